What follows belongs to an exercise in optimizing a design on an open flow for small area; a production flow would make more cautious choices. Where RTL was checked, it was by simulation tests only, not by an equivalence proof against the original. The runs stand in the order in which they began. Some may have run side by side, so a run need not build on the results above it, and the first need not be the original design. The series may have gaps, and a smaller design here may also do less where the tests do not look. The RTL of runs 2 and 3 was laid out without a check of its function. The clock cells of runs 16 to 18 come from the design's own scripts or RTL, not from TritonCTS. The clock port is modelled as an ideal driver, which makes a skipped or thinned clock tree look cheaper than it is; a real chip needs a root buffer or a tree. Power is estimated from default activity; no workload was simulated.

===== flow/config.mk =====
export PLATFORM = sky130hd
export DESIGN_NAME = level
export DESIGN_NICKNAME = level
export VERILOG_FILES = /design/flow/design.v
export SDC_FILE = /design/flow/constraint.sdc
export NUM_CORES = 4
export LEC_CHECK = 0
export CAP_MARGIN = 20
export CORE_MARGIN = 2
export CORE_UTILIZATION = 40
export SLEW_MARGIN = 20

===== flow/constraint.sdc =====
create_clock -name core_clock -period 20.0 [get_ports {clk}]
set_input_delay 4.0000 -clock core_clock [delete_from_list [all_inputs] [get_ports {clk}]]
set_output_delay 4.0000 -clock core_clock [all_outputs]
set_load 0.01 [all_outputs]

===== flow/run.sh =====
#!/bin/bash
# synth_recipe.tcl (not shown) runs the flow's synth.tcl, then flattens the netlist and writes it again
# the make line also repeats each setting of config.mk as NAME=value (left out here)
make -C /OpenROAD-flow-scripts/flow DESIGN_CONFIG=/design/flow/config.mk WORK_HOME=/design/flow/orfs CLKGATE_MAP_FILE= SYNTH_SCRIPT=/design/flow/synth_recipe.tcl finish

===== flow/design.v =====
module level_fsm (
  input wire          clk_i,
  input wire          reset_i,
  input wire          i2c_busy_i,
  input wire          i2c_rxak_i,
  input wire          i2c_arb_lost_i,
  input wire          i2c_write_done_i,
  input wire          i2c_data_out_valid_i,
  input wire  [7:0]   i2c_data_out_i,
  output wire         i2c_write_o,
  output wire         i2c_read_o,
  output logic [7:0]  i2c_slave_addr_o,
  output logic [7:0]  i2c_din_o,
  output logic [7:0]  i2c_command_byte_o,
  output logic [7:0]  i2c_num_bytes_o,
  output wire         error_led_o,
  output logic [8:0]  led_o
);
logic signed [7:0] raw_buffer;
localparam slave_address = {7'h68, 1'b0};
localparam accel_register = 8'h3D;
localparam wake_register = 8'h6b;
typedef enum logic [6:0] { 
  ENSURE_BUSY_1 =      7'b0000_000,  
  ASSIGN_WRITE_2 =     7'b0001_000,  
  ASSERT_WRITE_3 =     7'b0010_001,  
  WAIT_FOR_BUSY_4 =    7'b0011_000,  
  WAIT_FOR_DONE_5 =    7'b0100_000,  
  VERIFY_6 =           7'b0101_000,  
  ENSURE_BUSY_7 =      7'b0110_000,  
  ASSIGN_WRITE_8 =     7'b0111_000,  
  ASSERT_READ_9 =      7'b1000_010,  
  WAIT_FOR_BUSY_10 =   7'b1001_000,  
  WAIT_FOR_VALID_11 =  7'b1010_000,  
  VERIFY_12 =          7'b1011_000,  
  LED_OPERATION_13 =   7'b1100_000,  
  ERROR =              7'b1101_100
} state_e;
state_e state;
assign i2c_write_o = state[0];
assign i2c_read_o = state[1];
assign error_led_o = state[2];
always @(posedge clk_i) begin
  if (reset_i) begin 
    state <= ENSURE_BUSY_1;
    led_o <= 9'b0;
    raw_buffer <= 8'b0;
    i2c_din_o <= 8'b0;
    i2c_command_byte_o <= 8'h0;
    i2c_slave_addr_o <= 8'b0;
    i2c_num_bytes_o <= 8'd0;
  end
  else begin
    case(state)
      ENSURE_BUSY_1: begin
        if (i2c_busy_i === 1) state <= ENSURE_BUSY_1;
        else begin 
          state <= ASSIGN_WRITE_2;
          i2c_din_o <= 8'b0;
          i2c_command_byte_o <= wake_register;
          i2c_slave_addr_o <= slave_address;
          i2c_num_bytes_o <= 8'd2;
        end
      end
      ASSIGN_WRITE_2: state <= ASSERT_WRITE_3;  
      ASSERT_WRITE_3: state <= WAIT_FOR_BUSY_4;  
      WAIT_FOR_BUSY_4: begin
        if (i2c_busy_i === 1) state <= WAIT_FOR_DONE_5;  
        else state <= WAIT_FOR_BUSY_4;
      end
      WAIT_FOR_DONE_5: begin  
        if (i2c_write_done_i === 1) state <= VERIFY_6;
        else state <= WAIT_FOR_DONE_5;
      end
      VERIFY_6: begin
        if (i2c_arb_lost_i === 0 && i2c_rxak_i === 0) state <= ENSURE_BUSY_7; 
        else state <= ERROR;
      end
      ENSURE_BUSY_7: begin  
        if (i2c_busy_i === 1) state <= ENSURE_BUSY_7;
        else begin 
          state <= ASSIGN_WRITE_8;
          i2c_command_byte_o <= accel_register;
          i2c_slave_addr_o <= slave_address;
          i2c_num_bytes_o <= 8'd2;
        end
      end
      ASSIGN_WRITE_8: state <= ASSERT_READ_9;  
      ASSERT_READ_9: state <= WAIT_FOR_BUSY_10;  
      WAIT_FOR_BUSY_10: begin
        if (i2c_busy_i === 1) state <= WAIT_FOR_VALID_11;  
        else state <= WAIT_FOR_BUSY_10;
      end
      WAIT_FOR_VALID_11: begin
        if (i2c_data_out_valid_i === 1) state <= VERIFY_12;  
        else state <= WAIT_FOR_VALID_11;
      end
      VERIFY_12: begin
        if (i2c_arb_lost_i === 0 && i2c_rxak_i === 1) begin  
          state <= LED_OPERATION_13;
          raw_buffer <= i2c_data_out_i;  
        end
        else state <= ERROR;
      end
      LED_OPERATION_13: begin
        if (raw_buffer < 8'sb11111000)
          led_o <= 9'd256;
        else if (raw_buffer < 8'sb11111001)
          led_o <= 9'd384;
        else if (raw_buffer < 8'sb11111010)
          led_o <= 9'd128;
        else if (raw_buffer < 8'sb11111011)
          led_o <= 9'd192;
        else if (raw_buffer < 8'sb11111100)
          led_o <= 9'd64;
        else if (raw_buffer < 8'sb11111101)
          led_o <= 9'd96;
        else if (raw_buffer < 8'sb11111110)
          led_o <= 9'd32;
        else if (raw_buffer < 8'sb11111111)
          led_o <= 9'd48;
        else if (raw_buffer < 8'sb00000000)
          led_o <= 9'd16;
        else if (raw_buffer < 8'sb00000001)
          led_o <= 9'd24;
        else if (raw_buffer < 8'sb00000010)
          led_o <= 9'd8;
        else if (raw_buffer < 8'sb00000011)
          led_o <= 9'd12;
        else if (raw_buffer < 8'sb00000100)
          led_o <= 9'd4;
        else if (raw_buffer < 8'sb00000101)
          led_o <= 9'd6;
        else if (raw_buffer < 8'sb00000110)
          led_o <= 9'd2;
        else if (raw_buffer < 8'sb00000111)
          led_o <= 9'd3;
        else if (raw_buffer < 8'sb00001000)
          led_o <= 9'd1;
        else 
          led_o <= 9'd1;
        state <= ENSURE_BUSY_7;
      end
      ERROR: begin
        state <= ERROR;
      end
      default:  state <= ENSURE_BUSY_1;
    endcase
  end
end
endmodule
module i2c_interface (
input clk,
input rst,
input mst_scl_in,
input mst_sda_in,
output mst_scl_out,
output mst_sda_out,
output mst_sda_oe,
output mst_scl_oe,
output [7:0] mst_data_out,
output i2c_busy,
input i2c_soft_rst,
output i2c_rxak,
output i2c_arb_lost,
input i2c_arb_lost_clr,
input [7:0] mst_din,
input [7:0] i2c_slave_addr,
input [7:0] mst_command_byte,
input [7:0] mst_num_bytes,
input mst_read,
input mst_write,
output mst_write_done,
output mst_data_out_valid
);
i2c_controller_2e835ddf2f154dd587bb395c6ea8daac #(
.CLOCK_FREQ (50),
.DATA_BYTE_WIDTH (8),
.I2C_FAST_MODE (1),
.I2C_MODE ("MASTER"),
.SPIKE_FILTER_CYCLE (2),
.SLAVE_ADDR (84)
) u_i2c_controller_2e835ddf2f154dd587bb395c6ea8daac(
.clk ( clk ),
.rst ( rst ),
.mst_scl_in ( mst_scl_in ),
.mst_sda_in ( mst_sda_in ),
.mst_scl_out ( mst_scl_out ),
.mst_sda_out ( mst_sda_out ),
.mst_sda_oe ( mst_sda_oe ),
.mst_scl_oe ( mst_scl_oe ),
.mst_data_out ( mst_data_out ),
.i2c_busy ( i2c_busy ),
.i2c_soft_rst ( i2c_soft_rst ),
.i2c_rxak ( i2c_rxak ),
.i2c_arb_lost ( i2c_arb_lost ),
.i2c_arb_lost_clr ( i2c_arb_lost_clr ),
.mst_din ( mst_din ),
.i2c_slave_addr ( i2c_slave_addr ),
.mst_command_byte ( mst_command_byte ),
.mst_num_bytes ( mst_num_bytes ),
.mst_read ( mst_read ),
.mst_write ( mst_write ),
.mst_write_done ( mst_write_done ),
.mst_data_out_valid ( mst_data_out_valid )
);
endmodule
`resetall
`timescale 1ns / 1ps
module i2c_controller_2e835ddf2f154dd587bb395c6ea8daac (
	clk,
    rst,
    mst_scl_in,
    mst_sda_in,
    mst_scl_out,
    mst_sda_out,
    mst_sda_oe,
    mst_scl_oe,
    mst_data_out,
    mst_data_out_valid,
    i2c_busy,
    i2c_soft_rst,
    i2c_rxak,
    i2c_arb_lost,
    i2c_arb_lost_clr,
    mst_din,
    i2c_slave_addr,
    mst_command_byte,
    mst_num_bytes,
    mst_read,
    mst_write,
    mst_write_done,
    slv_scl_in,
    slv_sda_in,
    slv_scl_out,
    slv_scl_oe,
    slv_sda_out,
    slv_sda_oe,
    slv_data_out,
    slv_command_byte,
    slv_din,
    slv_read,
    slv_write,
    slv_busy,
    slv_ready_to_wr,
    slv_ready_to_rd,
    slv_rddata_valid
);
    parameter CLOCK_FREQ = 100;
    parameter DATA_BYTE_WIDTH = 32;
    parameter I2C_FAST_MODE = 1; 
    parameter SPIKE_FILTER_CYCLE = 2;
    parameter SLAVE_ADDR = 8'h54;
    parameter I2C_MODE = "MASTER";
    output wire   	                  mst_scl_out;
    output wire  	                  mst_scl_oe;     
    input 		                  mst_scl_in;
    output wire		                  mst_sda_out;
    output wire		                  mst_sda_oe;   
    input 		                  mst_sda_in;
    input 			              clk;	
    input  		                  rst;		 
    output wire[DATA_BYTE_WIDTH-1:0]   mst_data_out;	 
	output wire                   mst_data_out_valid;
    input [DATA_BYTE_WIDTH-1:0]   mst_din;		 
    input [7:0] 	              mst_command_byte;	 
    input [7:0] 		          mst_num_bytes;	 
    input 			              mst_read;		 
    input 			              mst_write;		 
    output wire                   mst_write_done;
	input 			              i2c_soft_rst;	 
    output wire 	    		          i2c_busy;	 
	output wire                       i2c_arb_lost;
    output wire      		          i2c_rxak;  
    input                         i2c_arb_lost_clr;
    input [7:0]                   i2c_slave_addr;	 
    output wire	                      slv_sda_out;
    output wire                       slv_sda_oe;
    input 		                  slv_sda_in;
    output wire	                      slv_scl_out;
    output wire                       slv_scl_oe;
    input 		                  slv_scl_in;
    input                         slv_read;      
    input                         slv_write;     
    input [DATA_BYTE_WIDTH-1:0]   slv_din;		 
    output wire[DATA_BYTE_WIDTH-1:0]  slv_data_out;	     
    output wire [7:0]                 slv_command_byte;
    output wire                       slv_busy;
    output wire                       slv_ready_to_wr;   
    output wire                       slv_ready_to_rd;
    output wire                       slv_rddata_valid;  
  generate
   if (I2C_MODE == "MASTER")
   i2c_master_ctl_2e835ddf2f154dd587bb395c6ea8daac #(
      .DATA_BYTE_WIDTH (DATA_BYTE_WIDTH),
      .I2C_FAST_MODE (I2C_FAST_MODE),
      .CLOCK_FREQ (CLOCK_FREQ),
      .SPIKE_FILTER_CYCLE (SPIKE_FILTER_CYCLE)
   ) master_ctl_inst (
    .scl_out          (mst_scl_out),
    .sda_out          (mst_sda_out),
    .sda_in           (mst_sda_in),
    .scl_in           (mst_scl_in), 
    .sda_oe           (mst_sda_oe),
    .scl_oe           (mst_scl_oe),
    .data_out         (mst_data_out),
    .data_out_valid   (mst_data_out_valid),
    .i2c_busy         (i2c_busy),
    .i2c_rxak         (i2c_rxak),
    .i2c_arb_lost     (i2c_arb_lost),
	.i2c_arb_lost_clr (i2c_arb_lost_clr),
    .din              (mst_din),
    .clk              (clk),
    .rst              (rst),
    .i2c_slave_addr   (i2c_slave_addr),
    .command_byte     (mst_command_byte),
    .num_bytes        (mst_num_bytes),
    .read             (mst_read),
    .write            (mst_write),
    .write_done       (mst_write_done),
    .i2c_soft_rst     (i2c_soft_rst));
   else if (I2C_MODE == "SLAVE")
   i2c_slave_ctl_2e835ddf2f154dd587bb395c6ea8daac  #(
      .DATA_BYTE_WIDTH (DATA_BYTE_WIDTH),
      .SLAVE_ADDR (SLAVE_ADDR),
      .I2C_FAST_MODE (I2C_FAST_MODE),
      .CLOCK_FREQ (CLOCK_FREQ),
      .SPIKE_FILTER_CYCLE (SPIKE_FILTER_CYCLE)
   ) slave_ctl_inst (
    .sda_out      (slv_sda_out),
    .sda_in       (slv_sda_in),
    .scl_in       (slv_scl_in),
    .scl_out      (slv_scl_out),    
    .sda_oe       (slv_sda_oe),
    .scl_oe       (slv_scl_oe),
    .clk          (clk),
    .rst          (rst),
    .read         (slv_read),
    .write        (slv_write),
    .din          (slv_din),
    .data_out     (slv_data_out),
    .command_byte (slv_command_byte),
    .busy         (slv_busy),
    .ready_to_wr  (slv_ready_to_wr),
    .ready_to_rd  (slv_ready_to_rd),
    .rddata_valid (slv_rddata_valid)
);
endgenerate
endmodule
`resetall
`timescale 1ns / 1ps
module i2c_master_ctl_2e835ddf2f154dd587bb395c6ea8daac
#(
    parameter DATA_BYTE_WIDTH = 32,
    parameter I2C_FAST_MODE = 0,   
    parameter CLOCK_FREQ = 100,    
    parameter SPIKE_FILTER_CYCLE = 2
) (
    output wire  	                  scl_out, 
    output wire  	                  scl_oe,     
    input 			                  scl_in,
    output wire		                  sda_out,
    output wire		                  sda_oe,    
    input 			                  sda_in,
    input 			                  clk,	
    input 			                  rst,		 
    output wire [DATA_BYTE_WIDTH-1:0] data_out,	 
    output wire                       data_out_valid,
	input [DATA_BYTE_WIDTH-1:0]       din,		 
    input [7:0] 	                  command_byte,	 
    input [7:0] 		              num_bytes,	 
    input 			                  read,		 
    input 			                  write,		 
    output wire                       write_done,
	input 			                  i2c_soft_rst,	 
    output wire 		              i2c_busy,	 
	output wire                       i2c_arb_lost,
    output wire 		              i2c_rxak,  
    input                             i2c_arb_lost_clr,
    input [7:0] 		              i2c_slave_addr	 
   ); 
   parameter [3:0]  
     IDLE_ST          = 4'h0,
     START_GEN0_ST    = 4'h1,
     WRITE_CMDBYTE0_ST= 4'h2,
     WRITE_DAT0_ST    = 4'h3,
     START_GEN1_ST    = 4'h4,
     WRITE_CMDBYTE1_ST= 4'h5, 
     RESTART_ST       = 4'h6,  
     WRITE_DAT2_ST    = 4'h7,  
     STOP_GEN_ST      = 4'h8,
     DONE_ST          = 4'h9;
   reg [3:0]   
	     current_st;   
   reg [3:0]  			      
	     next_st;
   reg [7:0] byte_cnt;   
   reg [7:0]  MIDR;  
   reg [7:0]  MBCR;  
   wire [7:0] MBSR;  
   wire [7:0] MODR;  
   wire       uc_wr_data;
   wire       uc_rd_data;
   reg [1:0]  mbcr_write0;
   reg 	      mbcr_write;
   wire       wuc0;
   reg 	      wuc1;
   wire       xfer_complete0;
   reg 	      xfer_complete1;
   reg 	      xfer_complete2;
   reg 	      restart;
   reg 	      mbcr_write_a;
   reg [1:0]  uc_wr_data0;
   reg [1:0]  uc_rd_data0;
   reg [7:0]  i2c_slave_addr0;
   wire       read_p,write_p;   
   reg [3:0]  soft_rst_reg;
   wire       soft_rst;
   reg [DATA_BYTE_WIDTH-1:0] data_out0;
   reg [2:0]  data_cnt;
   wire reset_cnt;   
   wire load_xfer, i2c_read;
   assign scl_oe = ~scl_out;
   assign sda_oe = ~sda_out;
   assign load_xfer = xfer_complete2 && ~xfer_complete1;
   assign i2c_rxak = MBSR[0];
   assign i2c_busy = MBSR[5];
   assign i2c_arb_lost = MBSR[4];
   assign i2c_read = ~MBCR[4];
   pulse_gen_fts_2e835ddf2f154dd587bb395c6ea8daac u_pgfts_wrflag
     (
      .data_out				(write_p),
      .clk				    (clk),
      .rst                  (rst),
      .data_in				(write));
   pulse_gen_fts_2e835ddf2f154dd587bb395c6ea8daac u_pgfts_rdflag
     (
      .data_out				(read_p),
      .clk				    (clk),
      .rst                  (rst),
      .data_in				(read));
   i2c_mstrslv_ctl_2e835ddf2f154dd587bb395c6ea8daac #(
      .I2C_FAST_MODE (I2C_FAST_MODE),
      .CLOCK_FREQ (CLOCK_FREQ),
      .SPIKE_FILTER_CYCLE (SPIKE_FILTER_CYCLE)
   ) u_i2c_mstrslv_ctl
     (
      .MBSR				(MBSR[7:0]),		 
      .MODR				(MODR[7:0]),		 
      .sda_out				(sda_out),		 
      .scl_out				(scl_out),		 
      .restart          (restart),
      .MBCR				(MBCR[7:0]),		 
      .MADR				(i2c_slave_addr0),	 
      .MIDR				(MIDR[7:0]),		 
      .sda_in				(sda_in),		 
      .scl_in				(scl_in),		 
      .mbcr_wr	         		(mbcr_write0[1]),	 
      .uc_rd_data			(uc_rd_data),		 
      .uc_wr_data			(uc_wr_data),		 
      .mif_clr				(1'b0),			 
      .mal_clr				(i2c_arb_lost_clr),			 
      .clk				(clk));		 
   always @(posedge clk)
     if (rst)
       i2c_slave_addr0 <= 8'h00;
     else    
       i2c_slave_addr0 <= i2c_slave_addr;
   always @(posedge clk)
     begin
	if (rst)
	  current_st <= IDLE_ST;
	else
	  current_st <= next_st;
     end
   always @(*)
     begin
	next_st = IDLE_ST;
	case(current_st)
	  IDLE_ST: begin
	     if (write_p) 
	       next_st = START_GEN0_ST;   
	     else if (read_p)
	       next_st = START_GEN1_ST;   
	     else
	       next_st = IDLE_ST;
	  end
	  START_GEN0_ST: begin  
	     if (write_p || read_p)
      	     next_st = STOP_GEN_ST;   
	     else if (MBSR[7] == 1'b1)  
	         next_st = WRITE_CMDBYTE0_ST;
	     else
	         next_st = START_GEN0_ST;
	  end
	  START_GEN1_ST: begin  
	     if (write_p || read_p)
           next_st = STOP_GEN_ST;   
	     else if (MBSR[7] == 1'b1)
	       next_st = WRITE_CMDBYTE1_ST;
	     else
	       next_st = START_GEN1_ST;
	  end
	  WRITE_CMDBYTE0_ST: begin
	     if (write_p || read_p)
             next_st = STOP_GEN_ST;  
	     else if (MBSR[7] == 1'b1)  
	         next_st = WRITE_DAT0_ST;
	     else
	         next_st = WRITE_CMDBYTE0_ST;
	  end
	  WRITE_CMDBYTE1_ST: begin
	     if (write_p || read_p)
             next_st = STOP_GEN_ST;  
	     else if (MBSR[7] == 1'b1)  
	         next_st = RESTART_ST;
	     else
	         next_st = WRITE_CMDBYTE1_ST;
	  end
	  WRITE_DAT0_ST: begin
	     if (write_p || read_p)
	       begin 
      		  next_st = STOP_GEN_ST;  
	       end
	     else if (byte_cnt == (num_bytes-1) && MBSR[7] == 1'b1)  
	       begin
		  next_st = STOP_GEN_ST;
	       end
	     else
	       begin
		  next_st = WRITE_DAT0_ST;
	       end  
	  end
	  RESTART_ST : begin  
	     if (MBSR[7] == 1'b1)
	       next_st = WRITE_DAT2_ST;
	     else
	       next_st = RESTART_ST;
	  end
	  WRITE_DAT2_ST: begin
	     if (read_p || write_p)
	       begin
		  next_st = STOP_GEN_ST;
	       end
	     else if ( (byte_cnt == (num_bytes - 1) ) && MBSR[7] == 1'b1)  
	       begin
		  next_st = STOP_GEN_ST;
	       end
	     else
	       begin
		  next_st = WRITE_DAT2_ST;
	       end  
	  end  
	  STOP_GEN_ST: begin 
	     if (MBSR[7] == 1'b0)  
	       next_st = DONE_ST;
	     else
	       next_st = STOP_GEN_ST;
	  end
	  DONE_ST: begin           
	     if (MBSR[5] == 1'b0)  
	       next_st = IDLE_ST;
	     else
	       next_st = DONE_ST;
	  end
	  default : next_st = IDLE_ST;
	endcase  
     end  
generate 
if (DATA_BYTE_WIDTH == 8) begin
    assign reset_cnt = (data_cnt == 1 || byte_cnt == num_bytes || current_st == IDLE_ST) ? 1'b1 : 1'b0;
    assign write_done = (data_cnt == 0) && (current_st == WRITE_DAT0_ST) && xfer_complete0 && ~xfer_complete1;
    assign data_out_valid = ((data_cnt == 1) && (current_st == WRITE_DAT2_ST) && ~xfer_complete0 && xfer_complete1) || (i2c_read && current_st == STOP_GEN_ST && ~xfer_complete0 && xfer_complete1);
    always @(posedge clk) begin
        if (rst) MIDR <= 8'h00;
        else if (write_p || read_p)               MIDR <= {i2c_slave_addr0[7:1],1'b0};  
        else if (current_st == RESTART_ST)        MIDR <= {i2c_slave_addr0[7:1],1'b1};  
        else if (current_st == WRITE_CMDBYTE0_ST || current_st == WRITE_CMDBYTE1_ST)  MIDR <= command_byte[7:0];
        else if (current_st == WRITE_DAT0_ST) begin
	        MIDR <= din[7:0];
	    end
	end
end
else if (DATA_BYTE_WIDTH == 16) begin
    assign reset_cnt = (data_cnt == 2 || byte_cnt == num_bytes || current_st == IDLE_ST) ? 1'b1 : 1'b0;
    assign write_done = (data_cnt == 1) && (current_st == WRITE_DAT0_ST) && xfer_complete0 && ~xfer_complete1;
    assign data_out_valid = ((data_cnt == 2) && (current_st == WRITE_DAT2_ST) && ~xfer_complete0 && xfer_complete1) || (i2c_read && current_st == STOP_GEN_ST && ~xfer_complete0 && xfer_complete1);
    always @(posedge clk) begin
        if (rst) MIDR <= 8'h00;
        else if (write_p || read_p)               MIDR <= {i2c_slave_addr0[7:1],1'b0};  
        else if (current_st == RESTART_ST)        MIDR <= {i2c_slave_addr0[7:1],1'b1};  
        else if (current_st == WRITE_CMDBYTE0_ST || current_st == WRITE_CMDBYTE1_ST)  MIDR <= command_byte[7:0];
        else if (current_st == WRITE_DAT0_ST) begin
	        if (data_cnt == 0)      MIDR <= din[7:0];
	        else if (data_cnt == 1) MIDR <= din[15:8];
	    end
	end
end
else if (DATA_BYTE_WIDTH == 24) begin
    assign reset_cnt = (data_cnt == 3 || byte_cnt == num_bytes || current_st == IDLE_ST) ? 1'b1 : 1'b0;
    assign write_done = (data_cnt == 2) && (current_st == WRITE_DAT0_ST) && xfer_complete0 && ~xfer_complete1;
    assign data_out_valid = ((data_cnt == 3) && (current_st == WRITE_DAT2_ST) && ~xfer_complete0 && xfer_complete1) || (i2c_read && current_st == STOP_GEN_ST && ~xfer_complete0 && xfer_complete1);
    always @(posedge clk) begin
        if (rst) MIDR <= 8'h00;
        else if (write_p || read_p)               MIDR <= {i2c_slave_addr0[7:1],1'b0};  
        else if (current_st == RESTART_ST)        MIDR <= {i2c_slave_addr0[7:1],1'b1};  
        else if (current_st == WRITE_CMDBYTE0_ST || current_st == WRITE_CMDBYTE1_ST)  MIDR <= command_byte[7:0];
        else if (current_st == WRITE_DAT0_ST) begin
	        if (data_cnt == 0)      MIDR <= din[7:0];
	        else if (data_cnt == 1) MIDR <= din[15:8];
	        else if (data_cnt == 2) MIDR <= din[23:16];
	    end
	end
end
else if (DATA_BYTE_WIDTH == 32) begin
    assign reset_cnt = (data_cnt == 4 || byte_cnt == num_bytes || current_st == IDLE_ST) ? 1'b1 : 1'b0;
    assign write_done = (data_cnt == 3) && (current_st == WRITE_DAT0_ST) && xfer_complete0 && ~xfer_complete1;
    assign data_out_valid = ((data_cnt == 4) && (current_st == WRITE_DAT2_ST) && ~xfer_complete0 && xfer_complete1) || (i2c_read && current_st == STOP_GEN_ST && ~xfer_complete0 && xfer_complete1);
    always @(posedge clk) begin
        if (rst) MIDR <= 8'h00;
        else if (write_p || read_p)               MIDR <= {i2c_slave_addr0[7:1],1'b0};  
        else if (current_st == RESTART_ST)        MIDR <= {i2c_slave_addr0[7:1],1'b1};  
        else if (current_st == WRITE_CMDBYTE0_ST || current_st == WRITE_CMDBYTE1_ST)  MIDR <= command_byte[7:0];
        else if (current_st == WRITE_DAT0_ST) begin
	        if (data_cnt == 0)      MIDR <= din[7:0];
	        else if (data_cnt == 1) MIDR <= din[15:8];
	        else if (data_cnt == 2) MIDR <= din[23:16];
	        else if (data_cnt == 3) MIDR <= din[31:24];
	    end
	end
end
endgenerate
   always @(posedge clk)
     if (rst | soft_rst)
       MBCR <= 8'h00;
     else if ( (current_st == WRITE_DAT0_ST || current_st == WRITE_CMDBYTE0_ST) && (read_p || write_p) ) 
       MBCR <= 8'hD0;  
     else if ( (current_st == WRITE_CMDBYTE1_ST  || current_st == WRITE_DAT2_ST) && (read_p || write_p) ) 
       MBCR <= 8'hC0;  
     else if (current_st == START_GEN0_ST || current_st == START_GEN1_ST)
       MBCR <= 8'hf0;  
     else if ( current_st == RESTART_ST && next_st != WRITE_DAT2_ST) 
       MBCR <= 8'hE4;  
     else if ((current_st == WRITE_DAT2_ST || (current_st == RESTART_ST && next_st == WRITE_DAT2_ST)) && byte_cnt == (num_bytes -2) && MBCR !== 8'hc0 && MBSR[7] == 1'b1)  
       MBCR <= 8'hE8;  
     else if ( (current_st == WRITE_DAT2_ST) && byte_cnt == (num_bytes -1) && MBSR[7] == 1'b1 )  
       MBCR <= 8'hC0;  
     else if ( (current_st == WRITE_DAT0_ST) && byte_cnt == (num_bytes -1) && MBSR[7] == 1'b1 )
       MBCR <= 8'hD0;  
   always @(posedge clk)
     if (rst | soft_rst)
       mbcr_write0 <= 2'b00;
     else if ( (current_st == WRITE_DAT0_ST || current_st == WRITE_CMDBYTE0_ST || current_st == WRITE_CMDBYTE1_ST || current_st == WRITE_DAT2_ST ) && (read_p || write_p) ) 
       mbcr_write0 <= 2'b11;
     else if ((current_st != START_GEN0_ST && next_st == START_GEN0_ST)|| (current_st != START_GEN1_ST && next_st == START_GEN1_ST))
       mbcr_write0 <= 2'b11;
     else if (current_st != RESTART_ST && next_st == RESTART_ST)
       mbcr_write0 <= 2'b11;
     else if ((current_st == WRITE_DAT2_ST) && byte_cnt == (num_bytes -2) && MBCR !== 8'hc0 && MBSR[7] == 1'b1)  
       mbcr_write0 <= 2'b11;
     else if ( (current_st == WRITE_DAT2_ST) && byte_cnt == (num_bytes -1) && MBSR[7] == 1'b1 )  
       mbcr_write0 <= 2'b11;
     else if ( (current_st == WRITE_DAT0_ST) && byte_cnt == (num_bytes -1) && MBSR[7] == 1'b1 )
       mbcr_write0 <= 2'b11;
     else
       mbcr_write0 <= {mbcr_write0[0],1'b0}; 
   always @(posedge clk)
     begin
	if (rst)
	  restart <= 1'b0;
	else
      restart <= (next_st == RESTART_ST && current_st != RESTART_ST);
     end
   always @(posedge clk)
     if (rst)
       begin
	  mbcr_write_a <= 1'b0;
	  mbcr_write   <= 1'b0;
       end
     else    
       begin 
	  mbcr_write_a <= mbcr_write0[1];
	  mbcr_write <= mbcr_write_a;
       end
   assign wuc0 = MBSR[3];
   assign xfer_complete0 = MBSR[7];
   always @(posedge clk)
     if (rst)
       begin
	  wuc1 <= 1'b0;
	  xfer_complete1 <= 1'b0;
	  xfer_complete2 <= 1'b0;
       end
     else
       begin
	  wuc1 <= wuc0;
	  xfer_complete1 <= xfer_complete0;
	  xfer_complete2 <= xfer_complete1;
      end
   always @(posedge clk)
     if (rst)
       uc_wr_data0 <= 2'b0;
     else if (next_st == RESTART_ST && current_st != RESTART_ST) 
       uc_wr_data0 <= 2'b11;
     else if (next_st == WRITE_CMDBYTE0_ST && current_st != WRITE_CMDBYTE0_ST) 
       uc_wr_data0 <= 2'b11;
     else if (next_st == WRITE_CMDBYTE1_ST && current_st != WRITE_CMDBYTE1_ST) 
       uc_wr_data0 <= 2'b11;
     else if ((current_st == WRITE_DAT0_ST) && (load_xfer) && byte_cnt < (num_bytes))  
       uc_wr_data0 <= 2'b11;
     else
       uc_wr_data0 <= {uc_wr_data0[0],1'b0};
   assign uc_wr_data = uc_wr_data0[1];
   always @(posedge clk)
     if (rst)
       uc_rd_data0 <= 2'b00;
     else if (current_st == WRITE_DAT2_ST && (load_xfer) && byte_cnt < (num_bytes) )
       uc_rd_data0 <= 2'b11;
     else
       uc_rd_data0 <= {uc_rd_data0[0],1'b0};
   assign uc_rd_data = uc_rd_data0[1];
   always @(posedge clk)
     if (rst)
       byte_cnt <= 8'h0;
     else if ((current_st == WRITE_DAT0_ST) || (current_st == WRITE_CMDBYTE0_ST))
       if (xfer_complete0 && ~xfer_complete1)
	 byte_cnt <= byte_cnt + 1;
       else
	 byte_cnt <= byte_cnt;
     else if (current_st == WRITE_DAT2_ST)
       if (~xfer_complete0 && xfer_complete1)
	 byte_cnt <= byte_cnt + 1;
       else
	 byte_cnt <= byte_cnt;
     else 
       byte_cnt <= 8'h0;
    always @(posedge clk) begin
        if (rst) begin
            data_cnt    <= 3'd0;
        end
        else begin
            if ((current_st == WRITE_DAT0_ST) && (xfer_complete0 && ~xfer_complete1))
                data_cnt    <= data_cnt + 3'd1;
            else if (current_st == WRITE_DAT2_ST && (xfer_complete0 && ~xfer_complete1))   
                data_cnt    <= data_cnt + 3'd1;
            else if (reset_cnt)
                data_cnt    <= 3'd0;	
        end
    end 
assign data_out = data_out0;
generate 
    if (DATA_BYTE_WIDTH == 8) begin
        always @(posedge clk)
            if (rst)
                data_out0 <= {8{1'b0}};
            else if (current_st == WRITE_DAT2_ST && (xfer_complete0 && ~xfer_complete1))
                data_out0 <= MODR;
    end
    else if (DATA_BYTE_WIDTH == 16) begin
        always @(posedge clk) begin
            if (rst) begin
                data_out0 <= {DATA_BYTE_WIDTH{1'b0}};
            end
            else if (current_st == WRITE_DAT2_ST && (xfer_complete0 && ~xfer_complete1)) begin
            	if (data_cnt == 0)      data_out0 <= {data_out0[DATA_BYTE_WIDTH-1:8], MODR};
            	else if (data_cnt == 1) data_out0 <= {MODR, data_out0[7:0]};
            	else data_out0 <= {DATA_BYTE_WIDTH{1'b0}};
            end
        end
    end
    else if (DATA_BYTE_WIDTH == 24) begin
        always @(posedge clk) begin
            if (rst) begin
                data_out0 <= {DATA_BYTE_WIDTH{1'b0}};
            end
            else if (current_st == WRITE_DAT2_ST && (xfer_complete0 && ~xfer_complete1)) begin
            	if (data_cnt == 0)      data_out0 <= {data_out0[DATA_BYTE_WIDTH-1:8], MODR};
            	else if (data_cnt == 1) data_out0 <= {data_out0[DATA_BYTE_WIDTH-1:16], MODR, data_out0[7:0]};
            	else if (data_cnt == 2) data_out0 <= {MODR, data_out0[15:0]};
            	else data_out0 <= {DATA_BYTE_WIDTH{1'b0}};
            end
        end
    end
    else if (DATA_BYTE_WIDTH == 32) begin
        always @(posedge clk) begin
            if (rst) begin
                data_out0 <= {DATA_BYTE_WIDTH{1'b0}};
            end
            else if (current_st == WRITE_DAT2_ST && (xfer_complete0 && ~xfer_complete1)) begin
            	if (data_cnt == 0)      data_out0 <= {data_out0[DATA_BYTE_WIDTH-1:8], MODR};
            	else if (data_cnt == 1) data_out0 <= {data_out0[DATA_BYTE_WIDTH-1:16], MODR, data_out0[7:0]};
            	else if (data_cnt == 2) data_out0 <= {data_out0[DATA_BYTE_WIDTH-1:24], MODR, data_out0[15:0]};
            	else if (data_cnt == 3) data_out0 <= {MODR, data_out0[23:0]};
            	else data_out0 <= {DATA_BYTE_WIDTH{1'b0}};
            end
        end
    end
endgenerate
   always @(posedge clk)
     if (rst | i2c_soft_rst)
       soft_rst_reg <= 4'hf;
     else
       soft_rst_reg <= {soft_rst_reg[2:0], 1'b0};
   assign soft_rst = soft_rst_reg[3];
endmodule  
`resetall
`timescale 1ns / 1ps
module i2c_mstrslv_ctl_2e835ddf2f154dd587bb395c6ea8daac 
#(
    parameter I2C_FAST_MODE = 0,   
    parameter CLOCK_FREQ = 100,    
    parameter SPIKE_FILTER_CYCLE = 2  
)(
   output [7:0] MBSR,              
   output reg [7:0] MODR,          
   output reg sda_out,             
   output reg scl_out,              
   input restart,
   input [7:0] MBCR,               
   input [7:0] MADR,               
   input [7:0] MIDR,               
   input sda_in,                   
   input scl_in,                   
   input mbcr_wr,                  
   input uc_rd_data,               
   input uc_wr_data,               
   input mif_clr,                  
   input mal_clr,                  
   input clk                       
  );
   parameter integer CLOCK_PERIOD_NS = 1000/(CLOCK_FREQ);
   parameter integer T_HIGH = I2C_FAST_MODE ? ((600 + CLOCK_PERIOD_NS-1) / CLOCK_PERIOD_NS) 
                                        : ((4000 + CLOCK_PERIOD_NS-1) / CLOCK_PERIOD_NS);       
   parameter integer T_LOW = I2C_FAST_MODE ? ((1300 + CLOCK_PERIOD_NS-1) / CLOCK_PERIOD_NS) 
                                        : ((4700 + CLOCK_PERIOD_NS-1) / CLOCK_PERIOD_NS);        
   parameter integer T_HD_START =  I2C_FAST_MODE ? ((600 + CLOCK_PERIOD_NS-1) / CLOCK_PERIOD_NS) 
                                             : ((4000 + CLOCK_PERIOD_NS-1) / CLOCK_PERIOD_NS);   
   parameter integer T_SU_START = I2C_FAST_MODE ? ((600 + CLOCK_PERIOD_NS-1) / CLOCK_PERIOD_NS)
                                            : ((4700 + CLOCK_PERIOD_NS-1) / CLOCK_PERIOD_NS);  
   parameter integer T_HD_DATA = I2C_FAST_MODE ? ((300 + CLOCK_PERIOD_NS-1) / CLOCK_PERIOD_NS)
                                           : ((300 + CLOCK_PERIOD_NS-1) / CLOCK_PERIOD_NS);    
   parameter integer T_SU_STOP = I2C_FAST_MODE ? ((600 + CLOCK_PERIOD_NS-1) / CLOCK_PERIOD_NS)
                                           : ((4000 + CLOCK_PERIOD_NS-1) / CLOCK_PERIOD_NS);    
   parameter integer T_BUF = I2C_FAST_MODE ? ((1300 + CLOCK_PERIOD_NS-1) / CLOCK_PERIOD_NS) 
                                       : ((4700 + CLOCK_PERIOD_NS-1) / CLOCK_PERIOD_NS);        
  parameter ST_SCL_IDLE       = 3'd0,
            ST_SCL_START      = 3'd1,
            ST_SCL_LOW_EDGE   = 3'd2,
            ST_SCL_WAIT_uC    = 3'd3,
            ST_SCL_LOW        = 3'd4,
            ST_SCL_HIGH_EDGE  = 3'd5,
            ST_SCL_HIGH       = 3'd6,
            ST_SCL_STOP_WAIT  = 3'd7;
  parameter ST_SLV_SCL_IDLE     = 2'd0,
            ST_SLV_SCL_HOLD_SDA = 2'd1,
            ST_SLV_SCL_WAIT_uC  = 2'd2,
            ST_SLV_SCL_STOP_WAIT= 2'd3;
  parameter ST_I2C_IDLE       = 3'd0,
            ST_I2C_HEADER     = 3'd1,
            ST_I2C_ACK_HEADER = 3'd2,
            ST_I2C_RCV_DATA   = 3'd3,
            ST_I2C_ACK_DATA   = 3'd4,
            ST_I2C_XMIT_DATA  = 3'd5,
            ST_I2C_WAIT_ACK   = 3'd6,
            ST_I2C_STOP       = 3'd7;
  parameter BYTE_CNT = 4'd7;
  parameter XFER_DONE = 4'd8;
  wire rst;
  wire men;
  wire mien;
  reg  mstaS1;
  reg  mstaS0;
  reg  msta;
  wire mtx;
  wire txak;
  wire rsta;
  wire rsv1;
  wire rsv0;
  reg  mcf;
  reg  maas;
  reg  mbbS0;
  reg  mbb;
  reg  mal;
  reg  wucS0;
  wire wuc;
  wire wuc_negedge;
  reg  srw;
  reg  mif;
  reg  rxak;
  reg  master;
  wire sclPosedge, sclNegedge;
  wire sdaPosedge, sdaNegedge;
  wire mstaPosedge;
  wire mstaNegedge;
  wire detectStart, detectStop;
  reg  genStart;
  reg  detect_start_pulse;
  reg  detectStartS0;
  reg  genStop;
  reg  detectStopS0;
  reg  rep_start;
  reg  mbcr_wr1;          
  reg  mbcr_wr2;          
  reg  rep_start1;
  reg  arb_lost;
  reg  [3:0] bitCount;
  reg  bitCountClr;
  reg  [10:0] mclkCount;
  reg  mclkCountClr;
  reg  [10:0] sclkCount;
  reg  sclkCountClr;
  reg  [7:0] mscl_state;
  reg  [7:0] mscl_next_state;
  reg  [3:0] sscl_state;
  reg  [3:0] sscl_next_state;
  reg  [7:0] i2c_state;
  reg  [7:0] i2c_next_state ;
  wire i2cHeaderEn;
  reg  [7:0] i2cHeader;
  wire addrMatch;
  wire sdaInData;
  reg  sdaInS0;
  reg  sdaOutNext;
  reg  sdaOutMaster;
  reg  sdaOutSlave, sdaOutSlaveNext;
  reg  sclOutNext;
  reg  sclOutSlave;
  reg sdaIn_0, sdaIn_1, sdaIn_int, sclIn_0, sclIn_1, sclIn_int;
  reg [3:0] sda_spike_cnt, scl_spike_cnt;
  wire sda_clear_cnt, sda_cnt_limit, sda_next, scl_clear_cnt, scl_cnt_limit, scl_next;
  reg sclIn_int_p1, sdaIn_int_p1, sda_next_p1;
  wire shiftOut;
  wire shiftRegEn;
  wire shiftRegLd;
  reg  [7:0] shiftReg;
  reg  uc_wr_data_p1;
  reg  genStart1;
  wire forceUpdate;
  assign men  = MBCR[7];  
  assign mien = MBCR[6];  
  always @ (posedge clk)
    if (rst | arb_lost)
      msta <= 1'b0;       
    else if (mbcr_wr1)
      msta <= MBCR[5];    
  assign mtx  = MBCR[4];  
  assign txak = MBCR[3];  
  assign rsta = MBCR[2];  
  assign rsv1 = MBCR[1];  
  assign rsv0 = MBCR[0];  
  assign rst = ~men;
    always @(posedge clk) begin
        if (rst) begin
            sdaIn_0 <= 1'b1; 
            sdaIn_1 <= 1'b1;
        end
        else begin
            sdaIn_0 <= sda_in; 
            sdaIn_1 <= sdaIn_0;
        end
    end
    assign sda_clear_cnt = ~(sdaIn_1 ^ sda_next);
    always @(posedge clk) begin
        if (rst) begin
            sda_spike_cnt <= 4'h0;
        end
        else if (sda_clear_cnt) begin
            sda_spike_cnt <= 4'h0;    
        end
        else begin
            sda_spike_cnt <= sda_spike_cnt + 4'h1;
        end
    end
    assign sda_cnt_limit = (sda_spike_cnt > (SPIKE_FILTER_CYCLE - 1));
    always @(posedge clk) begin
        if (rst) begin
            sdaIn_int <= 1'b1;
        end
        else begin
            sdaIn_int <= sda_next_p1;
        end
    end
    always @(posedge clk) begin
        if (rst) begin
            sda_next_p1 <= 1'b1;
        end
        else begin
            sda_next_p1 <= sda_next;
        end
    end
    assign sda_next = sda_cnt_limit ? sdaIn_1 : sda_next_p1;
    always @(posedge clk) begin
        if (rst) begin
            sclIn_0 <= 1'b1; 
            sclIn_1 <= 1'b1;
        end
        else begin
            sclIn_0 <= scl_in; 
            sclIn_1 <= sclIn_0;
        end
    end
    assign scl_clear_cnt = ~(sclIn_1 ^ scl_next);
    always @(posedge clk) begin
        if (rst) begin
            scl_spike_cnt <= 4'h0;
        end
        else if (scl_clear_cnt) begin
            scl_spike_cnt <= 4'h0;    
        end
        else begin
            scl_spike_cnt <= scl_spike_cnt + 4'h1;
        end
    end
    assign scl_cnt_limit = (scl_spike_cnt > (SPIKE_FILTER_CYCLE - 1));
    always @(posedge clk) begin
        if (rst) begin
            sclIn_int <= 1'b1;
        end
        else begin
            sclIn_int <= scl_next;
        end
    end
    assign scl_next = scl_cnt_limit ? sclIn_1 : sclIn_int;
  always @ (posedge clk)
    if (rst) begin
      sclIn_int_p1 <= 1'b1;
      sdaIn_int_p1 <= 1'b1;
    end
    else begin
      sclIn_int_p1 <= sclIn_int;
      sdaIn_int_p1 <= sdaIn_int;
    end
  assign sclPosedge = (~sclIn_int_p1 & sclIn_int);
  assign sclNegedge = (sclIn_int_p1 & ~sclIn_int);
  assign sdaPosedge = (~sdaIn_int_p1 & sdaIn_int);
  assign sdaNegedge = (sdaIn_int_p1 & ~sdaIn_int);
  always @ (posedge clk)
    if (rst)
      mstaS0 <= 1'b0;
    else
      mstaS0 <= msta;
  always @ (posedge clk)
    if (rst)
      mstaS1 <= 1'b0;
    else
      mstaS1 <= mstaS0;
  assign mstaPosedge = (~mstaS1 & mstaS0);
  assign mstaNegedge = (mstaS1 & ~mstaS0);
  always @ (posedge clk)
    if (rst)
      genStart <= 1'b0;
    else if (mstaPosedge)
      genStart <= 1'b1;
    else if (detectStartS0)
      genStart <= 1'b0;
  always @ (posedge clk)
    if (rst)
      genStart1 <= 1'b0;
    else
      genStart1 <= genStart;
  assign detectStart = sdaNegedge & sclIn_int;
  always @ (posedge clk)
    if (rst)
      detectStartS0 <= 1'b0;
    else
      detectStartS0 <= detectStart;
  always @ (posedge clk)
    if (rst)
      genStop <= 1'b0;
    else if ((mstaNegedge || i2c_state[ST_I2C_STOP]) && ~arb_lost)
      genStop <= 1'b1;
    else if (detectStopS0)
      genStop <= 1'b0;
   assign detectStop = sdaPosedge & sclIn_int;
   always @ (posedge clk)
     if (rst)
       detectStopS0 <= 1'b0;
     else
       detectStopS0 <= detectStop;
  always @ (posedge clk)
    if (rst)
      master <= 1'b0;
    else if (~mbb)  
      master <= msta;
  always @ (posedge clk)
    if (rst)
      mscl_state <= 8'h01;
    else
      mscl_state <= mscl_next_state;
  always @ (posedge clk)
    if (rst)
      sdaOutMaster <= 1'b1;
    else if (i2c_state[ST_I2C_HEADER] || i2c_state[ST_I2C_XMIT_DATA])
      sdaOutMaster <= shiftOut;
    else if (mclkCount >= T_HD_DATA && i2c_state[ST_I2C_ACK_DATA])
      sdaOutMaster <= txak;
    else
      sdaOutMaster <= 1'b1;
  always @ (posedge clk)
    if (rst)
      mclkCount <= 11'd0;
    else if (mclkCountClr)
      mclkCount <= 11'd0;
    else
      mclkCount <= mclkCount + 1;
  always @ (posedge clk)
    if (rst)
      sda_out <= 1'b1;
    else
      sda_out <= (master) ? sdaOutNext : sdaOutSlaveNext;
  always @ (posedge clk)
    if (rst)
      scl_out <= 1'b1;
    else
      scl_out <= (master) ? sclOutNext : sclOutSlave;
   always @(*)
     begin
	mscl_next_state = 8'h00;
	mclkCountClr = 1'b1;  
	sclOutNext = 1'b1;
	sdaOutNext = sda_out;
	case (1'b1)
	  mscl_state[ST_SCL_IDLE] :
            begin
               sdaOutNext = 1'b1;
               if (master & ~mbb & genStart)
                   mscl_next_state[ST_SCL_START] = 1'b1;
               else
                   mscl_next_state[ST_SCL_IDLE] = 1'b1;
            end
	  mscl_state[ST_SCL_START] :
            begin
               mclkCountClr = 1'b0;  
               sdaOutNext = 1'b0;
               if (mclkCount == (T_HD_START-1))
                   mscl_next_state[ST_SCL_LOW_EDGE] = 1'b1;
               else
                   mscl_next_state[ST_SCL_START] = 1'b1;
            end
	  mscl_state[ST_SCL_LOW_EDGE] :
            begin
               sclOutNext = 1'b0;
               if (i2c_state[ST_I2C_ACK_DATA] ||
		           i2c_state[ST_I2C_ACK_HEADER] ||
		           i2c_state[ST_I2C_WAIT_ACK])
		           mscl_next_state[ST_SCL_WAIT_uC] = 1'b1;
               else
		           mscl_next_state[ST_SCL_LOW] = 1'b1;
            end
	  mscl_state[ST_SCL_WAIT_uC] :
            begin
               sclOutNext = 1'b0;
               if (genStop | uc_rd_data | uc_wr_data)
                   mscl_next_state[ST_SCL_LOW] = 1'b1;
               else
                   mscl_next_state[ST_SCL_WAIT_uC] = 1'b1;
            end
	  mscl_state[ST_SCL_LOW] :
            begin
               mclkCountClr = 1'b0;  
               sclOutNext = 1'b0;
               if (mclkCount >= (T_HD_DATA-1))
		       begin
                   if (genStop)
                      sdaOutNext = 1'b0;
                   else if (rep_start | arb_lost)
                      sdaOutNext = 1'b1;
                   else
                      sdaOutNext = sdaOutMaster;
               end
               if (mclkCount == (T_LOW-1))
               begin
                   if ((bitCount == BYTE_CNT) && arb_lost)
                      mscl_next_state[ST_SCL_IDLE] = 1'b1;
                   else
                      mscl_next_state[ST_SCL_HIGH_EDGE] = 1'b1;
               end
               else
                   mscl_next_state[ST_SCL_LOW] = 1'b1;
            end
	  mscl_state[ST_SCL_HIGH_EDGE] :
            begin
               if (sclIn_int)
                   mscl_next_state[ST_SCL_HIGH] = 1'b1;
               else
                   mscl_next_state[ST_SCL_HIGH_EDGE] = 1'b1;
            end
	  mscl_state[ST_SCL_HIGH] :
            begin
               mclkCountClr = 1'b0;  
               if (genStop) begin
		          if (mclkCount == (T_SU_STOP-1)) begin
			          mclkCountClr = 1'b1;  
			          sdaOutNext = 1'b1;
			          mscl_next_state[ST_SCL_STOP_WAIT] = 1'b1;
                  end
		          else
                      mscl_next_state[ST_SCL_HIGH] = 1'b1;
		       end
               else if (rep_start) begin
		          if (mclkCount == (T_SU_START-1)) begin
                      mclkCountClr = 1'b1;  
                      mscl_next_state[ST_SCL_START] = 1'b1;
                  end
		          else
                      mscl_next_state[ST_SCL_HIGH] = 1'b1;
		       end
               else if (mclkCount == (T_HIGH-1))
                  mscl_next_state[ST_SCL_LOW_EDGE] = 1'b1;
               else
                  mscl_next_state[ST_SCL_HIGH] = 1'b1;
            end
	  mscl_state[ST_SCL_STOP_WAIT] :
            begin
               mclkCountClr = 1'b0;  
               if (mclkCount == (T_BUF-1)) 
                  mscl_next_state[ST_SCL_IDLE] = 1'b1;
               else
                  mscl_next_state[ST_SCL_STOP_WAIT] = 1'b1;
            end
	endcase
     end  
   always @ (posedge clk)
     if (rst)
       sscl_state <= 4'h01;
     else
       sscl_state <= sscl_next_state;
   always @ (posedge clk)
     if (rst)
       sdaOutSlave <= 1'b1;
     else if (i2c_state[ST_I2C_XMIT_DATA])
       sdaOutSlave <= shiftOut;
     else if ((addrMatch && sclkCount >= T_HD_DATA && i2c_state[ST_I2C_ACK_HEADER]) || (sclkCount >= T_HD_DATA && i2c_state[ST_I2C_ACK_DATA]))
       sdaOutSlave <= txak;
     else
       sdaOutSlave <= 1'b1;
  always @ (posedge clk)
    if (rst)
      sclkCount <= 11'd0;
    else if (sclkCountClr)
      sclkCount <= 11'd0;
    else
      sclkCount <= sclkCount + 1;
   reg wait_uc, wait_uc_next;
   always @ (*)
     begin
	sscl_next_state = 4'b0000;
	sclkCountClr = 1'b1;  
	sclOutSlave = 1'b1;
	sdaOutSlaveNext = sda_out;
	wait_uc_next = wait_uc;
	case (1'b1)
	  sscl_state[ST_SLV_SCL_IDLE] :
            begin         
               sdaOutSlaveNext = sdaOutSlave;
               if (~master && ((i2c_state[ST_I2C_ACK_HEADER] && addrMatch) || i2c_state[ST_I2C_ACK_DATA]) || (i2c_state[ST_I2C_WAIT_ACK] && ~sdaInData)) begin
		           sclkCountClr = 1'b0;
		       end
               if (~master && sclNegedge && ((i2c_state[ST_I2C_ACK_HEADER] && addrMatch && i2cHeader[0]) || i2c_state[ST_I2C_ACK_DATA] || (i2c_state[ST_I2C_WAIT_ACK] && ~sdaInData))) begin
		           sscl_next_state[ST_SLV_SCL_HOLD_SDA] = 1'b1;
		           sclkCountClr = 1'b1;
		           wait_uc_next = 1'b1;
		       end
               else if (~master && sclNegedge && (i2c_state[ST_I2C_ACK_HEADER] && addrMatch && ~i2cHeader[0])) begin
		           sscl_next_state[ST_SLV_SCL_HOLD_SDA] = 1'b1;
		           sclkCountClr = 1'b1;
		       end
               else begin
		           sscl_next_state[ST_SLV_SCL_IDLE] = 1'b1;
		       end
            end
	  sscl_state[ST_SLV_SCL_WAIT_uC] :
            begin
               sclOutSlave = 1'b0;  
               wait_uc_next = 1'b0;
                   if (uc_rd_data || i2c_state[ST_I2C_IDLE])
		               sscl_next_state[ST_SLV_SCL_IDLE] = 1'b1;
                   else if (uc_wr_data)
		               sscl_next_state[ST_SLV_SCL_STOP_WAIT] = 1'b1;
                   else
		               sscl_next_state[ST_SLV_SCL_WAIT_uC] = 1'b1;
            end
      sscl_state[ST_SLV_SCL_HOLD_SDA] :
            begin
            	sclOutSlave = 1'b0;  
                sclkCountClr = 1'b0;  
                if (sclkCount == T_HD_DATA) begin
                	sdaOutSlaveNext = 1'b1;
                	if (wait_uc) begin
                		sscl_next_state[ST_SLV_SCL_WAIT_uC] = 1'b1;
                    end
                    else begin
                        sscl_next_state[ST_SLV_SCL_IDLE] = 1'b1;
                    end
                end
                else
	                sscl_next_state[ST_SLV_SCL_HOLD_SDA] = 1'b1;
            end
	  sscl_state[ST_SLV_SCL_STOP_WAIT] :
            begin
               sclOutSlave = 1'b0;  
               sclkCountClr = 1'b0;  
               if (sclkCount == T_HD_DATA) 
		           sscl_next_state[ST_SLV_SCL_IDLE] = 1'b1;
               else
		           sscl_next_state[ST_SLV_SCL_STOP_WAIT] = 1'b1;
            end
	  default : sscl_next_state[ST_SLV_SCL_IDLE] = 1'b1;
	endcase
     end
    always @ (posedge clk)
    if (rst)
         wait_uc <= 1'b0;
    else  
         wait_uc <= wait_uc_next;
   always @ (posedge clk)
     if (rst | detectStopS0)
       i2c_state <= 8'h01;
     else  
       i2c_state <= i2c_next_state;
    always @ (posedge clk)
     if (rst) begin
     	 detect_start_pulse  <= 1'b0;
     end
     else begin
         if (sdaNegedge & sclIn_int) begin
     	     detect_start_pulse  <= 1'b1;
         end
         else if (sclPosedge) begin
     	     detect_start_pulse  <= 1'b0;
         end
     end
   always @ (posedge clk)
     if (rst)
       bitCount <= 4'd0;
     else if (bitCountClr & sclNegedge)
       bitCount <= 4'd0;
     else if (!detect_start_pulse & sclNegedge)
       bitCount <= bitCount + 1;
       assign sdaInData = sdaIn_int;
   always @ (*)
     begin
	i2c_next_state = 8'h00;
	bitCountClr = 1'b1;  
	case (1'b1)
	  i2c_state[ST_I2C_IDLE] :
            begin
               if (sclNegedge && detect_start_pulse)  
                   i2c_next_state[ST_I2C_HEADER] = 1'b1;
               else
                   i2c_next_state[ST_I2C_IDLE] = 1'b1;
            end
	  i2c_state[ST_I2C_HEADER] :
            begin
               bitCountClr = 1'b0;  
               if (detectStopS0)
                   i2c_next_state[ST_I2C_IDLE] = 1'b1;
               else if (bitCount == BYTE_CNT && sclNegedge)
                   i2c_next_state[ST_I2C_ACK_HEADER] = 1'b1;
               else                              
                   i2c_next_state[ST_I2C_HEADER] = 1'b1;
            end
	  i2c_state[ST_I2C_ACK_HEADER] :
            begin
               if (arb_lost | detectStopS0)
                   i2c_next_state[ST_I2C_IDLE] = 1'b1;
               else if (~sdaInData && sclNegedge) begin
		           if (master)
                   begin
			           if (mtx)
			             i2c_next_state[ST_I2C_XMIT_DATA] = 1'b1;
			           else
			             i2c_next_state[ST_I2C_RCV_DATA] = 1'b1;
                   end
		           else if (addrMatch)
                   begin
			           if (i2cHeader[0])
			             i2c_next_state[ST_I2C_XMIT_DATA] = 1'b1;
			           else
			             i2c_next_state[ST_I2C_RCV_DATA] = 1'b1;
                   end
		           else
                       i2c_next_state[ST_I2C_IDLE] = 1'b1;
		       end
               else if (sdaInData && sclNegedge) begin
		          if (master)
                       i2c_next_state[ST_I2C_STOP] = 1'b1;
		          else
                       i2c_next_state[ST_I2C_IDLE] = 1'b1;
		       end
		       else begin
                   i2c_next_state[ST_I2C_ACK_HEADER] = 1'b1;
		       end
           end
      i2c_state[ST_I2C_RCV_DATA] :
        begin
           if ((rep_start && master) || detectStartS0)
             bitCountClr = 1'b1;  
           else
             bitCountClr = 1'b0;  
          if (detectStopS0)
            i2c_next_state[ST_I2C_IDLE] = 1'b1;
          else if ((rep_start && master && sclNegedge) || detectStartS0)
            i2c_next_state[ST_I2C_HEADER] = 1'b1;
          else if (bitCount == BYTE_CNT && sclNegedge)
            i2c_next_state[ST_I2C_ACK_DATA] = 1'b1;  
          else
            i2c_next_state[ST_I2C_RCV_DATA] = 1'b1;
        end
	  i2c_state[ST_I2C_ACK_DATA] :
            begin
                if (detectStopS0) begin 
                	i2c_next_state[ST_I2C_IDLE] = 1'b1;
                end
                else if (sclNegedge) begin
		            i2c_next_state[ST_I2C_RCV_DATA] = 1'b1;
		        end
		        else begin
		        	i2c_next_state[ST_I2C_ACK_DATA] = 1'b1;
		        end
            end
	  i2c_state[ST_I2C_XMIT_DATA] :
            begin
               if ((rep_start && master) || detectStartS0)
		           bitCountClr = 1'b1;  
               else
		           bitCountClr = 1'b0;  
               if (detectStopS0)
		           i2c_next_state[ST_I2C_IDLE] = 1'b1;
               else if ((rep_start && master && sclNegedge) || detectStartS0)
		           i2c_next_state[ST_I2C_HEADER] = 1'b1;
               else if (bitCount == BYTE_CNT && sclNegedge)
		           i2c_next_state[ST_I2C_WAIT_ACK] = 1'b1;  
               else
		           i2c_next_state[ST_I2C_XMIT_DATA] = 1'b1;
            end
	  i2c_state[ST_I2C_WAIT_ACK] :
           begin
               if (arb_lost | detectStopS0) begin
		           i2c_next_state[ST_I2C_IDLE] = 1'b1;
               end
               else if (~sdaInData && sclNegedge) begin
		           i2c_next_state[ST_I2C_XMIT_DATA] = 1'b1;
               end
               else if (sdaInData && sclNegedge) begin
                   if (master)
                      i2c_next_state[ST_I2C_STOP] = 1'b1;
                   else
                      i2c_next_state[ST_I2C_IDLE] = 1'b1;
               end
               else
		           i2c_next_state[ST_I2C_WAIT_ACK] = 1'b1;
            end
	  i2c_state[ST_I2C_STOP] :
           begin
               if (sclNegedge) i2c_next_state[ST_I2C_IDLE] = 1'b1;
           end
	endcase
     end
  assign i2cHeaderEn = i2c_state[ST_I2C_HEADER];
  always @ (posedge clk)
    if (rst)
      i2cHeader <= 8'd0;
    else if (i2cHeaderEn & sclNegedge)
      i2cHeader <= {i2cHeader[6:0], sdaInData};
  assign addrMatch = (i2cHeader[7:1] == MADR[7:1]);
  assign forceUpdate = (uc_wr_data &&
                        (mscl_state[ST_SCL_WAIT_uC] || sscl_state[ST_SLV_SCL_WAIT_uC]));
  assign shiftRegLd  = ((i2c_state[ST_I2C_IDLE] && master) ||
                        i2c_state[ST_I2C_WAIT_ACK] ||
                        (i2c_state[ST_I2C_ACK_HEADER] && i2cHeader[0] && ~master) ||
                        (i2c_state[ST_I2C_ACK_HEADER] && mtx && master));
  assign shiftRegEn  = ((i2c_state[ST_I2C_HEADER] && master) || i2c_state[ST_I2C_RCV_DATA] || i2c_state[ST_I2C_XMIT_DATA]) && !rep_start;
  always @ (posedge clk)
    if (rst) uc_wr_data_p1 <= 1'b0;
    else uc_wr_data_p1 <= uc_wr_data;
  always @ (posedge clk)
    if (rst)
      shiftReg <= 8'd0;
    else if ((~genStart1 && genStart) | (~uc_wr_data && uc_wr_data_p1))
      shiftReg <= MIDR;  
    else if (shiftRegEn & sclNegedge)
      shiftReg <= {shiftReg[6:0], sdaInData};
  assign shiftOut = shiftReg[7];
  always @ (posedge clk)
    if (rst)
      MODR <= 8'd0;
    else if (i2c_state[ST_I2C_ACK_DATA] || i2c_state[ST_I2C_WAIT_ACK])
      MODR <= shiftReg;  
  always @ (posedge clk)
    if (rst || mscl_state[ST_SCL_IDLE])
      arb_lost <= 1'b0;
    else if (master && ~arb_lost && sclPosedge &&
             (i2c_state[ST_I2C_IDLE] || i2c_state[ST_I2C_HEADER] ||
              i2c_state[ST_I2C_XMIT_DATA] || i2c_state[ST_I2C_ACK_DATA])) begin
        if (sda_out == sdaIn_int)
           arb_lost <= 1'b0;	 
        else
           arb_lost <= 1'b1; 
    end
  assign MBSR[7] = mcf;   
  assign MBSR[6] = maas;  
  assign MBSR[5] = mbb;   
  assign MBSR[4] = mal;   
  assign MBSR[3] = wuc;   
  assign MBSR[2] = srw;   
  assign MBSR[1] = mif;   
  assign MBSR[0] = rxak;  
  always @ (posedge clk)
    if (rst)
      mcf <= 1'b0;
    else if ((bitCount == XFER_DONE) && (sclNegedge))
      mcf <= 1'b1;
    else  
      mcf <= 1'b0;
  always @ (posedge clk)
    if (rst | mbcr_wr)
      maas <= 1'b0;
    else if (i2c_state[ST_I2C_ACK_HEADER])
      maas <= addrMatch;
wire mbcr_wr_nedge;
  always @( posedge (clk) )
  begin
    if (rst) begin
      mbcr_wr1 <= 1'b0;
      mbcr_wr2 <= 1'b0;
      rep_start1<= 1'b0;
    end
    else begin
      mbcr_wr1 <= mbcr_wr;
      mbcr_wr2 <= mbcr_wr_nedge;
      rep_start1<= rep_start;
    end
  end
  assign mbcr_wr_nedge = ~mbcr_wr && mbcr_wr1;
  always @( posedge (clk) )
  begin
    if (rst | (i2c_state[ST_I2C_HEADER] && sclNegedge ) | mal)
      rep_start <= 1'b0;
    else
    begin
      if (mbcr_wr2 && rsta)  
        rep_start <= 1'b1;
      else if (detectStopS0)
        rep_start <= 1'b0;
    end
  end
  always @ (posedge clk)
    if (rst)
      mbb <= 1'b0;
    else if (detectStartS0)
      mbb <= 1'b1;
    else if (detectStopS0)
      mbb <= 1'b0;
  always @ (posedge clk)
    if (rst)
      mbbS0 <= 1'b0;
    else
      mbbS0 <= mbb;
  always @ (posedge clk)
    if (rst | mal_clr)
      mal <= 1'b0;
    else if (master)
      begin
        if ((arb_lost) ||                 
            (mbbS0 && genStart) ||       
            (detectStopS0 && !genStop))  
          mal <= 1'b1;
      end
    else if (rep_start)  
      mal <= 1'b1;
  assign wuc = (mscl_state[ST_SCL_WAIT_uC] || sscl_state[ST_SLV_SCL_WAIT_uC]);
  always @ (posedge clk)
    if (rst)
      wucS0 <= 1'b0;
    else
      wucS0 <= wuc;
  assign wuc_negedge = (wucS0 & ~wuc);
  always @ (posedge clk)
    if (rst)
      srw <= 1'b0;
    else if (i2c_state[ST_I2C_ACK_HEADER] && addrMatch)
      srw <= i2cHeader[0];
  always @ (posedge clk)
    if (rst | mif_clr)
      mif <= 1'b0;
    else if (mien && (mcf || (maas && ~i2cHeader[0] && ~master) || mal))
      mif <= 1'b1;
  always @ (posedge clk)
    if (rst)
      rxak <= 1'b1;   
    else if ((i2c_state[ST_I2C_ACK_HEADER] ||
              i2c_state[ST_I2C_ACK_DATA] ||
              i2c_state[ST_I2C_WAIT_ACK]) &&
             sclNegedge)
      rxak <= sdaInData;
endmodule 
`resetall
`timescale 1ns / 1ps
module i2c_slave_ctl_2e835ddf2f154dd587bb395c6ea8daac
#(
    parameter SLAVE_ADDR = 8'h54,
    parameter DATA_BYTE_WIDTH = 32,   
    parameter I2C_FAST_MODE = 1,   
    parameter CLOCK_FREQ = 100,    
    parameter SPIKE_FILTER_CYCLE = 2
) (
    output wire	                      sda_out,
    output wire                       sda_oe,
    input 			                  sda_in,
    output wire                       scl_out,
    output wire                       scl_oe,
    input 			                  scl_in,
    input                             clk,   
    input                             rst,    
    input                             read,      
    input                             write,     
    input [DATA_BYTE_WIDTH-1:0]       din,		 
    output wire [DATA_BYTE_WIDTH-1:0] data_out,	     
    output reg  [7:0]                 command_byte,
    output wire                       busy,
    output reg                        ready_to_wr,   
    output reg                        ready_to_rd,
    output wire                       rddata_valid  
   );
   parameter [2:0] IDLE_WRST      = 3'h0;
   parameter [2:0] GEN_WR_STROBE  = 3'h1;
   parameter [2:0] GEN_TX_DONE    = 3'h2;
   parameter [2:0] IDLE_RDST      = 3'h0;
   parameter [2:0] READ_CMDBYTE_ST= 3'h1;
   parameter [2:0] RESTART_ST     = 3'h2;
   parameter [2:0] WAIT_4_READ_ST = 3'h3;
   parameter [2:0] READ_ST        = 3'h4;
   parameter [2:0] GEN_RD_STROBE  = 3'h5;
   parameter [2:0] GEN_RD_VALID   = 3'h6;
   reg [2:0] current_rdst, next_rdst; 
   reg [1:0] current_wrst, next_wrst;
   reg [DATA_BYTE_WIDTH-1:0] data_in;
   reg [7:0] MBCR, data_out0, data_out1, data_out2, data_out3;
   reg [2:0] tx_byte_cnt, rx_byte_cnt;
   reg mbcr_wr0, mbcr_wr1, mbcr_write_p1, wuc_p1, slave_write_p1;
   wire [7:0] MIDR, MBSR, MODR;
   wire uc_rd_data, uc_wr_data, mbcr_write; 
   wire wuc, srw, slave_write;
   wire tx_complete; 
   wire write_p, read_p;
   reg rx_xfer;
   wire reset_bytecnt;
   assign reset_bytecnt = (current_rdst == IDLE_RDST) ? 1'b1 : 1'b0;   
   assign sda_oe = ~sda_out;
   assign scl_oe = 1'b0;
   assign srw           = MBSR[2];
   assign wuc           = MBSR[3];
   assign busy          = MBSR[5];
   assign slave_write   = srw;
   pulse_gen_fts_2e835ddf2f154dd587bb395c6ea8daac u_pgfts_wrflag
     (
      .data_out           (write_p),
      .clk                (clk),
      .rst                (rst),
      .data_in            (write));
   pulse_gen_fts_2e835ddf2f154dd587bb395c6ea8daac u_pgfts_rdflag
     (
      .data_out           (read_p),
      .clk                (clk),
      .rst                (rst),
      .data_in            (read));
   i2c_mstrslv_ctl_2e835ddf2f154dd587bb395c6ea8daac #(
      .I2C_FAST_MODE (I2C_FAST_MODE),
      .CLOCK_FREQ (CLOCK_FREQ),
      .SPIKE_FILTER_CYCLE (SPIKE_FILTER_CYCLE)
   ) u_i2c_slv_ctl
     (
      .MBSR             (MBSR),		     
      .MODR             (MODR),		 
      .sda_out          (sda_out),		 
      .scl_out          (scl_out),		 
      .restart          (1'b0),
      .MBCR             (MBCR),		 
      .MADR             (SLAVE_ADDR),	 
      .MIDR             (MIDR),		     
      .sda_in           (sda_in),		 
      .scl_in           (scl_in),		 
      .mbcr_wr          (mbcr_write_p1),	 
      .uc_rd_data       (uc_rd_data),		 
      .uc_wr_data       (uc_wr_data),		 
      .mif_clr		    (1'b0),			 
      .mal_clr		    (1'b0),			 
      .clk				(clk));		 
    always @(posedge clk) begin
        if (rst) begin
            ready_to_wr <= 1'b0;
            ready_to_rd <= 1'b0;
        end
        else begin
        	if (write_p) begin
                ready_to_wr <= 1'b0;
            end
            else if ((slave_write && wuc && ~wuc_p1 && tx_byte_cnt == 0) || (((tx_byte_cnt == (DATA_BYTE_WIDTH/8)) && wuc && ~wuc_p1) && current_wrst !=IDLE_WRST)) begin
                ready_to_wr <= 1'b1;
            end
        	if (read_p) begin
                ready_to_rd <= 1'b0;
            end
            else if ((current_rdst == WAIT_4_READ_ST)) begin
                ready_to_rd <= 1'b1;
            end
        end
    end
    assign MIDR = data_in[7:0];
    assign tx_complete = (next_wrst == GEN_TX_DONE);
    assign uc_wr_data  = (next_wrst == GEN_TX_DONE) || ((next_wrst == GEN_WR_STROBE) && (current_wrst == IDLE_WRST));
    assign mbcr_write  = ~mbcr_wr1 && mbcr_wr0;
    always @(posedge clk) begin
        if (rst) begin
            MBCR <= 8'h00;
        end
        else if (mbcr_write) begin
            MBCR <= 8'hc0;
        end
    end
    always @(posedge clk) begin
        if (rst) begin
            mbcr_wr0 <= 1'b0;
            mbcr_wr1 <= 1'b0;
            mbcr_write_p1 <= 1'b0;
            wuc_p1   <= 1'b0;
            slave_write_p1  <= 1'b0;
        end
        else begin
            mbcr_wr0 <= 1'b1;
            mbcr_wr1 <= mbcr_wr0;
            mbcr_write_p1 <= mbcr_write;
            wuc_p1   <= wuc;
            slave_write_p1  <= slave_write;
        end
    end
generate if (DATA_BYTE_WIDTH > 8) begin
    always @(posedge clk) begin
        if (rst) begin
            data_in <= {DATA_BYTE_WIDTH{1'b0}};
        end
        else if (write_p) begin
            data_in <= din;
        end
        else if (tx_complete) begin
            data_in <= {8'h00, data_in[DATA_BYTE_WIDTH-1:8]};
        end
    end
end
else begin
    always @(posedge clk) begin
        if (rst) begin
            data_in <= 8'b0;
        end
        else begin
            data_in <= din;
        end
    end
end
endgenerate
    always @(posedge clk) begin
        if (rst) begin
            tx_byte_cnt <= 3'h0;
        end
        else if (uc_wr_data) begin
            tx_byte_cnt <= tx_byte_cnt + 3'h1;
        end
        else if (current_wrst == IDLE_WRST || (tx_complete && (tx_byte_cnt == (DATA_BYTE_WIDTH/8)))) begin
            tx_byte_cnt <= 3'h0;
        end
    end
    always @(posedge clk) begin
	    if (rst) begin
	        current_wrst <= IDLE_WRST;
	    end
	    else begin
	        current_wrst <= next_wrst;
	    end
    end
    always @(*) begin
        next_wrst = IDLE_WRST;
        case (current_wrst)
	        IDLE_WRST: begin
	           if (write_p) 
	               next_wrst = GEN_WR_STROBE;
	           else
	               next_wrst = IDLE_WRST;
	        end
	        GEN_WR_STROBE: begin
	            if (~busy) begin
	                next_wrst = IDLE_WRST;
	            end
	            else if (wuc && (tx_byte_cnt < (DATA_BYTE_WIDTH/8))) begin 
	                next_wrst = GEN_TX_DONE;
	            end
	            else if (wuc && (tx_byte_cnt == (DATA_BYTE_WIDTH/8))) begin 
	                next_wrst = IDLE_WRST;
	            end
	            else begin
	                next_wrst = GEN_WR_STROBE;
	            end
	        end
	        GEN_TX_DONE: begin
	            next_wrst = GEN_WR_STROBE;
	        end
        endcase
    end
    generate begin
    	if (DATA_BYTE_WIDTH == 32)
            assign data_out = rddata_valid ? {data_out3, data_out2, data_out1, data_out0} : {32{1'b0}};
        else if (DATA_BYTE_WIDTH == 24)
        	assign data_out = rddata_valid ? {data_out2, data_out1, data_out0} : {24{1'b0}};
        else if (DATA_BYTE_WIDTH == 16)
        	assign data_out = rddata_valid ? {data_out1, data_out0} : {16{1'b0}};
        else if (DATA_BYTE_WIDTH == 8)
        	assign data_out = rddata_valid ? data_out0 : {8{1'b0}};
    end
    endgenerate
    assign uc_rd_data   = (next_rdst == GEN_RD_STROBE && current_rdst == READ_ST) || (next_rdst == RESTART_ST && current_rdst == READ_CMDBYTE_ST);
    assign rddata_valid = (current_rdst == GEN_RD_VALID);
    always @(posedge clk) begin
        if (rst) begin
            data_out0 <= 8'h0;
            data_out1 <= 8'h0;
            data_out2 <= 8'h0;
            data_out3 <= 8'h0;
            command_byte <= 8'h0;
        end
        else if (uc_rd_data) begin
        	if (next_rdst == RESTART_ST) begin
                command_byte <= MODR;
            end
        	else if (rx_byte_cnt == 3'h0) begin
                data_out0 <= MODR;
            end
        	else if (rx_byte_cnt == 3'h1) begin
                data_out1 <= MODR;
            end
        	else if (rx_byte_cnt == 3'h2) begin
                data_out2 <= MODR;
            end
        	else if (rx_byte_cnt == 3'h3) begin
                data_out3 <= MODR;
            end
        end
    end
    always @(posedge clk) begin
        if (rst) begin
            rx_byte_cnt <= 3'h0;
        end
        else if (uc_rd_data && (current_rdst == READ_ST)) begin
            rx_byte_cnt <= rx_byte_cnt + 3'h1;
        end
        else if (reset_bytecnt) begin
            rx_byte_cnt <= 3'h0;
        end
    end
    always @(posedge clk) begin
	    if (rst) begin
	        current_rdst <= IDLE_RDST;
	    end
	    else begin
	        current_rdst <= next_rdst;
	    end
    end
    always @(posedge clk) begin
	    if (rst) begin
	        rx_xfer <= 1'b0;
	    end
	    else if (current_rdst == READ_ST) begin
	        rx_xfer <= 1'b1;
	    end
	    else if (~busy) begin
	        rx_xfer <= 1'b0;
	    end
    end
    always @(*) begin
        next_rdst = IDLE_RDST;
        case (current_rdst)
	        IDLE_RDST: begin
	           if (wuc && ~wuc_p1 && rx_xfer) begin 
	               next_rdst = WAIT_4_READ_ST;
	           end
               else if (wuc && ~wuc_p1 && ~rx_xfer && !slave_write) begin
 	               next_rdst = READ_CMDBYTE_ST;
 	           end
	           else begin
	               next_rdst = IDLE_RDST;
	           end
	        end
	        READ_CMDBYTE_ST : begin
	            next_rdst = RESTART_ST; 
	        end
	        RESTART_ST: begin
	            if (wuc) begin
	                if (slave_write) begin  
	                    next_rdst = IDLE_RDST;
	                end
	                else begin
	                    next_rdst = WAIT_4_READ_ST;
	                end
	            end
	            else begin
	                next_rdst = RESTART_ST;
	            end
	        end
	        WAIT_4_READ_ST: begin
	            if (read_p) begin
	                next_rdst = READ_ST; 	
	            end
	            else begin
	                next_rdst = WAIT_4_READ_ST;
	            end
	        end
	        READ_ST: begin
	            next_rdst = GEN_RD_STROBE; 
	        end
	        GEN_RD_STROBE: begin
	            if (~busy) begin
	            	next_rdst = GEN_RD_VALID;
	            end
	            else if (~wuc && wuc_p1 && (rx_byte_cnt == (DATA_BYTE_WIDTH/8))) begin
	            	next_rdst = GEN_RD_VALID;
                end
                else if (wuc) begin
	                next_rdst = READ_ST;
	            end
	            else begin
	                next_rdst = GEN_RD_STROBE;	  
	            end
	        end
	        GEN_RD_VALID: begin
	            next_rdst = IDLE_RDST;	    
	        end
        endcase
    end
endmodule  
`resetall
`timescale 1ns / 1ps
module pulse_gen_fts_2e835ddf2f154dd587bb395c6ea8daac
    (
     output reg data_out,      
     input 	clk,            
     input 	rst,            
     input 	data_in         
     );
   reg data0_q;
   wire data0;
   reg data1,data2,data3,data4;
   assign data0 = data0_q | data_in;
   always @(posedge clk)
     if (data_in)
       data0_q <= 1'b1;
     else if (rst)
       data0_q <= 1'b0;
     else if (data2 & ~data3)
       data0_q <= 1'b0;
   always @(posedge clk)
     if (rst)
       begin
	  data1 <= 1'b0;
	  data2 <= 1'b0;
	  data3 <= 1'b0;
	  data4 <= 1'b0;
       end
     else    
       begin
	  data1 <= data0;
	  data2 <= data1;
	  data3 <= data2;
	  data4 <= data3;
       end
   always @(posedge clk)
     if (rst)
       data_out <= 1'b0;
     else if (data3 & ~data4)
       data_out <= 1'b1;
     else
       data_out <= 1'b0;
endmodule  
module level (
  input wire          clk,
  input wire          reset_i,
  output wire         sda_oe,
  output wire         sda_o,
  input  wire         sda_i,
  output wire         scl_oe,
  output wire         scl_o,
  input  wire         scl_i,	
  output wire         error_led_o,
  output wire [8:0]   led_o
);
  wire        i2c_busy;
  wire        i2c_rxak;
  wire        i2c_arb_lost;
  wire        i2c_write_done;
  wire        i2c_data_out_valid;
  wire [7:0]  i2c_data_out;
  wire        i2c_write;
  wire        i2c_read;
  wire [7:0]  i2c_slave_addr;
  wire [7:0]  i2c_din;
  wire [7:0]  i2c_command_byte;
  wire [7:0]  i2c_num_bytes;
  level_fsm level_inst (
    .clk_i (clk) ,
    .reset_i (~reset_i) ,
    .i2c_busy_i (i2c_busy) ,
    .i2c_rxak_i (i2c_rxak) ,
    .i2c_arb_lost_i (i2c_arb_lost) ,
    .i2c_write_done_i (i2c_write_done) ,
    .i2c_data_out_valid_i (i2c_data_out_valid) ,
    .i2c_data_out_i (i2c_data_out) ,
    .i2c_write_o (i2c_write) ,
    .i2c_read_o (i2c_read) ,
    .i2c_slave_addr_o (i2c_slave_addr) ,
    .i2c_din_o (i2c_din) ,
    .i2c_command_byte_o (i2c_command_byte) ,
    .i2c_num_bytes_o (i2c_num_bytes) ,
    .error_led_o (error_led_o) ,
    .led_o (led_o) 
  );
  i2c_interface u_i2c_interface(
    .clk ( clk ),
    .rst ( ~reset_i ),
    .mst_scl_in ( scl_i ),
    .mst_sda_in ( sda_i ),
    .mst_scl_out ( scl_o ),
    .mst_sda_out ( sda_o ),
    .mst_sda_oe ( sda_oe ),
    .mst_scl_oe ( scl_oe ),
    .i2c_busy ( i2c_busy ),
    .i2c_soft_rst ( ~reset_i ),
    .i2c_rxak ( i2c_rxak ),
    .i2c_arb_lost ( i2c_arb_lost ),
    .i2c_arb_lost_clr ( reset_i ),
    .mst_din ( i2c_din ),
    .i2c_slave_addr ( i2c_slave_addr ),
    .mst_command_byte ( i2c_command_byte ),
    .mst_data_out ( i2c_data_out ),
    .mst_num_bytes ( i2c_num_bytes ),
    .mst_read ( i2c_read ),
    .mst_write ( i2c_write ),
    .mst_write_done ( i2c_write_done ),
    .mst_data_out_valid ( i2c_data_out_valid )
  );
endmodule

==> impl_metrics.yaml, run 1 <==
pwr:
  swShare_pct: 24.3
  peakVddDrop_v: 0.0000573
  p_seq_share_pct: 53.3
  p_leak_uw: 0.00346
  p_int_uw: 595
  clkPwrFrac_pct: 40.9
  power_uw: 785
  p_switching_uw: 191
  p_per_area_mw_per_mm2: 78.9
  p_comb_share_pct: 5.8
final_layout:
  seq_area_mm2: 0.00400
  multi_input_area_mm2: 0.00467
  stdcell_count: 1342
  fill_cells: 2233
  design_area_mm2: 0.00995
  nets: 1067
  drive_gt1_share_pct: 5.77
  area_delta_synth_final_pct: 9.40
  diodes: 0
clocking:
  holdBufCountCts: 0
  cts_root_buf: "clkbuf_16"
  htreeDepth: 4
  cts_tree: "yes"
  post_cts_resized: 0
  clk_path_buf_depth: 2
  cts.sinks: 200
  clk_pin_slew_ns: 0.07
  postCtsSetupBuffers: 0
  insertion_delay_ns: 0.44
  cts-buffers-inserted: 17
grt:
  grt-ovfl-total: 0
  grt_max_degree: 35
  globalRouteMet1Util_pct: 23.4
  use_met3_pct: 3.03
  met2_usage_pct: 27.6
  grt_pass1_vias: 6794
  grt-busiest-layer: "met2"
  grt_util_all_layers_pct: 17.1
  grt_pass1_wl_um: 33800
  antenna_found_initial: 0
route:
  via_per_inst: 5.40
  final_antenna_net_count: 0
  first_iter_violations: 500
  routedWlPerCell_um: 14.8
  num_vias: 7251
  first_pass_iters: 5
  drc: 0
  wl_um: 19900
job:
  maxCapViolations: 0
logic_synthesis:
  ys_warn_count: 4
  synth_area_mm2: 0.00909
  synth_area_leader_cell: "dfxtp_1"
  yosysSeqAreaShare_pct: 44.0
  syn_avg_cell_area_um2: 8.56
  netlist_top_cells_area: "dfxtp_1 (44%), nor2_1 (5.7%), mux2i_1 (4.4%), a21oi_1 (4.0%), nand2_1 (3.4%)"
  synth_flop_cell: "dfxtp_1"
  synth_edf_count: 0
  synth_top_cell_area_share_pct: 44.0
  netlist_instances: 1063
  async_flop_share_pct: 0
  synth_commonest_cells: "dfxtp_1 (200), nor2_1 (139), nand2_1 (82)"
  ys_ff_latch: 200
  synth_cell_types: 76
  synth.most_common_cell: "dfxtp_1"
floorplan:
  rows: 55
  fp.coreArea_mm2: 0.0225
  initial_core_util_pct: 40.4
  die_w_um: 155
  die_area_mm2: 0.0240
  ios: 18
  die_y_um: 155
critical_path:
  crit_start: "reset_i"
  crit_path_start_kind: "input pin"
  worst-setup-path-type: "in -> reg"
  cp-end-kind: "flop"
  cp_max_fo: 34
  worstPathRequired_ns: 20.36
  critPathArrivalTime_ns: 6.16
  rr_worst_depth: 4
place:
  dp_cells: 1309
  dp_hpwl_um: 13500
  place_congestion: 0.817
  placed_area_mm2: 0.00940
  io_buffers: 17
timing:
  setup_viol: 0
  grt_setup_unrepaired: "no"
  relSlewSlack_pct: 39.8
  post-route-min-period_ns: 5.80
  tightest_slew_ns: 0.903
  fmax_mhz: 172
  timing.final.crit_share_pct: 29.0
  fin_worst_skew_ns: 0.0114
  hold_viol_final: 0
  setup_tns_ns: 0
  drv_slew: 0
worst_hold_path:
  holdPathStages: 1
  hold_path_class: "reg -> reg"
run_status:
  outcome: "timing/DRC/antenna clean"
metrics by stage:
| step | worst slack (ns) | util, % | hold slack, ns |
|---|---|---|---|
| after floorplan | 15.15 | - | 0.367 |
| after global placement | 13.71 | 41.8 | 0.371 |
| after detailed placement | 13.70 | 41.8 | 0.375 |
| after CTS | 14.15 | 44.2 | 0.386 |
| after global routing | 14.06 | 44.2 | 0.413 |
| final | 14.20 | 44.2 | 0.383 |
layout make-up:
| cell class | count | area share, % |
|---|---|---|
| clock inverter | 10 | 0.717 |
| inverter | 42 | 1.58 |
| timing repair buffer | 23 | 2.16 |
| tap | 285 | 3.58 |
| sequential | 200 | 40.2 |
| multi-input combinational | 760 | 46.9 |
| clock buffer | 22 | 4.77 |
metal layers:
layer,share of wire [%],wire [um]
met1,50,9950
met2,46,9140
met3,2.7,546
met4,1.4,271
met5,0,0
power groups by stage:
stage	registers, uW	logic, uW	clock network, uW
after floorplan	419	42.7	0
after global placement	427	45.6	0
after detailed placement	427	45.8	0
after CTS	418	46.1	330
after global routing	420	52.1	348
final	418	45.7	321
logic make-up (layout without fill, tap and decap cells):
kind of cell	after synthesis	in the layout	synth area share [%]
fa+ha+maj	19	19	2.61
xor+xnor	33	33	3.18
mux	42	42	4.68
buf+inv	104	97	4.66
simple gates	460	460	26.2
other cells	1	2	0.0412
compound gates	204	204	14.6
flops	200	200	44.0
critical path, cell delays in order:
cell	delay, ns
clkdlybuf4s50_1	0.45
buf_4	0.26
clkinv_1	0.53
buf_4	0.45
or3_1	0.34
nor3_1	0.12
placed cells by master, fill, tap and decap left out, types with 7 or more instances in the layout:
cell / netlist / routed
and3_1: 12 / 12
nand4_1: 12 / 12
a211oi_1: 16 / 16
xnor2_1: 17 / 17
mux2i_1: 40 / 40
or2_2: 7 / 7
nor2_1: 139 / 139
clkbuf_16: 0 / 17
nand3_1: 28 / 28
nor2b_1: 20 / 20
o21ai_0: 34 / 34
and2_1: 16 / 16
a31oi_1: 9 / 9
ha_1: 19 / 19
nand2b_1: 26 / 26
nor4_1: 12 / 12
inv_1: 41 / 41
a21oi_1: 73 / 73
nor4b_1: 10 / 10
or3_1: 11 / 11
nor3b_1: 10 / 10
nand2_1: 82 / 82
dfxtp_1: 200 / 200
nor3_1: 42 / 42
clkdlybuf4s50_1: 0 / 17
nand3b_1: 7 / 7
xor2_1: 16 / 16
path summary, 6_finish.rpt:
path | end | slack (ns)
max | level_inst.state[0]$_SDFF_PN0_ | 14.20
max reg2reg | flop | 17.59
min | flop | 0.38
min reg2reg | flop | 0.38
==> inputs of run 2 (changes only) <==
==> flow/design.v (replaced) <==
module level_fsm (
  input wire          clk_i,
  input wire          reset_i,
  input wire          i2c_busy_i,
  input wire          i2c_rxak_i,
  input wire          i2c_arb_lost_i,
  input wire          i2c_write_done_i,
  input wire          i2c_data_out_valid_i,
  input wire  [4:0]   i2c_data_out_i,
  output wire         i2c_req_o,
  output wire         i2c_wr_phase_o,
  output reg          i2c_cmd_rd_o,
  output wire         error_led_o,
  output reg  [8:0]   led_o
);
localparam [3:0]
  ENSURE_BUSY_1     = 4'd0,
  ASSIGN_WRITE_2    = 4'd1,
  ASSERT_WRITE_3    = 4'd2,
  WAIT_FOR_BUSY_4   = 4'd3,
  WAIT_FOR_DONE_5   = 4'd4,
  VERIFY_6          = 4'd5,
  ENSURE_BUSY_7     = 4'd6,
  ASSIGN_WRITE_8    = 4'd7,
  ASSERT_READ_9     = 4'd8,
  WAIT_FOR_BUSY_10  = 4'd9,
  WAIT_FOR_VALID_11 = 4'd10,
  VERIFY_12         = 4'd11,
  LED_OPERATION_13  = 4'd12,
  ERROR             = 4'd13;
reg [3:0] state;
assign i2c_req_o      = state == ASSERT_WRITE_3 || state == ASSERT_READ_9;
assign i2c_wr_phase_o = state == WAIT_FOR_BUSY_4 || state == WAIT_FOR_DONE_5;
assign error_led_o = state == ERROR;
wire [3:0] led_k = i2c_data_out_i[4:1];
wire       led_e = ~i2c_data_out_i[0];
reg  [8:0] led_next;
integer m;
always @(*)
  for (m = 0; m < 9; m = m + 1)
    led_next[m] = (led_k == m) || (led_e && led_k == m + 1);
always @(posedge clk_i) begin
  if (reset_i) begin
    state <= ENSURE_BUSY_1;
    led_o <= 9'b0;
    i2c_cmd_rd_o <= 1'b0;
  end
  else begin
    case (state)
      ENSURE_BUSY_1:     if (!i2c_busy_i) state <= ASSIGN_WRITE_2;
      ASSIGN_WRITE_2:    state <= ASSERT_WRITE_3;
      ASSERT_WRITE_3:    state <= WAIT_FOR_BUSY_4;
      WAIT_FOR_BUSY_4:   if (i2c_busy_i) state <= WAIT_FOR_DONE_5;
      WAIT_FOR_DONE_5:   if (i2c_write_done_i) state <= VERIFY_6;
      VERIFY_6:          state <= (!i2c_arb_lost_i && !i2c_rxak_i) ? ENSURE_BUSY_7 : ERROR;
      ENSURE_BUSY_7:     if (!i2c_busy_i) begin
                           state <= ASSIGN_WRITE_8;
                           i2c_cmd_rd_o <= 1'b1;
                         end
      ASSIGN_WRITE_8:    state <= ASSERT_READ_9;
      ASSERT_READ_9:     state <= WAIT_FOR_BUSY_10;
      WAIT_FOR_BUSY_10:  if (i2c_busy_i) state <= WAIT_FOR_VALID_11;
      WAIT_FOR_VALID_11: if (i2c_data_out_valid_i) state <= VERIFY_12;
      VERIFY_12:         state <= (!i2c_arb_lost_i && i2c_rxak_i) ? LED_OPERATION_13 : ERROR;
      LED_OPERATION_13:  begin
                           led_o <= led_next;
                           state <= ENSURE_BUSY_7;
                         end
      ERROR:             state <= ERROR;
      default:           state <= ENSURE_BUSY_1;
    endcase
  end
end
endmodule
module i2c_interface (
  input        clk,
  input        rst,
  input        mst_scl_in,
  input        mst_sda_in,
  output       mst_scl_out,
  output       mst_sda_out,
  output       mst_sda_oe,
  output       mst_scl_oe,
  output [4:0] mst_data_out,      
  output       i2c_busy,
  output       i2c_rxak,
  output       i2c_arb_lost,
  input        i2c_arb_lost_clr,
  input        cmd_rd,           
  input        mst_req,          
  input        mst_wr_phase,     
  output       mst_write_done,
  output       mst_data_out_valid
);
  localparam [3:0]
    IDLE_ST           = 4'h0,
    START_GEN0_ST     = 4'h1,
    WRITE_CMDBYTE0_ST = 4'h2,
    WRITE_DAT0_ST     = 4'h3,
    START_GEN1_ST     = 4'h4,
    WRITE_CMDBYTE1_ST = 4'h5,
    RESTART_ST        = 4'h6,
    WRITE_DAT2_ST     = 4'h7,
    STOP_GEN_ST       = 4'h8,
    DONE_ST           = 4'h9;
  reg  [3:0] current_st;
  reg  [3:0] next_st;
  reg  [1:0] byte_cnt;
  reg  [7:0] MIDR;
  reg        men, mb5, mb4, mb3, mb2;
  reg  [1:0] mbcr_write0;
  reg        xfer_complete1, xfer_complete2;
  reg  [1:0] uc_wr_data0, uc_rd_data0;
  reg  [4:0] data_out0;
  reg        data_cnt;
  wire       write_p, read_p, wr_rd_p;
  wire       mcf, mbb, rxak;
  wire [4:0] MODR;
  wire       uc_wr_data = uc_wr_data0[1];
  wire       uc_rd_data = uc_rd_data0[1];
  wire       mbcr_wr = mbcr_write0[1];
  wire       mbcr_is_c0 = men & ~mb5 & ~mb4 & ~mb3 & ~mb2;
  wire xfer_complete0 = mcf;
  wire load_xfer = xfer_complete2 && ~xfer_complete1;
  wire rise = xfer_complete0 && ~xfer_complete1;
  wire fall = ~xfer_complete0 && xfer_complete1;
  wire i2c_read = ~mb4;
  assign i2c_rxak = rxak;
  assign i2c_busy = mbb;
  assign i2c_arb_lost = 1'b0;
  assign mst_scl_oe = ~mst_scl_out;
  assign mst_sda_oe = ~mst_sda_out;
  reg [3:0] req_d;
  always @(posedge clk)
    if (rst) req_d <= 4'b0000;
    else req_d <= {req_d[2:0], mst_req};
  assign wr_rd_p = req_d[3];
  assign write_p = wr_rd_p & mst_wr_phase;
  assign read_p = wr_rd_p & ~mst_wr_phase;
  i2c_core u_core (
    .clk(clk), .men(men), .msta_in(mb5), .mtx(mb4), .txak(mb3), .rsta(mb2),
    .mbcr_wr(mbcr_wr), .uc_rd_data(uc_rd_data), .uc_wr_data(uc_wr_data),
    .MIDR(MIDR), .sda_in(mst_sda_in), .scl_in(mst_scl_in),
    .MODR(MODR), .sda_out(mst_sda_out), .scl_out(mst_scl_out),
    .mcf(mcf), .mbb(mbb), .rxak(rxak));
  always @(posedge clk)
    if (rst) current_st <= IDLE_ST;
    else     current_st <= next_st;
  always @(*) begin
    next_st = IDLE_ST;
    case (current_st)
      IDLE_ST:
        if (write_p) next_st = START_GEN0_ST;
        else if (read_p) next_st = START_GEN1_ST;
        else next_st = IDLE_ST;
      START_GEN0_ST:
        if (wr_rd_p) next_st = STOP_GEN_ST;
        else if (mcf) next_st = WRITE_CMDBYTE0_ST;
        else next_st = START_GEN0_ST;
      START_GEN1_ST:
        if (wr_rd_p) next_st = STOP_GEN_ST;
        else if (mcf) next_st = WRITE_CMDBYTE1_ST;
        else next_st = START_GEN1_ST;
      WRITE_CMDBYTE0_ST:
        if (wr_rd_p) next_st = STOP_GEN_ST;
        else if (mcf) next_st = WRITE_DAT0_ST;
        else next_st = WRITE_CMDBYTE0_ST;
      WRITE_CMDBYTE1_ST:
        if (wr_rd_p) next_st = STOP_GEN_ST;
        else if (mcf) next_st = RESTART_ST;
        else next_st = WRITE_CMDBYTE1_ST;
      WRITE_DAT0_ST:
        if (wr_rd_p) next_st = STOP_GEN_ST;
        else if (byte_cnt == 2'd1 && mcf) next_st = STOP_GEN_ST;
        else next_st = WRITE_DAT0_ST;
      RESTART_ST:
        if (mcf) next_st = WRITE_DAT2_ST;
        else next_st = RESTART_ST;
      WRITE_DAT2_ST:
        if (wr_rd_p) next_st = STOP_GEN_ST;
        else if (byte_cnt == 2'd1 && mcf) next_st = STOP_GEN_ST;
        else next_st = WRITE_DAT2_ST;
      STOP_GEN_ST:
        if (!mcf) next_st = DONE_ST;
        else next_st = STOP_GEN_ST;
      DONE_ST:
        if (!mbb) next_st = IDLE_ST;
        else next_st = DONE_ST;
      default: next_st = IDLE_ST;
    endcase
  end
  wire st_idle  = current_st == IDLE_ST;
  wire st_sg0   = current_st == START_GEN0_ST;
  wire st_sg1   = current_st == START_GEN1_ST;
  wire st_cmd0  = current_st == WRITE_CMDBYTE0_ST;
  wire st_cmd1  = current_st == WRITE_CMDBYTE1_ST;
  wire st_dat0  = current_st == WRITE_DAT0_ST;
  wire st_rest  = current_st == RESTART_ST;
  wire st_dat2  = current_st == WRITE_DAT2_ST;
  wire st_stop  = current_st == STOP_GEN_ST;
  wire reset_cnt = data_cnt || byte_cnt == 2'd2 || st_idle;
  assign mst_write_done = !data_cnt && st_dat0 && rise;
  assign mst_data_out_valid = (data_cnt && st_dat2 && fall) || (i2c_read && st_stop && fall);
  localparam [2:0] MI_00 = 3'd0, MI_D0 = 3'd1, MI_D1 = 3'd2, MI_6B = 3'd3, MI_3D = 3'd4;
  reg [2:0] midr_c;
  always @(posedge clk)
    if (rst) midr_c <= MI_00;
    else if (wr_rd_p) midr_c <= MI_D0;
    else if (st_rest) midr_c <= MI_D1;
    else if (st_cmd0 || st_cmd1) midr_c <= cmd_rd ? MI_3D : MI_6B;
    else if (st_dat0) midr_c <= MI_00;
  always @(*)
    case (midr_c)
      MI_D0:   MIDR = 8'hD0;
      MI_D1:   MIDR = 8'hD1;
      MI_6B:   MIDR = 8'h6B;
      MI_3D:   MIDR = 8'h3D;
      default: MIDR = 8'h00;
    endcase
  wire m4 = (st_dat2 || (st_rest && next_st == WRITE_DAT2_ST)) && byte_cnt == 2'd0 && !mbcr_is_c0 && mcf;
  wire m5 = st_dat2 && byte_cnt == 2'd1 && mcf;
  wire m6 = st_dat0 && byte_cnt == 2'd1 && mcf;
  always @(posedge clk)
    if (rst) {men, mb5, mb4, mb3, mb2} <= 5'b00000;
    else if ((st_dat0 || st_cmd0) && wr_rd_p)   {men, mb5, mb4, mb3, mb2} <= 5'b10100;  
    else if ((st_cmd1 || st_dat2) && wr_rd_p)   {men, mb5, mb4, mb3, mb2} <= 5'b10000;  
    else if (st_sg0 || st_sg1)                  {men, mb5, mb4, mb3, mb2} <= 5'b11100;  
    else if (st_rest && next_st != WRITE_DAT2_ST) {men, mb5, mb4, mb3, mb2} <= 5'b11001;  
    else if (m4)                                {men, mb5, mb4, mb3, mb2} <= 5'b11010;  
    else if (m5)                                {men, mb5, mb4, mb3, mb2} <= 5'b10000;  
    else if (m6)                                {men, mb5, mb4, mb3, mb2} <= 5'b10100;  
  always @(posedge clk)
    if (rst) mbcr_write0 <= 2'b00;
    else if ((st_dat0 || st_cmd0 || st_cmd1 || st_dat2) && wr_rd_p) mbcr_write0 <= 2'b11;
    else if ((!st_sg0 && next_st == START_GEN0_ST) || (!st_sg1 && next_st == START_GEN1_ST)) mbcr_write0 <= 2'b11;
    else if (!st_rest && next_st == RESTART_ST) mbcr_write0 <= 2'b11;
    else if (st_dat2 && byte_cnt == 2'd0 && !mbcr_is_c0 && mcf) mbcr_write0 <= 2'b11;
    else if (m5 || m6) mbcr_write0 <= 2'b11;
    else mbcr_write0 <= {mbcr_write0[0], 1'b0};
  always @(posedge clk)
    if (rst) begin
      xfer_complete1 <= 1'b0;
      xfer_complete2 <= 1'b0;
    end else begin
      xfer_complete1 <= xfer_complete0;
      xfer_complete2 <= xfer_complete1;
    end
  always @(posedge clk)
    if (rst) uc_wr_data0 <= 2'b00;
    else if (next_st == RESTART_ST && !st_rest) uc_wr_data0 <= 2'b11;
    else if (next_st == WRITE_CMDBYTE0_ST && !st_cmd0) uc_wr_data0 <= 2'b11;
    else if (next_st == WRITE_CMDBYTE1_ST && !st_cmd1) uc_wr_data0 <= 2'b11;
    else if (st_dat0 && load_xfer && byte_cnt < 2'd2) uc_wr_data0 <= 2'b11;
    else uc_wr_data0 <= {uc_wr_data0[0], 1'b0};
  always @(posedge clk)
    if (rst) uc_rd_data0 <= 2'b00;
    else if (st_dat2 && load_xfer && byte_cnt < 2'd2) uc_rd_data0 <= 2'b11;
    else uc_rd_data0 <= {uc_rd_data0[0], 1'b0};
  always @(posedge clk)
    if (rst) byte_cnt <= 2'd0;
    else if (st_dat0 || st_cmd0) begin
      if (rise) byte_cnt <= byte_cnt + 2'd1;
    end
    else if (st_dat2) begin
      if (fall) byte_cnt <= byte_cnt + 2'd1;
    end
    else byte_cnt <= 2'd0;
  always @(posedge clk)
    if (rst) data_cnt <= 1'b0;
    else if ((st_dat0 || st_dat2) && rise) data_cnt <= 1'b1;
    else if (reset_cnt) data_cnt <= 1'b0;
  always @(posedge clk)
    if (rst) data_out0 <= 5'd8;
    else if (st_dat2 && rise) data_out0 <= MODR;
  assign mst_data_out = data_out0;
endmodule
module i2c_core (
  input            clk,
  input            men,
  input            msta_in,
  input            mtx,
  input            txak,
  input            rsta,
  input            mbcr_wr,
  input            uc_rd_data,
  input            uc_wr_data,
  input      [7:0] MIDR,
  input            sda_in,
  input            scl_in,
  output reg [4:0] MODR,
  output reg       sda_out,
  output reg       scl_out,
  output reg       mcf,
  output reg       mbb,
  output reg       rxak
);
  localparam integer T_HIGH = 30, T_LOW = 65, T_HD_START = 30, T_SU_START = 30,
                     T_HD_DATA = 15, T_SU_STOP = 30, T_BUF = 65;
  localparam [2:0] ST_SCL_IDLE = 3'd0, ST_SCL_START = 3'd1, ST_SCL_LOW_EDGE = 3'd2,
             ST_SCL_WAIT_uC = 3'd3, ST_SCL_LOW = 3'd4, ST_SCL_HIGH_EDGE = 3'd5,
             ST_SCL_HIGH = 3'd6, ST_SCL_STOP_WAIT = 3'd7;
  localparam [1:0] ST_SLV_SCL_IDLE = 2'd0, ST_SLV_SCL_HOLD_SDA = 2'd1,
             ST_SLV_SCL_WAIT_uC = 2'd2, ST_SLV_SCL_STOP_WAIT = 2'd3;
  localparam [3:0] ST_I2C_IDLE = 4'd0, ST_I2C_HEADER = 4'd1, ST_I2C_ACK_HEADER = 4'd2,
             ST_I2C_RCV_DATA = 4'd3, ST_I2C_ACK_DATA = 4'd4, ST_I2C_XMIT_DATA = 4'd5,
             ST_I2C_WAIT_ACK = 4'd6, ST_I2C_STOP = 4'd7, ST_I2C_NONE = 4'd8;
  localparam BYTE_CNT = 4'd7;
  localparam XFER_DONE = 4'd8;
  wire rst = ~men;
  reg  msta, mstaS0, mstaS1;
  reg  master;
  reg  genStart, genStart1, genStop;
  reg  detectStartS0, detectStopS0, detect_start_pulse;
  reg  mbcr_wr1, mbcr_wr2;
  reg  rep_start;
  reg  arb_lost;
  reg  [3:0] bitCount;
  reg  bitCountClr;
  reg  [6:0] mclkCount;
  reg  mclkCountClr;
  reg  [10:0] sclkCount;
  reg  sclkCountClr;
  reg  [2:0] mscl_state, mscl_next_state;
  reg  [1:0] sscl_state, sscl_next_state;
  reg  [3:0] i2c_state, i2c_next_state;
  wire i_idle = i2c_state == ST_I2C_IDLE;
  wire i_head = i2c_state == ST_I2C_HEADER;
  wire i_ackh = i2c_state == ST_I2C_ACK_HEADER;
  wire i_rcv  = i2c_state == ST_I2C_RCV_DATA;
  wire i_ackd = i2c_state == ST_I2C_ACK_DATA;
  wire i_xmit = i2c_state == ST_I2C_XMIT_DATA;
  wire i_wack = i2c_state == ST_I2C_WAIT_ACK;
  wire i_stop = i2c_state == ST_I2C_STOP;
  reg  [7:0] i2cHeader;
  reg  sdaOutNext, sdaOutMaster;
  reg  sdaOutSlave, sdaOutSlaveNext;
  reg  sclOutNext, sclOutSlave;
  reg  sdaIn_0, sdaIn_1, sdaIn_int, sclIn_0, sclIn_1, sclIn_int;
  reg  [1:0] sda_spike_cnt, scl_spike_cnt;
  reg  sclIn_int_p1, sdaIn_int_p1, sda_next_p1;
  reg  [7:0] shiftReg;
  reg  uc_wr_data_p1;
  reg  wait_uc, wait_uc_next;
  wire sda_next;
  wire sda_clear_cnt = ~(sdaIn_1 ^ sda_next);
  wire sda_cnt_limit = sda_spike_cnt[1];
  assign sda_next = sda_cnt_limit ? sdaIn_1 : sda_next_p1;
  always @(posedge clk)
    if (rst) begin
      sdaIn_0 <= 1'b1; sdaIn_1 <= 1'b1;
      sda_spike_cnt <= 2'd0;
      sdaIn_int <= 1'b1; sda_next_p1 <= 1'b1;
    end else begin
      sdaIn_0 <= sda_in; sdaIn_1 <= sdaIn_0;
      sda_spike_cnt <= sda_clear_cnt ? 2'd0 : sda_spike_cnt + 2'd1;
      sdaIn_int <= sda_next_p1;
      sda_next_p1 <= sda_next;
    end
  wire scl_next;
  wire scl_clear_cnt = ~(sclIn_1 ^ scl_next);
  wire scl_cnt_limit = scl_spike_cnt[1];
  assign scl_next = scl_cnt_limit ? sclIn_1 : sclIn_int;
  always @(posedge clk)
    if (rst) begin
      sclIn_0 <= 1'b1; sclIn_1 <= 1'b1;
      scl_spike_cnt <= 2'd0;
      sclIn_int <= 1'b1;
    end else begin
      sclIn_0 <= scl_in; sclIn_1 <= sclIn_0;
      scl_spike_cnt <= scl_clear_cnt ? 2'd0 : scl_spike_cnt + 2'd1;
      sclIn_int <= scl_next;
    end
  always @(posedge clk)
    if (rst) begin
      sclIn_int_p1 <= 1'b1;
      sdaIn_int_p1 <= 1'b1;
    end else begin
      sclIn_int_p1 <= sclIn_int;
      sdaIn_int_p1 <= sdaIn_int;
    end
  wire sclPosedge = ~sclIn_int_p1 & sclIn_int;
  wire sclNegedge = sclIn_int_p1 & ~sclIn_int;
  wire sdaPosedge = ~sdaIn_int_p1 & sdaIn_int;
  wire sdaNegedge = sdaIn_int_p1 & ~sdaIn_int;
  wire sdaInData = sdaIn_int;
  always @(posedge clk)
    if (rst | arb_lost) msta <= 1'b0;
    else if (mbcr_wr1) msta <= msta_in;
  always @(posedge clk)
    if (rst) begin mstaS0 <= 1'b0; mstaS1 <= 1'b0; end
    else begin mstaS0 <= msta; mstaS1 <= mstaS0; end
  wire mstaPosedge = ~mstaS1 & mstaS0;
  wire mstaNegedge = mstaS1 & ~mstaS0;
  always @(posedge clk)
    if (rst) genStart <= 1'b0;
    else if (mstaPosedge) genStart <= 1'b1;
    else if (detectStartS0) genStart <= 1'b0;
  always @(posedge clk)
    if (rst) genStart1 <= 1'b0;
    else genStart1 <= genStart;
  wire detectStart = sdaNegedge & sclIn_int;
  wire detectStop = sdaPosedge & sclIn_int;
  always @(posedge clk)
    if (rst) begin detectStartS0 <= 1'b0; detectStopS0 <= 1'b0; end
    else begin detectStartS0 <= detectStart; detectStopS0 <= detectStop; end
  always @(posedge clk)
    if (rst) genStop <= 1'b0;
    else if ((mstaNegedge || i_stop) && ~arb_lost) genStop <= 1'b1;
    else if (detectStopS0) genStop <= 1'b0;
  always @(posedge clk)
    if (rst) master <= 1'b0;
    else if (~mbb) master <= msta;
  always @(posedge clk)
    if (rst) mscl_state <= ST_SCL_IDLE;
    else mscl_state <= mscl_next_state;
  wire shiftOut = shiftReg[7];
  always @(posedge clk)
    if (rst) sdaOutMaster <= 1'b1;
    else if (i_head || i_xmit) sdaOutMaster <= shiftOut;
    else if (mclkCount >= T_HD_DATA && i_ackd) sdaOutMaster <= txak;
    else sdaOutMaster <= 1'b1;
  always @(posedge clk)
    if (rst) mclkCount <= 7'd0;
    else if (mclkCountClr) mclkCount <= 7'd0;
    else mclkCount <= mclkCount + 7'd1;
  always @(posedge clk)
    if (rst) sda_out <= 1'b1;
    else sda_out <= master ? sdaOutNext : sdaOutSlaveNext;
  always @(posedge clk)
    if (rst) scl_out <= 1'b1;
    else scl_out <= master ? sclOutNext : sclOutSlave;
  always @(*) begin
    mscl_next_state = ST_SCL_IDLE;
    mclkCountClr = 1'b1;
    sclOutNext = 1'b1;
    sdaOutNext = sda_out;
    case (mscl_state)
      ST_SCL_IDLE: begin
        sdaOutNext = 1'b1;
        if (master & ~mbb & genStart) mscl_next_state = ST_SCL_START;
        else mscl_next_state = ST_SCL_IDLE;
      end
      ST_SCL_START: begin
        mclkCountClr = 1'b0;
        sdaOutNext = 1'b0;
        if (mclkCount == (T_HD_START-1)) mscl_next_state = ST_SCL_LOW_EDGE;
        else mscl_next_state = ST_SCL_START;
      end
      ST_SCL_LOW_EDGE: begin
        sclOutNext = 1'b0;
        if (i_ackd || i_ackh || i_wack)
          mscl_next_state = ST_SCL_WAIT_uC;
        else
          mscl_next_state = ST_SCL_LOW;
      end
      ST_SCL_WAIT_uC: begin
        sclOutNext = 1'b0;
        if (genStop | uc_rd_data | uc_wr_data) mscl_next_state = ST_SCL_LOW;
        else mscl_next_state = ST_SCL_WAIT_uC;
      end
      ST_SCL_LOW: begin
        mclkCountClr = 1'b0;
        sclOutNext = 1'b0;
        if (mclkCount >= (T_HD_DATA-1)) begin
          if (genStop) sdaOutNext = 1'b0;
          else if (rep_start | arb_lost) sdaOutNext = 1'b1;
          else sdaOutNext = sdaOutMaster;
        end
        if (mclkCount == (T_LOW-1)) begin
          if ((bitCount == BYTE_CNT) && arb_lost) mscl_next_state = ST_SCL_IDLE;
          else mscl_next_state = ST_SCL_HIGH_EDGE;
        end
        else mscl_next_state = ST_SCL_LOW;
      end
      ST_SCL_HIGH_EDGE: begin
        if (sclIn_int) mscl_next_state = ST_SCL_HIGH;
        else mscl_next_state = ST_SCL_HIGH_EDGE;
      end
      ST_SCL_HIGH: begin
        mclkCountClr = 1'b0;
        if (genStop) begin
          if (mclkCount == (T_SU_STOP-1)) begin
            mclkCountClr = 1'b1;
            sdaOutNext = 1'b1;
            mscl_next_state = ST_SCL_STOP_WAIT;
          end
          else mscl_next_state = ST_SCL_HIGH;
        end
        else if (rep_start) begin
          if (mclkCount == (T_SU_START-1)) begin
            mclkCountClr = 1'b1;
            mscl_next_state = ST_SCL_START;
          end
          else mscl_next_state = ST_SCL_HIGH;
        end
        else if (mclkCount == (T_HIGH-1)) mscl_next_state = ST_SCL_LOW_EDGE;
        else mscl_next_state = ST_SCL_HIGH;
      end
      ST_SCL_STOP_WAIT: begin
        mclkCountClr = 1'b0;
        if (mclkCount == (T_BUF-1)) mscl_next_state = ST_SCL_IDLE;
        else mscl_next_state = ST_SCL_STOP_WAIT;
      end
    endcase
  end
  wire addrMatch = (i2cHeader[7:1] == 7'h68);
  always @(posedge clk)
    if (rst) sscl_state <= ST_SLV_SCL_IDLE;
    else sscl_state <= sscl_next_state;
  always @(posedge clk)
    if (rst) sdaOutSlave <= 1'b1;
    else if (i_xmit) sdaOutSlave <= shiftOut;
    else if ((addrMatch && sclkCount >= T_HD_DATA && i_ackh) ||
             (sclkCount >= T_HD_DATA && i_ackd)) sdaOutSlave <= txak;
    else sdaOutSlave <= 1'b1;
  always @(posedge clk)
    if (rst) sclkCount <= 11'd0;
    else if (sclkCountClr) sclkCount <= 11'd0;
    else sclkCount <= sclkCount + 11'd1;
  always @(*) begin
    sscl_next_state = ST_SLV_SCL_IDLE;
    sclkCountClr = 1'b1;
    sclOutSlave = 1'b1;
    sdaOutSlaveNext = sda_out;
    wait_uc_next = wait_uc;
    case (sscl_state)
      ST_SLV_SCL_IDLE: begin
        sdaOutSlaveNext = sdaOutSlave;
        if (~master && ((i_ackh && addrMatch) || i_ackd) ||
            (i_wack && ~sdaInData))
          sclkCountClr = 1'b0;
        if (~master && sclNegedge && ((i_ackh && addrMatch && i2cHeader[0]) ||
            i_ackd || (i_wack && ~sdaInData))) begin
          sscl_next_state = ST_SLV_SCL_HOLD_SDA;
          sclkCountClr = 1'b1;
          wait_uc_next = 1'b1;
        end
        else if (~master && sclNegedge && (i_ackh && addrMatch && ~i2cHeader[0])) begin
          sscl_next_state = ST_SLV_SCL_HOLD_SDA;
          sclkCountClr = 1'b1;
        end
        else sscl_next_state = ST_SLV_SCL_IDLE;
      end
      ST_SLV_SCL_WAIT_uC: begin
        sclOutSlave = 1'b0;
        wait_uc_next = 1'b0;
        if (uc_rd_data || i_idle) sscl_next_state = ST_SLV_SCL_IDLE;
        else if (uc_wr_data) sscl_next_state = ST_SLV_SCL_STOP_WAIT;
        else sscl_next_state = ST_SLV_SCL_WAIT_uC;
      end
      ST_SLV_SCL_HOLD_SDA: begin
        sclOutSlave = 1'b0;
        sclkCountClr = 1'b0;
        if (sclkCount == T_HD_DATA) begin
          sdaOutSlaveNext = 1'b1;
          if (wait_uc) sscl_next_state = ST_SLV_SCL_WAIT_uC;
          else sscl_next_state = ST_SLV_SCL_IDLE;
        end
        else sscl_next_state = ST_SLV_SCL_HOLD_SDA;
      end
      ST_SLV_SCL_STOP_WAIT: begin
        sclOutSlave = 1'b0;
        sclkCountClr = 1'b0;
        if (sclkCount == T_HD_DATA) sscl_next_state = ST_SLV_SCL_IDLE;
        else sscl_next_state = ST_SLV_SCL_STOP_WAIT;
      end
      default: sscl_next_state = ST_SLV_SCL_IDLE;
    endcase
  end
  always @(posedge clk)
    if (rst) wait_uc <= 1'b0;
    else wait_uc <= wait_uc_next;
  always @(posedge clk)
    if (rst | detectStopS0) i2c_state <= ST_I2C_IDLE;
    else i2c_state <= i2c_next_state;
  always @(posedge clk)
    if (rst) detect_start_pulse <= 1'b0;
    else if (sdaNegedge & sclIn_int) detect_start_pulse <= 1'b1;
    else if (sclPosedge) detect_start_pulse <= 1'b0;
  always @(posedge clk)
    if (rst) bitCount <= 4'd0;
    else if (bitCountClr & sclNegedge) bitCount <= 4'd0;
    else if (!detect_start_pulse & sclNegedge) bitCount <= bitCount + 4'd1;
  always @(*) begin
    i2c_next_state = ST_I2C_NONE;
    bitCountClr = 1'b1;
    case (i2c_state)
      ST_I2C_IDLE: begin
        if (sclNegedge && detect_start_pulse) i2c_next_state = ST_I2C_HEADER;
        else i2c_next_state = ST_I2C_IDLE;
      end
      ST_I2C_HEADER: begin
        bitCountClr = 1'b0;
        if (detectStopS0) i2c_next_state = ST_I2C_IDLE;
        else if (bitCount == BYTE_CNT && sclNegedge) i2c_next_state = ST_I2C_ACK_HEADER;
        else i2c_next_state = ST_I2C_HEADER;
      end
      ST_I2C_ACK_HEADER: begin
        if (arb_lost | detectStopS0) i2c_next_state = ST_I2C_IDLE;
        else if (~sdaInData && sclNegedge) begin
          if (master) begin
            if (mtx) i2c_next_state = ST_I2C_XMIT_DATA;
            else i2c_next_state = ST_I2C_RCV_DATA;
          end
          else if (addrMatch) begin
            if (i2cHeader[0]) i2c_next_state = ST_I2C_XMIT_DATA;
            else i2c_next_state = ST_I2C_RCV_DATA;
          end
          else i2c_next_state = ST_I2C_IDLE;
        end
        else if (sdaInData && sclNegedge) begin
          if (master) i2c_next_state = ST_I2C_STOP;
          else i2c_next_state = ST_I2C_IDLE;
        end
        else i2c_next_state = ST_I2C_ACK_HEADER;
      end
      ST_I2C_RCV_DATA: begin
        if ((rep_start && master) || detectStartS0) bitCountClr = 1'b1;
        else bitCountClr = 1'b0;
        if (detectStopS0) i2c_next_state = ST_I2C_IDLE;
        else if ((rep_start && master && sclNegedge) || detectStartS0) i2c_next_state = ST_I2C_HEADER;
        else if (bitCount == BYTE_CNT && sclNegedge) i2c_next_state = ST_I2C_ACK_DATA;
        else i2c_next_state = ST_I2C_RCV_DATA;
      end
      ST_I2C_ACK_DATA: begin
        if (detectStopS0) i2c_next_state = ST_I2C_IDLE;
        else if (sclNegedge) i2c_next_state = ST_I2C_RCV_DATA;
        else i2c_next_state = ST_I2C_ACK_DATA;
      end
      ST_I2C_XMIT_DATA: begin
        if ((rep_start && master) || detectStartS0) bitCountClr = 1'b1;
        else bitCountClr = 1'b0;
        if (detectStopS0) i2c_next_state = ST_I2C_IDLE;
        else if ((rep_start && master && sclNegedge) || detectStartS0) i2c_next_state = ST_I2C_HEADER;
        else if (bitCount == BYTE_CNT && sclNegedge) i2c_next_state = ST_I2C_WAIT_ACK;
        else i2c_next_state = ST_I2C_XMIT_DATA;
      end
      ST_I2C_WAIT_ACK: begin
        if (arb_lost | detectStopS0) i2c_next_state = ST_I2C_IDLE;
        else if (~sdaInData && sclNegedge) i2c_next_state = ST_I2C_XMIT_DATA;
        else if (sdaInData && sclNegedge) begin
          if (master) i2c_next_state = ST_I2C_STOP;
          else i2c_next_state = ST_I2C_IDLE;
        end
        else i2c_next_state = ST_I2C_WAIT_ACK;
      end
      ST_I2C_STOP: begin
        if (sclNegedge) i2c_next_state = ST_I2C_IDLE;
      end
      default: ;
    endcase
  end
  always @(posedge clk)
    if (rst) i2cHeader <= 8'd0;
    else if (i_head & sclNegedge) i2cHeader <= {i2cHeader[6:0], sdaInData};
  wire shiftRegEn = ((i_head && master) || i_rcv ||
                     i_xmit) && !rep_start;
  always @(posedge clk)
    if (rst) uc_wr_data_p1 <= 1'b0;
    else uc_wr_data_p1 <= uc_wr_data;
  always @(posedge clk)
    if (rst) shiftReg <= 8'd0;
    else if ((~genStart1 && genStart) | (~uc_wr_data && uc_wr_data_p1)) shiftReg <= MIDR;
    else if (shiftRegEn & sclNegedge) shiftReg <= {shiftReg[6:0], sdaInData};
  wire signed [7:0] shiftRegS = shiftReg;
  wire [4:0] shiftCode = (shiftRegS >= 8'sd7) ? 5'd1 :
                         (shiftRegS <= -8'sd9) ? 5'd17 : 5'd8 - shiftReg[4:0];
  always @(posedge clk)
    if (rst) MODR <= 5'd8;
    else if (i_ackd || i_wack) MODR <= shiftCode;
  always @(posedge clk)
    if (rst || (mscl_state == ST_SCL_IDLE)) arb_lost <= 1'b0;
    else if (master && ~arb_lost && sclPosedge &&
             (i_idle || i_head ||
              i_xmit || i_ackd))
      arb_lost <= (sda_out != sdaIn_int);
  always @(posedge clk)
    if (rst) mcf <= 1'b0;
    else mcf <= (bitCount == XFER_DONE) && sclNegedge;
  always @(posedge clk)
    if (rst) begin mbcr_wr1 <= 1'b0; mbcr_wr2 <= 1'b0; end
    else begin mbcr_wr1 <= mbcr_wr; mbcr_wr2 <= ~mbcr_wr && mbcr_wr1; end
  always @(posedge clk)
    if (rst | (i_head && sclNegedge)) rep_start <= 1'b0;
    else if (mbcr_wr2 && rsta) rep_start <= 1'b1;
    else if (detectStopS0) rep_start <= 1'b0;
  always @(posedge clk)
    if (rst) mbb <= 1'b0;
    else if (detectStartS0) mbb <= 1'b1;
    else if (detectStopS0) mbb <= 1'b0;
  always @(posedge clk)
    if (rst) rxak <= 1'b1;
    else if ((i_ackh || i_ackd || i_wack) && sclNegedge)
      rxak <= sdaInData;
endmodule
module level (
  input wire          clk,
  input wire          reset_i,
  output wire         sda_oe,
  output wire         sda_o,
  input  wire         sda_i,
  output wire         scl_oe,
  output wire         scl_o,
  input  wire         scl_i,
  output wire         error_led_o,
  output wire [8:0]   led_o
);
  wire        i2c_busy;
  wire        i2c_rxak;
  wire        i2c_arb_lost;
  wire        i2c_write_done;
  wire        i2c_data_out_valid;
  wire [4:0]  i2c_data_out;
  wire        i2c_req;
  wire        i2c_wr_phase;
  wire        i2c_cmd_rd;
  level_fsm level_inst (
    .clk_i (clk),
    .reset_i (~reset_i),
    .i2c_busy_i (i2c_busy),
    .i2c_rxak_i (i2c_rxak),
    .i2c_arb_lost_i (i2c_arb_lost),
    .i2c_write_done_i (i2c_write_done),
    .i2c_data_out_valid_i (i2c_data_out_valid),
    .i2c_data_out_i (i2c_data_out),
    .i2c_req_o (i2c_req),
    .i2c_wr_phase_o (i2c_wr_phase),
    .i2c_cmd_rd_o (i2c_cmd_rd),
    .error_led_o (error_led_o),
    .led_o (led_o)
  );
  i2c_interface u_i2c_interface (
    .clk (clk),
    .rst (~reset_i),
    .mst_scl_in (scl_i),
    .mst_sda_in (sda_i),
    .mst_scl_out (scl_o),
    .mst_sda_out (sda_o),
    .mst_sda_oe (sda_oe),
    .mst_scl_oe (scl_oe),
    .mst_data_out (i2c_data_out),
    .i2c_busy (i2c_busy),
    .i2c_rxak (i2c_rxak),
    .i2c_arb_lost (i2c_arb_lost),
    .i2c_arb_lost_clr (reset_i),
    .cmd_rd (i2c_cmd_rd),
    .mst_req (i2c_req),
    .mst_wr_phase (i2c_wr_phase),
    .mst_write_done (i2c_write_done),
    .mst_data_out_valid (i2c_data_out_valid)
  );
endmodule
--- a/flow/config.mk
+++ b/flow/config.mk
@@ -5,6 +5,7 @@
 export SDC_FILE = /design/flow/constraint.sdc
 export NUM_CORES = 4
 export LEC_CHECK = 0
+export ABC_AREA = 1
 export CAP_MARGIN = 20
 export CORE_MARGIN = 2
 export CORE_UTILIZATION = 40
==> run 2 against run 1 <==
  * Still clean on timing, DRC and antenna
  * Wire length shrank 23%
  * Via count fell by 18%
  * Sequential share of layout area is 4.6 points lower
  * Synthesized cell count down 13%
  * Global-route usage is 1.5 points higher
  * Largest cell class unchanged
  * Highest routed layer unchanged
==> impl_metrics.yaml, run 2 <==
place:
  place_ws_ns: 14.06
  place_congestion: 0.913
  dp_hpwl_um: 11100
  io_buffers: 17
floorplan:
  die_area_mm2: 0.0174
  ios: 18
  die_w_um: 132
  fp.coreArea_mm2: 0.0159
  rows: 46
  die_y_um: 132
  initial_core_util_pct: 40.9
timing:
  fin_worst_skew_ns: 0.00644
  fmax_mhz: 169
  post-route-min-period_ns: 5.91
  timing.final.crit_share_pct: 29.5
  setup_ws_ns: 14.09
  setup_tns_ns: 0
  hold_viol_final: 0
  tightest_slew_ns: 0.533
  drv_slew: 0
  relSlewSlack_pct: 64.3
  setup_viol: 0
  grt_setup_unrepaired: "no"
final_layout:
  regMostFlops: "u_i2c_interface.u_core.sclkCount"
  layout_commonest_cell: "nand2_1"
  fill_cells: 1621
  reg_top3: "u_i2c_interface.u_core.sclkCount: 11 flops, level_inst.led_o: 9 flops"
  mostFrequentLayoutCells: "nand2_1 (155), dfxtp_1 (134), nor2_1 (133)"
  diodes: 0
  area_delta_synth_final_pct: 15.5
  nets: 964
  final_util_pct: 47.3
  drive_gt1_share_pct: 8.94
  largest_reg_flops: 11
critical_path:
  critPathArrivalTime_ns: 1.91
  cp-end-kind: "output port"
  crit_path_end: "error_led_o"
  r2r_start: "u_i2c_interface.u_core.sclIn_int$_SDFF_PN1_"
  rr_worst_depth: 8
  worst-setup-path-type: "reg -> out"
  crit_start: "level_inst.state[2]$_SDFFE_PN0P_"
  cp_max_fo: 6
  crit_path_start_kind: "flop"
  reg2reg_slack_ns: 18.04
  worstPathRequired_ns: 16.00
  r2r_end: "u_i2c_interface.u_core.sclkCount[10]$_SDFF_PP0_"
pwr:
  peakVddDrop_v: 0.0000594
  p_per_area_mw_per_mm2: 86.0
  p_leak_uw: 0.00301
  power_uw: 648
logic_synthesis:
  netlist_top_cells_area: "dfxtp_1 (41%), nand2_1 (8.9%), nor2_1 (7.6%), inv_1 (6.7%), nand3_1 (6.1%)"
  ys_ff_latch: 134
  synth_top_cell_area_share_pct: 41.1
  yosysSeqAreaShare_pct: 41.1
  syn_avg_cell_area_um2: 7.03
  ys_warn_count: 3
  synth_commonest_cells: "nand2_1 (155), dfxtp_1 (134), nor2_1 (133)"
  synth_flop_cell: "dfxtp_1"
  synth_edf_count: 0
  async_flop_share_pct: 0
  synth_area_leader_cell: "dfxtp_1"
  synth.most_common_cell: "nand2_1"
  synth_area_mm2: 0.00653
  netlist_instances: 928
  synth_cell_types: 46
worst_hold_path:
  hold_path_class: "reg -> reg"
  hold_start: "u_i2c_interface.req_d[1]$_SDFF_PN0_"
job:
  maxCapViolations: 0
grt:
  grt_max_degree: 33
  grt-ovfl-total: 0
  grt_pass1_wl_um: 26500
  grt_util_all_layers_pct: 18.6
  grt_pass1_vias: 5552
  antenna_found_initial: 0
clocking:
  clk_path_buf_depth: 2
  clk_pin_slew_ns: 0.06
  insertion_delay_ns: 0.42
  cts_tree: "yes"
  holdBufCountCts: 0
  cts_root_buf: "clkbuf_16"
  cts.sinks: 134
  postCtsSetupBuffers: 0
  post_cts_resized: 0
  cts-buffers-inserted: 17
  htreeDepth: 4
route:
  drc: 0
  num_vias: 5929
  wl_um: 15300
  first_iter_violations: 296
  via_per_inst: 5.03
  first_pass_iters: 5
  final_antenna_net_count: 0
  routedWlPerCell_um: 13.0
run_status:
  outcome: "timing/DRC/antenna clean"
run 2: cell count changes after synthesis, sizes merged, moves of 17 or more:
cell | before | now
and2 | 17 | 0
clkbuf | 39 | 11
dfxtp | 200 | 134
inv | 41 | 127
mux2i | 41 | 0
nand2 | 82 | 166
nand2b | 26 | 0
nand3 | 29 | 81
nor2b | 20 | 0
run 2: worst min path at each step:
stage               cells after the start  slack (ns)                                   to
CTS                                     2        0.41  u_i2c_interface.req_d[2]$_SDFF_PN0_
global route                            2        0.43  u_i2c_interface.req_d[2]$_SDFF_PN0_
global placement                        2        0.39  u_i2c_interface.req_d[2]$_SDFF_PN0_
floorplan                               2        0.39  u_i2c_interface.req_d[1]$_SDFF_PN0_
detailed placement                      2        0.40  u_i2c_interface.req_d[2]$_SDFF_PN0_
finish                                  2        0.41  u_i2c_interface.req_d[2]$_SDFF_PN0_
run 2: critical path: stages, from the launching register on:
cell and delay (ns):
dfxtp_1 0.41, inv_1 0.14, nor3_1 0.34, clkdlybuf4s50_1 0.60
run 2: metal layers:
layer,GRT usage (%),wire length (um)
met1,24.6,7470
met2,29.3,6860
met3,4.42,598
met4,7.79,384
met5,0,0
run 2: cell families (layout without fill, tap and decap cells):
| family | after synthesis | after routing | share of synthesized area [%] |
|---|---|---|---|
| flip-flops | 134 | 134 | 41.1 |
| AND/OR/NAND/NOR | 465 | 465 | 32.3 |
| buffers and inverters | 146 | 180 | 8.74 |
| adder cells (fa/ha/maj) | 11 | 11 | 2.11 |
| AO/OA/AOI/OAI | 157 | 157 | 13.7 |
| XOR/XNOR | 15 | 15 | 2.01 |
run 2: area by class of cell:
| class | instances | area (um^2) | share of cell area (%) |
|---|---|---|---|
| Sequential cell | 134 | 2680 | 35.6 |
| Clock inverter | 11 | 174 | 2.31 |
| Timing Repair Buffer | 20 | 193 | 2.56 |
| Multi-Input combinational cell | 648 | 3270 | 43.4 |
| Tap cell | 216 | 270 | 3.59 |
| Clock buffer | 21 | 460 | 6.11 |
| Inverter | 128 | 483 | 6.41 |
run 2: through the flow:
step                std cells  hold slack [ns]  area [um^2]
finish                   1178            0.410         7540
global route             1178            0.426         7540
CTS                      1178            0.414         7540
detailed placement       1146            0.399         6900
global placement         1146            0.392         6900
floorplan                 928            0.390         6530
run 2: where the power goes:
| part | leakage, uW | switching [uW] | internal (uW) |
|---|---|---|---|
| registers | 0.00108 | 4.70 | 272 |
| clock network | 0.000299 | 119 | 215 |
| logic | 0.00163 | 24.7 | 12.7 |
==> inputs of run 3 (changes only) <==
--- a/flow/design.v
+++ b/flow/design.v
@@ -9,7 +9,6 @@
   input wire  [4:0]   i2c_data_out_i,
   output wire         i2c_req_o,
   output wire         i2c_wr_phase_o,
-  output reg          i2c_cmd_rd_o,
   output wire         error_led_o,
   output reg  [8:0]   led_o
 );
@@ -32,18 +31,17 @@
 assign i2c_req_o      = state == ASSERT_WRITE_3 || state == ASSERT_READ_9;
 assign i2c_wr_phase_o = state == WAIT_FOR_BUSY_4 || state == WAIT_FOR_DONE_5;
 assign error_led_o = state == ERROR;
-wire [3:0] led_k = i2c_data_out_i[4:1];
-wire       led_e = ~i2c_data_out_i[0];
-reg  [8:0] led_next;
+reg  [4:0] led_c;
+wire [3:0] led_k = led_c[4:1];
+wire       led_e = ~led_c[0];
 integer m;
 always @(*)
   for (m = 0; m < 9; m = m + 1)
-    led_next[m] = (led_k == m) || (led_e && led_k == m + 1);
+    led_o[m] = (led_k == m) || (led_e && led_k == m + 1);
 always @(posedge clk_i) begin
   if (reset_i) begin
     state <= ENSURE_BUSY_1;
-    led_o <= 9'b0;
-    i2c_cmd_rd_o <= 1'b0;
+    led_c <= 5'd31;
   end
   else begin
     case (state)
@@ -53,17 +51,14 @@
       WAIT_FOR_BUSY_4:   if (i2c_busy_i) state <= WAIT_FOR_DONE_5;
       WAIT_FOR_DONE_5:   if (i2c_write_done_i) state <= VERIFY_6;
       VERIFY_6:          state <= (!i2c_arb_lost_i && !i2c_rxak_i) ? ENSURE_BUSY_7 : ERROR;
-      ENSURE_BUSY_7:     if (!i2c_busy_i) begin
-                           state <= ASSIGN_WRITE_8;
-                           i2c_cmd_rd_o <= 1'b1;
-                         end
+      ENSURE_BUSY_7:     if (!i2c_busy_i) state <= ASSIGN_WRITE_8;
       ASSIGN_WRITE_8:    state <= ASSERT_READ_9;
       ASSERT_READ_9:     state <= WAIT_FOR_BUSY_10;
       WAIT_FOR_BUSY_10:  if (i2c_busy_i) state <= WAIT_FOR_VALID_11;
       WAIT_FOR_VALID_11: if (i2c_data_out_valid_i) state <= VERIFY_12;
       VERIFY_12:         state <= (!i2c_arb_lost_i && i2c_rxak_i) ? LED_OPERATION_13 : ERROR;
       LED_OPERATION_13:  begin
-                           led_o <= led_next;
+                           led_c <= i2c_data_out_i;
                            state <= ENSURE_BUSY_7;
                          end
       ERROR:             state <= ERROR;
@@ -85,10 +80,8 @@
   output       i2c_busy,
   output       i2c_rxak,
   output       i2c_arb_lost,
-  input        i2c_arb_lost_clr,
-  input        cmd_rd,           
-  input        mst_req,          
-  input        mst_wr_phase,     
+  input        mst_req,           
+  input        mst_wr_phase,      
   output       mst_write_done,
   output       mst_data_out_valid
 );
@@ -105,7 +98,6 @@
     DONE_ST           = 4'h9;
   reg  [3:0] current_st;
   reg  [3:0] next_st;
-  reg  [1:0] byte_cnt;
   reg  [7:0] MIDR;
   reg        men, mb5, mb4, mb3, mb2;
   reg  [1:0] mbcr_write0;
@@ -119,11 +111,8 @@
   wire       uc_wr_data = uc_wr_data0[1];
   wire       uc_rd_data = uc_rd_data0[1];
   wire       mbcr_wr = mbcr_write0[1];
-  wire       mbcr_is_c0 = men & ~mb5 & ~mb4 & ~mb3 & ~mb2;
-  wire xfer_complete0 = mcf;
-  wire load_xfer = xfer_complete2 && ~xfer_complete1;
-  wire rise = xfer_complete0 && ~xfer_complete1;
-  wire fall = ~xfer_complete0 && xfer_complete1;
+  wire load_xfer = xfer_complete2;
+  wire fall = xfer_complete1;
   wire i2c_read = ~mb4;
   assign i2c_rxak = rxak;
   assign i2c_busy = mbb;
@@ -170,15 +159,13 @@
         else if (mcf) next_st = RESTART_ST;
         else next_st = WRITE_CMDBYTE1_ST;
       WRITE_DAT0_ST:
-        if (wr_rd_p) next_st = STOP_GEN_ST;
-        else if (byte_cnt == 2'd1 && mcf) next_st = STOP_GEN_ST;
+        if (wr_rd_p || mcf) next_st = STOP_GEN_ST;
         else next_st = WRITE_DAT0_ST;
       RESTART_ST:
         if (mcf) next_st = WRITE_DAT2_ST;
         else next_st = RESTART_ST;
       WRITE_DAT2_ST:
-        if (wr_rd_p) next_st = STOP_GEN_ST;
-        else if (byte_cnt == 2'd1 && mcf) next_st = STOP_GEN_ST;
+        if (wr_rd_p || mcf) next_st = STOP_GEN_ST;
         else next_st = WRITE_DAT2_ST;
       STOP_GEN_ST:
         if (!mcf) next_st = DONE_ST;
@@ -198,8 +185,7 @@
   wire st_rest  = current_st == RESTART_ST;
   wire st_dat2  = current_st == WRITE_DAT2_ST;
   wire st_stop  = current_st == STOP_GEN_ST;
-  wire reset_cnt = data_cnt || byte_cnt == 2'd2 || st_idle;
-  assign mst_write_done = !data_cnt && st_dat0 && rise;
+  assign mst_write_done = st_dat0 && mcf;
   assign mst_data_out_valid = (data_cnt && st_dat2 && fall) || (i2c_read && st_stop && fall);
   localparam [2:0] MI_00 = 3'd0, MI_D0 = 3'd1, MI_D1 = 3'd2, MI_6B = 3'd3, MI_3D = 3'd4;
   reg [2:0] midr_c;
@@ -207,7 +193,8 @@
     if (rst) midr_c <= MI_00;
     else if (wr_rd_p) midr_c <= MI_D0;
     else if (st_rest) midr_c <= MI_D1;
-    else if (st_cmd0 || st_cmd1) midr_c <= cmd_rd ? MI_3D : MI_6B;
+    else if (st_cmd0) midr_c <= MI_6B;
+    else if (st_cmd1) midr_c <= MI_3D;
     else if (st_dat0) midr_c <= MI_00;
   always @(*)
     case (midr_c)
@@ -217,61 +204,46 @@
       MI_3D:   MIDR = 8'h3D;
       default: MIDR = 8'h00;
     endcase
-  wire m4 = (st_dat2 || (st_rest && next_st == WRITE_DAT2_ST)) && byte_cnt == 2'd0 && !mbcr_is_c0 && mcf;
-  wire m5 = st_dat2 && byte_cnt == 2'd1 && mcf;
-  wire m6 = st_dat0 && byte_cnt == 2'd1 && mcf;
   always @(posedge clk)
     if (rst) {men, mb5, mb4, mb3, mb2} <= 5'b00000;
     else if ((st_dat0 || st_cmd0) && wr_rd_p)   {men, mb5, mb4, mb3, mb2} <= 5'b10100;  
     else if ((st_cmd1 || st_dat2) && wr_rd_p)   {men, mb5, mb4, mb3, mb2} <= 5'b10000;  
     else if (st_sg0 || st_sg1)                  {men, mb5, mb4, mb3, mb2} <= 5'b11100;  
-    else if (st_rest && next_st != WRITE_DAT2_ST) {men, mb5, mb4, mb3, mb2} <= 5'b11001;  
-    else if (m4)                                {men, mb5, mb4, mb3, mb2} <= 5'b11010;  
-    else if (m5)                                {men, mb5, mb4, mb3, mb2} <= 5'b10000;  
-    else if (m6)                                {men, mb5, mb4, mb3, mb2} <= 5'b10100;  
+    else if (st_rest && !mcf)                   {men, mb5, mb4, mb3, mb2} <= 5'b11001;  
+    else if (st_rest)                           {men, mb5, mb4, mb3, mb2} <= 5'b11010;  
+    else if (st_dat2 && mcf)                    {men, mb5, mb4, mb3, mb2} <= 5'b10000;  
+    else if (st_dat0 && mcf)                    {men, mb5, mb4, mb3, mb2} <= 5'b10100;  
   always @(posedge clk)
     if (rst) mbcr_write0 <= 2'b00;
     else if ((st_dat0 || st_cmd0 || st_cmd1 || st_dat2) && wr_rd_p) mbcr_write0 <= 2'b11;
-    else if ((!st_sg0 && next_st == START_GEN0_ST) || (!st_sg1 && next_st == START_GEN1_ST)) mbcr_write0 <= 2'b11;
-    else if (!st_rest && next_st == RESTART_ST) mbcr_write0 <= 2'b11;
-    else if (st_dat2 && byte_cnt == 2'd0 && !mbcr_is_c0 && mcf) mbcr_write0 <= 2'b11;
-    else if (m5 || m6) mbcr_write0 <= 2'b11;
+    else if (st_idle && wr_rd_p) mbcr_write0 <= 2'b11;
+    else if (st_cmd1 && mcf) mbcr_write0 <= 2'b11;
+    else if ((st_dat2 || st_dat0) && mcf) mbcr_write0 <= 2'b11;
     else mbcr_write0 <= {mbcr_write0[0], 1'b0};
   always @(posedge clk)
     if (rst) begin
       xfer_complete1 <= 1'b0;
       xfer_complete2 <= 1'b0;
     end else begin
-      xfer_complete1 <= xfer_complete0;
+      xfer_complete1 <= mcf;
       xfer_complete2 <= xfer_complete1;
     end
   always @(posedge clk)
     if (rst) uc_wr_data0 <= 2'b00;
-    else if (next_st == RESTART_ST && !st_rest) uc_wr_data0 <= 2'b11;
-    else if (next_st == WRITE_CMDBYTE0_ST && !st_cmd0) uc_wr_data0 <= 2'b11;
-    else if (next_st == WRITE_CMDBYTE1_ST && !st_cmd1) uc_wr_data0 <= 2'b11;
-    else if (st_dat0 && load_xfer && byte_cnt < 2'd2) uc_wr_data0 <= 2'b11;
+    else if (st_cmd1 && !wr_rd_p && mcf) uc_wr_data0 <= 2'b11;
+    else if ((st_sg0 || st_sg1) && !wr_rd_p && mcf) uc_wr_data0 <= 2'b11;
+    else if (st_dat0 && load_xfer) uc_wr_data0 <= 2'b11;
     else uc_wr_data0 <= {uc_wr_data0[0], 1'b0};
   always @(posedge clk)
     if (rst) uc_rd_data0 <= 2'b00;
-    else if (st_dat2 && load_xfer && byte_cnt < 2'd2) uc_rd_data0 <= 2'b11;
+    else if (st_dat2 && load_xfer) uc_rd_data0 <= 2'b11;
     else uc_rd_data0 <= {uc_rd_data0[0], 1'b0};
   always @(posedge clk)
-    if (rst) byte_cnt <= 2'd0;
-    else if (st_dat0 || st_cmd0) begin
-      if (rise) byte_cnt <= byte_cnt + 2'd1;
-    end
-    else if (st_dat2) begin
-      if (fall) byte_cnt <= byte_cnt + 2'd1;
-    end
-    else byte_cnt <= 2'd0;
-  always @(posedge clk)
     if (rst) data_cnt <= 1'b0;
-    else if ((st_dat0 || st_dat2) && rise) data_cnt <= 1'b1;
-    else if (reset_cnt) data_cnt <= 1'b0;
+    else data_cnt <= (st_dat0 || st_dat2) && mcf;
   always @(posedge clk)
     if (rst) data_out0 <= 5'd8;
-    else if (st_dat2 && rise) data_out0 <= MODR;
+    else if (st_dat2 && mcf) data_out0 <= MODR;
   assign mst_data_out = data_out0;
 endmodule
 module i2c_core (
@@ -713,7 +685,6 @@
   wire [4:0]  i2c_data_out;
   wire        i2c_req;
   wire        i2c_wr_phase;
-  wire        i2c_cmd_rd;
   level_fsm level_inst (
     .clk_i (clk),
     .reset_i (~reset_i),
@@ -725,7 +696,6 @@
     .i2c_data_out_i (i2c_data_out),
     .i2c_req_o (i2c_req),
     .i2c_wr_phase_o (i2c_wr_phase),
-    .i2c_cmd_rd_o (i2c_cmd_rd),
     .error_led_o (error_led_o),
     .led_o (led_o)
   );
@@ -742,8 +712,6 @@
     .i2c_busy (i2c_busy),
     .i2c_rxak (i2c_rxak),
     .i2c_arb_lost (i2c_arb_lost),
-    .i2c_arb_lost_clr (reset_i),
-    .cmd_rd (i2c_cmd_rd),
     .mst_req (i2c_req),
     .mst_wr_phase (i2c_wr_phase),
     .mst_write_done (i2c_write_done),
--- a/flow/config.mk
+++ b/flow/config.mk
@@ -5,8 +5,11 @@
 export SDC_FILE = /design/flow/constraint.sdc
 export NUM_CORES = 4
 export LEC_CHECK = 0
-export ABC_AREA = 1
+export ABC_AREA = 0
 export CAP_MARGIN = 20
 export CORE_MARGIN = 2
 export CORE_UTILIZATION = 40
+export CTS_BUF_LIST = sky130_fd_sc_hd__clkbuf_4
+export CTS_CLUSTER_DIAMETER = 100
+export CTS_CLUSTER_SIZE = 40
 export SLEW_MARGIN = 20
==> run 3 against run 2 <==
  * Die area fell by 2.9%
  * Core utilization fell by 2.0 points
  * Critical path type unchanged
  * Clock power fell by 37%
  * Register-to-register slack got worse by 0.38 ns
  * Area after synthesis fell by 3.0%
  * Critical endpoint unchanged
  * Worst hold slack improved by 0.014 ns
  * Fmax fell by 2.1%
  * Setup slack got worse by 0.12 ns
==> impl_metrics.yaml, run 3 <==
final_layout:
  largest_reg_flops: 11
  regMostFlops: "u_i2c_interface.u_core.sclkCount"
  reg_top3: "u_i2c_interface.u_core.sclkCount: 11 flops, u_i2c_interface.u_core.i2cHeader: 8 flops, u_i2c_interface.u_core.shiftReg: 8 flops"
  drive_gt1_share_pct: 6.15
  nets: 781
  area_delta_synth_final_pct: 9.37
  layout_commonest_cell: "dfxtp_1"
  mostFrequentLayoutCells: "dfxtp_1 (127), nand2_1 (77), nor2_1 (71)"
  stdcell_count: 993
  design_area_mm2: 0.00693
critical_path:
  crit_path_start_kind: "flop"
  r2r_start: "u_i2c_interface.u_core.sclIn_int$_SDFF_PN1_"
  worst-path-buf-inv: 1
  worstPathRequired_ns: 16.00
  crit_path_end: "error_led_o"
  cp_max_fo: 13
  crit_chain: "nand2_1 > nor3b_1 > clkdlybuf4s50_1"
  crit_start: "level_inst.state[2]$_SDFFE_PN0P_"
  cp-end-kind: "output port"
  critPathArrivalTime_ns: 2.03
  rr_worst_depth: 5
  worst_path_largest_cell_delay_ns: 0.57
  cpLargestDelayFamily: "buffers and inverters"
  worst-path-stages: 3
  critPathSlowestCell: "clkdlybuf4s50_1"
  r2r_end: "u_i2c_interface.u_core.shiftReg[6]$_SDFFE_PN0P_"
  worst-setup-path-type: "reg -> out"
  reg2reg_slack_ns: 17.66
run_status:
  outcome: "timing/DRC/antenna clean"
clocking:
  cts.sinks: 127
  post_cts_resized: 0
  cts_tree: "yes"
  holdBufCountCts: 0
  cts_root_buf: "clkbuf_4"
  cts-buffers-inserted: 17
  clk_path_buf_depth: 2
  insertion_delay_ns: 0.55
  htreeDepth: 4
  clk_pin_slew_ns: 0.12
  postCtsSetupBuffers: 0
timing:
  setup_tns_ns: 0
  grt_setup_unrepaired: "no"
  setup_viol: 0
  hold_slack_ns: 0.424
  drv_slew: 0
  post-route-min-period_ns: 6.03
  fmax_mhz: 166
  hold_viol_final: 0
  timing.final.crit_share_pct: 30.2
  tightest_slew_ns: 0.949
  relSlewSlack_pct: 36.3
  fin_worst_skew_ns: 0.0241
logic_synthesis:
  netlist_instances: 786
  syn_avg_cell_area_um2: 8.06
  synth_commonest_cells: "dfxtp_1 (127), nand2_1 (77), nor2_1 (71)"
  synth_top_cell_area_share_pct: 40.2
  synth_area_leader_cell: "dfxtp_1"
  ys_warn_count: 3
  synth_edf_count: 0
  async_flop_share_pct: 0
  synth_flop_cell: "dfxtp_1"
  ys_ff_latch: 127
  netlist_top_cells_area: "dfxtp_1 (40%), nand2_1 (4.6%), nor2_1 (4.2%), a21oi_1 (3.4%), nand3_1 (3.2%)"
  synth.most_common_cell: "dfxtp_1"
  yosysSeqAreaShare_pct: 40.2
  synth_cell_types: 65
  synth_area_mm2: 0.00633
pwr:
  p_per_area_mw_per_mm2: 73.9
  p_leak_uw: 0.00233
  peakVddDrop_v: 0.0000428
route:
  first_iter_violations: 287
  first_pass_iters: 5
  num_vias: 5430
  wl_um: 14700
  routedWlPerCell_um: 14.8
  drc: 0
  final_antenna_net_count: 0
  via_per_inst: 5.47
grt:
  grt-ovfl-total: 0
  grt_pass1_vias: 5149
  antenna_found_initial: 1
  use_met3_pct: 4.63
  globalRouteMet1Util_pct: 25.3
  met2_usage_pct: 29.5
  grt_pass1_wl_um: 25100
  grt-busiest-layer: "met2"
  grt_util_all_layers_pct: 18.6
  grt_max_degree: 52
place:
  io_buffers: 17
  dp_cells: 960
  placed_area_mm2: 0.00658
  dp_hpwl_um: 10200
  place_congestion: 0.889
floorplan:
  die_area_mm2: 0.0169
  rows: 45
  die_y_um: 130
  ios: 18
  die_w_um: 130
  initial_core_util_pct: 41.3
  fp.coreArea_mm2: 0.0153
job:
  maxCapViolations: 0
worst_hold_path:
  hold_path_class: "reg -> reg"
## run 3: area by class of cell
| cell class | count | area [um^2] |
|---|---|---|
| sequential | 127 | 2540 |
| multi-input combinational | 564 | 3440 |
| timing repair buffer | 20 | 193 |
| antenna | 2 | 5.00 |
| clock buffer | 17 | 128 |
| tap | 211 | 264 |
| inverter | 38 | 143 |
| fill | 1576 | 8390 |
| clock inverter | 14 | 214 |
## run 3: per-stage QoR
step	setup slack, ns	power, uW	util (%)
2_1_floorplan	14.97	301	-
3_3_place_gp	13.99	305	43.0
3_5_place_dp	13.94	307	43.0
4_1_cts	13.91	517	45.2
5_1_grt	13.79	536	45.2
6_report	13.97	512	45.2
## run 3: kinds of logic after synthesis
| family | Yosys count | synth area share [%] |
|---|---|---|
| xor gates and xnor gates | 28 | 3.87 |
| muxes | 18 | 2.86 |
| and+or+nand+nor | 338 | 27.8 |
| DFF | 127 | 40.2 |
| buffers and inverters | 95 | 5.67 |
| adders and majority gates | 9 | 1.78 |
| AOI/OAI and AO/OA | 171 | 17.9 |
## run 3: power by group
group | internal, uW | leakage (uW) | total [uW] | switching, uW
Combinational | 16.0 | 0.00113 | 29.1 | 13.2
Sequential | 258 | 0.00102 | 272 | 14.1
Clock | 111 | 0.000178 | 210 | 99.2
Total | 385 | 0.00233 | 512 | 126
## run 3: layer usage
| layer | wire [um] | part of all wire (%) | vias to the layer above |
|---|---|---|---|
| met5 | 0 | 0 | - |
| met4 | 176 | 1.2 | 0 |
| met3 | 647 | 4.4 | 13 |
| met2 | 6810 | 46 | 122 |
| met1 | 7080 | 48 | 2560 |
| li1 | - | - | 2735 |
## run 3: worst min path at each step
stage                                                                     to                                          startpoint  slack, ns  depth (start not counted)
after floorplan                   u_i2c_interface.u_core.mbcr_wr2$_SDFF_PN0_           u_i2c_interface.mbcr_write0[1]$_SDFF_PN0_       0.38                          1
after global placement             u_i2c_interface.u_core.sclIn_1$_SDFF_PN1_           u_i2c_interface.u_core.sclIn_0$_SDFF_PN1_       0.39                          1
after detailed placement           u_i2c_interface.u_core.sclIn_1$_SDFF_PN1_           u_i2c_interface.u_core.sclIn_0$_SDFF_PN1_       0.40                          1
after CTS                 u_i2c_interface.u_core.scl_spike_cnt[0]$_SDFF_PN0_  u_i2c_interface.u_core.scl_spike_cnt[0]$_SDFF_PN0_       0.43                          1
after global routing      u_i2c_interface.u_core.scl_spike_cnt[0]$_SDFF_PN0_  u_i2c_interface.u_core.scl_spike_cnt[0]$_SDFF_PN0_       0.45                          1
final                     u_i2c_interface.u_core.scl_spike_cnt[0]$_SDFF_PN0_  u_i2c_interface.u_core.scl_spike_cnt[0]$_SDFF_PN0_       0.42                          1
==> inputs of run 4 (changes only) <==
--- a/flow/design.v
+++ b/flow/design.v
@@ -96,19 +96,26 @@
     WRITE_DAT2_ST     = 4'h7,
     STOP_GEN_ST       = 4'h8,
     DONE_ST           = 4'h9;
+  localparam [2:0] MB_00 = 3'b000, MB_D0 = 3'b001, MB_C0 = 3'b010, MB_F0 = 3'b101,
+                   MB_E4 = 3'b110, MB_E8 = 3'b111;
+  reg [2:0] mbcr_c;
+  wire men = |mbcr_c;
+  wire mb5 = mbcr_c[2];
+  wire mb4 = mbcr_c[0] & ~mbcr_c[1];
+  wire mb3 = mbcr_c == MB_E8;
+  wire mb2 = mbcr_c == MB_E4;
   reg  [3:0] current_st;
   reg  [3:0] next_st;
   reg  [7:0] MIDR;
-  reg        men, mb5, mb4, mb3, mb2;
   reg  [1:0] mbcr_write0;
   reg        xfer_complete1, xfer_complete2;
-  reg  [1:0] uc_wr_data0, uc_rd_data0;
+  reg  [1:0] uc_wr_st, uc_rd_data0;
+  wire       uc_wr_data, uc_wr_fall;
   reg  [4:0] data_out0;
   reg        data_cnt;
   wire       write_p, read_p, wr_rd_p;
   wire       mcf, mbb, rxak;
   wire [4:0] MODR;
-  wire       uc_wr_data = uc_wr_data0[1];
   wire       uc_rd_data = uc_rd_data0[1];
   wire       mbcr_wr = mbcr_write0[1];
   wire load_xfer = xfer_complete2;
@@ -128,7 +135,7 @@
   assign read_p = wr_rd_p & ~mst_wr_phase;
   i2c_core u_core (
     .clk(clk), .men(men), .msta_in(mb5), .mtx(mb4), .txak(mb3), .rsta(mb2),
-    .mbcr_wr(mbcr_wr), .uc_rd_data(uc_rd_data), .uc_wr_data(uc_wr_data),
+    .mbcr_wr(mbcr_wr), .uc_rd_data(uc_rd_data), .uc_wr_data(uc_wr_data), .uc_wr_fall(uc_wr_fall),
     .MIDR(MIDR), .sda_in(mst_sda_in), .scl_in(mst_scl_in),
     .MODR(MODR), .sda_out(mst_sda_out), .scl_out(mst_scl_out),
     .mcf(mcf), .mbb(mbb), .rxak(rxak));
@@ -205,14 +212,14 @@
       default: MIDR = 8'h00;
     endcase
   always @(posedge clk)
-    if (rst) {men, mb5, mb4, mb3, mb2} <= 5'b00000;
-    else if ((st_dat0 || st_cmd0) && wr_rd_p)   {men, mb5, mb4, mb3, mb2} <= 5'b10100;  
-    else if ((st_cmd1 || st_dat2) && wr_rd_p)   {men, mb5, mb4, mb3, mb2} <= 5'b10000;  
-    else if (st_sg0 || st_sg1)                  {men, mb5, mb4, mb3, mb2} <= 5'b11100;  
-    else if (st_rest && !mcf)                   {men, mb5, mb4, mb3, mb2} <= 5'b11001;  
-    else if (st_rest)                           {men, mb5, mb4, mb3, mb2} <= 5'b11010;  
-    else if (st_dat2 && mcf)                    {men, mb5, mb4, mb3, mb2} <= 5'b10000;  
-    else if (st_dat0 && mcf)                    {men, mb5, mb4, mb3, mb2} <= 5'b10100;  
+    if (rst) mbcr_c <= MB_00;
+    else if ((st_dat0 || st_cmd0) && wr_rd_p) mbcr_c <= MB_D0;
+    else if ((st_cmd1 || st_dat2) && wr_rd_p) mbcr_c <= MB_C0;
+    else if (st_sg0 || st_sg1)                mbcr_c <= MB_F0;
+    else if (st_rest && !mcf)                 mbcr_c <= MB_E4;
+    else if (st_rest)                         mbcr_c <= MB_E8;
+    else if (st_dat2 && mcf)                  mbcr_c <= MB_C0;
+    else if (st_dat0 && mcf)                  mbcr_c <= MB_D0;
   always @(posedge clk)
     if (rst) mbcr_write0 <= 2'b00;
     else if ((st_dat0 || st_cmd0 || st_cmd1 || st_dat2) && wr_rd_p) mbcr_write0 <= 2'b11;
@@ -229,11 +236,12 @@
       xfer_complete2 <= xfer_complete1;
     end
   always @(posedge clk)
-    if (rst) uc_wr_data0 <= 2'b00;
-    else if (st_cmd1 && !wr_rd_p && mcf) uc_wr_data0 <= 2'b11;
-    else if ((st_sg0 || st_sg1) && !wr_rd_p && mcf) uc_wr_data0 <= 2'b11;
-    else if (st_dat0 && load_xfer) uc_wr_data0 <= 2'b11;
-    else uc_wr_data0 <= {uc_wr_data0[0], 1'b0};
+    if (rst) uc_wr_st <= 2'd0;
+    else if ((st_cmd1 || st_sg0 || st_sg1) && !wr_rd_p && mcf) uc_wr_st <= 2'd1;
+    else if (st_dat0 && load_xfer) uc_wr_st <= 2'd1;
+    else if (uc_wr_st != 2'd0) uc_wr_st <= uc_wr_st + 2'd1;
+  assign uc_wr_data = uc_wr_st == 2'd1 || uc_wr_st == 2'd2;
+  assign uc_wr_fall = uc_wr_st == 2'd3;
   always @(posedge clk)
     if (rst) uc_rd_data0 <= 2'b00;
     else if (st_dat2 && load_xfer) uc_rd_data0 <= 2'b11;
@@ -256,6 +264,7 @@
   input            mbcr_wr,
   input            uc_rd_data,
   input            uc_wr_data,
+  input            uc_wr_fall,
   input      [7:0] MIDR,
   input            sda_in,
   input            scl_in,
@@ -303,7 +312,6 @@
   wire i_xmit = i2c_state == ST_I2C_XMIT_DATA;
   wire i_wack = i2c_state == ST_I2C_WAIT_ACK;
   wire i_stop = i2c_state == ST_I2C_STOP;
-  reg  [7:0] i2cHeader;
   reg  sdaOutNext, sdaOutMaster;
   reg  sdaOutSlave, sdaOutSlaveNext;
   reg  sclOutNext, sclOutSlave;
@@ -311,7 +319,6 @@
   reg  [1:0] sda_spike_cnt, scl_spike_cnt;
   reg  sclIn_int_p1, sdaIn_int_p1, sda_next_p1;
   reg  [7:0] shiftReg;
-  reg  uc_wr_data_p1;
   reg  wait_uc, wait_uc_next;
   wire sda_next;
   wire sda_clear_cnt = ~(sdaIn_1 ^ sda_next);
@@ -475,7 +482,7 @@
       end
     endcase
   end
-  wire addrMatch = (i2cHeader[7:1] == 7'h68);
+  wire addrMatch = (hkmp == 3'd7);
   always @(posedge clk)
     if (rst) sscl_state <= ST_SLV_SCL_IDLE;
     else sscl_state <= sscl_next_state;
@@ -501,13 +508,13 @@
         if (~master && ((i_ackh && addrMatch) || i_ackd) ||
             (i_wack && ~sdaInData))
           sclkCountClr = 1'b0;
-        if (~master && sclNegedge && ((i_ackh && addrMatch && i2cHeader[0]) ||
+        if (~master && sclNegedge && ((i_ackh && addrMatch && hbit) ||
             i_ackd || (i_wack && ~sdaInData))) begin
           sscl_next_state = ST_SLV_SCL_HOLD_SDA;
           sclkCountClr = 1'b1;
           wait_uc_next = 1'b1;
         end
-        else if (~master && sclNegedge && (i_ackh && addrMatch && ~i2cHeader[0])) begin
+        else if (~master && sclNegedge && (i_ackh && addrMatch && ~hbit)) begin
           sscl_next_state = ST_SLV_SCL_HOLD_SDA;
           sclkCountClr = 1'b1;
         end
@@ -575,7 +582,7 @@
             else i2c_next_state = ST_I2C_RCV_DATA;
           end
           else if (addrMatch) begin
-            if (i2cHeader[0]) i2c_next_state = ST_I2C_XMIT_DATA;
+            if (hbit) i2c_next_state = ST_I2C_XMIT_DATA;
             else i2c_next_state = ST_I2C_RCV_DATA;
           end
           else i2c_next_state = ST_I2C_IDLE;
@@ -622,17 +629,33 @@
       default: ;
     endcase
   end
+  reg [2:0] hkmp;
+  reg       hbit;
+  reg [2:0] hkmp_next;
+  always @(*)
+    case (hkmp)
+      3'd0: hkmp_next = hbit ? 3'd1 : 3'd0;
+      3'd1: hkmp_next = hbit ? 3'd2 : 3'd0;
+      3'd2: hkmp_next = hbit ? 3'd2 : 3'd3;
+      3'd3: hkmp_next = hbit ? 3'd4 : 3'd0;
+      3'd4: hkmp_next = hbit ? 3'd2 : 3'd5;
+      3'd5: hkmp_next = hbit ? 3'd1 : 3'd6;
+      3'd6: hkmp_next = hbit ? 3'd1 : 3'd7;
+      default: hkmp_next = hbit ? 3'd1 : 3'd0;
+    endcase
   always @(posedge clk)
-    if (rst) i2cHeader <= 8'd0;
-    else if (i_head & sclNegedge) i2cHeader <= {i2cHeader[6:0], sdaInData};
+    if (rst) begin
+      hkmp <= 3'd0;
+      hbit <= 1'b0;
+    end else if (i_head & sclNegedge) begin
+      hkmp <= hkmp_next;
+      hbit <= sdaInData;
+    end
   wire shiftRegEn = ((i_head && master) || i_rcv ||
                      i_xmit) && !rep_start;
   always @(posedge clk)
-    if (rst) uc_wr_data_p1 <= 1'b0;
-    else uc_wr_data_p1 <= uc_wr_data;
-  always @(posedge clk)
     if (rst) shiftReg <= 8'd0;
-    else if ((~genStart1 && genStart) | (~uc_wr_data && uc_wr_data_p1)) shiftReg <= MIDR;
+    else if ((~genStart1 && genStart) | uc_wr_fall) shiftReg <= MIDR;
     else if (shiftRegEn & sclNegedge) shiftReg <= {shiftReg[6:0], sdaInData};
   wire signed [7:0] shiftRegS = shiftReg;
   wire [4:0] shiftCode = (shiftRegS >= 8'sd7) ? 5'd1 :
==> flow/config.mk (replaced) <==
export PLATFORM = sky130hd
export DESIGN_NAME = level
export DESIGN_NICKNAME = level
export VERILOG_FILES = /design/flow/design.v
export SDC_FILE = /design/flow/constraint.sdc
export NUM_CORES = 4
export LEC_CHECK = 0
export ABC_AREA = 1
export CAP_MARGIN = 20
export CORE_MARGIN = 2
export CORE_UTILIZATION = 40
export CTS_BUF_LIST = sky130_fd_sc_hd__clkbuf_8
export CTS_CLUSTER_DIAMETER = 150
export CTS_CLUSTER_SIZE = 60
export SLEW_MARGIN = 20
==> run 4 against run 3 <==
  * Still clean on timing, DRC and antenna
  * Non-clock buffer count down 1
  * Flip-flop and latch count is 7 lower
  * Area after synthesis down 3.2%
  * Fmax grew 1.8%
  * Wire length is 4.0% lower
  * Cell count increased by 14%
  * Clock skew is 0.016 ns lower
  * Clock power grew 16%
  * Sequential power shrank 7.7%
  * Worst hold slack lost 0.0086 ns
  * Critical path type unchanged
  * Largest power group unchanged
  * Highest routed layer unchanged
==> impl_metrics.yaml, run 4 <==
run_status:
  outcome: "timing/DRC/antenna clean"
timing:
  setup_tns_ns: 0
  fmax_mhz: 169
  grt_setup_unrepaired: "no"
  drv_slew: 0
  hold_viol_final: 0
  tightest_slew_ns: 0.679
  fin_worst_skew_ns: 0.00840
  relSlewSlack_pct: 54.7
  setup_viol: 0
  timing.final.crit_share_pct: 29.7
  post-route-min-period_ns: 5.93
floorplan:
  fp.coreArea_mm2: 0.0151
  die_w_um: 128
  ios: 18
  initial_core_util_pct: 40.6
  die_y_um: 128
  rows: 45
  die_area_mm2: 0.0163
pwr:
  p_leak_uw: 0.00293
  p_per_area_mw_per_mm2: 79.1
  peakVddDrop_v: 0.0000472
final_layout:
  largest_reg_flops: 11
  layout_commonest_cell: "nand2_1"
  regMostFlops: "u_i2c_interface.u_core.sclkCount"
  final_util_pct: 45.9
  design_area_mm2: 0.00693
  nets: 945
  mostFrequentLayoutCells: "nand2_1 (184), inv_1 (135), nor2_1 (125)"
  diodes: 0
  area_delta_synth_final_pct: 13.0
  drive_gt1_share_pct: 7.42
  reg_top3: "u_i2c_interface.u_core.sclkCount: 11 flops, u_i2c_interface.u_core.shiftReg: 8 flops, u_i2c_interface.u_core.mclkCount: 7 flops"
clocking:
  htreeDepth: 4
  cts_root_buf: "clkbuf_8"
  cts.sinks: 120
  cts-buffers-inserted: 17
  cts_tree: "yes"
  post_cts_resized: 0
  clk_pin_slew_ns: 0.07
  postCtsSetupBuffers: 0
  insertion_delay_ns: 0.44
  holdBufCountCts: 0
  clk_path_buf_depth: 2
place:
  dp_hpwl_um: 10500
  placed_area_mm2: 0.00647
  place_congestion: 0.916
  io_buffers: 17
route:
  num_vias: 5619
  first_pass_iters: 5
  final_antenna_net_count: 0
  wl_um: 14100
  via_per_inst: 4.97
  wl_met3_um: 455
  wl_met2_um: 6340
  routedWlPerCell_um: 12.5
  first_iter_violations: 409
  drc: 0
  met1_length_um: 7160
  dr.max_layer_used: "met4"
logic_synthesis:
  ys_warn_count: 3
  netlist_instances: 910
  yosysSeqAreaShare_pct: 39.2
  syn_avg_cell_area_um2: 6.74
  synth_edf_count: 0
  synth_area_leader_cell: "dfxtp_1"
  synth_top_cell_area_share_pct: 39.2
  synth.most_common_cell: "nand2_1"
  synth_flop_cell: "dfxtp_1"
  synth_area_mm2: 0.00613
  ys_ff_latch: 120
  async_flop_share_pct: 0
  synth_commonest_cells: "nand2_1 (184), inv_1 (132), nor2_1 (125)"
  netlist_top_cells_area: "dfxtp_1 (39%), nand2_1 (11%), inv_1 (8.1%), nor2_1 (7.7%), nand3_1 (6.5%)"
  synth_cell_types: 40
worst_hold_path:
  hold_start: "u_i2c_interface.u_core.sdaIn_0$_SDFF_PP1_"
  hold_path_class: "reg -> reg"
  whs_endpoint: "u_i2c_interface.u_core.sdaIn_1$_SDFF_PP1_"
  holdPathStages: 1
critical_path:
  reg2reg_slack_ns: 17.93
  cp-end-kind: "output port"
  crit_path_start_kind: "flop"
  r2r_end: "u_i2c_interface.u_core.sclkCount[9]$_SDFF_PP0_"
  worst-setup-path-type: "reg -> out"
  worst_path_largest_cell_delay_ns: 0.61
  r2r_start: "u_i2c_interface.u_core.master$_SDFFE_PP0N_"
  worst-path-buf-inv: 2
  worstPathRequired_ns: 16.00
  cpLargestDelayFamily: "buffers and inverters"
  rr_worst_depth: 8
  critPathArrivalTime_ns: 1.93
  cp_max_fo: 6
  crit_chain: "inv_1 > nor3_1 > clkdlybuf4s50_1"
  critPathSlowestCell: "clkdlybuf4s50_1"
job:
  maxCapViolations: 0
grt:
  grt_pass1_wl_um: 24100
  grt_max_degree: 33
  grt_util_all_layers_pct: 18.4
  antenna_found_initial: 0
  grt_pass1_vias: 5113
  grt-ovfl-total: 0
run 4: changes by cell type after synthesis, moves of 9 or more:
cell | previous run | this run
nand2_1 | 77 | 184
inv_1 | 38 | 132
nor2_1 | 71 | 125
clkbuf_1 | 51 | 11
nand3_1 | 40 | 80
nand2b_1 | 23 | 0
nor2b_1 | 19 | 0
a21oi_1 | 43 | 61
mux2i_1 | 17 | 0
nor2_2 | 0 | 15
xor2_1 | 16 | 6
and2_1 | 11 | 2
o21ai_0 | 34 | 43
run 4: worst max path at each step:
stage	from	to	slack (ns)	cells after the start
3_5_place_dp	reset_i	u_i2c_interface.midr_c[2]$_SDFFE_PP0P_	14.20	3
2_1_floorplan	level_inst.led_c[3]$_SDFFE_PN1N_	led_o[3]	15.02	4
4_1_cts	level_inst.state[0]$_SDFFE_PN0P_	error_led_o	14.07	3
6_report	level_inst.state[0]$_SDFFE_PN0P_	error_led_o	14.07	3
3_3_place_gp	reset_i	level_inst.led_c[0]$_SDFFE_PN1N_	14.20	4
5_1_grt	level_inst.led_c[3]$_SDFFE_PN1N_	led_o[3]	13.89	5
run 4: per-layer routing:
metal  GRT usage (%)  vias up
li1                -     2997
met5               0        -
met2            29.2      107
met1            24.8     2503
met4            6.59        0
met3            3.96       12
run 4: kinds of logic after synthesis:
group | after synthesis | synth area share (%)
compound gates | 139 | 12.8
xor+xnor | 13 | 1.86
fa+ha+maj | 11 | 2.24
buf+inv | 156 | 9.80
flops | 120 | 39.2
simple gates | 471 | 34.1
run 4: layout make-up:
class | instances | area [um^2]
Clock buffer | 22 | 303
Clock inverter | 10 | 149
Fill cell | 1539 | 8160
Inverter | 138 | 518
Multi-Input combinational cell | 634 | 3130
Sequential cell | 120 | 2400
Tap cell | 188 | 235
Timing Repair Buffer | 19 | 185
run 4: power by group:
group          total, uW  leakage (uW)  internal [uW]  switching [uW]
sequential           251      0.000968            245            6.37
combinational       53.2       0.00172           18.2            35.0
clock                243      0.000239            151            92.6
total                548       0.00293            414             134
run 4: metrics by stage:
step,std cells,power (uW),worst slack [ns],hold WS (ns)
after global placement,1099,310,14.20,0.399
after global routing,1131,575,13.89,0.431
final,1131,548,14.07,0.415
after floorplan,910,297,15.02,0.390
after detailed placement,1099,310,14.20,0.402
after CTS,1131,554,14.07,0.417
run 4: worst register-to-register path, cell delays in order, from the launching register on:
cell	delay, ns
dfxtp_1	0.66
clkinv_1	0.44
nand2_1	0.23
nand2_1	0.06
a21oi_1	0.11
nand2_1	0.06
nand2_1	0.07
nand2_2	0.20
nor2_1	0.16
==> inputs of run 5 (changes only) <==
--- a/flow/config.mk
+++ b/flow/config.mk
@@ -9,7 +9,7 @@
 export CAP_MARGIN = 20
 export CORE_MARGIN = 2
 export CORE_UTILIZATION = 40
-export CTS_BUF_LIST = sky130_fd_sc_hd__clkbuf_8
-export CTS_CLUSTER_DIAMETER = 150
-export CTS_CLUSTER_SIZE = 60
+export CTS_BUF_LIST = sky130_fd_sc_hd__clkbuf_4
+export CTS_CLUSTER_DIAMETER = 60
+export CTS_CLUSTER_SIZE = 25
 export SLEW_MARGIN = 20
==> run 5 against run 4 <==
  * Still clean on timing, DRC and antenna
  * Fmax is 2.0% lower
  * Critical path type unchanged
  * Largest cell class unchanged
  * Clock-buffer cell count shrank 2
  * Clock power is 23% lower
  * Setup slack worse by 0.12 ns
  * Core utilization down 0.93 points
  * Register-to-register slack got worse by 0.02 ns
  * Area after synthesis is the same
  * Combinational power up 0.8%
==> impl_metrics.yaml, run 5 <==
grt:
  grt_pass1_wl_um: 24200
  use_met3_pct: 3.96
  met2_usage_pct: 29.3
  globalRouteMet1Util_pct: 24.8
  grt-ovfl-total: 0
  grt-busiest-layer: "met2"
  antenna_found_initial: 1
  grt_max_degree: 33
  grt_util_all_layers_pct: 18.5
  grt_pass1_vias: 5115
timing:
  timing.final.crit_share_pct: 30.2
  drv_slew: 0
  fmax_mhz: 165
  relSlewSlack_pct: 54.9
  hold_viol_final: 0
  post-route-min-period_ns: 6.05
  hold_slack_ns: 0.421
  setup_tns_ns: 0
  setup_viol: 0
  setup_ws_ns: 13.95
  tightest_slew_ns: 0.676
  grt_setup_unrepaired: "no"
  fin_worst_skew_ns: 0.0136
floorplan:
  fp.coreArea_mm2: 0.0151
  die_w_um: 128
  die_y_um: 128
  rows: 45
  ios: 18
  initial_core_util_pct: 40.6
  die_area_mm2: 0.0163
route:
  via_per_inst: 4.97
  drc: 0
  final_antenna_net_count: 0
  first_pass_iters: 5
  wl_um: 14100
  num_vias: 5631
  first_iter_violations: 399
  routedWlPerCell_um: 12.5
clocking:
  htreeDepth: 4
  clk_pin_slew_ns: 0.10
  clk_path_buf_depth: 2
  cts_tree: "yes"
  cts-buffers-inserted: 17
  insertion_delay_ns: 0.55
  cts_root_buf: "clkbuf_4"
  cts.sinks: 120
  postCtsSetupBuffers: 0
  post_cts_resized: 0
  holdBufCountCts: 0
pwr:
  peakVddDrop_v: 0.0000345
  power_uw: 492
  p_leak_uw: 0.00285
  p_per_area_mw_per_mm2: 72.5
final_layout:
  final_util_pct: 45.0
  mostFrequentLayoutCells: "nand2_1 (184), inv_1 (132), nor2_1 (125)"
  drive_gt1_share_pct: 7.21
  area_delta_synth_final_pct: 10.7
  regMostFlops: "u_i2c_interface.u_core.sclkCount"
  nets: 945
  layout_commonest_cell: "nand2_1"
  largest_reg_flops: 11
  reg_top3: "u_i2c_interface.u_core.sclkCount: 11 flops, u_i2c_interface.u_core.shiftReg: 8 flops, u_i2c_interface.u_core.mclkCount: 7 flops"
logic_synthesis:
  netlist_instances: 910
  ys_ff_latch: 120
  synth.most_common_cell: "nand2_1"
  async_flop_share_pct: 0
  synth_area_mm2: 0.00613
  synth_edf_count: 0
  ys_warn_count: 3
  synth_cell_types: 40
  netlist_top_cells_area: "dfxtp_1 (39%), nand2_1 (11%), inv_1 (8.1%), nor2_1 (7.7%), nand3_1 (6.5%)"
  syn_avg_cell_area_um2: 6.74
  synth_area_leader_cell: "dfxtp_1"
  synth_flop_cell: "dfxtp_1"
  synth_commonest_cells: "nand2_1 (184), inv_1 (132), nor2_1 (125)"
  synth_top_cell_area_share_pct: 39.2
  yosysSeqAreaShare_pct: 39.2
job:
  maxCapViolations: 0
critical_path:
  crit_path_end: "error_led_o"
  reg2reg_slack_ns: 17.91
  r2r_end: "u_i2c_interface.u_core.sclkCount[9]$_SDFF_PP0_"
  worst_path_largest_cell_delay_ns: 0.61
  cp_max_fo: 6
  r2r_start: "u_i2c_interface.u_core.master$_SDFFE_PP0N_"
  crit_chain: "inv_1 > nor3_1 > clkdlybuf4s50_1"
  critPathSlowestCell: "clkdlybuf4s50_1"
  worst-setup-path-type: "reg -> out"
  crit_path_start_kind: "flop"
  rr_worst_depth: 8
  critPathArrivalTime_ns: 2.05
  crit_start: "level_inst.state[0]$_SDFFE_PN0P_"
  cp-end-kind: "output port"
  worstPathRequired_ns: 16.00
worst_hold_path:
  holdPathStages: 1
  hold_path_class: "reg -> reg"
run_status:
  outcome: "timing/DRC/antenna clean"
place:
  dp_hpwl_um: 10500
  place_ws_ns: 14.20
  place_congestion: 0.916
  io_buffers: 17
## run 5: cells by family after synthesis
kind of cell	after synthesis	synth area share [%]
compound gates	139	12.8
flops	120	39.2
fa+ha+maj	11	2.24
xor+xnor	13	1.86
simple gates	471	34.1
buf+inv	156	9.80
## run 5: power by group
| group | total (uW) | switching, uW | leakage [uW] | internal, uW |
|---|---|---|---|---|
| combinational | 53.6 | 35.4 | 0.00172 | 18.2 |
| sequential | 251 | 6.33 | 0.000968 | 245 |
| clock | 187 | 86.5 | 0.000164 | 101 |
| total | 492 | 128 | 0.00285 | 364 |
## run 5: worst min path at each step
| stage | start | slack, ns | to |
|---|---|---|---|
| after global placement | u_i2c_interface.req_d[1]$_SDFF_PN0_ | 0.40 | u_i2c_interface.req_d[2]$_SDFF_PN0_ |
| after CTS | u_i2c_interface.u_core.sdaIn_0$_SDFF_PP1_ | 0.43 | u_i2c_interface.u_core.sdaIn_1$_SDFF_PP1_ |
| after global routing | u_i2c_interface.u_core.sclIn_0$_SDFF_PP1_ | 0.44 | u_i2c_interface.u_core.sclIn_1$_SDFF_PP1_ |
| after floorplan | u_i2c_interface.req_d[0]$_SDFF_PN0_ | 0.39 | u_i2c_interface.req_d[1]$_SDFF_PN0_ |
| after detailed placement | u_i2c_interface.req_d[1]$_SDFF_PN0_ | 0.40 | u_i2c_interface.req_d[2]$_SDFF_PN0_ |
| final | u_i2c_interface.u_core.sclIn_0$_SDFF_PP1_ | 0.42 | u_i2c_interface.u_core.sclIn_1$_SDFF_PP1_ |
## run 5: final cells by class
type / count / area [um^2]
clock buffer: 20 / 150
inverter: 138 / 518
sequential: 120 / 2400
fill: 1551 / 8300
timing repair buffer: 19 / 185
antenna: 2 / 5.00
clock inverter: 12 / 156
tap: 188 / 235
multi-input combinational: 634 / 3130
## run 5: metrics by stage
stage	cells	instance area, um^2
after global routing	1133	6790
after detailed placement	1099	6470
final	1133	6790
after global placement	1099	6470
after floorplan	910	6130
after CTS	1131	6780
## run 5: critical path: cells and delay by family, from the launching register on
family,cells,cell delay [ns]
buf+inv,2,0.72
flops,1,0.44
simple gates,1,0.34
## run 5: layer usage
layer,vias to the layer above,share of wire (%)
met5,-,0
met4,0,1.7
met3,17,3.3
met2,90,45
met1,2518,50
li1,3006,-
==> inputs of run 6 (changes only) <==
==> flow/config.mk (replaced) <==
export PLATFORM = sky130hd
export DESIGN_NAME = level
export DESIGN_NICKNAME = level
export VERILOG_FILES = /design/flow/design.v
export SDC_FILE = /design/flow/constraint.sdc
export NUM_CORES = 4
export LEC_CHECK = 0
export CAP_MARGIN = 20
export CORE_MARGIN = 2
export CORE_UTILIZATION = 40
export SLEW_MARGIN = 20
==> run 6 against run 5 <==
  * Still clean on timing, DRC and antenna
  * Synthesized cell count decreased by 20%
  * Cell count shrank 18%
  * Register-to-register slack worse by 0.27 ns
  * Sequential power grew 5%
  * Critical endpoint is now led_o[3]
  * Highest routed layer unchanged
==> impl_metrics.yaml, run 6 <==
critical_path:
  cp-end-kind: "output port"
  worst-setup-path-type: "reg -> out"
  crit_path_start_kind: "flop"
  r2r_start: "u_i2c_interface.current_st[1]$_SDFF_PN0_"
  reg2reg_slack_ns: 17.64
  rr_worst_depth: 4
  cp_max_fo: 6
  crit_path_end: "led_o[3]"
  worstPathRequired_ns: 16.00
  r2r_end: "level_inst.state[1]$_SDFFE_PN0P_"
  critPathArrivalTime_ns: 2.05
  crit_start: "level_inst.led_c[1]$_SDFFE_PN1N_"
route:
  routedWlPerCell_um: 15.7
  wl_um: 14500
  final_antenna_net_count: 0
  via_per_inst: 5.73
  drc: 0
  num_vias: 5301
  first_pass_iters: 8
  first_iter_violations: 404
place:
  place_ws_ns: 14.38
  place_congestion: 0.887
  dp_hpwl_um: 9950
  placed_area_mm2: 0.00634
  io_buffers: 17
worst_hold_path:
  hold_path_class: "reg -> reg"
logic_synthesis:
  ys_ff_latch: 120
  synth_flop_cell: "dfxtp_1"
  synth_edf_count: 0
  async_flop_share_pct: 0
  netlist_instances: 732
  synth_top_cell_area_share_pct: 39.3
  synth.most_common_cell: "dfxtp_1"
  synth_area_leader_cell: "dfxtp_1"
  synth_commonest_cells: "dfxtp_1 (120), nor2_1 (84), nand2_1 (50)"
  syn_avg_cell_area_um2: 8.35
  synth_area_mm2: 0.00611
  yosysSeqAreaShare_pct: 39.3
  ys_warn_count: 3
  synth_cell_types: 75
  netlist_top_cells_area: "dfxtp_1 (39%), nor2_1 (5.2%), mux2i_1 (3.6%), a21oi_1 (3.4%), nand2_1 (3.1%)"
clocking:
  clk_pin_slew_ns: 0.05
  cts_tree: "yes"
  clk_path_buf_depth: 2
  postCtsSetupBuffers: 0
  cts_root_buf: "clkbuf_16"
  htreeDepth: 4
  cts.sinks: 120
  insertion_delay_ns: 0.42
  cts-buffers-inserted: 17
  holdBufCountCts: 0
  post_cts_resized: 0
timing:
  relSlewSlack_pct: 34.3
  fin_worst_skew_ns: 0.00980
  setup_ws_ns: 13.95
  drv_slew: 0
  hold_slack_ns: 0.408
  setup_viol: 0
  fmax_mhz: 165
  hold_viol_final: 0
  setup_tns_ns: 0
  tightest_slew_ns: 0.986
  grt_setup_unrepaired: "no"
  post-route-min-period_ns: 6.05
  timing.final.crit_share_pct: 30.2
floorplan:
  ios: 18
  die_y_um: 128
  initial_core_util_pct: 40.5
  fp.coreArea_mm2: 0.0151
  die_area_mm2: 0.0163
  die_w_um: 128
  rows: 45
final_layout:
  design_area_mm2: 0.00690
  mostFrequentLayoutCells: "dfxtp_1 (120), nor2_1 (84), nand2_1 (50)"
  regMostFlops: "u_i2c_interface.u_core.sclkCount"
  reg_top3: "u_i2c_interface.u_core.sclkCount: 11 flops, u_i2c_interface.u_core.shiftReg: 8 flops, u_i2c_interface.u_core.mclkCount: 7 flops"
  diodes: 0
  drive_gt1_share_pct: 7.73
  largest_reg_flops: 11
  fill_cells: 1461
  nets: 740
  area_delta_synth_final_pct: 12.8
  layout_commonest_cell: "dfxtp_1"
pwr:
  peakVddDrop_v: 0.0000667
  p_leak_uw: 0.00241
  p_per_area_mw_per_mm2: 90.9
grt:
  antenna_found_initial: 0
  grt_pass1_vias: 4905
  grt_pass1_wl_um: 24500
  grt-ovfl-total: 0
  grt_util_all_layers_pct: 18.7
  grt_max_degree: 42
job:
  maxCapViolations: 0
run_status:
  outcome: "timing/DRC/antenna clean"
==> run 6: critical path: stages, from the launching register on <==
cell and delay (ns):
dfxtp_1 0.35, or3_1 0.37, mux2_2 0.27, nor2_1 0.10, clkdlybuf4s50_1 0.55
==> run 6: how the worst min path moves through the flow <==
stage                                         startpoint                                   endpoint  slack (ns)  cells after the start
2_1_floorplan  u_i2c_interface.u_core.sclIn_0$_SDFF_PP1_  u_i2c_interface.u_core.sclIn_1$_SDFF_PP1_        0.39                      1
3_3_place_gp   u_i2c_interface.u_core.sdaIn_0$_SDFF_PP1_  u_i2c_interface.u_core.sdaIn_1$_SDFF_PP1_        0.39                      1
3_5_place_dp   u_i2c_interface.u_core.sclIn_0$_SDFF_PP1_  u_i2c_interface.u_core.sclIn_1$_SDFF_PP1_        0.40                      1
4_1_cts        u_i2c_interface.u_core.sclIn_0$_SDFF_PP1_  u_i2c_interface.u_core.sclIn_1$_SDFF_PP1_        0.41                      1
5_1_grt        u_i2c_interface.u_core.sclIn_0$_SDFF_PP1_  u_i2c_interface.u_core.sclIn_1$_SDFF_PP1_        0.42                      1
6_report       u_i2c_interface.u_core.sclIn_0$_SDFF_PP1_  u_i2c_interface.u_core.sclIn_1$_SDFF_PP1_        0.41                      1
==> run 6: power by group <==
| group | internal (uW) | total (uW) | switching (uW) |
|---|---|---|---|
| clock | 185 | 292 | 108 |
| combinational | 26.3 | 70.1 | 43.8 |
| sequential | 248 | 264 | 16.5 |
==> run 6: cells by family after synthesis <==
kind of cell | after synthesis | share of synthesized area, %
AND/OR/NAND/NOR | 299 | 25.5
AO/OA/AOI/OAI | 172 | 19.3
flip-flops | 120 | 39.3
buffers and inverters | 75 | 5.16
XOR/XNOR | 29 | 4.15
multiplexers | 26 | 4.34
adder cells (fa/ha/maj) | 11 | 2.25
==> run 6: layer usage <==
layer  global-route usage (%)  share of wire, %  up-vias
li1                         -                 -     2593
met3                     4.77               5.3       28
met4                     7.95               2.1        0
met1                     24.9                47     2547
met5                        0                 0        -
met2                     28.7                46      133
==> run 6: area by class of cell <==
cell class	count	area, um^2	share of cell area (%)
flip-flops and latches	120	2400	34.8
well taps	188	235	3.41
clock buffers	22	454	6.59
repair buffers	19	185	2.69
clock inverters	9	101	1.47
inverters	30	113	1.63
multi-input cells	537	3410	49.4
==> run 6: through the flow <==
step           power [uW]  util, %  std cells
2_1_floorplan         322        -        732
3_3_place_gp          337     42.0        894
3_5_place_dp          339     42.0        894
4_1_cts               632     45.7        925
5_1_grt               653     45.7        925
6_report              627     45.7        925
==> inputs of run 7 (changes only) <==
==> flow/flow/run.sh (new file) <==
#!/bin/bash
# Own layout flow: the standard ORFS flow (standard.sh), with
#  - synthesis mapping with an area-oriented ABC script (flow/abc_area.script:
#    fraig, dc2, dch and the &nf area-recovering mapper) in place of ORFS's
#    abc_area.script; the rest of the synthesis (registers included) is the
#    standard one,
#  - clock tree synthesis without dummy loads, with clkbuf_4 clusters,
#  - the port buffers made with buf_1.
# Each step's full output goes to a log file in this folder.
set -euo pipefail
W=$(pwd)
rm -rf "$W/scripts_abc"
cp -r "$FLOW_HOME/scripts" "$W/scripts_abc"
cp "$W/flow/abc_area.script" "$W/scripts_abc/abc_area.script"

bash standard.sh "SCRIPTS_DIR=$W/scripts_abc" synth > "$W/synth.log" 2>&1

CTS="-sink_clustering_enable -repair_clock_nets -dont_use_dummy_load"
CTS="$CTS -sink_clustering_size 25 -sink_clustering_max_diameter 60"
CTS="$CTS -buf_list sky130_fd_sc_hd__clkbuf_4"
bash standard.sh "CTS_ARGS=$CTS" "BUFFER_PORTS_ARGS=-buffer_cell sky130_fd_sc_hd__buf_1" finish > "$W/layout.log" 2>&1
==> flow/flow/abc_area.script (new file) <==
strash
&get -n
&fraig -x
&put
dc2
strash
&get -n
&dch -f
&nf -R 1000
&put
==> flow/standard.sh (new file) <==
#!/bin/bash
# synth_recipe.tcl (not shown) runs the flow's synth.tcl, then flattens the netlist and writes it again
# the make line also repeats each setting of config.mk as NAME=value (left out here)
make -C /OpenROAD-flow-scripts/flow DESIGN_CONFIG=/design/flow/config.mk WORK_HOME=/design/flow/orfs CLKGATE_MAP_FILE= SYNTH_SCRIPT=/design/flow/synth_recipe.tcl "${@:-finish}"
--- a/flow/config.mk
+++ b/flow/config.mk
@@ -5,6 +5,7 @@
 export SDC_FILE = /design/flow/constraint.sdc
 export NUM_CORES = 4
 export LEC_CHECK = 0
+export ABC_AREA = 1
 export CAP_MARGIN = 20
 export CORE_MARGIN = 2
 export CORE_UTILIZATION = 40
removed: flow/run.sh
==> run 7 against run 6 <==
  * Still clean on timing, DRC and antenna
  * Area after synthesis is 10% lower
  * Cell area is 14% lower
  * Combinational power is 37% lower
  * Clock-buffer cell count is 5 lower
  * Die area is 9.9% lower
  * Worst hold slack better by 0.0039 ns
  * Cell count is 2.2% lower
  * Critical endpoint is now error_led_o
==> impl_metrics.yaml, run 7 <==
run_status:
  outcome: "timing/DRC/antenna clean"
final_layout:
  area_delta_synth_final_pct: 7.97
  layout_commonest_cell: "dfxtp_1"
  design_area_mm2: 0.00593
  fill_cells: 1388
  nets: 745
  largest_reg_flops: 11
  mostFrequentLayoutCells: "dfxtp_1 (120), nor2_1 (114), nand2_1 (71)"
  reg_top3: "u_i2c_interface.u_core.sclkCount: 11 flops, u_i2c_interface.u_core.shiftReg: 8 flops, u_i2c_interface.u_core.mclkCount: 7 flops"
  regMostFlops: "u_i2c_interface.u_core.sclkCount"
  drive_gt1_share_pct: 2.88
pwr:
  p_switching_uw: 108
  clkPwrFrac_pct: 27.5
  swShare_pct: 26.5
  p_per_area_mw_per_mm2: 68.9
  peakVddDrop_v: 0.0000397
  p_leak_uw: 0.00208
  p_comb_share_pct: 10.8
  p_seq_share_pct: 61.7
  p_int_uw: 300
logic_synthesis:
  synth_area_mm2: 0.00549
  ys_warn_count: 3
  async_flop_share_pct: 0
  synth_top_cell_area_share_pct: 43.7
  synth_commonest_cells: "dfxtp_1 (120), nor2_1 (114), nand2_1 (71)"
  yosysSeqAreaShare_pct: 43.7
  ys_ff_latch: 120
  netlist_top_cells_area: "dfxtp_1 (44%), nor2_1 (7.8%), a21oi_1 (5.0%), nand2_1 (4.9%), o21ai_0 (4.3%)"
  synth_area_leader_cell: "dfxtp_1"
  synth.most_common_cell: "dfxtp_1"
  synth_cell_types: 48
  syn_avg_cell_area_um2: 7.94
  netlist_instances: 692
  synth_edf_count: 0
  synth_flop_cell: "dfxtp_1"
critical_path:
  cp-end-kind: "output port"
  critPathArrivalTime_ns: 1.72
  rr_worst_depth: 9
  worst-path-stages: 3
  worstPathRequired_ns: 16.00
  worst-setup-path-type: "reg -> out"
  cpLargestDelayFamily: "simple AND/OR/NAND/NOR gates"
  critPathSlowestCell: "dfxtp_1"
  crit_chain: "nor2b_1 > and3_1 > buf_1"
  crit_path_start_kind: "flop"
  cp_max_fo: 9
  worst_path_largest_cell_delay_ns: 0.49
  worst-path-buf-inv: 1
floorplan:
  fp.coreArea_mm2: 0.0133
  initial_core_util_pct: 41.1
  ios: 18
  die_area_mm2: 0.0147
  rows: 42
  die_y_um: 121
  die_w_um: 121
clocking:
  cts_root_buf: "clkbuf_4"
  postCtsSetupBuffers: 0
  clk_path_buf_depth: 2
  clk_pin_slew_ns: 0.09
  post_cts_resized: 0
  cts-buffers-inserted: 17
  holdBufCountCts: 0
  insertion_delay_ns: 0.51
  htreeDepth: 4
  cts_tree: "yes"
  cts.sinks: 120
timing:
  fmax_mhz: 175
  relSlewSlack_pct: 40.1
  grt_setup_unrepaired: "no"
  setup_viol: 0
  tightest_slew_ns: 0.892
  timing.final.crit_share_pct: 28.6
  setup_tns_ns: 0
  post-route-min-period_ns: 5.72
  fin_worst_skew_ns: 0.0291
  hold_viol_final: 0
  drv_slew: 0
route:
  num_vias: 5060
  drc: 0
  routedWlPerCell_um: 14.3
  wl_um: 13000
  first_iter_violations: 419
  via_per_inst: 5.59
  first_pass_iters: 5
  final_antenna_net_count: 0
grt:
  antenna_found_initial: 1
  grt_max_degree: 30
  grt_pass1_wl_um: 21800
  grt_util_all_layers_pct: 18.7
  grt_pass1_vias: 4486
  grt-ovfl-total: 0
place:
  placed_area_mm2: 0.00580
  place_congestion: 0.957
  dp_hpwl_um: 9270
  io_buffers: 17
worst_hold_path:
  holdPathStages: 1
  hold_path_class: "reg -> reg"
job:
  maxCapViolations: 0
run 7: cell count changes after synthesis, sizes merged, moves of 12 or more:
cell,delta
nor3,+14
clkbuf,-30
a21oi,+13
buf,-15
o21ai,+12
clkinv,+26
mux2i,-13
nand2,+21
nor2,+20
inv,-30
run 7: power by group through the flow:
| stage | registers [uW] | clock network [uW] | logic (uW) |
|---|---|---|---|
| floorplan | 255 | 0 | 33.8 |
| global placement | 257 | 0 | 42.7 |
| detailed placement | 257 | 0 | 44.0 |
| CTS | 252 | 118 | 43.9 |
| global route | 253 | 128 | 50.1 |
| finish | 252 | 112 | 44.0 |
run 7: cell families (layout without fill, tap and decap cells):
family | after synthesis | in the layout | synth area share, %
flops | 120 | 120 | 43.7
compound gates | 162 | 162 | 17.5
simple gates | 345 | 345 | 29.8
mux | 9 | 9 | 1.64
fa+ha+maj | 11 | 11 | 2.51
other cells | 0 | 1 | 0
buf+inv | 26 | 62 | 1.78
xor+xnor | 19 | 19 | 3.03
run 7: final cells by class:
| cell class | count | area, um^2 | share of cell area (%) |
|---|---|---|---|
| Clock buffer | 17 | 128 | 2.15 |
| Antenna cell | 1 | 2.50 | 0.0422 |
| Sequential cell | 120 | 2400 | 40.5 |
| Multi-Input combinational cell | 546 | 3000 | 50.6 |
| Inverter | 26 | 97.6 | 1.65 |
| Tap cell | 176 | 220 | 3.71 |
| Timing Repair Buffer | 19 | 78.8 | 1.33 |
run 7: stage by stage:
step	std cells	worst slack [ns]	util [%]	total power, uW	hold slack (ns)
after floorplan	692	15.02	-	289	0.383
after global placement	887	14.22	43.4	300	0.391
after detailed placement	887	14.10	43.4	301	0.391
after CTS	904	14.27	44.4	413	0.415
after global routing	905	14.17	44.4	431	0.434
final	905	14.28	44.4	408	0.412
run 7: layer usage:
layer | wire [um] | track usage (%)
met1 | 6260 | 24.6
met4 | 97 | 6.25
met3 | 643 | 4.89
met5 | 0 | 0
met2 | 5980 | 29.7
run 7: worst paths after layout:
path / from / endpoint / slack [ns]
hold / removal: u_i2c_interface.u_core.sclIn_0$_SDFF_PP1_ / u_i2c_interface.u_core.sclIn_1$_SDFF_PP1_ / 0.41
setup reg to reg: u_i2c_interface.u_core.i2c_state[2]$_SDFF_PP0_ / u_i2c_interface.u_core.sclkCount[3]$_SDFF_PP0_ / 17.32
setup / recovery: level_inst.state[0]$_SDFFE_PN0P_ / error_led_o / 14.28
hold reg to reg: u_i2c_interface.u_core.sclIn_0$_SDFF_PP1_ / u_i2c_interface.u_core.sclIn_1$_SDFF_PP1_ / 0.41
==> inputs of run 8 (changes only) <==
--- a/flow/design.v
+++ b/flow/design.v
@@ -112,7 +112,6 @@
   reg  [1:0] uc_wr_st, uc_rd_data0;
   wire       uc_wr_data, uc_wr_fall;
   reg  [4:0] data_out0;
-  reg        data_cnt;
   wire       write_p, read_p, wr_rd_p;
   wire       mcf, mbb, rxak;
   wire [4:0] MODR;
@@ -193,7 +192,7 @@
   wire st_dat2  = current_st == WRITE_DAT2_ST;
   wire st_stop  = current_st == STOP_GEN_ST;
   assign mst_write_done = st_dat0 && mcf;
-  assign mst_data_out_valid = (data_cnt && st_dat2 && fall) || (i2c_read && st_stop && fall);
+  assign mst_data_out_valid = i2c_read && st_stop && fall;
   localparam [2:0] MI_00 = 3'd0, MI_D0 = 3'd1, MI_D1 = 3'd2, MI_6B = 3'd3, MI_3D = 3'd4;
   reg [2:0] midr_c;
   always @(posedge clk)
@@ -247,9 +246,6 @@
     else if (st_dat2 && load_xfer) uc_rd_data0 <= 2'b11;
     else uc_rd_data0 <= {uc_rd_data0[0], 1'b0};
   always @(posedge clk)
-    if (rst) data_cnt <= 1'b0;
-    else data_cnt <= (st_dat0 || st_dat2) && mcf;
-  always @(posedge clk)
     if (rst) data_out0 <= 5'd8;
     else if (st_dat2 && mcf) data_out0 <= MODR;
   assign mst_data_out = data_out0;
@@ -291,7 +287,7 @@
   reg  msta, mstaS0, mstaS1;
   reg  master;
   reg  genStart, genStart1, genStop;
-  reg  detectStartS0, detectStopS0, detect_start_pulse;
+  reg  detect_start_pulse;
   reg  mbcr_wr1, mbcr_wr2;
   reg  rep_start;
   reg  arb_lost;
@@ -362,6 +358,12 @@
   wire sdaPosedge = ~sdaIn_int_p1 & sdaIn_int;
   wire sdaNegedge = sdaIn_int_p1 & ~sdaIn_int;
   wire sdaInData = sdaIn_int;
+  reg  sdaIn_int_p2;
+  always @(posedge clk)
+    if (rst) sdaIn_int_p2 <= 1'b1;
+    else sdaIn_int_p2 <= sdaIn_int_p1;
+  wire detectStartS0 = sdaIn_int_p2 & ~sdaIn_int_p1 & sclIn_int_p1;
+  wire detectStopS0 = ~sdaIn_int_p2 & sdaIn_int_p1 & sclIn_int_p1;
   always @(posedge clk)
     if (rst | arb_lost) msta <= 1'b0;
     else if (mbcr_wr1) msta <= msta_in;
@@ -377,11 +379,6 @@
   always @(posedge clk)
     if (rst) genStart1 <= 1'b0;
     else genStart1 <= genStart;
-  wire detectStart = sdaNegedge & sclIn_int;
-  wire detectStop = sdaPosedge & sclIn_int;
-  always @(posedge clk)
-    if (rst) begin detectStartS0 <= 1'b0; detectStopS0 <= 1'b0; end
-    else begin detectStartS0 <= detectStart; detectStopS0 <= detectStop; end
   always @(posedge clk)
     if (rst) genStop <= 1'b0;
     else if ((mstaNegedge || i_stop) && ~arb_lost) genStop <= 1'b1;
==> run 8 against run 7 <==
  * Total power fell by 1.3%
  * Flip-flop and latch count down 2
  * Via count about the same
  * Cell area decreased by 0.36%
  * Non-clock buffer count stayed put
  * Critical path type unchanged
==> impl_metrics.yaml, run 8 <==
run_status:
  outcome: "timing/DRC/antenna clean"
final_layout:
  drive_gt1_share_pct: 2.76
  reg_top3: "u_i2c_interface.u_core.sclkCount: 11 flops, u_i2c_interface.u_core.shiftReg: 8 flops, u_i2c_interface.u_core.mclkCount: 7 flops"
  mostFrequentLayoutCells: "dfxtp_1 (118), nor2_1 (108), nand2_1 (67)"
  nets: 741
  final_util_pct: 44.4
  layout_commonest_cell: "dfxtp_1"
  largest_reg_flops: 11
  seq_area_mm2: 0.00236
  fill_cells: 1368
  regMostFlops: "u_i2c_interface.u_core.sclkCount"
  area_delta_synth_final_pct: 7.93
  multi_input_area_mm2: 0.00302
pwr:
  p_int_uw: 295
  clkPwrFrac_pct: 28.0
  power_uw: 403
  peakVddDrop_v: 0.0000374
  p_switching_uw: 108
  p_seq_share_pct: 61.6
  p_comb_share_pct: 10.4
  p_leak_uw: 0.00202
  p_per_area_mw_per_mm2: 68.2
  swShare_pct: 26.8
clocking:
  clk_pin_slew_ns: 0.08
  cts-buffers-inserted: 17
  postCtsSetupBuffers: 0
  htreeDepth: 4
  cts_root_buf: "clkbuf_4"
  holdBufCountCts: 0
  insertion_delay_ns: 0.52
  clk_path_buf_depth: 2
  cts_tree: "yes"
  cts.sinks: 118
  post_cts_resized: 0
place:
  io_buffers: 17
  place_congestion: 0.879
  dp_hpwl_um: 9570
floorplan:
  fp.coreArea_mm2: 0.0133
  die_y_um: 121
  die_area_mm2: 0.0146
  ios: 18
  rows: 42
  die_w_um: 121
  initial_core_util_pct: 41.2
timing:
  setup_viol: 0
  relSlewSlack_pct: 37.1
  post-route-min-period_ns: 5.53
  hold_viol_final: 0
  tightest_slew_ns: 0.944
  grt_setup_unrepaired: "no"
  timing.final.crit_share_pct: 27.7
  fin_worst_skew_ns: 0.0397
  fmax_mhz: 181
  setup_tns_ns: 0
  drv_slew: 0
critical_path:
  crit_chain: "nor2b_1 > a32o_1 > buf_1"
  crit_start: "level_inst.led_c[3]$_SDFFE_PN1P_"
  reg2reg_slack_ns: 17.38
  critPathSlowestCell: "dfxtp_1"
  worst_path_largest_cell_delay_ns: 0.42
  critPathArrivalTime_ns: 1.53
  rr_worst_depth: 9
  cp_max_fo: 7
  worst-setup-path-type: "reg -> out"
  crit_path_start_kind: "flop"
  r2r_start: "u_i2c_interface.u_core.i2c_state[1]$_SDFF_PP0_"
  cpLargestDelayFamily: "flip-flops"
  worst-path-buf-inv: 1
  r2r_end: "u_i2c_interface.u_core.shiftReg[3]$_SDFFE_PP0P_"
  cp-end-kind: "output port"
  worstPathRequired_ns: 16.00
route:
  drc: 0
  wl_um: 13300
  final_antenna_net_count: 0
  via_per_inst: 5.61
  routedWlPerCell_um: 14.8
  first_pass_iters: 5
  num_vias: 5056
  first_iter_violations: 414
grt:
  antenna_found_initial: 1
  grt_max_degree: 28
  grt_util_all_layers_pct: 19.5
  grt_pass1_vias: 4791
  grt_pass1_wl_um: 22700
  grt-ovfl-total: 0
worst_hold_path:
  holdPathStages: 1
  whs_endpoint: "u_i2c_interface.u_core.sdaIn_1$_SDFF_PP1_"
  hold_path_class: "reg -> reg"
  hold_start: "u_i2c_interface.u_core.sdaIn_0$_SDFF_PP1_"
logic_synthesis:
  yosysSeqAreaShare_pct: 43.2
  ys_warn_count: 3
  synth_area_leader_cell: "dfxtp_1"
  synth_commonest_cells: "dfxtp_1 (118), nor2_1 (108), nand2_1 (67)"
  syn_avg_cell_area_um2: 7.96
  netlist_top_cells_area: "dfxtp_1 (43%), nor2_1 (7.4%), a21oi_1 (5.6%), o21ai_0 (4.8%), nand2_1 (4.6%)"
  netlist_instances: 688
  async_flop_share_pct: 0
  synth_edf_count: 0
  synth_flop_cell: "dfxtp_1"
  synth_top_cell_area_share_pct: 43.2
  ys_ff_latch: 118
  synth_cell_types: 50
  synth.most_common_cell: "dfxtp_1"
  synth_area_mm2: 0.00547
job:
  maxCapViolations: 0
[run 8: cell types whose count changed after synthesis, sizes merged, moves of 4 or more]
cell / delta
a21oi: +6
and2: +4
mux2i: -7
nand2: -4
nand3: -6
nor2: -6
nor3: -4
o211ai: +4
o21ai: +5
xnor2: -4
[run 8: cell families after synthesis]
family                     after synthesis  synth area share [%]
AOI/OAI and AO/OA                      185                  20.7
DFF                                    118                  43.2
and+or+nand+nor                        331                  29.2
xor gates and xnor gates                14                  2.24
buffers and inverters                   27                  1.85
adders and majority gates               11                  2.51
muxes                                    2                 0.366
[run 8: final cells by class]
| cell class | count | area share [%] |
|---|---|---|
| Inverter | 27 | 1.72 |
| Sequential cell | 118 | 40.0 |
| Antenna cell | 1 | 0.0424 |
| Timing Repair Buffer | 19 | 1.33 |
| Tap cell | 176 | 3.73 |
| Clock buffer | 17 | 2.16 |
| Multi-Input combinational cell | 543 | 51.0 |
[run 8: worst register-to-register path, delay by kind of cell (launching register included)]
family / cells / cell delay (ns)
AO/OA/AOI/OAI: 2 / 0.25
flip-flops: 1 / 0.41
AND/OR/NAND/NOR: 7 / 1.87
[run 8: layer usage]
layer | global-route usage, % | part of all wire [%] | vias to the layer above | wire length (um)
li1 | - | - | 2553 | -
met1 | 26.0 | 48 | 2341 | 6340
met2 | 30.6 | 45 | 145 | 5920
met3 | 5.31 | 6.3 | 17 | 835
met4 | 6.03 | 1.5 | 0 | 204
met5 | 0 | 0 | - | 0
[run 8: worst max path at each step]
stage,slack [ns],to,cells after the start
finish,14.47,led_o[7],3
global route,14.29,led_o[1],4
CTS,14.44,led_o[6],4
detailed placement,14.18,u_i2c_interface.uc_wr_st[1]$_SDFFE_PP0P_,3
global placement,14.29,u_i2c_interface.uc_wr_st[1]$_SDFFE_PP0P_,3
floorplan,15.13,led_o[6],3
[run 8: stage by stage]
step | setup slack, ns | instances | cell area, um^2 | hold slack (ns)
6_report | 14.47 | 901 | 5910 | 0.414
5_1_grt | 14.29 | 901 | 5910 | 0.438
4_1_cts | 14.44 | 900 | 5910 | 0.419
3_5_place_dp | 14.18 | 883 | 5780 | 0.397
3_3_place_gp | 14.29 | 883 | 5780 | 0.395
2_1_floorplan | 15.13 | 688 | 5470 | 0.383
[run 8: power by group through the flow]
stage          registers, uW  logic, uW  clock network [uW]
3_3_place_gp             253       40.9                   0
4_1_cts                  248       42.0                 117
6_report                 248       41.9                 113
2_1_floorplan            252       31.3                   0
5_1_grt                  250       47.9                 127
3_5_place_dp             254       41.8                   0
==> inputs of run 9 (changes only) <==
--- a/flow/flow/run.sh
+++ b/flow/flow/run.sh
@@ -16,6 +16,6 @@
 bash standard.sh "SCRIPTS_DIR=$W/scripts_abc" synth > "$W/synth.log" 2>&1
 
 CTS="-sink_clustering_enable -repair_clock_nets -dont_use_dummy_load"
-CTS="$CTS -sink_clustering_size 25 -sink_clustering_max_diameter 60"
-CTS="$CTS -buf_list sky130_fd_sc_hd__clkbuf_4"
+CTS="$CTS -sink_clustering_size 50 -sink_clustering_max_diameter 150"
+CTS="$CTS -buf_list sky130_fd_sc_hd__clkbuf_8"
 bash standard.sh "CTS_ARGS=$CTS" "BUFFER_PORTS_ARGS=-buffer_cell sky130_fd_sc_hd__buf_1" finish > "$W/layout.log" 2>&1
==> run 9 against run 8 <==
  * Flip-flop and latch count unchanged
  * Setup slack improved by 0.090 ns
  * Cell area increased by 1.8%
  * Die area unchanged
  * Synthesized cell count unchanged
  * Still clean
  * Critical path type unchanged
  * Sequential share of layout area decreased by 0.69 points
==> impl_metrics.yaml, run 9 <==
final_layout:
  largest_reg_flops: 11
  reg_top3: "u_i2c_interface.u_core.sclkCount: 11 flops, u_i2c_interface.u_core.shiftReg: 8 flops, u_i2c_interface.u_core.mclkCount: 7 flops"
  fill_cells: 1353
  nets: 741
  area_delta_synth_final_pct: 9.83
  design_area_mm2: 0.00601
  diodes: 0
  drive_gt1_share_pct: 2.76
  regMostFlops: "u_i2c_interface.u_core.sclkCount"
  mostFrequentLayoutCells: "dfxtp_1 (118), nor2_1 (108), nand2_1 (67)"
  layout_commonest_cell: "dfxtp_1"
critical_path:
  crit_start: "level_inst.led_c[3]$_SDFFE_PN1P_"
  worst_path_largest_cell_delay_ns: 0.42
  cp-end-kind: "output port"
  cp_max_fo: 7
  worst-path-stages: 3
  r2r_start: "u_i2c_interface.u_core.i2c_state[1]$_SDFF_PP0_"
  worst-path-buf-inv: 1
  worstPathRequired_ns: 16.00
  critPathSlowestCell: "dfxtp_1"
  critPathArrivalTime_ns: 1.45
  crit_chain: "nor2b_1 > a32o_1 > buf_1"
  worst-setup-path-type: "reg -> out"
  crit_path_start_kind: "flop"
  rr_worst_depth: 9
  cpLargestDelayFamily: "flip-flops"
timing:
  fin_worst_skew_ns: 0.0271
  grt_setup_unrepaired: "no"
  post-route-min-period_ns: 5.45
  setup_tns_ns: 0
  hold_viol_final: 0
  fmax_mhz: 184
  drv_slew: 0
  timing.final.crit_share_pct: 27.2
  tightest_slew_ns: 0.925
  setup_viol: 0
  relSlewSlack_pct: 38.3
clocking:
  htreeDepth: 4
  holdBufCountCts: 0
  cts_tree: "yes"
  clk_pin_slew_ns: 0.05
  insertion_delay_ns: 0.43
  cts.sinks: 118
  cts-buffers-inserted: 17
  postCtsSetupBuffers: 0
  clk_path_buf_depth: 2
  post_cts_resized: 0
  cts_root_buf: "clkbuf_8"
logic_synthesis:
  netlist_instances: 688
  yosysSeqAreaShare_pct: 43.2
  ys_warn_count: 3
  ys_ff_latch: 118
  synth.most_common_cell: "dfxtp_1"
  synth_cell_types: 50
  async_flop_share_pct: 0
  synth_top_cell_area_share_pct: 43.2
  synth_flop_cell: "dfxtp_1"
  syn_avg_cell_area_um2: 7.96
  synth_edf_count: 0
  synth_commonest_cells: "dfxtp_1 (118), nor2_1 (108), nand2_1 (67)"
  netlist_top_cells_area: "dfxtp_1 (43%), nor2_1 (7.4%), a21oi_1 (5.6%), o21ai_0 (4.8%), nand2_1 (4.6%)"
  synth_area_mm2: 0.00547
  synth_area_leader_cell: "dfxtp_1"
route:
  via_per_inst: 5.65
  num_vias: 5087
  drc: 0
  first_iter_violations: 480
  routedWlPerCell_um: 14.8
  first_pass_iters: 5
  wl_um: 13300
  final_antenna_net_count: 0
floorplan:
  rows: 42
  initial_core_util_pct: 41.2
  die_w_um: 121
  die_area_mm2: 0.0146
  fp.coreArea_mm2: 0.0133
  ios: 18
  die_y_um: 121
place:
  place_congestion: 0.879
  dp_hpwl_um: 9570
  placed_area_mm2: 0.00578
  io_buffers: 17
grt:
  grt_max_degree: 28
  grt_pass1_vias: 4764
  grt_util_all_layers_pct: 19.4
  grt_pass1_wl_um: 22600
  grt-ovfl-total: 0
  antenna_found_initial: 0
job:
  maxCapViolations: 0
worst_hold_path:
  holdPathStages: 1
  hold_start: "u_i2c_interface.u_core.sdaIn_0$_SDFF_PP1_"
  hold_path_class: "reg -> reg"
pwr:
  p_leak_uw: 0.00207
  p_per_area_mw_per_mm2: 73.9
  peakVddDrop_v: 0.0000352
run_status:
  outcome: "timing/DRC/antenna clean"
-- run 9: cell counts after synthesis --
Identical to the previous run, type by type.
-- run 9: kinds of logic (layout without fill, tap and decap cells) --
| family | after synthesis | in the layout | synth area share, % |
|---|---|---|---|
| AOI/OAI and AO/OA | 185 | 185 | 20.7 |
| xor gates and xnor gates | 14 | 14 | 2.24 |
| adders and majority gates | 11 | 11 | 2.51 |
| buffers and inverters | 27 | 63 | 1.85 |
| DFF | 118 | 118 | 43.2 |
| muxes | 2 | 2 | 0.366 |
| and+or+nand+nor | 331 | 331 | 29.2 |
-- run 9: worst paths after layout --
path                            slack (ns)                                         endpoint
worst min register to register        0.41        u_i2c_interface.u_core.sdaIn_1$_SDFF_PP1_
worst min-delay path                  0.41        u_i2c_interface.u_core.sdaIn_1$_SDFF_PP1_
worst max-delay path                 14.55                                         led_o[7]
worst max register to register       17.39  u_i2c_interface.u_core.shiftReg[3]$_SDFFE_PP0P_
-- run 9: area by class of cell --
type                    instances  area, um^2  area share (%)
clock buffers                  17         234            3.89
inverters                      27         101            1.69
multi-input cells             543        3020            50.2
flip-flops and latches        118        2360            39.3
well taps                     176         220            3.66
repair buffers                 19        78.8            1.31
-- run 9: power by group --
group	internal, uW	total (uW)	switching [uW]	leakage, uW
clock network	74.3	153	79.0	0.000122
logic	15.9	41.8	25.9	0.000994
registers	241	249	8.09	0.000952
total	331	444	113	0.00207
-- run 9: stage by stage --
step | util [%] | cells | hold WS (ns) | setup slack, ns | total power (uW)
finish | 45.2 | 900 | 0.409 | 14.55 | 444
global route | 45.2 | 900 | 0.433 | 14.40 | 466
CTS | 45.2 | 900 | 0.414 | 14.54 | 449
detailed placement | 43.5 | 883 | 0.397 | 14.18 | 295
global placement | 43.5 | 883 | 0.395 | 14.29 | 294
floorplan | - | 688 | 0.383 | 15.13 | 283
-- run 9: routing by layer --
| layer | share of wire [%] | global-route usage [%] | up-vias |
|---|---|---|---|
| met5 | 0 | 0 | - |
| met2 | 44 | 30.2 | 164 |
| li1 | - | - | 2549 |
| met3 | 6.2 | 4.42 | 27 |
| met4 | 2.1 | 7.78 | 0 |
| met1 | 48 | 26.0 | 2347 |
-- run 9: worst reg2reg max path, stage by stage, from the launching register on --
cell and delay [ns]:
dfxtp_1 0.39, nor2_1 0.15, and2_0 0.26, nor2b_1 0.53, a21oi_1 0.13, or3_1 0.47
nand2_1 0.30, nand2_1 0.08, a21oi_1 0.12, nor2_1 0.06
==> inputs of run 10 (changes only) <==
--- a/flow/flow/run.sh
+++ b/flow/flow/run.sh
@@ -16,6 +16,6 @@
 bash standard.sh "SCRIPTS_DIR=$W/scripts_abc" synth > "$W/synth.log" 2>&1
 
 CTS="-sink_clustering_enable -repair_clock_nets -dont_use_dummy_load"
-CTS="$CTS -sink_clustering_size 50 -sink_clustering_max_diameter 150"
-CTS="$CTS -buf_list sky130_fd_sc_hd__clkbuf_8"
+CTS="$CTS -sink_clustering_size 30 -sink_clustering_max_diameter 100"
+CTS="$CTS -buf_list sky130_fd_sc_hd__clkbuf_4 sky130_fd_sc_hd__clkbuf_8"
 bash standard.sh "CTS_ARGS=$CTS" "BUFFER_PORTS_ARGS=-buffer_cell sky130_fd_sc_hd__buf_1" finish > "$W/layout.log" 2>&1
==> run 10 against run 9 <==
  * The flow now stops in clock tree synthesis
  * Synthesized cell count unchanged
  * Area after synthesis unchanged
==> impl_metrics.yaml, run 10 <==
logic_synthesis:
  ys_ff_latch: 118
  netlist_instances: 688
  synth_commonest_cells: "dfxtp_1 (118), nor2_1 (108), nand2_1 (67)"
  synth_flop_cell: "dfxtp_1"
  async_flop_share_pct: 0
  synth_edf_count: 0
  synth_area_mm2: 0.00547
  netlist_top_cells_area: "dfxtp_1 (43%), nor2_1 (7.4%), a21oi_1 (5.6%), o21ai_0 (4.8%), nand2_1 (4.6%)"
  yosysSeqAreaShare_pct: 43.2
  ys_warn_count: 3
  synth.most_common_cell: "dfxtp_1"
  syn_avg_cell_area_um2: 7.96
  synth_cell_types: 50
  synth_top_cell_area_share_pct: 43.2
  synth_area_leader_cell: "dfxtp_1"
place:
  dp_hpwl_um: 9570
  io_buffers: 17
  place_congestion: 0.879
  dp_cells: 883
floorplan:
  rows: 42
  initial_core_util_pct: 41.2
  ios: 18
  die_y_um: 121
  die_w_um: 121
run_status:
  failing_step: "clock tree synthesis"
  outcome: "stopped before the end"
  error: "[ERROR STA-0564] clock_tree_synthesis positional arguments not supported."
run 10: cell counts after synthesis:
Identical to the previous run, type by type.
run 10: through the flow:
stage | instance area [um^2] | hold WS, ns | util (%) | worst slack [ns] | total power (uW)
2_1_floorplan | 5470 | 0.383 | - | 15.13 | 283
3_3_place_gp | 5780 | 0.395 | 43.5 | 14.29 | 294
3_5_place_dp | 5780 | 0.397 | 43.5 | 14.18 | 295
run 10: cell families after synthesis:
group           count (synthesis)  share of synthesized area (%)
buf+inv                        27                           1.85
xor+xnor                       14                           2.24
compound gates                185                           20.7
simple gates                  331                           29.2
mux                             2                          0.366
fa+ha+maj                      11                           2.51
flops                         118                           43.2
run 10: how the worst max path moves through the flow:
stage	endpoint	slack (ns)	cells after the start
3_5_place_dp	u_i2c_interface.uc_wr_st[1]$_SDFFE_PP0P_	14.18	3
3_3_place_gp	u_i2c_interface.uc_wr_st[1]$_SDFFE_PP0P_	14.29	3
2_1_floorplan	led_o[6]	15.13	3
run 10: power groups by stage:
| stage | combinational [uW] | sequential, uW | clock, uW |
|---|---|---|---|
| detailed placement | 41.8 | 254 | 0 |
| global placement | 40.9 | 253 | 0 |
| floorplan | 31.3 | 252 | 0 |
==> inputs of run 11 (changes only) <==
--- a/flow/design.v
+++ b/flow/design.v
@@ -31,17 +31,15 @@
 assign i2c_req_o      = state == ASSERT_WRITE_3 || state == ASSERT_READ_9;
 assign i2c_wr_phase_o = state == WAIT_FOR_BUSY_4 || state == WAIT_FOR_DONE_5;
 assign error_led_o = state == ERROR;
-reg  [4:0] led_c;
-wire [3:0] led_k = led_c[4:1];
-wire       led_e = ~led_c[0];
+reg  signed [4:0] led_c;
 integer m;
 always @(*)
   for (m = 0; m < 9; m = m + 1)
-    led_o[m] = (led_k == m) || (led_e && led_k == m + 1);
+    led_o[m] = (led_c >= 6 - 2 * m) && (led_c <= 8 - 2 * m);
 always @(posedge clk_i) begin
   if (reset_i) begin
     state <= ENSURE_BUSY_1;
-    led_c <= 5'd31;
+    led_c <= 5'sd15;
   end
   else begin
     case (state)
@@ -246,7 +244,7 @@
     else if (st_dat2 && load_xfer) uc_rd_data0 <= 2'b11;
     else uc_rd_data0 <= {uc_rd_data0[0], 1'b0};
   always @(posedge clk)
-    if (rst) data_out0 <= 5'd8;
+    if (rst) data_out0 <= 5'd0;
     else if (st_dat2 && mcf) data_out0 <= MODR;
   assign mst_data_out = data_out0;
 endmodule
@@ -654,11 +652,11 @@
     if (rst) shiftReg <= 8'd0;
     else if ((~genStart1 && genStart) | uc_wr_fall) shiftReg <= MIDR;
     else if (shiftRegEn & sclNegedge) shiftReg <= {shiftReg[6:0], sdaInData};
-  wire signed [7:0] shiftRegS = shiftReg;
-  wire [4:0] shiftCode = (shiftRegS >= 8'sd7) ? 5'd1 :
-                         (shiftRegS <= -8'sd9) ? 5'd17 : 5'd8 - shiftReg[4:0];
+  wire pos_over = ~shiftReg[7] & (shiftReg[6:3] != 4'b0000);
+  wire neg_over = shiftReg[7] & (shiftReg[6:3] != 4'b1111);
+  wire [4:0] shiftCode = pos_over ? 5'b00111 : neg_over ? 5'b10111 : shiftReg[4:0];
   always @(posedge clk)
-    if (rst) MODR <= 5'd8;
+    if (rst) MODR <= 5'd0;
     else if (i_ackd || i_wack) MODR <= shiftCode;
   always @(posedge clk)
     if (rst || (mscl_state == ST_SCL_IDLE)) arb_lost <= 1'b0;
--- a/flow/flow/run.sh
+++ b/flow/flow/run.sh
@@ -16,6 +16,6 @@
 bash standard.sh "SCRIPTS_DIR=$W/scripts_abc" synth > "$W/synth.log" 2>&1
 
 CTS="-sink_clustering_enable -repair_clock_nets -dont_use_dummy_load"
-CTS="$CTS -sink_clustering_size 30 -sink_clustering_max_diameter 100"
-CTS="$CTS -buf_list sky130_fd_sc_hd__clkbuf_4 sky130_fd_sc_hd__clkbuf_8"
+CTS="$CTS -sink_clustering_size 25 -sink_clustering_max_diameter 60"
+CTS="$CTS -buf_list sky130_fd_sc_hd__clkbuf_4"
 bash standard.sh "CTS_ARGS=$CTS" "BUFFER_PORTS_ARGS=-buffer_cell sky130_fd_sc_hd__buf_1" finish > "$W/layout.log" 2>&1
==> run 11 against run 10 <==
  * Synthesized cell count down 1.5%
  * The run now finishes clean
  * Area after synthesis down 1.1%
==> impl_metrics.yaml, run 11 <==
logic_synthesis:
  syn_avg_cell_area_um2: 7.99
  synth_flop_cell: "dfxtp_1"
  netlist_instances: 678
  synth_commonest_cells: "dfxtp_1 (118), nor2_1 (118), a21oi_1 (56), nand2_1 (56), o21ai_0 (50)"
  synth_area_mm2: 0.00542
  synth_cell_types: 48
  async_flop_share_pct: 0
  ys_warn_count: 3
  synth_edf_count: 0
  netlist_top_cells_area: "dfxtp_1 (44%), nor2_1 (8.2%), a21oi_1 (5.2%), o21ai_0 (4.6%), nand2_1 (3.9%)"
  ys_ff_latch: 118
  synth_top_cell_area_share_pct: 43.6
  yosysSeqAreaShare_pct: 43.6
  synth_area_leader_cell: "dfxtp_1"
pwr:
  p_comb_share_pct: 10.9
  swShare_pct: 27.0
  p_per_area_mw_per_mm2: 69.2
  p_seq_share_pct: 61.2
  p_leak_uw: 0.00199
  p_switching_uw: 110
  peakVddDrop_v: 0.0000415
  p_int_uw: 296
  power_uw: 406
  clkPwrFrac_pct: 27.9
timing:
  grt_setup_unrepaired: "no"
  setup_tns_ns: 0
  timing.final.crit_share_pct: 28.3
  drv_slew: 0
  relSlewSlack_pct: 39.3
  post-route-min-period_ns: 5.66
  hold_viol_final: 0
  setup_ws_ns: 14.34
  fin_worst_skew_ns: 0.0324
  setup_viol: 0
  fmax_mhz: 177
  tightest_slew_ns: 0.909
critical_path:
  cp_max_fo: 9
  crit_path_start_kind: "flop"
  worstPathRequired_ns: 16.00
  critPathArrivalTime_ns: 1.66
  worst-setup-path-type: "reg -> out"
  cp-end-kind: "output port"
final_layout:
  regMostFlops: "u_i2c_interface.u_core.sclkCount"
  nets: 731
  largest_reg_flops: 11
  design_area_mm2: 0.00586
  area_delta_synth_final_pct: 8.25
  diodes: 0
  drive_gt1_share_pct: 3.07
  reg_top3: "u_i2c_interface.u_core.sclkCount: 11 flops, u_i2c_interface.u_core.shiftReg: 8 flops, u_i2c_interface.u_core.mclkCount: 7 flops"
  mostFrequentLayoutCells: "nor2_1 (118), dfxtp_1 (118), a21oi_1 (56), nand2_1 (56), o21ai_0 (50)"
job:
  maxCapViolations: 0
route:
  via_per_inst: 5.63
  first_pass_iters: 5
  routedWlPerCell_um: 14.4
  num_vias: 5023
  final_antenna_net_count: 0
  first_iter_violations: 559
  drc: 0
  wl_um: 12800
clocking:
  cts_tree: "yes"
  cts-buffers-inserted: 17
  holdBufCountCts: 0
  postCtsSetupBuffers: 0
  cts.sinks: 118
  clk_path_buf_depth: 2
  cts_root_buf: "clkbuf_4"
  htreeDepth: 4
  insertion_delay_ns: 0.51
  post_cts_resized: 0
  clk_pin_slew_ns: 0.10
worst_hold_path:
  hold_path_class: "reg -> reg"
grt:
  antenna_found_initial: 0
  use_met3_pct: 4.81
  met2_usage_pct: 29.6
  grt_pass1_wl_um: 21800
  grt-ovfl-total: 0
  grt-busiest-layer: "met2"
  grt_util_all_layers_pct: 18.5
  globalRouteMet1Util_pct: 24.2
  grt_max_degree: 26
  grt_pass1_vias: 4660
floorplan:
  rows: 42
  die_w_um: 120
  initial_core_util_pct: 40.9
  die_area_mm2: 0.0145
  die_y_um: 120
  ios: 18
  fp.coreArea_mm2: 0.0132
place:
  place_ws_ns: 14.69
  io_buffers: 17
  dp_hpwl_um: 8990
  placed_area_mm2: 0.00573
  place_congestion: 0.893
run_status:
  outcome: "timing/DRC/antenna clean"
[run 11: per-layer routing]
metal	share of wire, %	wire length (um)
met1	48	6150
met2	45	5760
met4	1.9	239
met5	0	0
met3	5.1	654
[run 11: cells by family after synthesis]
family	synth area share, %
adder cells (fa/ha/maj)	2.08
buffers and inverters	1.52
AO/OA/AOI/OAI	19.6
XOR/XNOR	2.43
multiplexers	0.762
AND/OR/NAND/NOR	30.0
flip-flops	43.6
[run 11: path summary, 6_finish.rpt]
| kind | cells past startpoint | start | slack, ns | end |
|---|---|---|---|---|
| max | 3 | level_inst.led_c[2]$_SDFFE_PN1N_ | 14.34 | led_o[4] |
| min | 1 | u_i2c_interface.u_core.sclIn_0$_SDFF_PP1_ | 0.43 | u_i2c_interface.u_core.sclIn_1$_SDFF_PP1_ |
| max reg2reg | 6 | u_i2c_interface.u_core.i2c_state[2]$_SDFF_PP0_ | 17.32 | u_i2c_interface.u_core.sclkCount[6]$_SDFF_PP0_ |
| min reg2reg | 1 | u_i2c_interface.u_core.sclIn_0$_SDFF_PP1_ | 0.43 | u_i2c_interface.u_core.sclIn_1$_SDFF_PP1_ |
[run 11: area by class of cell]
type                            count  area, um^2
Multi-Input combinational cell    538        2980
Inverter                           22        82.6
Clock buffer                       17         128
Timing Repair Buffer               21        93.8
Fill cell                        1375        7380
Sequential cell                   118        2360
Tap cell                          176         220
[run 11: power by group through the flow]
stage / Clock (uW) / Sequential (uW) / Combinational (uW)
after floorplan: 0 / 252 / 32.7
after global placement: 0 / 253 / 42.8
after detailed placement: 0 / 254 / 43.4
after CTS: 118 / 248 / 43.7
after global routing: 127 / 250 / 49.5
final: 113 / 249 / 44.3
[run 11: metrics by stage]
stage	util (%)	hold WS, ns	instances
final	44.3	0.428	892
after global routing	44.3	0.453	892
after CTS	44.3	0.435	892
after detailed placement	43.3	0.406	875
after global placement	43.3	0.389	875
after floorplan	-	0.383	678
[run 11: critical path: stages, from the launching register on]
cell and delay (ns):
dfxtp_1 0.38, or3_1 0.41, o31ai_1 0.21, buf_1 0.18
==> inputs of run 12 (changes only) <==
==> flow/flow/abc_area.script (replaced) <==
strash
&get -n
&fraig -x
&st
&dch -f
&nf -R 1000
&put
strash
&get -n
&dch -f
&nf -R 1000
&put
strash
&get -n
&dch -f
&nf -R 1000
&put
==> run 12 against run 11 <==
  * Worst hold slack got worse by 0.0067 ns
  * Clock power about the same
  * Fmax decreased by 0.66%
  * Setup slack got worse by 0.038 ns
  * Largest power group unchanged
  * Highest routed layer unchanged
==> impl_metrics.yaml, run 12 <==
clocking:
  insertion_delay_ns: 0.51
  cts_root_buf: "clkbuf_4"
  cts_tree: "yes"
  htreeDepth: 4
  clk_pin_slew_ns: 0.09
  post_cts_resized: 0
  clk_path_buf_depth: 2
  postCtsSetupBuffers: 0
  cts.sinks: 118
  cts-buffers-inserted: 17
  holdBufCountCts: 0
critical_path:
  worstPathRequired_ns: 16.00
  worst-setup-path-type: "reg -> out"
  crit_path_start_kind: "flop"
  cp_max_fo: 8
  cp-end-kind: "output port"
  critPathArrivalTime_ns: 1.70
timing:
  post-route-min-period_ns: 5.70
  relSlewSlack_pct: 40.9
  fmax_mhz: 175
  fin_worst_skew_ns: 0.0308
  drv_slew: 0
  hold_viol_final: 0
  setup_viol: 0
  grt_setup_unrepaired: "no"
  tightest_slew_ns: 0.882
  setup_tns_ns: 0
  timing.final.crit_share_pct: 28.5
floorplan:
  fp.coreArea_mm2: 0.0131
  die_area_mm2: 0.0142
  initial_core_util_pct: 40.6
  die_w_um: 119
  die_y_um: 119
  rows: 42
  ios: 18
route:
  routedWlPerCell_um: 14.5
  drc: 0
  final_antenna_net_count: 0
  wl_um: 12800
  num_vias: 4904
  first_pass_iters: 5
  first_iter_violations: 436
  via_per_inst: 5.59
place:
  placed_area_mm2: 0.00562
  place_congestion: 0.893
  io_buffers: 17
  dp_hpwl_um: 9020
final_layout:
  largest_reg_flops: 11
  mostFrequentLayoutCells: "dfxtp_1 (118), nor2_1 (93), a21oi_1 (78)"
  seq_area_mm2: 0.00236
  fill_cells: 1368
  area_delta_synth_final_pct: 8.37
  layout_commonest_cell: "dfxtp_1"
  drive_gt1_share_pct: 3.13
  multi_input_area_mm2: 0.00286
  reg_top3: "u_i2c_interface.u_core.sclkCount: 11 flops, u_i2c_interface.u_core.shiftReg: 8 flops, u_i2c_interface.u_core.mclkCount: 7 flops"
  regMostFlops: "u_i2c_interface.u_core.sclkCount"
  diodes: 0
  design_area_mm2: 0.00575
  nets: 717
job:
  maxCapViolations: 0
run_status:
  outcome: "timing/DRC/antenna clean"
logic_synthesis:
  synth_cell_types: 50
  syn_avg_cell_area_um2: 7.98
  netlist_top_cells_area: "dfxtp_1 (44%), a21oi_1 (7.4%), nor2_1 (6.6%), o21ai_0 (4.4%), nand2_1 (4.3%)"
  synth_edf_count: 0
  synth_commonest_cells: "dfxtp_1 (118), nor2_1 (93), a21oi_1 (78)"
  netlist_instances: 665
  synth_area_mm2: 0.00531
  ys_warn_count: 3
  synth_flop_cell: "dfxtp_1"
  synth.most_common_cell: "dfxtp_1"
  ys_ff_latch: 118
  async_flop_share_pct: 0
  synth_top_cell_area_share_pct: 44.5
  synth_area_leader_cell: "dfxtp_1"
  yosysSeqAreaShare_pct: 44.5
grt:
  grt_pass1_wl_um: 21400
  grt-ovfl-total: 0
  grt_max_degree: 34
  antenna_found_initial: 0
  grt_pass1_vias: 4539
  grt_util_all_layers_pct: 18.8
pwr:
  p_leak_uw: 0.00198
  peakVddDrop_v: 0.0000324
  p_per_area_mw_per_mm2: 69.3
worst_hold_path:
  hold_path_class: "reg -> reg"
[run 12: final timing paths]
kind | start | to | slack, ns | depth (start not counted)
worst min register to register | u_i2c_interface.u_core.sdaIn_0$_SDFF_PP1_ | u_i2c_interface.u_core.sdaIn_1$_SDFF_PP1_ | 0.42 | 1
worst max register to register | u_i2c_interface.u_core.i2c_state[0]$_SDFF_PP0_ | u_i2c_interface.u_core.shiftReg[3]$_SDFFE_PP0P_ | 17.23 | 9
worst min-delay path | u_i2c_interface.u_core.sdaIn_0$_SDFF_PP1_ | u_i2c_interface.u_core.sdaIn_1$_SDFF_PP1_ | 0.42 | 1
worst max-delay path | level_inst.led_c[1]$_SDFFE_PN1N_ | led_o[8] | 14.30 | 3
[run 12: cell families (layout without fill, tap and decap cells)]
group,Yosys count,after routing,synth area share [%]
compound gates,194,194,21.6
mux,2,2,0.377
simple gates,304,304,27.6
xor+xnor,12,12,1.98
buf+inv,26,63,1.84
fa+ha+maj,9,9,2.12
flops,118,118,44.5
[run 12: critical path, stage by stage (launching register included)]
cell and delay (ns):
dfxtp_1 0.37, or3_1 0.40, a211oi_1 0.25, buf_1 0.17
[run 12: cell type report]
type | instances | area share (%)
tap | 176 | 3.83
timing repair buffer | 20 | 1.50
clock buffer | 17 | 2.22
sequential | 118 | 41.1
inverter | 26 | 1.70
multi-input combinational | 521 | 49.7
[run 12: report_power, final]
group / leakage [uW] / internal (uW) / switching, uW
Combinational: 0.000946 / 15.3 / 25.0
Clock: 0.0000782 / 38.8 / 72.7
Sequential: 0.000952 / 240 / 6.61
Total: 0.00198 / 294 / 104
[run 12: layer usage]
metal	track usage (%)	share of wire, %	vias to the layer above
met1	24.1	48	2284
met5	0	0	-
met4	6.55	1.5	0
met2	30.2	47	126
met3	5.22	4.1	14
li1	-	-	2480
[run 12: through the flow]
stage	utilization [%]	cells	total power, uW	worst slack (ns)	hold slack [ns]
floorplan	-	665	280	14.90	0.383
global placement	43.0	861	290	14.85	0.400
detailed placement	43.0	861	292	14.81	0.397
CTS	43.9	878	403	14.24	0.415
global route	44.0	878	418	14.13	0.428
finish	44.0	878	398	14.30	0.421
==> inputs of run 13 (changes only) <==
--- a/flow/design.v
+++ b/flow/design.v
@@ -13,20 +13,20 @@
   output reg  [8:0]   led_o
 );
 localparam [3:0]
-  ENSURE_BUSY_1     = 4'd0,
-  ASSIGN_WRITE_2    = 4'd1,
-  ASSERT_WRITE_3    = 4'd2,
-  WAIT_FOR_BUSY_4   = 4'd3,
-  WAIT_FOR_DONE_5   = 4'd4,
-  VERIFY_6          = 4'd5,
-  ENSURE_BUSY_7     = 4'd6,
-  ASSIGN_WRITE_8    = 4'd7,
-  ASSERT_READ_9     = 4'd8,
-  WAIT_FOR_BUSY_10  = 4'd9,
-  WAIT_FOR_VALID_11 = 4'd10,
-  VERIFY_12         = 4'd11,
-  LED_OPERATION_13  = 4'd12,
-  ERROR             = 4'd13;
+  ENSURE_BUSY_1     = 4'd1,
+  ASSIGN_WRITE_2    = 4'd11,
+  ASSERT_WRITE_3    = 4'd5,
+  WAIT_FOR_BUSY_4   = 4'd7,
+  WAIT_FOR_DONE_5   = 4'd0,
+  VERIFY_6          = 4'd2,
+  ENSURE_BUSY_7     = 4'd3,
+  ASSIGN_WRITE_8    = 4'd13,
+  ASSERT_READ_9     = 4'd4,
+  WAIT_FOR_BUSY_10  = 4'd6,
+  WAIT_FOR_VALID_11 = 4'd8,
+  VERIFY_12         = 4'd14,
+  LED_OPERATION_13  = 4'd15,
+  ERROR             = 4'd12;
 reg [3:0] state;
 assign i2c_req_o      = state == ASSERT_WRITE_3 || state == ASSERT_READ_9;
 assign i2c_wr_phase_o = state == WAIT_FOR_BUSY_4 || state == WAIT_FOR_DONE_5;
@@ -191,7 +191,7 @@
   wire st_stop  = current_st == STOP_GEN_ST;
   assign mst_write_done = st_dat0 && mcf;
   assign mst_data_out_valid = i2c_read && st_stop && fall;
-  localparam [2:0] MI_00 = 3'd0, MI_D0 = 3'd1, MI_D1 = 3'd2, MI_6B = 3'd3, MI_3D = 3'd4;
+  localparam [2:0] MI_00 = 3'd1, MI_D0 = 3'd0, MI_D1 = 3'd5, MI_6B = 3'd3, MI_3D = 3'd7;
   reg [2:0] midr_c;
   always @(posedge clk)
     if (rst) midr_c <= MI_00;
@@ -271,14 +271,14 @@
 );
   localparam integer T_HIGH = 30, T_LOW = 65, T_HD_START = 30, T_SU_START = 30,
                      T_HD_DATA = 15, T_SU_STOP = 30, T_BUF = 65;
-  localparam [2:0] ST_SCL_IDLE = 3'd0, ST_SCL_START = 3'd1, ST_SCL_LOW_EDGE = 3'd2,
-             ST_SCL_WAIT_uC = 3'd3, ST_SCL_LOW = 3'd4, ST_SCL_HIGH_EDGE = 3'd5,
-             ST_SCL_HIGH = 3'd6, ST_SCL_STOP_WAIT = 3'd7;
+  localparam [2:0] ST_SCL_IDLE = 3'd6, ST_SCL_START = 3'd4, ST_SCL_LOW_EDGE = 3'd7,
+             ST_SCL_WAIT_uC = 3'd3, ST_SCL_LOW = 3'd0, ST_SCL_HIGH_EDGE = 3'd2,
+             ST_SCL_HIGH = 3'd5, ST_SCL_STOP_WAIT = 3'd1;
   localparam [1:0] ST_SLV_SCL_IDLE = 2'd0, ST_SLV_SCL_HOLD_SDA = 2'd1,
              ST_SLV_SCL_WAIT_uC = 2'd2, ST_SLV_SCL_STOP_WAIT = 2'd3;
-  localparam [3:0] ST_I2C_IDLE = 4'd0, ST_I2C_HEADER = 4'd1, ST_I2C_ACK_HEADER = 4'd2,
-             ST_I2C_RCV_DATA = 4'd3, ST_I2C_ACK_DATA = 4'd4, ST_I2C_XMIT_DATA = 4'd5,
-             ST_I2C_WAIT_ACK = 4'd6, ST_I2C_STOP = 4'd7, ST_I2C_NONE = 4'd8;
+  localparam [3:0] ST_I2C_IDLE = 4'd13, ST_I2C_HEADER = 4'd14, ST_I2C_ACK_HEADER = 4'd8,
+             ST_I2C_RCV_DATA = 4'd2, ST_I2C_ACK_DATA = 4'd15, ST_I2C_XMIT_DATA = 4'd12,
+             ST_I2C_WAIT_ACK = 4'd3, ST_I2C_STOP = 4'd9, ST_I2C_NONE = 4'd0;
   localparam BYTE_CNT = 4'd7;
   localparam XFER_DONE = 4'd8;
   wire rst = ~men;
@@ -310,37 +310,30 @@
   reg  sdaOutSlave, sdaOutSlaveNext;
   reg  sclOutNext, sclOutSlave;
   reg  sdaIn_0, sdaIn_1, sdaIn_int, sclIn_0, sclIn_1, sclIn_int;
-  reg  [1:0] sda_spike_cnt, scl_spike_cnt;
   reg  sclIn_int_p1, sdaIn_int_p1, sda_next_p1;
   reg  [7:0] shiftReg;
   reg  wait_uc, wait_uc_next;
-  wire sda_next;
-  wire sda_clear_cnt = ~(sdaIn_1 ^ sda_next);
-  wire sda_cnt_limit = sda_spike_cnt[1];
-  assign sda_next = sda_cnt_limit ? sdaIn_1 : sda_next_p1;
+  reg  sdaIn_2, sdaIn_3;
+  wire sda_cnt_limit = (sdaIn_2 ^ sda_next_p1) & (sdaIn_3 ^ sda_next_p1);
+  wire sda_next = sda_cnt_limit ? sdaIn_1 : sda_next_p1;
   always @(posedge clk)
     if (rst) begin
-      sdaIn_0 <= 1'b1; sdaIn_1 <= 1'b1;
-      sda_spike_cnt <= 2'd0;
+      sdaIn_0 <= 1'b1; sdaIn_1 <= 1'b1; sdaIn_2 <= 1'b1; sdaIn_3 <= 1'b1;
       sdaIn_int <= 1'b1; sda_next_p1 <= 1'b1;
     end else begin
-      sdaIn_0 <= sda_in; sdaIn_1 <= sdaIn_0;
-      sda_spike_cnt <= sda_clear_cnt ? 2'd0 : sda_spike_cnt + 2'd1;
+      sdaIn_0 <= sda_in; sdaIn_1 <= sdaIn_0; sdaIn_2 <= sdaIn_1; sdaIn_3 <= sdaIn_2;
       sdaIn_int <= sda_next_p1;
       sda_next_p1 <= sda_next;
     end
-  wire scl_next;
-  wire scl_clear_cnt = ~(sclIn_1 ^ scl_next);
-  wire scl_cnt_limit = scl_spike_cnt[1];
-  assign scl_next = scl_cnt_limit ? sclIn_1 : sclIn_int;
+  reg  sclIn_2, sclIn_3;
+  wire scl_cnt_limit = (sclIn_2 ^ sclIn_int) & (sclIn_3 ^ sclIn_int);
+  wire scl_next = scl_cnt_limit ? sclIn_1 : sclIn_int;
   always @(posedge clk)
     if (rst) begin
-      sclIn_0 <= 1'b1; sclIn_1 <= 1'b1;
-      scl_spike_cnt <= 2'd0;
+      sclIn_0 <= 1'b1; sclIn_1 <= 1'b1; sclIn_2 <= 1'b1; sclIn_3 <= 1'b1;
       sclIn_int <= 1'b1;
     end else begin
-      sclIn_0 <= scl_in; sclIn_1 <= sclIn_0;
-      scl_spike_cnt <= scl_clear_cnt ? 2'd0 : scl_spike_cnt + 2'd1;
+      sclIn_0 <= scl_in; sclIn_1 <= sclIn_0; sclIn_2 <= sclIn_1; sclIn_3 <= sclIn_2;
       sclIn_int <= scl_next;
     end
   always @(posedge clk)
--- a/flow/flow/run.sh
+++ b/flow/flow/run.sh
@@ -1,9 +1,9 @@
 #!/bin/bash
 # Own layout flow: the standard ORFS flow (standard.sh), with
 #  - synthesis mapping with an area-oriented ABC script (flow/abc_area.script:
-#    fraig, dc2, dch and the &nf area-recovering mapper) in place of ORFS's
-#    abc_area.script; the rest of the synthesis (registers included) is the
-#    standard one,
+#    fraig, then three rounds of dch and the &nf area-recovering mapper) in
+#    place of ORFS's abc_area.script; the rest of the synthesis (registers
+#    included) is the standard one,
 #  - clock tree synthesis without dummy loads, with clkbuf_4 clusters,
 #  - the port buffers made with buf_1.
 # Each step's full output goes to a log file in this folder.
==> run 13 against run 12 <==
  * Still clean on timing, DRC and antenna
  * Synthesized cell count shrank 0.15%
  * Total power grew 3.4%
  * Area after synthesis is essentially flat
  * Cell area is essentially flat
  * Die area is essentially flat
  * Critical path type unchanged
  * Critical endpoint unchanged
  * Largest power group unchanged
  * Highest routed layer unchanged
==> impl_metrics.yaml, run 13 <==
run_status:
  outcome: "timing/DRC/antenna clean"
final_layout:
  diodes: 0
  mostFrequentLayoutCells: "dfxtp_1 (118), nor2_1 (95), a21oi_1 (67)"
  fill_cells: 1308
  reg_top3: "u_i2c_interface.u_core.sclkCount: 11 flops, u_i2c_interface.u_core.shiftReg: 8 flops, u_i2c_interface.u_core.mclkCount: 7 flops"
  regMostFlops: "u_i2c_interface.u_core.sclkCount"
  nets: 717
  seq_area_mm2: 0.00236
  largest_reg_flops: 11
  multi_input_area_mm2: 0.00286
  drive_gt1_share_pct: 3.13
  area_delta_synth_final_pct: 8.42
  layout_commonest_cell: "dfxtp_1"
clocking:
  cts_tree: "yes"
  post_cts_resized: 0
  insertion_delay_ns: 0.52
  cts-buffers-inserted: 17
  postCtsSetupBuffers: 0
  clk_path_buf_depth: 2
  cts_root_buf: "clkbuf_4"
  cts.sinks: 118
  clk_pin_slew_ns: 0.08
  holdBufCountCts: 0
  htreeDepth: 4
timing:
  tightest_slew_ns: 0.929
  setup_viol: 0
  drv_slew: 0
  timing.final.crit_share_pct: 28.5
  fmax_mhz: 176
  hold_viol_final: 0
  post-route-min-period_ns: 5.69
  hold_slack_ns: 0.409
  relSlewSlack_pct: 38.1
  grt_setup_unrepaired: "no"
  fin_worst_skew_ns: 0.0357
  setup_tns_ns: 0
critical_path:
  r2r_start: "u_i2c_interface.u_core.sclIn_int$_SDFFE_PP1P_"
  crit_path_start_kind: "flop"
  critPathArrivalTime_ns: 1.69
  rr_worst_depth: 7
  crit_start: "level_inst.led_c[1]$_SDFFE_PN1P_"
  worst-setup-path-type: "reg -> out"
  cp-end-kind: "output port"
  cp_max_fo: 8
  worstPathRequired_ns: 16.00
  crit_path_end: "led_o[8]"
  reg2reg_slack_ns: 17.54
  r2r_end: "u_i2c_interface.u_core.i2c_state[3]$_SDFF_PP1_"
floorplan:
  initial_core_util_pct: 40.6
  die_y_um: 119
  rows: 42
  ios: 18
  die_area_mm2: 0.0142
  die_w_um: 119
  fp.coreArea_mm2: 0.0131
pwr:
  power_uw: 412
  p_per_area_mw_per_mm2: 71.6
  p_leak_uw: 0.00196
  peakVddDrop_v: 0.0000372
logic_synthesis:
  synth_area_leader_cell: "dfxtp_1"
  netlist_instances: 664
  synth.most_common_cell: "dfxtp_1"
  ys_warn_count: 3
  synth_commonest_cells: "dfxtp_1 (118), nor2_1 (95), a21oi_1 (67)"
  netlist_top_cells_area: "dfxtp_1 (45%), nor2_1 (6.7%), a21oi_1 (6.3%), o21ai_0 (4.9%), nor3_1 (4.6%)"
  ys_ff_latch: 118
  synth_flop_cell: "dfxtp_1"
  yosysSeqAreaShare_pct: 44.5
  synth_edf_count: 0
  async_flop_share_pct: 0
  syn_avg_cell_area_um2: 7.99
  synth_top_cell_area_share_pct: 44.5
  synth_area_mm2: 0.00531
  synth_cell_types: 46
route:
  first_iter_violations: 512
  final_antenna_net_count: 0
  via_per_inst: 5.61
  first_pass_iters: 5
  wl_um: 12800
  routedWlPerCell_um: 14.6
  num_vias: 4922
  drc: 0
grt:
  antenna_found_initial: 0
  grt-ovfl-total: 0
  grt_pass1_wl_um: 21400
  grt_util_all_layers_pct: 18.8
  grt_max_degree: 27
  grt_pass1_vias: 4577
place:
  dp_hpwl_um: 9120
  io_buffers: 17
  place_congestion: 0.859
worst_hold_path:
  holdPathStages: 1
  hold_path_class: "reg -> reg"
job:
  maxCapViolations: 0
==> run 13: changes by cell type in the layout (fill, tap and decap cells not counted), moves of 5 or more <==
cell | before | now
a21oi_1 | 78 | 67
o21ai_0 | 47 | 52
nor3_1 | 36 | 48
o211ai_1 | 7 | 2
a211oi_1 | 6 | 11
nand3b_1 | 1 | 7
==> run 13: final cells by class <==
| cell class | instances | share of cell area [%] |
|---|---|---|
| sequential | 118 | 41.1 |
| multi-input combinational | 523 | 49.8 |
| timing repair buffer | 21 | 1.63 |
| inverter | 23 | 1.50 |
| clock buffer | 17 | 2.22 |
| tap | 176 | 3.83 |
==> run 13: cells by family (layout without fill, tap and decap cells) <==
logic type | Yosys count | count (layout) | synth area share, %
simple gates | 319 | 319 | 29.3
compound gates | 183 | 183 | 20.4
flops | 118 | 118 | 44.5
buf+inv | 23 | 61 | 1.63
fa+ha+maj | 9 | 9 | 2.12
xor+xnor | 9 | 9 | 1.49
mux | 3 | 3 | 0.566
==> run 13: critical path, cell delays in order (launching register included) <==
cell and delay, ns:
dfxtp_1 0.37, or3_1 0.40, a211oi_1 0.25, buf_1 0.18
==> run 13: how the worst min path moves through the flow <==
stage,startpoint,end
after CTS,u_i2c_interface.u_core.sdaIn_0$_SDFF_PP1_,u_i2c_interface.u_core.sdaIn_1$_SDFF_PP1_
after global placement,u_i2c_interface.u_core.sclIn_0$_SDFF_PP1_,u_i2c_interface.u_core.sclIn_1$_SDFF_PP1_
after detailed placement,u_i2c_interface.u_core.sclIn_0$_SDFF_PP1_,u_i2c_interface.u_core.sclIn_1$_SDFF_PP1_
final,u_i2c_interface.u_core.sdaIn_0$_SDFF_PP1_,u_i2c_interface.u_core.sdaIn_1$_SDFF_PP1_
after floorplan,u_i2c_interface.mbcr_write0[1]$_SDFF_PN0_,u_i2c_interface.u_core.mbcr_wr2$_SDFF_PP0_
after global routing,u_i2c_interface.u_core.sclIn_0$_SDFF_PP1_,u_i2c_interface.u_core.sclIn_1$_SDFF_PP1_
==> run 13: metal layers <==
layer / vias up / GRT usage [%] / wire length (um)
met1: 2258 / 23.2 / 6040
met4: 0 / 6.92 / 269
li1: 2499 / - / -
met3: 28 / 5.65 / 576
met2: 137 / 30.9 / 5890
met5: - / 0 / 0
==> run 13: power by group <==
group	total (uW)	leakage, uW	internal (uW)	switching, uW
combinational	47.0	0.000933	18.3	28.7
clock	112	0.0000782	38.7	73.2
sequential	253	0.000953	241	11.6
total	412	0.00196	298	113
==> run 13: per-stage QoR <==
step                worst slack [ns]  std cells  utilization (%)  cell area (um^2)
finish                         14.31        878             44.0              5750
global route                   14.17        878             44.0              5750
CTS                            14.26        878             44.0              5750
detailed placement             14.08        861             43.0              5630
global placement               14.25        861             43.0              5630
floorplan                      14.90        664                -              5310
==> inputs of run 14 (changes only) <==
--- a/flow/design.v
+++ b/flow/design.v
@@ -94,12 +94,12 @@
     WRITE_DAT2_ST     = 4'h7,
     STOP_GEN_ST       = 4'h8,
     DONE_ST           = 4'h9;
-  localparam [2:0] MB_00 = 3'b000, MB_D0 = 3'b001, MB_C0 = 3'b010, MB_F0 = 3'b101,
-                   MB_E4 = 3'b110, MB_E8 = 3'b111;
+  localparam [2:0] MB_00 = 3'd0, MB_D0 = 3'd1, MB_C0 = 3'd2, MB_F0 = 3'd5,
+                   MB_E4 = 3'd6, MB_E8 = 3'd7;
   reg [2:0] mbcr_c;
-  wire men = |mbcr_c;
-  wire mb5 = mbcr_c[2];
-  wire mb4 = mbcr_c[0] & ~mbcr_c[1];
+  wire men = mbcr_c != MB_00;
+  wire mb5 = mbcr_c == MB_F0 || mbcr_c == MB_E4 || mbcr_c == MB_E8;
+  wire mb4 = mbcr_c == MB_D0 || mbcr_c == MB_F0;
   wire mb3 = mbcr_c == MB_E8;
   wire mb2 = mbcr_c == MB_E4;
   reg  [3:0] current_st;
@@ -232,13 +232,16 @@
       xfer_complete1 <= mcf;
       xfer_complete2 <= xfer_complete1;
     end
+  localparam [1:0] UW_IDLE = 2'd0, UW_H1 = 2'd1, UW_H2 = 2'd2, UW_FELL = 2'd3;
   always @(posedge clk)
-    if (rst) uc_wr_st <= 2'd0;
-    else if ((st_cmd1 || st_sg0 || st_sg1) && !wr_rd_p && mcf) uc_wr_st <= 2'd1;
-    else if (st_dat0 && load_xfer) uc_wr_st <= 2'd1;
-    else if (uc_wr_st != 2'd0) uc_wr_st <= uc_wr_st + 2'd1;
-  assign uc_wr_data = uc_wr_st == 2'd1 || uc_wr_st == 2'd2;
-  assign uc_wr_fall = uc_wr_st == 2'd3;
+    if (rst) uc_wr_st <= UW_IDLE;
+    else if ((st_cmd1 || st_sg0 || st_sg1) && !wr_rd_p && mcf) uc_wr_st <= UW_H1;
+    else if (st_dat0 && load_xfer) uc_wr_st <= UW_H1;
+    else if (uc_wr_st == UW_H1) uc_wr_st <= UW_H2;
+    else if (uc_wr_st == UW_H2) uc_wr_st <= UW_FELL;
+    else uc_wr_st <= UW_IDLE;
+  assign uc_wr_data = uc_wr_st == UW_H1 || uc_wr_st == UW_H2;
+  assign uc_wr_fall = uc_wr_st == UW_FELL;
   always @(posedge clk)
     if (rst) uc_rd_data0 <= 2'b00;
     else if (st_dat2 && load_xfer) uc_rd_data0 <= 2'b11;
==> flow/flow/abc_area.script (replaced) <==
strash
&get -n
&fraig -x
&put
dc2
strash
&get -n
&dch -f
&nf -R 1000
&put
strash
dc2
&get -n
&dch -f
&nf -R 1000
&put
strash
dc2
&get -n
&dch -f
&nf -R 1000
&put
strash
dc2
&get -n
&dch -f
&nf -R 1000
&put
strash
dc2
&get -n
&dch -f
&nf -R 1000
&put
strash
dc2
&get -n
&dch -f
&nf -R 1000
&put
==> run 14 against run 13 <==
  * Setup slack better by 0.022 ns
  * Critical path depth stayed put
  * Sequential power down 2%
  * Global-route usage down 0.52 points
  * Cell area down 1.8%
  * Flip-flop and latch count unchanged
  * Clock-buffer cell count unchanged
  * Synthesized cell count is 5.0% lower
  * Combinational power shrank about 30%
  * Die area shrank 1.5%
  * Largest cell class unchanged
  * Highest routed layer unchanged
==> impl_metrics.yaml, run 14 <==
run_status:
  outcome: "timing/DRC/antenna clean"
place:
  dp_hpwl_um: 8720
  io_buffers: 17
  place_congestion: 0.914
  place_ws_ns: 14.26
timing:
  tightest_slew_ns: 0.877
  setup_ws_ns: 14.33
  setup_tns_ns: 0
  grt_setup_unrepaired: "no"
  fin_worst_skew_ns: 0.0482
  drv_slew: 0
  timing.final.crit_share_pct: 28.3
  setup_viol: 0
  relSlewSlack_pct: 40.9
  hold_slack_ns: 0.415
  post-route-min-period_ns: 5.67
  fmax_mhz: 176
  hold_viol_final: 0
floorplan:
  fp.coreArea_mm2: 0.0127
  rows: 41
  initial_core_util_pct: 41.2
  ios: 18
  die_area_mm2: 0.0140
  die_w_um: 118
  die_y_um: 118
logic_synthesis:
  synth_edf_count: 0
  netlist_top_cells_area: "dfxtp_1 (45%), nor2_1 (5.6%), nand2_1 (4.5%), a21oi_1 (4.5%), o21ai_0 (3.8%)"
  synth_area_leader_cell: "dfxtp_1"
  synth_flop_cell: "dfxtp_1"
  ys_ff_latch: 118
  synth_cell_types: 49
  synth_commonest_cells: "dfxtp_1 (118), nor2_1 (78), nand2_1 (63)"
  ys_warn_count: 3
  syn_avg_cell_area_um2: 8.28
  netlist_instances: 631
  synth.most_common_cell: "dfxtp_1"
  yosysSeqAreaShare_pct: 45.2
  synth_area_mm2: 0.00523
  async_flop_share_pct: 0
  synth_top_cell_area_share_pct: 45.2
clocking:
  post_cts_resized: 0
  holdBufCountCts: 0
  insertion_delay_ns: 0.51
  postCtsSetupBuffers: 0
  cts-buffers-inserted: 17
  cts_tree: "yes"
  cts.sinks: 118
  htreeDepth: 4
  clk_path_buf_depth: 2
  cts_root_buf: "clkbuf_4"
  clk_pin_slew_ns: 0.09
pwr:
  power_uw: 393
  p_per_area_mw_per_mm2: 69.5
  peakVddDrop_v: 0.0000392
  p_leak_uw: 0.00192
route:
  met1_length_um: 5700
  num_vias: 4757
  first_pass_iters: 5
  dr.max_layer_used: "met4"
  wl_met2_um: 5510
  routedWlPerCell_um: 14.6
  wl_um: 12200
  drc: 0
  wl_met3_um: 749
  via_per_inst: 5.67
  first_iter_violations: 299
  final_antenna_net_count: 0
grt:
  grt-ovfl-total: 0
  grt_pass1_wl_um: 21000
  grt_max_degree: 32
  antenna_found_initial: 0
  grt_pass1_vias: 4380
  grt_util_all_layers_pct: 18.2
final_layout:
  mostFrequentLayoutCells: "dfxtp_1 (118), nor2_1 (78), nand2_1 (63)"
  diodes: 0
  reg_top3: "u_i2c_interface.u_core.sclkCount: 11 flops, u_i2c_interface.u_core.shiftReg: 8 flops, u_i2c_interface.u_core.mclkCount: 7 flops"
  fill_cells: 1320
  nets: 682
  layout_commonest_cell: "dfxtp_1"
  area_delta_synth_final_pct: 8.17
  largest_reg_flops: 11
  drive_gt1_share_pct: 3.00
  regMostFlops: "u_i2c_interface.u_core.sclkCount"
critical_path:
  worstPathRequired_ns: 16.00
  crit_path_start_kind: "flop"
  critPathArrivalTime_ns: 1.67
  critPathSlowestCell: "or3_1"
  worst_path_largest_cell_delay_ns: 0.39
  cp_max_fo: 7
  worst-setup-path-type: "reg -> out"
  cpLargestDelayFamily: "simple AND/OR/NAND/NOR gates"
  crit_chain: "or3_1 > o31ai_1 > buf_1"
  worst-path-buf-inv: 1
  cp-end-kind: "output port"
worst_hold_path:
  hold_path_class: "reg -> reg"
job:
  maxCapViolations: 0
run 14: report_power, final:
part / total (uW) / switching (uW) / internal, uW
Combinational: 32.7 / 19.9 / 12.8
Clock: 111 / 71.9 / 38.8
Sequential: 249 / 9.72 / 240
Total: 393 / 102 / 291
run 14: final timing paths:
path	from	end	slack, ns	cells past startpoint
max reg2reg	u_i2c_interface.u_core.i2c_state[1]$_SDFF_PP0_	u_i2c_interface.u_core.sclkCount[3]$_SDFF_PP0_	17.49	7
min	u_i2c_interface.u_core.sdaIn_0$_SDFF_PP1_	u_i2c_interface.u_core.sdaIn_1$_SDFF_PP1_	0.41	1
max	level_inst.led_c[1]$_SDFFE_PN1P_	led_o[4]	14.33	3
min reg2reg	u_i2c_interface.u_core.sdaIn_0$_SDFF_PP1_	u_i2c_interface.u_core.sdaIn_1$_SDFF_PP1_	0.41	1
run 14: layout make-up:
class                      instances  area [um^2]  area share (%)
timing repair buffer              19         78.8            1.39
tap                              172          215            3.81
inverter                          28          105            1.86
multi-input combinational        485         2760            48.9
sequential                       118         2360            41.8
clock buffer                      17          128            2.26
run 14: cell families (layout without fill, tap and decap cells):
family / after synthesis / count (layout) / synth area share [%]
muxes: 1 / 1 / 0.192
DFF: 118 / 118 / 45.2
buffers and inverters: 28 / 64 / 2.01
AOI/OAI and AO/OA: 170 / 170 / 20.8
xor gates and xnor gates: 10 / 10 / 1.68
adders and majority gates: 9 / 9 / 2.16
and+or+nand+nor: 295 / 295 / 28.0
run 14: per-layer routing:
metal / GRT usage, % / vias to the layer above
met4: 7.30 / 0
met3: 5.45 / 16
li1: - / 2403
met1: 23.2 / 2194
met2: 28.8 / 144
met5: 0 / -
run 14: worst reg2reg max path: cells and delay by family, from the launching register on:
family	cells	cell delay, ns
simple gates	6	1.78
compound gates	1	0.12
flops	1	0.49
run 14: metrics by stage:
| stage | utilization, % | cell area, um^2 | cells |
|---|---|---|---|
| after floorplan | - | 5230 | 631 |
| after global placement | 43.6 | 5520 | 822 |
| after detailed placement | 43.6 | 5520 | 822 |
| after CTS | 44.6 | 5650 | 839 |
| after global routing | 44.6 | 5650 | 839 |
| final | 44.6 | 5650 | 839 |
==> inputs of run 15 (changes only) <==
--- a/flow/flow/run.sh
+++ b/flow/flow/run.sh
@@ -1,7 +1,7 @@
 #!/bin/bash
 # Own layout flow: the standard ORFS flow (standard.sh), with
 #  - synthesis mapping with an area-oriented ABC script (flow/abc_area.script:
-#    fraig, then three rounds of dch and the &nf area-recovering mapper) in
+#    fraig, then six rounds of dch and the &nf area-recovering mapper) in
 #    place of ORFS's abc_area.script; the rest of the synthesis (registers
 #    included) is the standard one,
 #  - clock tree synthesis without dummy loads, with clkbuf_4 clusters,
==> run 15 against run 14 <==
  * Still clean on timing, DRC and antenna
  * Die area unchanged
  * Register-to-register slack about the same
  * Synthesized cell count unchanged
  * Cell area unchanged
==> impl_metrics.yaml, run 15 <==
clocking:
  cts_tree: "yes"
  post_cts_resized: 0
  htreeDepth: 4
  clk_path_buf_depth: 2
  clk_pin_slew_ns: 0.09
  holdBufCountCts: 0
  postCtsSetupBuffers: 0
  cts.sinks: 118
  cts_root_buf: "clkbuf_4"
  insertion_delay_ns: 0.51
  cts-buffers-inserted: 17
pwr:
  p_leak_uw: 0.00192
  swShare_pct: 25.8
  p_int_uw: 291
  p_comb_share_pct: 8.3
  clkPwrFrac_pct: 28.2
  p_seq_share_pct: 63.5
  peakVddDrop_v: 0.0000392
  power_uw: 393
  p_switching_uw: 102
  p_per_area_mw_per_mm2: 69.5
critical_path:
  critPathArrivalTime_ns: 1.67
  r2r_end: "u_i2c_interface.u_core.sclkCount[3]$_SDFF_PP0_"
  crit_chain: "or3_1 > o31ai_1 > buf_1"
  worst-setup-path-type: "reg -> out"
  rr_worst_depth: 7
  cp-end-kind: "output port"
  worst_path_largest_cell_delay_ns: 0.39
  worstPathRequired_ns: 16.00
  cp_max_fo: 7
  reg2reg_slack_ns: 17.49
  crit_path_start_kind: "flop"
  r2r_start: "u_i2c_interface.u_core.i2c_state[1]$_SDFF_PP0_"
  critPathSlowestCell: "or3_1"
timing:
  tightest_slew_ns: 0.877
  fmax_mhz: 176
  setup_tns_ns: 0
  timing.final.crit_share_pct: 28.3
  post-route-min-period_ns: 5.67
  relSlewSlack_pct: 40.9
  drv_slew: 0
  grt_setup_unrepaired: "no"
  hold_viol_final: 0
  fin_worst_skew_ns: 0.0482
  setup_viol: 0
floorplan:
  initial_core_util_pct: 41.2
  ios: 18
  die_area_mm2: 0.0140
  die_w_um: 118
  rows: 41
  die_y_um: 118
  fp.coreArea_mm2: 0.0127
logic_synthesis:
  synth_edf_count: 0
  synthAdderAreaFrac_pct: 2.16
  synth_area_leader_cell: "dfxtp_1"
  ys_warn_count: 3
  synth_top_family_by_area: "simple AND/OR/NAND/NOR gates"
  synth_compound_area_share_pct: 20.8
  netlist_top_cells_area: "dfxtp_1 (45%), nor2_1 (5.6%), nand2_1 (4.5%), a21oi_1 (4.5%), o21ai_0 (3.8%)"
  synth.most_common_cell: "dfxtp_1"
  synth_area_mm2: 0.00523
  yosysSeqAreaShare_pct: 45.2
  synth_cell_types: 49
  async_flop_share_pct: 0
  netlist_instances: 631
  synth_flop_cell: "dfxtp_1"
  ys_ff_latch: 118
  synth_commonest_cells: "dfxtp_1 (118), nor2_1 (78), nand2_1 (63)"
  syn_avg_cell_area_um2: 8.28
  synth_top_cell_area_share_pct: 45.2
  synthMuxAreaShare_pct: 0.192
  synthSimpleGateAreaFrac_pct: 28.0
  yosys.area_share.xor_xnor_pct: 1.68
final_layout:
  regMostFlops: "u_i2c_interface.u_core.sclkCount"
  mostFrequentLayoutCells: "dfxtp_1 (118), nor2_1 (78), nand2_1 (63)"
  largest_reg_flops: 11
  diodes: 0
  reg_top3: "u_i2c_interface.u_core.sclkCount: 11 flops, u_i2c_interface.u_core.shiftReg: 8 flops, u_i2c_interface.u_core.mclkCount: 7 flops"
  nets: 682
  layout_commonest_cell: "dfxtp_1"
  area_delta_synth_final_pct: 8.17
  drive_gt1_share_pct: 3.00
grt:
  grt_pass1_wl_um: 21000
  grt-ovfl-total: 0
  grt_util_all_layers_pct: 18.2
  grt_pass1_vias: 4380
  antenna_found_initial: 0
  grt_max_degree: 32
job:
  maxCapViolations: 0
route:
  routedWlPerCell_um: 14.6
  num_vias: 4757
  first_iter_violations: 299
  drc: 0
  final_antenna_net_count: 0
  wl_um: 12200
  first_pass_iters: 5
  via_per_inst: 5.67
worst_hold_path:
  hold_start: "u_i2c_interface.u_core.sdaIn_0$_SDFF_PP1_"
  hold_path_class: "reg -> reg"
  whs_endpoint: "u_i2c_interface.u_core.sdaIn_1$_SDFF_PP1_"
  holdPathStages: 1
place:
  dp_hpwl_um: 8720
  io_buffers: 17
  place_congestion: 0.914
run_status:
  outcome: "timing/DRC/antenna clean"
==> run 15: area by class of cell <==
cell class / count / area (um^2)
Inverter: 28 / 105
Fill cell: 1320 / 7020
Timing Repair Buffer: 19 / 78.8
Clock buffer: 17 / 128
Multi-Input combinational cell: 485 / 2760
Sequential cell: 118 / 2360
Tap cell: 172 / 215
==> run 15: power groups by stage <==
stage / combinational (uW) / clock [uW] / sequential (uW)
after floorplan: 25.6 / 0 / 252
after global placement: 31.8 / 0 / 254
after detailed placement: 33.0 / 0 / 254
after CTS: 33.1 / 118 / 249
after global routing: 38.1 / 127 / 251
final: 32.7 / 111 / 249
==> run 15: per-stage QoR <==
stage / instances / hold slack [ns] / instance area, um^2 / util [%] / setup WS, ns
6_report: 839 / 0.415 / 5650 / 44.6 / 14.33
2_1_floorplan: 631 / 0.383 / 5230 / - / 14.91
3_3_place_gp: 822 / 0.391 / 5520 / 43.6 / 14.32
4_1_cts: 839 / 0.417 / 5650 / 44.6 / 14.27
3_5_place_dp: 822 / 0.397 / 5520 / 43.6 / 14.26
5_1_grt: 839 / 0.427 / 5650 / 44.6 / 14.16
==> run 15: worst max-delay path by stage <==
stage                                           startpoint                               end  cells after the start
after floorplan           level_inst.led_c[1]$_SDFFE_PN1P_                          led_o[0]                      2
after global placement                             reset_i  level_inst.led_c[3]$_SDFFE_PN1P_                      4
after detailed placement                           reset_i  level_inst.led_c[2]$_SDFFE_PN1P_                      4
after CTS                 level_inst.led_c[1]$_SDFFE_PN1P_                          led_o[0]                      3
after global routing      level_inst.led_c[1]$_SDFFE_PN1P_                          led_o[0]                      3
final                     level_inst.led_c[1]$_SDFFE_PN1P_                          led_o[4]                      3
==> run 15: per-layer routing <==
| metal | global-route usage, % | share of wire (%) | up-vias |
|---|---|---|---|
| met2 | 28.8 | 45 | 144 |
| met3 | 5.45 | 6.1 | 16 |
| met4 | 7.30 | 2.0 | 0 |
| met5 | 0 | 0 | - |
| met1 | 23.2 | 47 | 2194 |
| li1 | - | - | 2403 |
==> run 15: worst max-delay path, delay by kind of cell (launching register included) <==
kind                   cells  cell delay [ns]
AOI/OAI and AO/OA          1             0.24
buffers and inverters      1             0.18
DFF                        1             0.37
and+or+nand+nor            1             0.39
==> run 15: cell families after synthesis <==
logic type                 count (synthesis)
DFF                                      118
buffers and inverters                     28
adders and majority gates                  9
xor gates and xnor gates                  10
AOI/OAI and AO/OA                        170
and+or+nand+nor                          295
muxes                                      1
==> inputs of run 16 (changes only) <==
--- a/flow/flow/run.sh
+++ b/flow/flow/run.sh
@@ -4,7 +4,9 @@
 #    fraig, then six rounds of dch and the &nf area-recovering mapper) in
 #    place of ORFS's abc_area.script; the rest of the synthesis (registers
 #    included) is the standard one,
-#  - clock tree synthesis without dummy loads, with clkbuf_4 clusters,
+#  - clock tree synthesis without dummy loads, with clkbuf_4 clusters, after
+#    which flow/post_cts.tcl (ORFS's POST_CTS_TCL hook) replaces the tree by
+#    four clkbuf_16 buffers driven by the clock port, one per quadrant,
 #  - the port buffers made with buf_1.
 # Each step's full output goes to a log file in this folder.
 set -euo pipefail
@@ -18,4 +20,5 @@
 CTS="-sink_clustering_enable -repair_clock_nets -dont_use_dummy_load"
 CTS="$CTS -sink_clustering_size 25 -sink_clustering_max_diameter 60"
 CTS="$CTS -buf_list sky130_fd_sc_hd__clkbuf_4"
-bash standard.sh "CTS_ARGS=$CTS" "BUFFER_PORTS_ARGS=-buffer_cell sky130_fd_sc_hd__buf_1" finish > "$W/layout.log" 2>&1
+bash standard.sh "CTS_ARGS=$CTS" "POST_CTS_TCL=$W/flow/post_cts.tcl" \
+  "BUFFER_PORTS_ARGS=-buffer_cell sky130_fd_sc_hd__buf_1" finish > "$W/layout.log" 2>&1
==> flow/flow/post_cts.tcl (new file) <==
# Rebuild the clock tree: the clock port drives four clkbuf_16 buffers, each
# driving the flip-flops of one quadrant of the core (split at the median x,
# then at the median y of each half). Runs after ORFS's clock tree synthesis,
# whose buffers it replaces, and legalises the placement again.
set db [ord::get_db]
set block [ord::get_db_block]
set clk_net [$block findNet clk]
set bufm [$db findMaster sky130_fd_sc_hd__clkbuf_16]

# flip-flop clock pins
set sinks {}
foreach inst [$block getInsts] {
  set mname [[$inst getMaster] getName]
  if { [string match "sky130_fd_sc_hd__df*" $mname] } {
    set it [$inst findITerm CLK]
    if { $it ne "NULL" && $it ne "" } {
      set loc [$inst getLocation]
      lappend sinks [list $it [lindex $loc 0] [lindex $loc 1]]
    }
  }
}
puts "post_cts: [llength $sinks] flip-flop clock pins"

# remove the existing clock buffers and their nets
foreach inst [$block getInsts] {
  set mname [[$inst getMaster] getName]
  if { [string match "sky130_fd_sc_hd__clkbuf_*" $mname] } {
    set onet ""
    foreach it [$inst getITerms] {
      if { [$it isOutputSignal] } { set onet [$it getNet] }
    }
    odb::dbInst_destroy $inst
    if { $onet ne "" && $onet ne "NULL" && [$onet getName] ne "clk" } {
      foreach it [$onet getITerms] { $it disconnect }
      odb::dbNet_destroy $onet
    }
  }
}
foreach s $sinks { [lindex $s 0] disconnect }

proc median { l } {
  set l [lsort -integer $l]
  return [lindex $l [expr { [llength $l] / 2 }]]
}
set mx [median [lmap s $sinks { lindex $s 1 }]]
set halves [list {} {}]
foreach s $sinks {
  set h [expr { [lindex $s 1] < $mx ? 0 : 1 }]
  lset halves $h [concat [lindex $halves $h] [list $s]]
}
set groups {}
foreach h $halves {
  set my [median [lmap s $h { lindex $s 2 }]]
  set lo {}; set hi {}
  foreach s $h { if { [lindex $s 2] < $my } { lappend lo $s } else { lappend hi $s } }
  lappend groups $lo $hi
}
set i 0
foreach g $groups {
  set sx 0; set sy 0
  foreach s $g { incr sx [lindex $s 1]; incr sy [lindex $s 2] }
  set n [llength $g]
  set inst [odb::dbInst_create $block $bufm "clkbuf_q$i"]
  set net [odb::dbNet_create $block "clknet_q$i"]
  $net setSigType CLOCK
  [$inst findITerm A] connect $clk_net
  [$inst findITerm X] connect $net
  foreach s $g { [lindex $s 0] connect $net }
  $inst setLocation [expr { $sx / $n }] [expr { $sy / $n }]
  $inst setPlacementStatus PLACED
  puts "post_cts: clkbuf_q$i drives $n flip-flops"
  incr i
}
detailed_placement
check_placement -verbose
estimate_parasitics -placement
report_clock_skew
==> run 16 against run 15 <==
  * Sequential share of layout area is 0.20 points higher
  * Critical path depth is 1 higher
  * Flip-flop and latch count stayed put
  * Total power down 3.8%
  * Synthesized cell count unchanged
  * Setup slack better by 0.22 ns
  * Area after synthesis unchanged
  * Die area is the same
  * Largest power group unchanged
==> impl_metrics.yaml, run 16 <==
floorplan:
  initial_core_util_pct: 41.2
  fp.coreArea_mm2: 0.0127
  ios: 18
  die_w_um: 118
  die_y_um: 118
  die_area_mm2: 0.0140
  rows: 41
logic_synthesis:
  synth_top_cell_area_share_pct: 45.2
  synth_edf_count: 0
  synth_area_mm2: 0.00523
  synth_commonest_cells: "dfxtp_1 (118), nor2_1 (78), nand2_1 (63)"
  synth_cell_types: 49
  syn_avg_cell_area_um2: 8.28
  synth_area_leader_cell: "dfxtp_1"
  netlist_instances: 631
  yosysSeqAreaShare_pct: 45.2
  synth_flop_cell: "dfxtp_1"
  ys_warn_count: 3
  async_flop_share_pct: 0
  netlist_top_cells_area: "dfxtp_1 (45%), nor2_1 (5.6%), nand2_1 (4.5%), a21oi_1 (4.5%), o21ai_0 (3.8%)"
  ys_ff_latch: 118
  synth.most_common_cell: "dfxtp_1"
place:
  place_congestion: 0.914
  dp_hpwl_um: 8720
  place_ws_ns: 14.26
  dp_cells: 822
  io_buffers: 17
pwr:
  p_leak_uw: 0.00189
  power_uw: 378
  p_per_area_mw_per_mm2: 67.2
  peakVddDrop_v: 0.0000361
final_layout:
  diodes: 0
  area_delta_synth_final_pct: 7.64
  reg_top3: "u_i2c_interface.u_core.sclkCount: 11 flops, u_i2c_interface.u_core.shiftReg: 8 flops, u_i2c_interface.u_core.mclkCount: 7 flops"
  drive_gt1_share_pct: 1.07
  stdcell_count: 826
  fill_cells: 1317
  mostFrequentLayoutCells: "dfxtp_1 (118), nor2_1 (78), nand2_1 (63)"
  layout_commonest_cell: "dfxtp_1"
  regMostFlops: "u_i2c_interface.u_core.sclkCount"
  largest_reg_flops: 11
  nets: 669
worst_hold_path:
  hold_path_class: "reg -> reg"
  holdPathStages: 1
  hold_start: "u_i2c_interface.u_core.sdaIn_0$_SDFF_PP1_"
  whs_endpoint: "u_i2c_interface.u_core.sdaIn_1$_SDFF_PP1_"
timing:
  relSlewSlack_pct: 40.4
  fin_worst_skew_ns: 0.0102
  setup_tns_ns: 0
  setup_viol: 0
  drv_slew: 0
  setup_ws_ns: 14.55
  grt_setup_unrepaired: "no"
  hold_slack_ns: 0.422
  tightest_slew_ns: 0.884
  post-route-min-period_ns: 5.45
  fmax_mhz: 183
  hold_viol_final: 0
  timing.final.crit_share_pct: 27.3
grt:
  grt_pass1_wl_um: 20600
  grt_util_all_layers_pct: 17.5
  grt_max_degree: 32
  grt_pass1_vias: 4260
  grt-ovfl-total: 0
  antenna_found_initial: 0
job:
  maxCapViolations: 0
route:
  first_pass_iters: 5
  wl_um: 12000
  num_vias: 4683
  routedWlPerCell_um: 14.5
  drc: 0
  first_iter_violations: 356
  via_per_inst: 5.67
  final_antenna_net_count: 0
critical_path:
  r2r_end: "u_i2c_interface.u_core.sclkCount[3]$_SDFF_PP0_"
  crit_path_start_kind: "input pin"
  r2r_start: "u_i2c_interface.u_core.i2c_state[1]$_SDFF_PP0_"
  cp_max_fo: 23
  reg2reg_slack_ns: 17.54
  worst-setup-path-type: "in -> reg"
  worstPathRequired_ns: 20.05
  cp-end-kind: "flop"
  rr_worst_depth: 7
  critPathArrivalTime_ns: 5.50
run_status:
  outcome: "timing/DRC/antenna clean"
clocking:
  cts.sinks: 118
  insertion_delay_ns: 0.17
  clk_pin_slew_ns: 0.11
run 16: cell types whose count changed in the layout (fill, tap and decap cells not counted), sizes merged:
cell,delta
clkbuf,-13
run 16: worst max-delay path by stage:
stage	from	to	slack (ns)	cells past startpoint
after floorplan	level_inst.led_c[1]$_SDFFE_PN1P_	led_o[0]	14.91	2
after global placement	reset_i	level_inst.led_c[3]$_SDFFE_PN1P_	14.32	4
after detailed placement	reset_i	level_inst.led_c[2]$_SDFFE_PN1P_	14.26	4
after global routing	reset_i	level_inst.led_c[3]$_SDFFE_PN1P_	14.22	4
final	reset_i	level_inst.led_c[2]$_SDFFE_PN1P_	14.55	4
run 16: worst max-delay path, cell delays in order:
cell	delay, ns
buf_1	0.60
clkinv_1	0.56
a21oi_1	0.24
o21ai_0	0.10
run 16: power breakdown:
| part | switching (uW) | total (uW) | internal [uW] |
|---|---|---|---|
| clock | 58.7 | 95.9 | 37.2 |
| sequential | 9.64 | 249 | 240 |
| combinational | 19.9 | 32.7 | 12.8 |
run 16: area by class of cell:
class / count / area [um^2] / share of cell area [%]
Tap cell: 172 / 215 / 3.83
Inverter: 28 / 105 / 1.87
Multi-Input combinational cell: 485 / 2760 / 49.1
Sequential cell: 118 / 2360 / 42.0
Timing Repair Buffer: 19 / 78.8 / 1.40
Buffer: 4 / 100 / 1.78
run 16: logic make-up after synthesis:
logic type               after synthesis  synth area share, %
AO/OA/AOI/OAI                        170                 20.8
multiplexers                           1                0.192
flip-flops                           118                 45.2
XOR/XNOR                              10                 1.68
AND/OR/NAND/NOR                      295                 28.0
adder cells (fa/ha/maj)                9                 2.16
buffers and inverters                 28                 2.01
run 16: metal layers:
metal  GRT usage, %  part of all wire (%)
met1           23.4                    48
met2           28.6                    45
met3           2.61                   4.3
met4           6.48                   2.4
met5              0                     0
run 16: stage by stage:
stage | util [%] | instance area [um^2]
after floorplan | - | 5230
after global placement | 43.6 | 5520
after detailed placement | 43.6 | 5520
after global routing | 44.4 | 5620
final | 44.4 | 5620
==> inputs of run 17 (changes only) <==
--- a/flow/design.v
+++ b/flow/design.v
@@ -13,20 +13,20 @@
   output reg  [8:0]   led_o
 );
 localparam [3:0]
-  ENSURE_BUSY_1     = 4'd1,
-  ASSIGN_WRITE_2    = 4'd11,
-  ASSERT_WRITE_3    = 4'd5,
-  WAIT_FOR_BUSY_4   = 4'd7,
-  WAIT_FOR_DONE_5   = 4'd0,
-  VERIFY_6          = 4'd2,
-  ENSURE_BUSY_7     = 4'd3,
-  ASSIGN_WRITE_8    = 4'd13,
-  ASSERT_READ_9     = 4'd4,
-  WAIT_FOR_BUSY_10  = 4'd6,
-  WAIT_FOR_VALID_11 = 4'd8,
-  VERIFY_12         = 4'd14,
-  LED_OPERATION_13  = 4'd15,
-  ERROR             = 4'd12;
+  ENSURE_BUSY_1     = 4'd12,
+  ASSIGN_WRITE_2    = 4'd6,
+  ASSERT_WRITE_3    = 4'd9,
+  WAIT_FOR_BUSY_4   = 4'd11,
+  WAIT_FOR_DONE_5   = 4'd15,
+  VERIFY_6          = 4'd1,
+  ENSURE_BUSY_7     = 4'd10,
+  ASSIGN_WRITE_8    = 4'd4,
+  ASSERT_READ_9     = 4'd7,
+  WAIT_FOR_BUSY_10  = 4'd3,
+  WAIT_FOR_VALID_11 = 4'd5,
+  VERIFY_12         = 4'd2,
+  LED_OPERATION_13  = 4'd8,
+  ERROR             = 4'd0;
 reg [3:0] state;
 assign i2c_req_o      = state == ASSERT_WRITE_3 || state == ASSERT_READ_9;
 assign i2c_wr_phase_o = state == WAIT_FOR_BUSY_4 || state == WAIT_FOR_DONE_5;
@@ -232,7 +232,7 @@
       xfer_complete1 <= mcf;
       xfer_complete2 <= xfer_complete1;
     end
-  localparam [1:0] UW_IDLE = 2'd0, UW_H1 = 2'd1, UW_H2 = 2'd2, UW_FELL = 2'd3;
+  localparam [1:0] UW_IDLE = 2'd1, UW_H1 = 2'd0, UW_H2 = 2'd2, UW_FELL = 2'd3;
   always @(posedge clk)
     if (rst) uc_wr_st <= UW_IDLE;
     else if ((st_cmd1 || st_sg0 || st_sg1) && !wr_rd_p && mcf) uc_wr_st <= UW_H1;
@@ -279,9 +279,9 @@
              ST_SCL_HIGH = 3'd5, ST_SCL_STOP_WAIT = 3'd1;
   localparam [1:0] ST_SLV_SCL_IDLE = 2'd0, ST_SLV_SCL_HOLD_SDA = 2'd1,
              ST_SLV_SCL_WAIT_uC = 2'd2, ST_SLV_SCL_STOP_WAIT = 2'd3;
-  localparam [3:0] ST_I2C_IDLE = 4'd13, ST_I2C_HEADER = 4'd14, ST_I2C_ACK_HEADER = 4'd8,
-             ST_I2C_RCV_DATA = 4'd2, ST_I2C_ACK_DATA = 4'd15, ST_I2C_XMIT_DATA = 4'd12,
-             ST_I2C_WAIT_ACK = 4'd3, ST_I2C_STOP = 4'd9, ST_I2C_NONE = 4'd0;
+  localparam [3:0] ST_I2C_IDLE = 4'd14, ST_I2C_HEADER = 4'd0, ST_I2C_ACK_HEADER = 4'd6,
+             ST_I2C_RCV_DATA = 4'd8, ST_I2C_ACK_DATA = 4'd12, ST_I2C_XMIT_DATA = 4'd10,
+             ST_I2C_WAIT_ACK = 4'd2, ST_I2C_STOP = 4'd3, ST_I2C_NONE = 4'd5;
   localparam BYTE_CNT = 4'd7;
   localparam XFER_DONE = 4'd8;
   wire rst = ~men;
==> run 17 against run 16 <==
  * Critical path depth is 1 lower
  * Die area is 1.4% lower
  * Sequential power grew 3%
  * Clock power barely moved
  * Fmax up 2.0%
  * Synthesized cell count is 1.9% higher
  * Clock skew is 0.0059 ns higher
  * Wire length grew 3.2%
  * Critical endpoint is now led_o[0]
  * Largest cell class unchanged
  * Largest power group unchanged
  * Highest routed layer unchanged
==> impl_metrics.yaml, run 17 <==
worst_hold_path:
  whs_endpoint: "u_i2c_interface.u_core.sclIn_1$_SDFF_PP1_"
  hold_path_class: "reg -> reg"
  holdPathStages: 1
  hold_start: "u_i2c_interface.u_core.sclIn_0$_SDFF_PP1_"
place:
  placed_area_mm2: 0.00546
  dp_cells: 836
  place_congestion: 0.917
  io_buffers: 17
  dp_hpwl_um: 8800
final_layout:
  diodes: 0
  design_area_mm2: 0.00556
  mostFrequentLayoutCells: "dfxtp_1 (118), nor2_1 (96), nand2_1 (70)"
  area_delta_synth_final_pct: 8.04
  stdcell_count: 840
  layout_commonest_cell: "dfxtp_1"
  regMostFlops: "u_i2c_interface.u_core.sclkCount"
  largest_reg_flops: 11
  reg_top3: "u_i2c_interface.u_core.sclkCount: 11 flops, u_i2c_interface.u_core.shiftReg: 8 flops, u_i2c_interface.u_core.mclkCount: 7 flops"
  final_util_pct: 44.3
  drive_gt1_share_pct: 1.35
  nets: 681
pwr:
  p_int_uw: 296
  p_switching_uw: 98.5
  swShare_pct: 25.0
  p_comb_share_pct: 10.4
  p_seq_share_pct: 65.2
  power_uw: 394
  clkPwrFrac_pct: 24.4
  p_per_area_mw_per_mm2: 70.8
  peakVddDrop_v: 0.0000414
  p_leak_uw: 0.00183
floorplan:
  rows: 41
  die_area_mm2: 0.0138
  fp.coreArea_mm2: 0.0126
  die_w_um: 117
  initial_core_util_pct: 41.0
  die_y_um: 117
  ios: 18
grt:
  use_met3_pct: 2.62
  antenna_found_initial: 0
  globalRouteMet1Util_pct: 24.1
  grt_util_all_layers_pct: 17.7
  grt_max_degree: 41
  grt-busiest-layer: "met2"
  grt_pass1_vias: 4260
  met2_usage_pct: 29.3
  grt_pass1_wl_um: 20600
  grt-ovfl-total: 0
logic_synthesis:
  synth_edf_count: 0
  synth_commonest_cells: "dfxtp_1 (118), nor2_1 (96), nand2_1 (70)"
  syn_avg_cell_area_um2: 8.01
  netlist_top_cells_area: "dfxtp_1 (46%), nor2_1 (7.0%), a21oi_1 (5.8%), o21ai_0 (5.5%), nand2_1 (5.1%)"
  synth_flop_cell: "dfxtp_1"
  synth_top_cell_area_share_pct: 45.9
  synth.most_common_cell: "dfxtp_1"
  netlist_instances: 643
  async_flop_share_pct: 0
  synth_area_mm2: 0.00515
  ys_warn_count: 3
  synth_cell_types: 43
  yosysSeqAreaShare_pct: 45.9
  synth_area_leader_cell: "dfxtp_1"
  ys_ff_latch: 118
critical_path:
  worstPathRequired_ns: 16.00
  critPathArrivalTime_ns: 1.35
  rr_worst_depth: 7
  r2r_end: "u_i2c_interface.u_core.shiftReg[4]$_SDFFE_PP0P_"
  cp-end-kind: "output port"
  crit_chain: "or3_1 > a211oi_1 > buf_1"
  reg2reg_slack_ns: 17.20
  cp_max_fo: 7
  worst_path_largest_cell_delay_ns: 0.40
  crit_path_start_kind: "flop"
  r2r_start: "u_i2c_interface.u_core.i2c_state[1]$_SDFF_PP1_"
  worst-setup-path-type: "reg -> out"
  critPathSlowestCell: "or3_1"
timing:
  tightest_slew_ns: 0.955
  grt_setup_unrepaired: "no"
  post-route-min-period_ns: 5.35
  relSlewSlack_pct: 35.8
  setup_viol: 0
  fin_worst_skew_ns: 0.0162
  drv_slew: 0
  fmax_mhz: 187
  setup_tns_ns: 0
  hold_viol_final: 0
  timing.final.crit_share_pct: 26.7
clocking:
  insertion_delay_ns: 0.18
  clk_pin_slew_ns: 0.11
  cts.sinks: 118
route:
  first_iter_violations: 555
  drc: 0
  wl_um: 12300
  final_antenna_net_count: 0
  via_per_inst: 5.57
  num_vias: 4678
  routedWlPerCell_um: 14.7
  first_pass_iters: 5
job:
  maxCapViolations: 0
run_status:
  outcome: "timing/DRC/antenna clean"
run 17: worst max-delay path, delay by kind of cell (launching register included):
family | cells | cell delay, ns
AO/OA/AOI/OAI | 1 | 0.24
buffers and inverters | 1 | 0.17
AND/OR/NAND/NOR | 1 | 0.40
flip-flops | 1 | 0.37
run 17: layer usage:
metal,share of wire [%],up-vias
li1,-,2373
met1,47,2178
met2,46,106
met3,4.0,21
met4,2.2,0
met5,0,-
run 17: per-stage QoR:
stage / setup WS (ns) / hold slack [ns]
floorplan: 14.91 / 0.383
global placement: 14.81 / 0.395
detailed placement: 14.72 / 0.396
global route: 14.55 / 0.444
finish: 14.65 / 0.418
run 17: cells by family (layout without fill, tap and decap cells):
| logic type | count (synthesis) | count (layout) | synth area share [%] |
|---|---|---|---|
| AOI/OAI and AO/OA | 183 | 183 | 21.4 |
| xor gates and xnor gates | 10 | 10 | 1.70 |
| adders and majority gates | 7 | 7 | 1.70 |
| buffers and inverters | 20 | 45 | 1.46 |
| DFF | 118 | 118 | 45.9 |
| and+or+nand+nor | 305 | 305 | 27.8 |
run 17: worst max-delay path by stage:
stage | endpoint | slack (ns) | startpoint
global route | led_o[0] | 14.55 | level_inst.led_c[1]$_SDFFE_PN1P_
detailed placement | u_i2c_interface.uc_rd_data0[1]$_SDFF_PN0_ | 14.72 | reset_i
global placement | u_i2c_interface.uc_rd_data0[1]$_SDFF_PN0_ | 14.81 | reset_i
floorplan | led_o[0] | 14.91 | level_inst.led_c[1]$_SDFFE_PN1P_
finish | led_o[0] | 14.65 | level_inst.led_c[1]$_SDFFE_PN1P_
run 17: final cells by class:
| cell class | instances | area, um^2 |
|---|---|---|
| Buffer | 4 | 100 |
| Fill cell | 1281 | 7010 |
| Inverter | 20 | 75.1 |
| Multi-Input combinational cell | 505 | 2720 |
| Sequential cell | 118 | 2360 |
| Tap cell | 172 | 215 |
| Timing Repair Buffer | 21 | 93.8 |
run 17: power groups by stage:
stage,logic [uW],registers (uW),clock network (uW)
after floorplan,31.8,259,0
after global placement,40.0,261,0
after detailed placement,40.8,262,0
after global routing,46.7,259,107
final,41.1,257,96.0
==> inputs of run 18 (changes only) <==
--- a/flow/design.v
+++ b/flow/design.v
@@ -191,7 +191,7 @@
   wire st_stop  = current_st == STOP_GEN_ST;
   assign mst_write_done = st_dat0 && mcf;
   assign mst_data_out_valid = i2c_read && st_stop && fall;
-  localparam [2:0] MI_00 = 3'd1, MI_D0 = 3'd0, MI_D1 = 3'd5, MI_6B = 3'd3, MI_3D = 3'd7;
+  localparam [2:0] MI_00 = 3'd0, MI_D0 = 3'd2, MI_D1 = 3'd1, MI_6B = 3'd7, MI_3D = 3'd3;
   reg [2:0] midr_c;
   always @(posedge clk)
     if (rst) midr_c <= MI_00;
==> run 18 against run 17 <==
  * Clock skew is 0.0033 ns lower
  * Total power hardly changed
  * First-iteration DRC count is 43% lower
  * Largest power group unchanged
  * Critical path type unchanged
  * Global-route usage is 1.2 points higher
  * Via count is 1.2% lower
  * Combinational power is 2% higher
  * Synthesized cell count is 0.93% lower
  * Worst hold slack worse by 0.0015 ns
  * Largest cell class unchanged
  * Sequential share of layout area is 0.18 points higher
  * Area after synthesis is 0.61% lower
  * Wire length is 0.54% lower
==> impl_metrics.yaml, run 18 <==
timing:
  hold_slack_ns: 0.417
  relSlewSlack_pct: 44.5
  drv_slew: 0
  setup_viol: 0
  setup_tns_ns: 0
  grt_setup_unrepaired: "no"
  fin_worst_skew_ns: 0.0128
  timing.final.crit_share_pct: 26.9
  post-route-min-period_ns: 5.38
  tightest_slew_ns: 0.827
  hold_viol_final: 0
  fmax_mhz: 186
logic_synthesis:
  synth_top_cell_area_share_pct: 46.2
  yosysSeqAreaShare_pct: 46.2
  netlist_instances: 637
  syn_avg_cell_area_um2: 8.03
  synth_commonest_cells: "dfxtp_1 (118), nor2_1 (97), nand2_1 (66)"
  ys_warn_count: 3
  synth_flop_cell: "dfxtp_1"
  netlist_top_cells_area: "dfxtp_1 (46%), nor2_1 (7.1%), o21ai_0 (4.9%), nand2_1 (4.8%), a21oi_1 (4.6%)"
  synth_area_mm2: 0.00512
  synth.most_common_cell: "dfxtp_1"
  synth_area_leader_cell: "dfxtp_1"
  synth_cell_types: 47
  synth_edf_count: 0
  ys_ff_latch: 118
  async_flop_share_pct: 0
job:
  maxCapViolations: 0
final_layout:
  diodes: 0
  largest_reg_flops: 11
  stdcell_count: 835
  drive_gt1_share_pct: 1.51
  final_util_pct: 44.1
  reg_top3: "u_i2c_interface.u_core.sclkCount: 11 flops, u_i2c_interface.u_core.shiftReg: 8 flops, u_i2c_interface.u_core.mclkCount: 7 flops"
  regMostFlops: "u_i2c_interface.u_core.sclkCount"
  area_delta_synth_final_pct: 8.24
  mostFrequentLayoutCells: "dfxtp_1 (118), nor2_1 (97), nand2_1 (66)"
  layout_commonest_cell: "dfxtp_1"
  nets: 676
clocking:
  clk_pin_slew_ns: 0.11
  insertion_delay_ns: 0.18
  cts.sinks: 118
route:
  first_pass_iters: 4
  first_iter_violations: 319
  num_vias: 4621
  wl_um: 12300
  final_antenna_net_count: 0
  drc: 0
  routedWlPerCell_um: 14.7
  via_per_inst: 5.53
floorplan:
  die_area_mm2: 0.0137
  ios: 18
  initial_core_util_pct: 40.7
  rows: 41
  die_y_um: 117
  fp.coreArea_mm2: 0.0126
  die_w_um: 117
place:
  io_buffers: 17
  place_congestion: 0.961
  dp_cells: 831
  dp_hpwl_um: 9100
grt:
  antenna_found_initial: 0
  grt_pass1_wl_um: 20700
  grt_util_all_layers_pct: 18.9
  grt_max_degree: 32
  grt-ovfl-total: 0
  grt_pass1_vias: 4252
pwr:
  power_uw: 394
  peakVddDrop_v: 0.0000423
  p_per_area_mw_per_mm2: 71.1
  p_leak_uw: 0.00183
critical_path:
  critPathArrivalTime_ns: 1.38
  worstPathRequired_ns: 16.00
  cp_max_fo: 7
  crit_path_start_kind: "flop"
  cp-end-kind: "output port"
  worst-setup-path-type: "reg -> out"
worst_hold_path:
  hold_path_class: "reg -> reg"
run_status:
  outcome: "timing/DRC/antenna clean"
-- run 18: changes by cell type in the layout (fill, tap and decap cells not counted), moves of 3 or more --
cell and delta:
a21oi_1 -13, a221oi_1 -3, a31oi_1 +6, clkinv_1 +7
nand2_1 -4, nand3_1 +18, nor3_1 -8, o2111ai_1 +4
o211ai_1 +3, o21ai_0 -7
-- run 18: area by class of cell --
cell class	count	area (um^2)
fill	1304	7030
multi-input combinational	492	2660
sequential	118	2360
inverter	27	101
tap	172	215
timing repair buffer	22	101
buffer	4	100
-- run 18: logic make-up (layout without fill, tap and decap cells) --
family                   after synthesis  after routing  synth area share (%)
XOR/XNOR                               9              9                  1.54
buffers and inverters                 27             53                  1.98
flip-flops                           118            118                  46.2
adder cells (fa/ha/maj)                7              7                  1.71
AND/OR/NAND/NOR                      307            307                  28.3
AO/OA/AOI/OAI                        169            169                  20.3
-- run 18: final timing paths --
check | start | end | cells past startpoint | slack [ns]
worst max-delay path | level_inst.led_c[1]$_SDFFE_PN1P_ | led_o[0] | 3 | 14.62
worst min-delay path | u_i2c_interface.u_core.sclIn_0$_SDFF_PP1_ | u_i2c_interface.u_core.sclIn_1$_SDFF_PP1_ | 1 | 0.42
worst max register to register | u_i2c_interface.u_core.i2c_state[1]$_SDFF_PP1_ | u_i2c_interface.u_core.sclkCount[7]$_SDFF_PP0_ | 10 | 17.34
worst min register to register | u_i2c_interface.u_core.sclIn_0$_SDFF_PP1_ | u_i2c_interface.u_core.sclIn_1$_SDFF_PP1_ | 1 | 0.42
-- run 18: power by group --
part           internal [uW]  switching [uW]  leakage [uW]
sequential               242            13.5      0.000953
clock                   37.2            59.1     0.0000493
combinational           15.8            26.2      0.000829
-- run 18: metrics by stage --
step	worst slack (ns)	area, um^2
3_5_place_dp	14.83	5440
3_3_place_gp	14.88	5440
5_1_grt	14.54	5540
2_1_floorplan	14.91	5120
6_report	14.62	5540
-- run 18: critical path, stage by stage (launching register included) --
cell,delay [ns]
dfxtp_1,0.37
or3_1,0.40
a211oi_1,0.26
buf_1,0.18
-- run 18: metal layers --
| layer | track usage [%] | routed length [um] |
|---|---|---|
| met1 | 25.4 | 5990 |
| met2 | 32.3 | 5830 |
| met3 | 3.09 | 341 |
| met4 | 3.92 | 106 |
| met5 | 0 | 0 |

-- re-timing with driven ports --
The flow's constraints put no driver on any port. The routed layouts listed below were extracted and timed again, unchanged, in two steps.
Step 1 (the two cells are an assumption about what drives the block):
set clk [get_ports {clk}]
set_driving_cell -lib_cell sky130_fd_sc_hd__clkbuf_16 $clk
set_driving_cell -lib_cell sky130_fd_sc_hd__buf_2 [delete_from_list [all_inputs] $clk]
Step 2 also shifts input and output timing later by t, the mid clock arrival at the registers, as if the neighbouring blocks saw the same clock.
Slacks: no drivers / after step 1 / after step 2; pairs: no drivers / after step 1.
run | t, ns | slack for setup (ns) | clock arrival spread, ns
run 1 | 0.474 | 14.197 / 14.205 / 13.731 | 0.011 / 0.011
run 2 | 0.462 | 14.090 / 14.047 / 14.089 | 0.007 / 0.007
run 3 | 0.574 | 13.965 / 13.929 / 13.934 | 0.026 / 0.026
run 4 | 0.470 | 14.070 / 14.033 / 14.216 | 0.008 / 0.008
run 5 | 0.579 | 13.951 / 13.911 / 14.224 | 0.014 / 0.014
run 6 | 0.460 | 13.950 / 13.907 / 14.366 | 0.010 / 0.011
run 7 | 0.532 | 14.283 / 14.248 / 14.112 | 0.029 / 0.029
run 8 | 0.544 | 14.465 / 14.427 / 14.226 | 0.043 / 0.043
run 9 | 0.455 | 14.555 / 14.517 / 14.224 | 0.027 / 0.027
run 11 | 0.529 | 14.337 / 14.303 / 14.650 | 0.032 / 0.032
run 12 | 0.524 | 14.299 / 14.267 / 14.792 | 0.031 / 0.031
run 13 | 0.536 | 14.308 / 14.274 / 14.140 | 0.035 / 0.036
run 14 | 0.518 | 14.330 / 14.299 / 14.372 | 0.048 / 0.049
run 15 | 0.518 | 14.330 / 14.299 / 14.372 | 0.048 / 0.049
run 16 | 0.253 | 14.546 / 14.569 / 14.354 | 0.010 / 0.010
run 17 | 0.254 | 14.653 / 14.566 / 14.743 | 0.016 / 0.016
run 18 | 0.248 | 14.621 / 14.544 / 14.793 | 0.013 / 0.013
After both steps setup and hold are still met in every run listed. For run 1, which loses most, drivers alone change the setup slack by +0.008 ns; drivers and shift together by -0.466 ns.
